Background: an optimization exercise with open tools, aiming at small area, a short achievable clock period and few clock cycles. Do not read the settings as production practice. The RTL was checked by simulation tests, not by an equivalence proof against the original design. The runs stand in the order in which they began. Some may have run side by side, so a run need not build on the results above it, and the first need not be the original design. The series may have gaps, and a smaller design here may also do less where the tests do not look. No activity file was given, so power comes from the tool's default toggle rates.

`design.v`:
```
`timescale 1ns / 1ps
package RISCV_PKG;
    parameter REG_COUNT = 32,
              REG_WIDTH = 32,
              ADDRESS_PORT_WIDTH = 5,
              INSTRUCTION_SIZE = 32, 
              IMMEDIATE_SIZE = 32,
              WORD_LENGTH = 32,
              OPCODE_SIZE = 7, 
              MEM_WIDTH=4, 
              MEM_SIZE = 268435456, 
              HALF_MEM = 32768,
              MEM_ROWS = 1 << 25;
endpackage
import RISCV_PKG::*;
module ALU(input logic [REG_WIDTH-1:0] dataA, dataB,
           input logic [3:0] ALUOperation,
           output logic [REG_WIDTH-1:0] ALUOutput);
    always_comb begin
        case(ALUOperation)
            4'b0000: ALUOutput = dataA | dataB;
            4'b0001: ALUOutput = dataA & dataB;
            4'b0010: ALUOutput = dataA + dataB;
            4'b0011: ALUOutput = dataA - dataB;
            4'b0101: ALUOutput = {31'b0, ($signed(dataA) < $signed(dataB))};
            4'b1000: ALUOutput = dataA << dataB[4:0];
            4'b1001: ALUOutput = dataA ^ dataB;
            4'b1010: ALUOutput = $unsigned(dataA) >> dataB[4:0];
            4'b1011: ALUOutput = $signed(dataA) >>> dataB[4:0];
            4'b1101: ALUOutput = {31'b0, (dataA < dataB)};
            default: ALUOutput = 32'b0;
        endcase
    end
endmodule
`timescale 1ns / 1ps
module ALUControl(input logic [2:0] ALUOp,
                  input logic [2:0] func3,
                  input logic [6:0] func7,
                  output logic [3:0] ALUOperation);
    always_comb begin
        casez({ALUOp,func3, func7[5]})
            7'b000110?, 7'b101110?: ALUOperation = 4'b0000;
            7'b000111?, 7'b101111?: ALUOperation = 4'b0001;
            7'b100????, 7'b1010000, 7'b000000?, 7'b110????, 7'b001????, 7'b111????, 7'b010????: ALUOperation = 4'b0010;
            7'b1010001: ALUOperation = 4'b0011;
            7'b101010?, 7'b000010?: ALUOperation = 4'b0101;
            7'b101001?, 7'b000001?: ALUOperation = 4'b1000;
            7'b101100?, 7'b000100?: ALUOperation = 4'b1001;
            7'b1011010, 7'b0001010: ALUOperation = 4'b1010;
            7'b1011011, 7'b0001011: ALUOperation = 4'b1011;
            7'b101011?, 7'b000011?: ALUOperation = 4'b1101;
            default: ALUOperation = 4'b1111;
        endcase
    end
endmodule
import RISCV_PKG::*;
module BranchDecisionUnit(input logic [OPCODE_SIZE-1:0] Opcode, 
                          input logic [WORD_LENGTH-1:0] dataA, dataB,
                          input logic [2:0] Func3,
                          output logic ONE);
    always_comb begin
        case({Opcode, Func3}) 
            10'b1100011_000: ONE = ($signed(dataA) == $signed(dataB));
            10'b1100011_001: ONE = ($signed(dataA) != $signed(dataB));
            10'b1100011_100: ONE = ($signed(dataA) < $signed(dataB));
            10'b1100011_101: ONE = ($signed(dataA) >= $signed(dataB));
            10'b1100011_110: ONE = (dataA < dataB);
            10'b1100011_111: ONE = (dataA >= dataB);
            default: ONE = 1'b0;
        endcase
    end
endmodule
import RISCV_PKG::*;
module ControlUnit(input logic [OPCODE_SIZE-1:0] Opcode, 
                   input logic ONE,
                   output logic [2:0] ALUOp,
                   output logic ID_Flush, JumpReg, Jump, Branch, RegSrc1, RegSrc2, UpperImm, RegWrite, MemWrite, MemToReg, RetAddr, imm, 
                   output logic rvfi_i_bool);
    always_comb begin
        case(Opcode)
            7'b0110011: begin 
                JumpReg = 0; 
                Branch = 0;
                Jump = 0;
                RegSrc1 = 1;
                RegSrc2 = 1;
                UpperImm = 0;
                RegWrite = 1;
                MemWrite = 0;
                MemToReg = 0;
                RetAddr = 0;
                ALUOp = 3'b101;
                imm = 0;
                ID_Flush = 0;
                rvfi_i_bool = 1;
            end 
            7'b0010011: begin 
                JumpReg = 0; 
                Branch = 0;
                Jump = 0;
                RegSrc1 = 1;
                RegSrc2 = 0;
                UpperImm = 0;
                RegWrite = 1;
                MemWrite = 0;
                MemToReg = 0;
                RetAddr = 0;
                ALUOp = 3'b000;
                imm = 1;
                ID_Flush = 0;
                rvfi_i_bool = 1;
            end 
            7'b0000011: begin 
                JumpReg = 0; 
                Branch = 0;
                Jump = 0;
                RegSrc1 = 1;
                RegSrc2 = 0;
                UpperImm = 0;
                RegWrite = 1;
                MemWrite = 0;
                MemToReg = 1;
                RetAddr = 0;
                ALUOp = 3'b110;
                imm = 1;
                ID_Flush = 0;
                rvfi_i_bool = 1;
            end 
            7'b0100011: begin 
                JumpReg = 0; 
                Branch = 0;
                Jump = 0;
                RegSrc1 = 1;
                RegSrc2 = 0;
                UpperImm = 0;
                RegWrite = 0;
                MemWrite = 1;
                MemToReg = 0;
                RetAddr = 0;
                ALUOp = 3'b001;  
                imm = 1;
                ID_Flush = 0;
                rvfi_i_bool = 1;
            end 
            7'b1100011: begin 
                Jump = 0;
                JumpReg = 0; 
                Branch = 1;
                RegSrc1 = 1;
                RegSrc2 = 1;
                UpperImm = 0;
                RegWrite = 0;
                MemWrite = 0;
                MemToReg = 0;
                RetAddr = 0;
                ALUOp = 3'b011;  
                imm = 0;
                ID_Flush = ONE;
                rvfi_i_bool = 1;
            end 
            7'b1100111: begin 
                Jump = 1;
                JumpReg = 1; 
                Branch = 1;
                RegSrc1 = 0;
                RegSrc2 = 0;
                UpperImm = 0;
                RegWrite = 1;
                MemWrite = 0;
                MemToReg = 0;
                RetAddr = 1;
                ALUOp = 3'b100;  
                imm = 0;
                ID_Flush = 1;
                rvfi_i_bool = 1;
            end 
            7'b1101111: begin 
                Jump = 1;
                JumpReg = 0; 
                Branch = 1;
                RegSrc1 = 0;
                RegSrc2 = 0;
                UpperImm = 0;
                RegWrite = 1;
                MemWrite = 0;
                MemToReg = 0;
                RetAddr = 1;
                ALUOp = 3'b100;
                imm = 0;  
                ID_Flush = 1;
                rvfi_i_bool = 1;
            end 
            7'b0110111: begin 
                Jump = 0;
                JumpReg = 0; 
                Branch = 0;
                RegSrc1 = 0;
                RegSrc2 = 0;
                UpperImm = 1;
                RegWrite = 1;
                MemWrite = 0;
                MemToReg = 0;
                RetAddr = 0;
                ALUOp = 3'b010;  
                imm = 1;
                ID_Flush = 0;
                rvfi_i_bool = 1;
            end   
            7'b0010111: begin 
                Jump = 0;
                JumpReg = 0; 
                Branch = 0;
                RegSrc1 = 0;
                RegSrc2 = 0;
                UpperImm = 0;
                RegWrite = 1;
                MemWrite = 0;
                MemToReg = 0;
                RetAddr = 0;
                ALUOp = 3'b010;  
                imm = 1;
                ID_Flush = 0;
                rvfi_i_bool = 1;
            end
            default: begin
                JumpReg   = 0;
                Jump      = 0;
                Branch    = 0;
                RegSrc1   = 0;
                RegSrc2   = 0;
                UpperImm  = 0;
                RegWrite  = 0;
                MemWrite  = 0;
                MemToReg  = 0;
                RetAddr   = 0;
                ALUOp     = 3'b000;
                imm = 0;
                ID_Flush = 0;
                rvfi_i_bool = 0;
            end
        endcase
    end
endmodule
`timescale 1ns / 1ps
import RISCV_PKG::*;
module ImmediateGenerator(input logic [INSTRUCTION_SIZE-1:0] Instruction,
                          output logic [IMMEDIATE_SIZE-1:0] ImmediateOutput);
    logic [OPCODE_SIZE-1:0] Opcode;
    always_comb begin
        Opcode = Instruction[6:0];
        case(Opcode) 
            7'b0010011, 7'b0000011, 7'b1100111: ImmediateOutput = {{20{Instruction[31]}},Instruction[31:20]};
            7'b0010111, 7'b0110111: ImmediateOutput = {Instruction[31:12], 12'b0};
            7'b0100011: ImmediateOutput = {{20{Instruction[31]}}, Instruction[31:25], Instruction[11:7]};
            7'b1100011: ImmediateOutput = {{19{Instruction[31]}}, Instruction[31], Instruction[7], Instruction[30:25], Instruction[11:8], 1'b0};
            7'b1101111: ImmediateOutput = {{11{Instruction[31]}}, Instruction[31], Instruction[19:12], Instruction[20], Instruction[30:21], 1'b0};
            default: ImmediateOutput = 32'b0;
        endcase
    end
endmodule
import RISCV_PKG::*;
module HazardDetectionUnit(input logic MemToReg, 
                           input logic [ADDRESS_PORT_WIDTH-1:0] ID_EX_RD, IF_ID_RS1, IF_ID_RS2,
                           input logic RegBranch, EX_MEM_MemToReg,
                           input logic [ADDRESS_PORT_WIDTH-1:0] EX_MEM_RD,
                           output logic HazardDetected);
    always_comb begin
        HazardDetected = 1'b0;
        if (MemToReg && (ID_EX_RD != 0) && (ID_EX_RD == IF_ID_RS1 || ID_EX_RD == IF_ID_RS2)) begin
            HazardDetected = 1'b1;
        end
        else if (RegBranch && EX_MEM_MemToReg && (EX_MEM_RD != 0) && (EX_MEM_RD == IF_ID_RS1 || EX_MEM_RD == IF_ID_RS2)) begin
            HazardDetected = 1'b1;
        end
        else begin
            HazardDetected = 1'b0;
        end
    end
endmodule
import RISCV_PKG::*;
module ForwardingUnit(input logic [ADDRESS_PORT_WIDTH-1:0] ID_EX_RD, EX_MEM_RD, MEM_WB_RD, ID_RS1, ID_RS2, ID_EX_RS1, ID_EX_RS2,
                      input logic ID_EX_RegWrite, EX_MEM_RegWrite, MEM_WB_RegWrite, MemToReg,
                      output logic ForwardALU_A, ForwardALU_B, ForwardMemToRegData_A, ForwardMemToRegData_B, ForwardMemToRegData_RS1, ForwardMemToRegData_RS2, Forward_EX_MEM_ALU_To_ID_A, Forward_EX_MEM_ALU_To_ID_B, Forward_ID_EX_ALU_To_ID_A, Forward_ID_EX_ALU_To_ID_B);
    always_comb begin
        ForwardALU_A = 1'b0;
        ForwardALU_B = 1'b0;
        ForwardMemToRegData_A = 1'b0;
        ForwardMemToRegData_B = 1'b0; 
        ForwardMemToRegData_RS1 = 1'b0;
        ForwardMemToRegData_RS2 = 1'b0;
        Forward_EX_MEM_ALU_To_ID_A = 1'b0;
        Forward_EX_MEM_ALU_To_ID_B = 1'b0;
        Forward_ID_EX_ALU_To_ID_A = 1'b0;
        Forward_ID_EX_ALU_To_ID_B = 1'b0;
        if (EX_MEM_RD == ID_EX_RS1 && EX_MEM_RegWrite && EX_MEM_RD != 0) begin
            ForwardALU_A = 1'b1;
        end
        if (EX_MEM_RD == ID_EX_RS2 && EX_MEM_RegWrite && EX_MEM_RD != 0) begin
            ForwardALU_B = 1'b1;
        end
        if (MEM_WB_RD == ID_EX_RS1 && MEM_WB_RegWrite && MEM_WB_RD != 0) begin
            ForwardMemToRegData_A = 1'b1;
        end
        if (MEM_WB_RD == ID_EX_RS2 && MEM_WB_RegWrite && MEM_WB_RD != 0) begin
            ForwardMemToRegData_B = 1'b1;
        end
        if (MEM_WB_RD == ID_RS1 && MEM_WB_RegWrite && MEM_WB_RD != 0) begin
            ForwardMemToRegData_RS1 = 1'b1;
        end
        if (MEM_WB_RD == ID_RS2 && MEM_WB_RegWrite && MEM_WB_RD != 0) begin
            ForwardMemToRegData_RS2 = 1'b1;
        end
        if (EX_MEM_RD == ID_RS1 && EX_MEM_RegWrite && EX_MEM_RD !=0) begin
            Forward_EX_MEM_ALU_To_ID_A = 1'b1;
        end
        if (EX_MEM_RD == ID_RS2 && EX_MEM_RegWrite && EX_MEM_RD !=0) begin
            Forward_EX_MEM_ALU_To_ID_B = 1'b1;
        end
        if (ID_EX_RD == ID_RS1 && ID_EX_RegWrite && ID_EX_RD !=0) begin
            Forward_ID_EX_ALU_To_ID_A = 1'b1;
        end
        if (ID_EX_RD == ID_RS2 && ID_EX_RegWrite && ID_EX_RD !=0) begin
            Forward_ID_EX_ALU_To_ID_B = 1'b1;
        end
    end 
endmodule
`timescale 1ns / 1ps
import RISCV_PKG::*;
module RegisterFile (input logic [ADDRESS_PORT_WIDTH-1:0] ReadReg1, ReadReg2, WriteAddress,
                    input logic CLK, Reset, RegWrite,
                    input logic [REG_WIDTH-1:0] WriteData,
                    output logic [REG_WIDTH-1:0] ReadData1, ReadData2);
    logic [REG_COUNT-1:0][REG_WIDTH-1:0] Registers;
    always_comb begin
        ReadData1 = Registers[ReadReg1];
        ReadData2 = Registers[ReadReg2];
    end
    always @(posedge CLK or posedge Reset) begin
        if (Reset) begin
             Registers <= '0;
        end
        else begin
             if (RegWrite && (WriteAddress != 5'b0)) begin
                 Registers[WriteAddress]<= WriteData;
             end
        end
    end
endmodule
import RISCV_PKG::*;
module ProgramCounter(input logic CLK, Reset, JumpReg, Jump, Branch, ONE, RetainPC,
                      input logic [31:0] ImmediateOutput, ReadData1, IF_ID_PC,
                      input logic [WORD_LENGTH-1:0] IF_ID_ReadData1,
                      output logic signed [31:0] PC);
    always_ff @(posedge CLK or posedge Reset) begin
        if (Reset) begin
            PC <= -4;
        end
        else begin
            PC <= ((JumpReg && !RetainPC)? IF_ID_ReadData1: ((Jump||(Branch && ONE))? IF_ID_PC: PC))  +  ((RetainPC) ? 32'b0 : ((Jump||(Branch && ONE))? ImmediateOutput: 32'd4)); 
        end
    end
endmodule
import RISCV_PKG::*;
module InstructionFetch(input logic IF_Flush, CLK, EN, ONE, Reset, JumpReg, Jump, Branch, RetainPC, RetainIF_ID,
                        input logic Forward_ID_EX_ALU_To_ID_A, Forward_EX_MEM_ALU_To_ID_A, ForwardMemToRegData_RS1,
                        input logic [WORD_LENGTH-1:0] ImmediateOutput, ReadData1, WriteData,EX_ALUResult,EX_MEM_ALUResult,
                        input logic [INSTRUCTION_SIZE-1:0] imem_rdata,
                        input logic [WORD_LENGTH-1:0] IF_ID_ReadData1,
                        output logic [INSTRUCTION_SIZE-1:0] Instruction, PC, PCcomputed
                        );
    logic [INSTRUCTION_SIZE-1:0] InstructionFetched;
    logic [WORD_LENGTH-1:0] ForwardedRS1;
    always_comb begin
        if (Forward_ID_EX_ALU_To_ID_A) begin
            ForwardedRS1 = EX_ALUResult;
        end
        else if (Forward_EX_MEM_ALU_To_ID_A) begin
            ForwardedRS1 = EX_MEM_ALUResult;
        end
        else if (ForwardMemToRegData_RS1) begin
            ForwardedRS1 = WriteData;
        end
        else begin
            ForwardedRS1 = IF_ID_ReadData1;
        end
    end
    ProgramCounter ProgCount(
            .CLK(CLK),
            .Reset(Reset),
            .JumpReg(JumpReg),
            .Jump(Jump),
            .Branch(Branch),
            .IF_ID_PC(PC),
            .ONE(ONE),
            .ImmediateOutput(ImmediateOutput),
            .IF_ID_ReadData1(ForwardedRS1),
            .ReadData1(ReadData1),
            .PC(PCcomputed),
            .RetainPC(RetainPC)
        );
    assign InstructionFetched = imem_rdata;
    always_ff @(posedge CLK or posedge Reset) begin
        if (Reset) begin
            Instruction <= 32'b0;
            PC <= 32'b0;
        end
        else if (IF_Flush) begin
            Instruction <= 32'b0;
            PC <= 32'b0;
        end
        else if (EN && !RetainIF_ID) begin
            Instruction <= InstructionFetched;
            PC <= PCcomputed;
        end
    end
endmodule
import RISCV_PKG::*;
module InstructionDecode(
    input logic CLK, Reset, EN, MEM_WB_RegWrite, ForwardMemToRegData_RS1, ForwardMemToRegData_RS2, Forward_ID_EX_ALU_To_ID_A, Forward_ID_EX_ALU_To_ID_B, Forward_EX_MEM_ALU_To_ID_A, Forward_EX_MEM_ALU_To_ID_B,
    input logic [ADDRESS_PORT_WIDTH-1:0] prevReadReg1, prevReadReg2, MEM_WB_WriteAddress,
    input logic EX_MEM_MemToReg,
    input logic [ADDRESS_PORT_WIDTH-1:0] EX_MEM_WriteAddress,
    input logic [OPCODE_SIZE-1:0] prevOpcode, 
    input logic [WORD_LENGTH-1:0] previousPC, ReadInstruction, WriteData, EX_ALUResult, EX_MEM_ALUResult,
    output logic [2:0] ALUOp, Func3,
    output logic [6:0] Func7,
    output logic [OPCODE_SIZE-1:0] Opcode,
    output logic [ADDRESS_PORT_WIDTH-1:0] WriteAddress, ReadReg1, ReadReg2,
    output logic [WORD_LENGTH-1:0] dataA, ReadData1, ReadData2, PC, ImmediateOutput, ImmediateOutputforPC,
    output logic ID_EX_HazardDetected, ID_Flush, ONE, imm, JumpReg, Jump, Branch, RegSrc1, MemToReg, RegSrc2, RegWrite, UpperImm, MemWrite, RetAddr, HazardDetected,
    output logic rvfi_i_bool);
    logic [2:0] iALUOp;
    logic [WORD_LENGTH-1:0] iReadData1, iReadData2, dataB;
    logic iRegSrc1, iRegSrc2, iMemToReg, iUpperImm, iRegWrite, iMemWrite, iRetAddr, iimm;
    ControlUnit CU(
        .Opcode(prevOpcode),
        .ONE(ONE),
        .ALUOp(iALUOp),
        .JumpReg(JumpReg),
        .Jump(Jump),
        .Branch(Branch),
        .RegSrc1(iRegSrc1),
        .RegSrc2(iRegSrc2),
        .UpperImm(iUpperImm),
        .RegWrite(iRegWrite),
        .MemWrite(iMemWrite),
        .MemToReg(iMemToReg),
        .RetAddr(iRetAddr),
        .imm(iimm),
        .ID_Flush(ID_Flush),
        .rvfi_i_bool(rvfi_i_bool)
        );
    always_comb begin
        if (HazardDetected) begin
            dataA = WriteData;
        end
        else if (Forward_ID_EX_ALU_To_ID_A) begin
            dataA = EX_ALUResult;
        end
        else if (Forward_EX_MEM_ALU_To_ID_A) begin
            dataA = EX_MEM_ALUResult;
        end
        else if (ForwardMemToRegData_RS1) begin
            dataA = WriteData;
        end
        else begin
            dataA = iReadData1;
        end
        if (HazardDetected) begin
            dataB = WriteData;
        end
        else if (Forward_ID_EX_ALU_To_ID_B) begin
            dataB = EX_ALUResult;
        end
        else if (Forward_EX_MEM_ALU_To_ID_B) begin
            dataB = EX_MEM_ALUResult;
        end
        else if (ForwardMemToRegData_RS2) begin
            dataB = WriteData;
        end      
        else begin
            dataB = iReadData2;
        end
    end
    BranchDecisionUnit BDU(
        .Opcode(prevOpcode),
        .Func3(ReadInstruction[14:12]),
        .dataA(dataA),
        .dataB(dataB),
        .ONE(ONE)
    );  
    RegisterFile RF(.CLK(CLK), 
                  .Reset(Reset), 
                  .RegWrite(MEM_WB_RegWrite), 
                  .ReadReg1(prevReadReg1), 
                  .ReadReg2(prevReadReg2),
                  .WriteAddress(MEM_WB_WriteAddress),
                  .WriteData(WriteData),
                  .ReadData1(iReadData1),
                  .ReadData2(iReadData2)
                  );
    ImmediateGenerator IG(.Instruction(ReadInstruction),
                        .ImmediateOutput(ImmediateOutputforPC));
    HazardDetectionUnit HDU(
        .MemToReg(MemToReg),
        .ID_EX_RD(WriteAddress),
        .IF_ID_RS1(prevReadReg1),
        .IF_ID_RS2(prevReadReg2),
        .RegBranch(Branch && (JumpReg || !Jump)),
        .EX_MEM_MemToReg(EX_MEM_MemToReg),
        .EX_MEM_RD(EX_MEM_WriteAddress),
        .HazardDetected(HazardDetected)
    );
    always_ff @(posedge CLK) begin
        if (Reset || HazardDetected) begin
            ID_EX_HazardDetected <= (Branch) ? 1 : 0; 
            RegSrc1 <= 0;
            RegSrc2 <= 0;
            UpperImm <= 0;
            MemWrite <= 0;
            RegWrite <= 0;
            MemToReg <= 0;
            RetAddr <= 0;
            ALUOp <= 3'b000;
            ReadData1 <= 32'b0;
            ReadData2 <= 32'b0;
            PC <= 32'b0;
            ImmediateOutput <= 32'b0;
            Func3 <= 3'b0;
            Func7 <= 7'b0;
            WriteAddress <= 5'b0;
            ReadReg1 <= 5'b0;
            ReadReg2 <= 5'b0;
            Opcode <= 0;
            imm <= 0;
        end
        else if (EN) begin
            ID_EX_HazardDetected <= 0;
            RegSrc1 <= iRegSrc1;
            RegSrc2 <= iRegSrc2;
            UpperImm <= iUpperImm;
            MemWrite <= iMemWrite;
            RegWrite <= iRegWrite;
            MemToReg <= iMemToReg;
            RetAddr <= iRetAddr;
            ALUOp <= iALUOp;
            ReadData1 <= (ForwardMemToRegData_RS1)? WriteData : iReadData1;
            ReadData2 <= (ForwardMemToRegData_RS2)? WriteData : iReadData2;
            PC <= previousPC;
            ImmediateOutput <= ImmediateOutputforPC;
            Func3 <= ReadInstruction[14:12];
            Func7 <= ReadInstruction[31:25];
            WriteAddress <= ReadInstruction[11:7];
            ReadReg1 <= prevReadReg1;
            ReadReg2 <= prevReadReg2;
            Opcode <= prevOpcode;
            imm <= iimm;
        end
    end
endmodule
import RISCV_PKG::*;
module Execute(input logic CLK, EN, Reset, ID_EX_HazardDetected, HazardDetected, imm, MEM_WB_MemToReg, MEM_WB_RegWrite, UpperImm, RetAddr, RegSrc1, RegSrc2, prevMemToReg, prevRegWrite, prevMemWrite,
               input logic [WORD_LENGTH-1:0] PC, ReadData1, previousReadData2, ImmediateOutput, WB_WriteData,
               input logic [ADDRESS_PORT_WIDTH-1:0] ID_RS1, ID_RS2, prevWriteAddress, MEM_WB_WriteAddress, prevReadReg1, prevReadReg2,
               input logic [2:0] prevFunc3, ALUOp, 
               input logic [OPCODE_SIZE-1:0] Opcode,
               input logic [6:0] Func7,
               output logic [2:0] Func3,
               output logic [WORD_LENGTH-1:0] ALUResult, ReadData2, exReadData1, exImmediateOutput, iALUResult,
               output logic [ADDRESS_PORT_WIDTH-1:0] WriteAddress,
               output logic MemToReg, RegWrite, MemWrite, ForwardMemToRegData_RS1, ForwardMemToRegData_RS2, Forward_ID_EX_ALU_To_ID_A, Forward_ID_EX_ALU_To_ID_B, Forward_EX_MEM_ALU_To_ID_A, Forward_EX_MEM_ALU_To_ID_B);
    logic [3:0] ALUOperation;
    logic [WORD_LENGTH-1:0] DataA, DataB, FinalReadData2;   
    logic ForwardALU_A, ForwardALU_B, ForwardMemToRegData_A, ForwardMemToRegData_B;
    always_comb begin
        if (UpperImm) begin
            DataA = 32'b0;
        end
        else if (RetAddr) begin 
            DataA = PC;
        end
        else if (ForwardALU_A && RegSrc1) begin
            DataA = ALUResult;
        end
        else if (ForwardMemToRegData_A && RegSrc1 && (Opcode != 7'b1100111)) begin
            DataA = WB_WriteData;
        end
        else if (RegSrc1) begin
            DataA = ReadData1;
        end
        else begin
            DataA = PC;
        end
    end
    always_comb begin
        FinalReadData2 = previousReadData2;
        DataB = 0;    
        if (ForwardALU_B) begin
            FinalReadData2 = ALUResult;
        end
        else if (ForwardMemToRegData_B) begin
            FinalReadData2 = WB_WriteData;
        end
        if(imm) begin
            DataB = ImmediateOutput;
        end    
        else if (RetAddr) begin
            DataB = 4;
        end 
        else if (RegSrc2) begin
            DataB = FinalReadData2;
        end
    end
    ALUControl ALUCU(.ALUOp(ALUOp),
                .func3(prevFunc3),
                .func7(Func7),
                .ALUOperation(ALUOperation));
    ALU ALU(
        .dataA(DataA),
        .dataB(DataB),
        .ALUOperation(ALUOperation),
        .ALUOutput(iALUResult)        
        );
    ForwardingUnit FU(
        .EX_MEM_RD(WriteAddress),
        .MEM_WB_RD(MEM_WB_WriteAddress),
        .ID_EX_RS1(prevReadReg1),
        .ID_EX_RS2(prevReadReg2),
        .ID_RS1(ID_RS1),
        .ID_RS2(ID_RS2),
        .ID_EX_RD(prevWriteAddress),
        .ID_EX_RegWrite(prevRegWrite),
        .EX_MEM_RegWrite(RegWrite),
        .MEM_WB_RegWrite(MEM_WB_RegWrite),
        .MemToReg(MEM_WB_MemToReg),
        .ForwardALU_A(ForwardALU_A),
        .ForwardALU_B(ForwardALU_B),
        .ForwardMemToRegData_A(ForwardMemToRegData_A),
        .ForwardMemToRegData_B(ForwardMemToRegData_B),
        .ForwardMemToRegData_RS1(ForwardMemToRegData_RS1),
        .ForwardMemToRegData_RS2(ForwardMemToRegData_RS2),
        .Forward_ID_EX_ALU_To_ID_A(Forward_ID_EX_ALU_To_ID_A),
        .Forward_ID_EX_ALU_To_ID_B(Forward_ID_EX_ALU_To_ID_B),
        .Forward_EX_MEM_ALU_To_ID_A(Forward_EX_MEM_ALU_To_ID_A),
        .Forward_EX_MEM_ALU_To_ID_B(Forward_EX_MEM_ALU_To_ID_B)
        );
    always_ff @(posedge CLK) begin
        if (Reset || ID_EX_HazardDetected) begin
            MemWrite <= 1'b0;
            RegWrite <= 1'b0;
            MemToReg <= 1'b0;
            ALUResult <= 32'b0;
            ReadData2 <= 32'b0;   
            Func3 <= 3'b0;
            exReadData1 <= 32'b0;
            exImmediateOutput <= 32'b0;
            WriteAddress <= 5'b0;
        end
        else if (EN) begin
            MemWrite <= prevMemWrite;
            RegWrite <= prevRegWrite;
            MemToReg <= prevMemToReg;
            ALUResult <= iALUResult;
            ReadData2 <= FinalReadData2;
            Func3 <= prevFunc3;
            exReadData1 <= ReadData1;
            exImmediateOutput <= ImmediateOutput;
            WriteAddress <= prevWriteAddress;
        end
    end
endmodule
import RISCV_PKG::*;
module Memory(input logic CLK, EN, Reset, MemWrite, prevRegWrite, prevMemToReg,
              input logic [ADDRESS_PORT_WIDTH-1:0] prevWriteAddress,
              input logic [2:0] Funct3,
              input logic [WORD_LENGTH-1:0] ReadData2, prevALUResult,
              input logic [WORD_LENGTH-1:0] dmem_rdata,
              output logic [WORD_LENGTH-1:0] dmem_addr, dmem_wdata,
              output logic [3:0] dmem_wstrb,
              output logic RegWrite, MemToReg,
              output logic [ADDRESS_PORT_WIDTH-1:0] WriteAddress,
              output logic [WORD_LENGTH-1:0] ReadData, ALUResult);  
    logic [WORD_LENGTH-1:0] iReadData;
    logic [WORD_LENGTH-1:0] DataAddress, Word;
    assign DataAddress = prevALUResult;
    assign Word = dmem_rdata;
    assign dmem_addr = DataAddress;
    always_comb begin
        dmem_wstrb = 4'b0000;
        dmem_wdata = ReadData2;
        if (EN && MemWrite) begin
            case (Funct3)
                3'b010: begin  
                    dmem_wstrb = 4'b1111;
                end
                3'b001: begin  
                    dmem_wdata = {ReadData2[15:0], ReadData2[15:0]};
                    dmem_wstrb = DataAddress[1] ? 4'b1100 : 4'b0011;
                end
                3'b000: begin  
                    dmem_wdata = {4{ReadData2[7:0]}};
                    dmem_wstrb = 4'b0001 << DataAddress[1:0];
                end
                default: ;
            endcase
        end
    end
    always_comb begin
        if (EN) begin
            case (Funct3)
                3'b010: begin  
                    iReadData = Word;
                end
                3'b001: begin  
                    case (DataAddress[1])
                        1'b0: iReadData = {{16{Word[15]}}, Word[15:0]};
                        1'b1: iReadData = {{16{Word[31]}}, Word[31:16]};
                    endcase
                end
                3'b000: begin  
                    case (DataAddress[1:0])
                        2'b00: iReadData = {{24{Word[7]}},  Word[7:0]};
                        2'b01: iReadData = {{24{Word[15]}}, Word[15:8]};
                        2'b10: iReadData = {{24{Word[23]}}, Word[23:16]};
                        2'b11: iReadData = {{24{Word[31]}}, Word[31:24]};
                    endcase
                end
                3'b101: begin  
                    case (DataAddress[1])
                        1'b0: iReadData = {16'b0, Word[15:0]};
                        1'b1: iReadData = {16'b0, Word[31:16]};
                    endcase
                end
                3'b100: begin  
                    case (DataAddress[1:0])
                        2'b00: iReadData = {24'b0, Word[7:0]};
                        2'b01: iReadData = {24'b0, Word[15:8]};
                        2'b10: iReadData = {24'b0, Word[23:16]};
                        2'b11: iReadData = {24'b0, Word[31:24]};
                    endcase
                end
                default: iReadData = 32'b0;
            endcase
        end else begin
            iReadData = 32'b0;
        end
    end
    always_ff @(posedge CLK or posedge Reset) begin
        if (Reset) begin
            ReadData <= 32'b0;
            ALUResult <= 32'b0;
            RegWrite <= 0;
            MemToReg <= 0;
            WriteAddress <= 5'b0;
        end
        else if (EN) begin
            ReadData <= iReadData;
            ALUResult <= prevALUResult;
            RegWrite <= prevRegWrite;
            MemToReg <= prevMemToReg;
            WriteAddress <= prevWriteAddress;
        end
    end
endmodule
import RISCV_PKG::*;
module WriteBack(input logic CLK, MemToReg,
                input logic [WORD_LENGTH-1:0] ReadData, ALUResult,
                output logic [WORD_LENGTH-1:0] WriteData);
    always_comb begin 
        WriteData = (MemToReg) ? ReadData : ALUResult;
    end
endmodule
import RISCV_PKG::*;
module MainDatapath(input logic CLK, Reset,
                    output logic [31:0] imem_addr,
                    input  logic [31:0] imem_rdata,
                    output logic [31:0] dmem_addr,
                    output logic [31:0] dmem_wdata,
                    output logic [3:0]  dmem_wstrb,
                    input  logic [31:0] dmem_rdata);
    logic EN;
    assign EN = 1'b1;
    assign imem_addr = prevPC;
    logic [WORD_LENGTH-1:0] IF_PC, IF_Instruction, prevPC;
    logic [WORD_LENGTH-1:0] ReadData1_TO_IF, ID_PC, ID_ImmediateOutput, ImmediateOutputforPC, ID_ReadData1, ID_ReadData2;
    logic [WORD_LENGTH-1:0] iALUResult, EX_ALUResult, EX_ReadData2, EX_ReadData1, EX_ImmediateOutput;
    logic [WORD_LENGTH-1:0] MEM_ReadData, MEM_ALUResult;
    logic [WORD_LENGTH-1:0] WB_WriteData;
    logic ID_EX_HazardDetected;
    logic ID_ValidInstruction, ID_Flush, ID_imm, ID_JumpReg, ID_Jump, ID_Branch, ID_RegSrc1, ID_RegSrc2, ID_UpperImm, ID_RegWrite, ID_MemWrite, ID_MemToReg, ID_RetAddr, HazardDetected, ID_ONE;
    logic EX_RegWrite, EX_MemWrite, EX_MemToReg;
    logic MEM_RegWrite, MEM_MemToReg;
    logic ForwardMemToRegData_RS1, ForwardMemToRegData_RS2, Forward_ID_EX_ALU_To_ID_A, Forward_ID_EX_ALU_To_ID_B, Forward_EX_MEM_ALU_To_ID_A, Forward_EX_MEM_ALU_To_ID_B;
    logic [2:0] ID_Func3, EX_Func3, ID_ALUOp;
    logic [6:0] ID_Func7;
    logic [OPCODE_SIZE-1:0] ID_Opcode;
    logic [ADDRESS_PORT_WIDTH-1:0] ID_WriteAddress, EX_WriteAddress, MEM_WriteAddress;
    logic [ADDRESS_PORT_WIDTH-1:0] ID_ReadReg1, ID_ReadReg2;
    InstructionFetch IF_STAGE (
        .CLK(CLK),
        .EN(EN),
        .ONE(ID_ONE),
        .Reset(Reset),
        .Forward_ID_EX_ALU_To_ID_A(Forward_ID_EX_ALU_To_ID_A),
        .Forward_EX_MEM_ALU_To_ID_A(Forward_EX_MEM_ALU_To_ID_A),
        .ForwardMemToRegData_RS1(ForwardMemToRegData_RS1),
        .WriteData(WB_WriteData),
        .EX_ALUResult(iALUResult),
        .EX_MEM_ALUResult(EX_ALUResult),
        .JumpReg(ID_JumpReg),
        .Jump(ID_Jump),
        .Branch(ID_Branch),
        .ImmediateOutput(ImmediateOutputforPC),
        .IF_ID_ReadData1(ReadData1_TO_IF),
        .ReadData1(EX_ReadData1),
        .Instruction(IF_Instruction),
        .PC(IF_PC),
        .PCcomputed(prevPC),
        .RetainPC(HazardDetected || ID_EX_HazardDetected),
        .RetainIF_ID(HazardDetected || ID_EX_HazardDetected),
        .IF_Flush(ID_Flush),
        .imem_rdata(imem_rdata)
    );
    InstructionDecode ID_STAGE (
        .CLK(CLK),
        .Reset(Reset),
        .EN(EN),
        .ID_Flush(ID_Flush),
        .MEM_WB_RegWrite(MEM_RegWrite),
        .ID_EX_HazardDetected(ID_EX_HazardDetected),
        .prevReadReg1(IF_Instruction[19:15]),
        .prevReadReg2(IF_Instruction[24:20]),
        .MEM_WB_WriteAddress(MEM_WriteAddress),
        .EX_MEM_MemToReg(EX_MemToReg),
        .EX_MEM_WriteAddress(EX_WriteAddress),
        .prevOpcode(IF_Instruction[6:0]),
        .ForwardMemToRegData_RS1(ForwardMemToRegData_RS1),
        .ForwardMemToRegData_RS2(ForwardMemToRegData_RS2),
        .Forward_ID_EX_ALU_To_ID_A(Forward_ID_EX_ALU_To_ID_A), 
        .Forward_ID_EX_ALU_To_ID_B(Forward_ID_EX_ALU_To_ID_B), 
        .Forward_EX_MEM_ALU_To_ID_A(Forward_EX_MEM_ALU_To_ID_A), 
        .Forward_EX_MEM_ALU_To_ID_B(Forward_EX_MEM_ALU_To_ID_B),
        .Opcode(ID_Opcode),
        .previousPC(IF_PC),
        .ReadInstruction(IF_Instruction),
        .WriteData(WB_WriteData),
        .EX_ALUResult(iALUResult),
        .EX_MEM_ALUResult(EX_ALUResult),
        .ALUOp(ID_ALUOp),
        .Func3(ID_Func3),
        .Func7(ID_Func7),
        .WriteAddress(ID_WriteAddress),
        .ReadReg1(ID_ReadReg1),
        .ReadReg2(ID_ReadReg2),
        .ReadData1(ID_ReadData1),
        .ReadData2(ID_ReadData2),
        .dataA(ReadData1_TO_IF),
        .PC(ID_PC),
        .ImmediateOutput(ID_ImmediateOutput),
        .ImmediateOutputforPC(ImmediateOutputforPC),
        .JumpReg(ID_JumpReg),
        .Jump(ID_Jump),
        .Branch(ID_Branch),
        .RegSrc1(ID_RegSrc1),
        .MemToReg(ID_MemToReg),
        .RegSrc2(ID_RegSrc2),
        .RegWrite(ID_RegWrite),
        .UpperImm(ID_UpperImm),
        .MemWrite(ID_MemWrite),
        .RetAddr(ID_RetAddr),
        .HazardDetected(HazardDetected),
        .imm(ID_imm),
        .ONE(ID_ONE),
        .rvfi_i_bool(ID_ValidInstruction)
    );
    Execute EX_STAGE (
        .CLK(CLK),
        .EN(EN),
        .Reset(Reset),
        .Opcode(ID_Opcode),
        .UpperImm(ID_UpperImm),
        .imm(ID_imm),
        .RetAddr(ID_RetAddr),
        .RegSrc1(ID_RegSrc1),
        .RegSrc2(ID_RegSrc2),
        .ID_EX_HazardDetected(ID_EX_HazardDetected),
        .MEM_WB_WriteAddress(MEM_WriteAddress),
        .MEM_WB_MemToReg(MEM_MemToReg),
        .MEM_WB_RegWrite(MEM_RegWrite),
        .ID_RS1(IF_Instruction[19:15]),
        .ID_RS2(IF_Instruction[24:20]),
        .prevMemToReg(ID_MemToReg),
        .prevRegWrite(ID_RegWrite),
        .prevMemWrite(ID_MemWrite),
        .prevWriteAddress(ID_WriteAddress),
        .prevReadReg1(ID_ReadReg1),
        .prevReadReg2(ID_ReadReg2),
        .PC(ID_PC),
        .ReadData1(ID_ReadData1),
        .previousReadData2(ID_ReadData2),
        .ImmediateOutput(ID_ImmediateOutput),
        .prevFunc3(ID_Func3),
        .WB_WriteData(WB_WriteData),
        .ALUOp(ID_ALUOp),
        .Func7(ID_Func7),
        .Func3(EX_Func3),
        .ALUResult(EX_ALUResult),
        .iALUResult(iALUResult),
        .ReadData2(EX_ReadData2),
        .MemToReg(EX_MemToReg),
        .RegWrite(EX_RegWrite),
        .MemWrite(EX_MemWrite),
        .exReadData1(EX_ReadData1),
        .exImmediateOutput(EX_ImmediateOutput),
        .WriteAddress(EX_WriteAddress),
        .ForwardMemToRegData_RS1(ForwardMemToRegData_RS1),
        .ForwardMemToRegData_RS2(ForwardMemToRegData_RS2),
        .Forward_ID_EX_ALU_To_ID_A(Forward_ID_EX_ALU_To_ID_A), 
        .Forward_ID_EX_ALU_To_ID_B(Forward_ID_EX_ALU_To_ID_B), 
        .Forward_EX_MEM_ALU_To_ID_A(Forward_EX_MEM_ALU_To_ID_A), 
        .Forward_EX_MEM_ALU_To_ID_B(Forward_EX_MEM_ALU_To_ID_B),
        .HazardDetected(HazardDetected)
    );
    Memory MEM_STAGE (
        .CLK(CLK),
        .prevWriteAddress(EX_WriteAddress),
        .EN(EN),
        .Reset(Reset),
        .dmem_rdata(dmem_rdata),
        .dmem_addr(dmem_addr),
        .dmem_wdata(dmem_wdata),
        .dmem_wstrb(dmem_wstrb),
        .MemWrite(EX_MemWrite),
        .prevRegWrite(EX_RegWrite),
        .prevMemToReg(EX_MemToReg),
        .Funct3(EX_Func3),
        .ReadData2(EX_ReadData2),
        .prevALUResult(EX_ALUResult),
        .RegWrite(MEM_RegWrite),
        .MemToReg(MEM_MemToReg),
        .ReadData(MEM_ReadData),
        .ALUResult(MEM_ALUResult),
        .WriteAddress(MEM_WriteAddress)
    );
    WriteBack WB_STAGE (
        .CLK(CLK),
        .MemToReg(MEM_MemToReg),
        .ReadData(MEM_ReadData),
        .ALUResult(MEM_ALUResult),
        .WriteData(WB_WriteData)
    );
endmodule
```
`run.sh`:
```
#!/bin/bash
# synth_recipe.tcl (not shown) runs the flow's synth.tcl, then flattens the netlist and writes it again
# the make line also repeats each setting of config.mk as NAME=value (left out here)
make -C /OpenROAD-flow-scripts/flow DESIGN_CONFIG=/design/flow/config.mk WORK_HOME=/design/flow/orfs CLKGATE_MAP_FILE= SYNTH_SCRIPT=/design/flow/synth_recipe.tcl finish
```
`config.mk`:
```
export PLATFORM = sky130hd
export DESIGN_NAME = MainDatapath
export DESIGN_NICKNAME = MainDatapath
export VERILOG_FILES = /design/flow/design.v
export SDC_FILE = /design/flow/constraint.sdc
export NUM_CORES = 4
export LEC_CHECK = 0
export CAP_MARGIN = 20
export CORE_MARGIN = 2
export CORE_UTILIZATION = 40
export SLEW_MARGIN = 20
```
`constraint.sdc`:
```
create_clock -name core_clock -period 13.0 [get_ports {CLK}]
set_input_delay 2.6000 -clock core_clock [delete_from_list [all_inputs] [get_ports {CLK}]]
set_output_delay 2.6000 -clock core_clock [all_outputs]
set_load 0.01 [all_outputs]
```
==> results of run 1 <==
-- registers in the layout (all words and copies together), names as in the netlist, 7 cells and up --
name	flops
ID_STAGE.ReadData1	32
IF_STAGE.ProgCount.PC	32
ID_STAGE.ReadData2	32
MEM_STAGE.ALUResult	32
ID_STAGE.PC	32
IF_STAGE.Instruction	32
EX_STAGE.ReadData2	32
ID_STAGE.ImmediateOutput	32
EX_STAGE.ALUResult	32
ID_STAGE.Opcode	7
IF_STAGE.PC	32
MEM_STAGE.ReadData	32
ID_STAGE.RF.Registers	1024
-- per-stage QoR --
stage	area, um2	util (%)	total power [W]	setup TNS, ns
2_1_floorplan	83300	-	0.00617	0
3_3_place_gp	90200	43.5	0.00760	-2.20
3_5_place_dp	90200	43.5	0.00759	-2.72
4_1_cts	96100	46.4	0.0126	0
5_1_grt	96400	46.6	0.0130	-0.00140
6_report	96500	46.6	0.0127	0
-- per-layer routing --
| metal | vias to the layer above | share of wire [%] | GRT usage (%) | wire length (um) |
|---|---|---|---|---|
| met5 | - | 0.043 | 0 | 172 |
| met4 | 26 | 7.2 | 22.8 | 29000 |
| met3 | 1242 | 11 | 11.3 | 45600 |
| met2 | 5014 | 43 | 54.6 | 172000 |
| met1 | 37300 | 38 | 48.6 | 154000 |
| li1 | 29500 | - | - | - |
-- kinds of logic after synthesis --
| kind of cell | Yosys count | synth area share [%] |
|---|---|---|
| buf+inv | 915 | 4.32 |
| simple gates | 1983 | 10.3 |
| fa+ha+maj | 167 | 2.53 |
| flops | 1432 | 41.6 |
| xor+xnor | 94 | 0.988 |
| compound gates | 2206 | 17.6 |
| mux | 1061 | 22.7 |
-- repair_timing --
item | in CTS | in global routing
buffers inserted | 1 | 2
setup endpoints to repair | 9 | 9
gates resized for setup | 1 | 60
pin swaps | 1 | 18
-- power groups by stage --
stage / clock [W] / combinational (W) / sequential (W)
after floorplan: 0 / 0.00132 / 0.00484
after global placement: 0 / 0.00254 / 0.00506
after detailed placement: 0 / 0.00254 / 0.00505
after CTS: 0.00510 / 0.00255 / 0.00497
after global routing: 0.00528 / 0.00275 / 0.00498
final: 0.00508 / 0.00266 / 0.00499
-- layout by cell type, fill, tap and decap left out, drive strengths merged, types with 55 or more instances in the layout --
| cell | netlist | layout |
|---|---|---|
| dfrtp | 1161 | 1161 |
| nand2 | 987 | 987 |
| o21ai | 759 | 759 |
| mux4 | 647 | 647 |
| buf | 189 | 517 |
| nor2 | 516 | 516 |
| a21oi | 481 | 481 |
| mux2i | 316 | 316 |
| a22o | 252 | 252 |
| dfxtp | 241 | 241 |
| clkbuf | 609 | 225 |
| a32o | 180 | 180 |
| clkdlybuf4s50 | 0 | 165 |
| ha | 164 | 164 |
| and3 | 131 | 131 |
| inv | 115 | 122 |
| mux2 | 98 | 98 |
| nand3 | 93 | 93 |
| and2 | 59 | 59 |
| a211oi | 59 | 59 |
| o221ai | 58 | 58 |
| nor3 | 57 | 57 |
| xnor2 | 55 | 55 |
-- final cells by class --
type	instances	area (um2)
Antenna cell	21	52.6
Sequential cell	1432	34700
Inverter	117	447
Clock inverter	80	1210
Tap cell	2788	3490
Clock buffer	225	4660
Fill cell	19000	111000
Multi-Input combinational cell	5511	46000
Timing Repair Buffer	682	5900
-- worst paths after layout --
check | depth (start not counted) | endpoint | startpoint | slack (ns)
setup / recovery | 53 | IF_STAGE.ProgCount.PC[30]$_DFF_PP1_ | MEM_STAGE.WriteAddress[0]$_DFF_PP0_ | 0.42
hold / removal | 0 | ID_STAGE.RF.Registers[30]$_DFFE_PP0P_ | ID_STAGE.RF.Registers[30]$_DFFE_PP0P_ | 0.39
hold reg to reg | 0 | ID_STAGE.RF.Registers[30]$_DFFE_PP0P_ | ID_STAGE.RF.Registers[30]$_DFFE_PP0P_ | 0.39
min in group asynchronous | 2 | IF_STAGE.Instruction[27]$_DFFE_PP0P_ | Reset | 2.59
max in group asynchronous | 5 | ID_STAGE.RF.Registers[356]$_DFFE_PP0P_ | Reset | 7.73
setup reg to reg | 53 | IF_STAGE.ProgCount.PC[30]$_DFF_PP1_ | MEM_STAGE.WriteAddress[0]$_DFF_PP0_ | 0.42
==> out/results.env, run 1 <==
DETAILED_PLACE_HPWL_MM=271
WORST_PIN_SLEW_NS=1.35
MAX_CAP_VIOLS=0
TIMING.FINAL.SETUP_VIOLATIONS=0
SYNTH_AREA_PER_CELL_UM2=10.6
CRITICAL-PATH-SLOWEST-CELL='sky130_fd_sc_hd__or4b_4'
STATUS='complete, no violations'
INITIAL_CORE_UTILIZATION_PCT=40.2
FINAL.MIN_CLOCK_PERIOD_NS=12.58
TIMING_WORST_SETUP_PATH_TYPE='reg2reg'
NUMPLACEDINSTANCES=10500
CLOCK_LATENCY_NS=0.88
DIE_HEIGHT_UM=460
CRIT_PATH_START_KIND='flip-flop'
BUFFERS_ADDED_ON_PORTS=165
PIN_COUNT_OF_THE_BIGGEST_NET_ENTERING_GLOBAL_ROUTING=192
SYNTH-ASYNC-RESET-RATIO_PCT=83.2
SHARE_OF_THE_CLOCK_PERIOD_USED_BY_THE_WORST_PATH_AFTER_LAYOUT_PCT=96.7
TIMING.CLOCK.SKEW_NS=0.0617
GR-TOTAL-OVERFLOW=0
FINALWORSTSETUPSLACK_NS=0.424
MAX_FREQ_GHz=0.0795
P_SW_SHARE_PCT=32.6
P_INT_W=0.00858
DETAILEDROUTE.FIRSTPASSITERATIONCOUNT=6
PATH_BUF_INV=5
IOPINCOUNT=166
CTS_BUFS_INSERTED=163
MAXIMUM_CELL_STAGE_DELAY_ALONG_THE_CRITICAL_PATH_NS=0.61
MIN_PATH_TYPE='reg2reg'
ROUTED_WL_MM=401
PLACEMENT_ROWS=167
ARR_TIME_CRIT_PATH_NS=13.36
PLACE.GP.CONGESTION=1.10
DESIGN.DIE.AREA_UM2=212000
ROUTE.DETAILED.VIAS_PER_INST=6.74
FINISH.NET_COUNT=8140
POWER.SHARE.SEQUENTIAL_PCT=39.2
SYNTH_LARGEST_TYPE_AREA_FRACTION_PCT=34.9
CHIPWIDTH_UM=460
CRIT_PATH_END_KIND='flip-flop'
SYNTH_COMMONEST_CELLS='sky130_fd_sc_hd__dfrtp_1, sky130_fd_sc_hd__nand2_1, sky130_fd_sc_hd__o21ai_0'
INSTANCES_NO_FILL=10900
CP_MAX_FO=25
CLOCKPOWERSHARE_PCT=39.9
HTREE_LEVELS=4
SYNTHCELLS=7858
REPORT.FINAL.HOLD_VIOL_COUNT=0
SYNTH_AREA_LEADERS='sky130_fd_sc_hd__dfrtp_1, sky130_fd_sc_hd__mux4_2, sky130_fd_sc_hd__dfxtp_1'
CTS_HOLD_BUFFERS=0
TIMING.SLEW.HEADROOM_PCT=8.99
TIMING.CRITICAL_PATH.REQUIRED_NS=13.78
GR-USAGE-ALL-LAYERS_PCT=37.4
SYNTH.LARGEST_AREA_CELL='sky130_fd_sc_hd__dfrtp_1'
TIMING_MAX_TRANSITION_VIOLATIONS_FINAL=0
MAX-VDD-IR-DROP_uV=155
WL_PER_CELL_UM=37.0
AREAGROWTHSYNTHTOFINISH_PCT=15.8
CTS.SINKS=1432
CORE_REGION_AREA_UM2=207000
SYNTH.DISTINCT_CELLS=103
ANT_NETS=0
TIMING.HOLD.WS_NS=0.393
SYNTH_EDF_COUNT=0
PLACE_WORST_SETUP_SLACK_NS=-0.590
NETSWITCHINGPOWER_W=0.00414
CRITICAL_PATH.TOP_DELAY_FAMILY='compound AO/OA/AOI/OAI gates'
GRT_ANTENNA_BEFORE_REPAIR=36
MAX-CLOCK-PATH-BUFFERS=3
SYNTH-WARNING-COUNT=14
DETAIL_ROUTE.DRC_VIOLATIONS=0
YOSYSMOSTFREQUENTCELL='sky130_fd_sc_hd__dfrtp_1'
ROOT_BUFFER_MASTER='sky130_fd_sc_hd__clkbuf_16'
SYN_AREA_UM2=83300
PWR-SHARE-COMB_PCT=20.9
GRT_PASS1_VIAS=70800
FRACTION_OF_FINAL_LAYOUT_CELLS_SIZED_BEYOND_DRIVE_STRENGTH_1_PCT=22.5
TRITONCTS='done'
GRT_PASS1_WL_MM=559
DRT_FIRST_ITER_VIOLATIONS=10200
FLIP_FLOP_AND_LATCH_COUNT_AFTER_SYNTHESIS=1432
YS_DOMINANT_REG_CELL='sky130_fd_sc_hd__dfrtp_1'
ROUTE.VIAS.TOTAL=73100
YS_SEQ_AREA_SHARE_PCT=41.6
POWER_DENSITY_OVER_THE_CELLS_nW_PER_UM2=132
P_LEAK_nW=40.5
CP_COMMON_CELL='sky130_fd_sc_hd__a21oi_1'
CTS.REPORTEDPATHS.CLKPINSLEW_NS=0.06
Testbench counts, summed over its fixed seeds: cycles 166,588.
==> run 2: changes to the inputs <==
==> design.v (replaced) <==
package RISCV_PKG;
    parameter REG_COUNT = 32,
              REG_WIDTH = 32,
              ADDRESS_PORT_WIDTH = 5,
              WORD_LENGTH = 32;
endpackage
module ALU(input  logic [31:0] dataA, dataB,
           input  logic [2:0]  f3,
           input  logic        alt,           
           output logic [31:0] ALUOutput);
    logic [31:0] sr;
    assign sr = $signed({alt & dataA[31], dataA}) >>> dataB[4:0];
    always_comb begin
        case (f3)
            3'd0: ALUOutput = alt ? dataA - dataB : dataA + dataB;
            3'd1: ALUOutput = dataA << dataB[4:0];
            3'd2: ALUOutput = {31'b0, $signed(dataA) < $signed(dataB)};
            3'd3: ALUOutput = {31'b0, dataA < dataB};
            3'd4: ALUOutput = dataA ^ dataB;
            3'd5: ALUOutput = sr;
            3'd6: ALUOutput = dataA | dataB;
            default: ALUOutput = dataA & dataB;
        endcase
    end
endmodule
module RegisterFile (input  logic        CLK, Reset, RegWrite,
                     input  logic [4:0]  ReadReg1, ReadReg2, WriteAddress,
                     input  logic [31:0] WriteData,
                     output logic [31:0] ReadData1, ReadData2);
    logic [31:0] Registers [1:31];
    logic [31:1] Valid;
    logic [31:0] v;
    assign v = {Valid, 1'b0};
    always_ff @(posedge CLK)
        if (RegWrite && WriteAddress != 5'd0) Registers[WriteAddress] <= WriteData;
    always_ff @(posedge CLK or posedge Reset)
        if (Reset) Valid <= '0;
        else if (RegWrite && WriteAddress != 5'd0) Valid[WriteAddress] <= 1'b1;
    assign ReadData1 = (ReadReg1 == 5'd0) ? 32'd0 : (Registers[ReadReg1] & {32{v[ReadReg1]}});
    assign ReadData2 = (ReadReg2 == 5'd0) ? 32'd0 : (Registers[ReadReg2] & {32{v[ReadReg2]}});
endmodule
module MainDatapath(input  logic CLK, Reset,
                    output logic [31:0] imem_addr,
                    input  logic [31:0] imem_rdata,
                    output logic [31:0] dmem_addr,
                    output logic [31:0] dmem_wdata,
                    output logic [3:0]  dmem_wstrb,
                    input  logic [31:0] dmem_rdata);
    logic [31:0] pc, pc_next;
    assign imem_addr = pc;
    logic [31:0] ins, dpc;
    logic        dv;
    logic [31:0] m_res, m_sdata;
    logic [3:0]  m_wstrb;
    logic [4:0]  m_rd;
    logic        m_we, m_ld;
    logic [2:0]  m_f3;
    logic [4:0] opc;
    logic [2:0] f3;
    logic [4:0] rs1, rs2, rd;
    assign opc = ins[6:2];
    assign f3  = ins[14:12];
    assign rs1 = ins[19:15];
    assign rs2 = ins[24:20];
    assign rd  = ins[11:7];
    logic is_lui, is_auipc, is_jal, is_jalr, is_br, is_ld, is_st, is_opi, is_op;
    assign is_lui   = opc == 5'b01101;
    assign is_auipc = opc == 5'b00101;
    assign is_jal   = opc == 5'b11011;
    assign is_jalr  = opc == 5'b11001;
    assign is_br    = opc == 5'b11000;
    assign is_ld    = opc == 5'b00000;
    assign is_st    = opc == 5'b01000;
    assign is_opi   = opc == 5'b00100;
    assign is_op    = opc == 5'b01100;
    logic use1, use2, wr;
    assign use1 = is_jalr | is_br | is_ld | is_st | is_opi | is_op;
    assign use2 = is_br | is_st | is_op;
    assign wr   = is_lui | is_auipc | is_jal | is_jalr | is_ld | is_opi | is_op;
    logic [31:0] imm;
    always_comb begin
        if (is_st)                imm = {{20{ins[31]}}, ins[31:25], ins[11:7]};
        else if (is_br)           imm = {{19{ins[31]}}, ins[31], ins[7], ins[30:25], ins[11:8], 1'b0};
        else if (is_jal)          imm = {{11{ins[31]}}, ins[31], ins[19:12], ins[20], ins[30:21], 1'b0};
        else if (is_lui | is_auipc) imm = {ins[31:12], 12'b0};
        else                      imm = {{20{ins[31]}}, ins[31:20]};
    end
    logic [31:0] rf1, rf2, wb_data;
    logic        wb_we;
    RegisterFile RF(.CLK(CLK), .Reset(Reset), .RegWrite(wb_we),
                    .ReadReg1(rs1), .ReadReg2(rs2), .WriteAddress(m_rd),
                    .WriteData(wb_data), .ReadData1(rf1), .ReadData2(rf2));
    logic fw1, fw2;
    assign fw1 = m_we && !m_ld && (m_rd == rs1) && (rs1 != 5'd0);
    assign fw2 = m_we && !m_ld && (m_rd == rs2) && (rs2 != 5'd0);
    logic [31:0] a, b;
    assign a = fw1 ? m_res : rf1;
    assign b = fw2 ? m_res : rf2;
    logic stall;
    assign stall = dv && m_we && m_ld && (m_rd != 5'd0) &&
                   ((use1 && m_rd == rs1) || (use2 && m_rd == rs2));
    logic [31:0] opA, opB, alu;
    logic        alt;
    assign opA = (is_op | is_opi | is_ld | is_st) ? a : (is_lui ? 32'd0 : dpc);
    assign opB = is_op ? b : ((is_jal | is_jalr) ? 32'd4 : imm);
    assign alt = ins[30] & (is_op | (is_opi & f3 == 3'd5));
    ALU ALU(.dataA(opA), .dataB(opB), .f3((is_op | is_opi) ? f3 : 3'd0), .alt(alt), .ALUOutput(alu));
    logic eq, lt, ltu, cond;
    assign eq  = a == b;
    assign lt  = $signed(a) < $signed(b);
    assign ltu = a < b;
    always_comb begin
        case (f3)
            3'd0: cond = eq;
            3'd1: cond = !eq;
            3'd4: cond = lt;
            3'd5: cond = !lt;
            3'd6: cond = ltu;
            3'd7: cond = !ltu;
            default: cond = 1'b0;
        endcase
    end
    logic [31:0] tgt;
    assign tgt = (is_jalr ? a : dpc) + imm;
    logic redirect;
    assign redirect = dv && !stall && (is_jal || is_jalr || (is_br && cond));
    always_comb begin
        if (stall)         pc_next = pc;
        else if (redirect) pc_next = {tgt[31:1], 1'b0};
        else               pc_next = pc + 32'd4;
    end
    always_ff @(posedge CLK or posedge Reset)
        if (Reset) pc <= 32'd0;
        else       pc <= pc_next;
    always_ff @(posedge CLK or posedge Reset)
        if (Reset)       dv <= 1'b0;
        else if (!stall) dv <= !redirect;
    always_ff @(posedge CLK)
        if (!stall) begin
            ins <= imem_rdata;
            dpc <= pc;
        end
    logic [31:0] sdata;
    logic [3:0]  wstrb;
    always_comb begin
        case (f3[1:0])
            2'd0: begin sdata = {4{b[7:0]}};  wstrb = 4'b0001 << alu[1:0]; end
            2'd1: begin sdata = {2{b[15:0]}}; wstrb = alu[1] ? 4'b1100 : 4'b0011; end
            default: begin sdata = b;         wstrb = 4'b1111; end
        endcase
    end
    logic go;
    assign go = dv && !stall;
    always_ff @(posedge CLK or posedge Reset)
        if (Reset) begin
            m_we    <= 1'b0;
            m_wstrb <= 4'd0;
        end else begin
            m_we    <= go && wr && (rd != 5'd0);
            m_wstrb <= (go && is_st) ? wstrb : 4'd0;
        end
    always_ff @(posedge CLK) begin
        m_res   <= alu;
        m_sdata <= sdata;
        m_rd    <= rd;
        m_ld    <= is_ld;
        m_f3    <= f3;
    end
    assign dmem_addr  = m_res;
    assign dmem_wdata = m_sdata;
    assign dmem_wstrb = m_wstrb;
    logic [31:0] ldata;
    logic [7:0]  byte_;
    logic [15:0] half;
    assign half  = m_res[1] ? dmem_rdata[31:16] : dmem_rdata[15:0];
    assign byte_ = m_res[0] ? half[15:8] : half[7:0];
    always_comb begin
        case (m_f3[1:0])
            2'd0: ldata = {{24{byte_[7] & !m_f3[2]}}, byte_};
            2'd1: ldata = {{16{half[15] & !m_f3[2]}}, half};
            default: ldata = dmem_rdata;
        endcase
    end
    assign wb_data = m_ld ? ldata : m_res;
    assign wb_we   = m_we;
endmodule
==> run 2 against run 1 <==
  * Cell count shrank 33%
  * Core utilization decreased by 0.90 points
  * Die area fell by 19%
  * Global-route usage down 8.7 points
  * Critical endpoint is now m_res[31]$_DFF_P_
  * Via count down 36%
  * Maximum frequency increased by 47%
  * Critical path depth shrank 31
  * Synthesized cell count down 39%
==> out/results.env, run 2 <==
STATUS='complete, no violations'
FINAL.SETUP.TNS_NS=0
MIN_PATH_TYPE='reg2reg'
YS_SEQ_AREA_SHARE_PCT=51.8
WORST_PIN_SLEW_NS=1.29
POSTCTSSETUPREPAIRBUFS=0
TOP_USAGE_LAYER='met2'
TIMING.FINAL.SETUP_VIOLATIONS=0
FINISH.NET_COUNT=5190
DRT_FIRST_ITER_VIOLATIONS=6250
SYNTH.LARGEST_AREA_CELL='sky130_fd_sc_hd__edfxtp_1'
SETUP_REPAIR_AFTER_GLOBAL_ROUTING_MISSED_ITS_MARGIN='no'
SYNTH_AREA_PER_CELL_UM2=14.0
YOSYSMOSTFREQUENTCELL='sky130_fd_sc_hd__edfxtp_1'
ARR_TIME_CRIT_PATH_NS=9.18
STDCELL_AREA_UM2=76500
BUFFERS_ADDED_ON_PORTS=162
GRT_PASS1_WL_MM=350
ROUTED_WL_MM=251
INITIAL_CORE_UTILIZATION_PCT=40.3
CTSRESIZECOUNT=0
CRITICAL_PATH_END='m_res[31]$_DFF_P_'
REPORT.FINAL.HOLD_VIOL_COUNT=0
DIE_HEIGHT_UM=415
SHARE_OF_THE_CLOCK_PERIOD_USED_BY_THE_WORST_PATH_AFTER_LAYOUT_PCT=65.7
MAX-CLOCK-PATH-BUFFERS=3
SYNTH_EDF_COUNT=1053
GR-TOTAL-OVERFLOW=0
GRT_PASS1_VIAS=46200
FINAL.MIN_CLOCK_PERIOD_NS=8.54
CRIT_REG_REG_ENDPOINT='m_res[31]$_DFF_P_'
CHIPWIDTH_UM=415
CTS.SINKS=1204
TRITONCTS='done'
LARGEST-REGISTER='RF.Registers'
DETAIL_ROUTE.DRC_VIOLATIONS=0
CTS_HOLD_BUFFERS=0
POSTPLACECELLAREA_UM2=71900
TIMING.CRITICAL_PATH.REQUIRED_NS=13.65
IOPINCOUNT=166
TIMING.SLEW.HEADROOM_PCT=13.0
HTREE_LEVELS=4
DETAILED_PLACE_HPWL_MM=164
SYNTH_LARGEST_TYPE_AREA_FRACTION_PCT=46.8
CP_MAX_FO=59
YS_DOMINANT_REG_CELL='sky130_fd_sc_hd__edfxtp_1'
GR-USAGE-ALL-LAYERS_PCT=28.7
CRIT_PATH_END_KIND='flip-flop'
MET1_TRACK_DEMAND_OVER_RESOURCE_IN_GLOBAL_ROUTING_PCT=34.2
AREAGROWTHSYNTHTOFINISH_PCT=13.3
CLOCK_LATENCY_NS=0.79
SYNTH-ASYNC-RESET-RATIO_PCT=5.65
CTS.REPORTEDPATHS.CLKPINSLEW_NS=0.06
MAX_FREQ_GHz=0.117
GRT_ANTENNA_BEFORE_REPAIR=12
LAYOUT_TOP_REGISTERS='RF.Registers (992), m_res (32), m_sdata (32)'
MAX-VDD-IR-DROP_uV=129
PLACEMENT_ROWS=150
GROUTE.LAYER.MET3.USAGE_PCT=5.84
PIN_COUNT_OF_THE_BIGGEST_NET_ENTERING_GLOBAL_ROUTING=147
SYNTHCELLS=4811
ROOT_BUFFER_MASTER='sky130_fd_sc_hd__clkbuf_16'
TIMING.CLOCK.SKEW_NS=0.0345
TIMING_WORST_SETUP_PATH_TYPE='reg2reg'
ANT_NETS=0
PLACE.GP.CONGESTION=1.03
WL_PER_CELL_UM=34.5
POWER_DENSITY_OVER_THE_CELLS_nW_PER_UM2=174
MAX_CAP_VIOLS=0
FLIP_FLOP_AND_LATCH_COUNT_AFTER_SYNTHESIS=1204
FRACTION_OF_FINAL_LAYOUT_CELLS_SIZED_BEYOND_DRIVE_STRENGTH_1_PCT=22.7
R2R_SETUP_SLACK_NS=4.46
DETAILEDROUTE.FIRSTPASSITERATIONCOUNT=5
CRIT_PATH_START_KIND='flip-flop'
GROUTE.LAYER.MET2.USAGE_PCT=47.0
DESIGN.DIE.AREA_UM2=172000
SYNTH.DISTINCT_CELLS=94
TIMING_MAX_TRANSITION_VIOLATIONS_FINAL=0
CORE_REGION_AREA_UM2=167000
ROUTE.DETAILED.VIAS_PER_INST=6.42
SYNTH-WARNING-COUNT=3
P_LEAK_nW=27.0
WORSTREGTOREGCELLS=22
ROUTE.VIAS.TOTAL=46700
CTS_BUFS_INSERTED=137
SYNTH_AREA_LEADERS='sky130_fd_sc_hd__edfxtp_1, sky130_fd_sc_hd__mux4_2, sky130_fd_sc_hd__mux2i_1'
LARGEST_REG_FLOPS=992
SYN_AREA_UM2=67500
LAYOUT.CELLS.MOST_COMMON='sky130_fd_sc_hd__edfxtp_1'
MOSTFREQUENTLAYOUTCELLS='sky130_fd_sc_hd__edfxtp_1, sky130_fd_sc_hd__mux4_2, sky130_fd_sc_hd__a21oi_1'
SYNTH_COMMONEST_CELLS='sky130_fd_sc_hd__edfxtp_1, sky130_fd_sc_hd__mux4_2, sky130_fd_sc_hd__a21oi_1'
run 2: changes by cell type after synthesis, moves of 244 or more:
| cell | change |
|---|---|
| sky130_fd_sc_hd__a22o_1 | -244 |
| sky130_fd_sc_hd__clkbuf_1 | -428 |
| sky130_fd_sc_hd__dfrtp_1 | -1093 |
| sky130_fd_sc_hd__edfxtp_1 | +1053 |
| sky130_fd_sc_hd__nand2_1 | -687 |
| sky130_fd_sc_hd__o21ai_0 | -568 |
run 2: metal layers:
metal | part of all wire (%) | vias up
met2 | 48 | 2530
met4 | 8.0 | 4
li1 | - | 19500
met1 | 35 | 24000
met3 | 8.6 | 698
met5 | 0.0080 | -
run 2: worst max-delay path: stages (launching register included):
cell                       delay (ns)
sky130_fd_sc_hd__dfxtp_4         0.75
sky130_fd_sc_hd__buf_4           0.76
sky130_fd_sc_hd__mux4_2          0.42
sky130_fd_sc_hd__mux4_2          0.50
sky130_fd_sc_hd__mux2i_1         0.54
sky130_fd_sc_hd__o32ai_1         0.17
sky130_fd_sc_hd__buf_4           0.19
sky130_fd_sc_hd__a22oi_2         0.49
sky130_fd_sc_hd__inv_1           0.23
sky130_fd_sc_hd__ha_1            0.37
sky130_fd_sc_hd__nor2b_1         0.17
sky130_fd_sc_hd__o21ai_0         0.10
sky130_fd_sc_hd__a21oi_1         0.33
sky130_fd_sc_hd__o311ai_0        0.25
sky130_fd_sc_hd__o21ai_0         0.49
sky130_fd_sc_hd__a21oi_1         0.29
sky130_fd_sc_hd__o211ai_1        0.52
sky130_fd_sc_hd__nand2_1         0.08
sky130_fd_sc_hd__o21ai_0         0.42
sky130_fd_sc_hd__a211oi_1        0.16
sky130_fd_sc_hd__a311oi_1        0.58
sky130_fd_sc_hd__xor2_1          0.14
sky130_fd_sc_hd__o221ai_1        0.37
run 2: how the worst min path moves through the flow:
stage / startpoint / end / cells past startpoint
finish: RF.Valid[31]$_DFFE_PP0P_ / RF.Valid[31]$_DFFE_PP0P_ / 1
global route: RF.Valid[31]$_DFFE_PP0P_ / RF.Valid[31]$_DFFE_PP0P_ / 1
CTS: RF.Valid[31]$_DFFE_PP0P_ / RF.Valid[31]$_DFFE_PP0P_ / 1
detailed placement: RF.Valid[31]$_DFFE_PP0P_ / RF.Valid[31]$_DFFE_PP0P_ / 1
global placement: RF.Valid[14]$_DFFE_PP0P_ / RF.Valid[14]$_DFFE_PP0P_ / 1
floorplan: ins[12]$_DFFE_PN_ / m_f3[0]$_DFF_P_ / 0
run 2: cells by family (layout without fill, tap and decap cells):
| group | Yosys count | in the layout | synth area share [%] |
|---|---|---|---|
| fa+ha+maj | 177 | 177 | 3.31 |
| mux | 906 | 906 | 24.4 |
| compound gates | 1020 | 1020 | 10.0 |
| flops | 1204 | 1204 | 51.8 |
| buf+inv | 540 | 791 | 3.63 |
| simple gates | 892 | 892 | 5.92 |
| other cells | 1 | 6 | 0.00555 |
| xor+xnor | 71 | 71 | 0.921 |
run 2: power breakdown:
part | internal [W] | switching (W)
Combinational | 0.00146 | 0.00261
Sequential | 0.00488 | 0.000420
Clock | 0.00226 | 0.00165
Total | 0.00860 | 0.00468
run 2: layout make-up:
type | count | area, um2
Inverter | 202 | 764
Multi-Input combinational cell | 3067 | 30400
Sequential cell | 1204 | 35000
Tap cell | 2204 | 2760
Antenna cell | 5 | 12.5
Clock inverter | 68 | 693
Clock buffer | 186 | 3830
Timing Repair Buffer | 335 | 2980
Fill cell | 14700 | 90900
run 2: metrics by stage:
step / utilization, % / std cells / setup slack [ns] / hold slack, ns / power [W]
final: 45.7 / 7271 / 4.46 / 0.475 / 0.0133
after global routing: 45.7 / 7266 / 4.19 / 0.493 / 0.0137
after CTS: 45.7 / 7266 / 4.75 / 0.476 / 0.0132
after global placement: 42.9 / 7011 / 4.75 / 0.449 / 0.00931
after detailed placement: 43.0 / 7012 / 4.79 / 0.463 / 0.00934
after floorplan: - / 4811 / 6.88 / 0.346 / 0.00753
Testbench counts for the RTL of run 2, summed over its fixed seeds: cycles 166,588.
==> run 3: changes to the inputs <==
==> design.v (replaced) <==
package RISCV_PKG;
    parameter REG_COUNT = 32,
              REG_WIDTH = 32,
              ADDRESS_PORT_WIDTH = 5,
              WORD_LENGTH = 32;
endpackage
module ALU(input  logic [31:0] dataA, dataB,
           input  logic [2:0]  f3,
           input  logic        sub, alt,
           output logic [31:0] Sum,
           output logic [31:0] ALUOutput);
    logic [31:0] bx, sr, sl;
    assign bx = dataB ^ {32{sub}};
    logic [31:0] g [0:5];
    logic [31:0] p [0:5];
    assign g[0] = (dataA & bx) | {31'd0, (dataA[0] | bx[0]) & sub};
    assign p[0] = dataA ^ bx;
    for (genvar l = 0; l < 5; l++) begin : ks
        for (genvar j = 0; j < 32; j++) begin : bitj
            if (j >= (1 << l)) begin : mrg
                assign g[l+1][j] = g[l][j] | (p[l][j] & g[l][j - (1 << l)]);
                assign p[l+1][j] = p[l][j] & p[l][j - (1 << l)];
            end else begin : pass
                assign g[l+1][j] = g[l][j];
                assign p[l+1][j] = p[l][j];
            end
        end
    end
    assign Sum  = p[0] ^ {g[5][30:0], sub};
    logic        left;
    logic [31:0] sin, srev;
    assign left = f3 == 3'd1;
    always_comb
        for (int i = 0; i < 32; i++) begin
            sin[i]  = left ? dataA[31 - i] : dataA[i];
            srev[i] = sr[31 - i];
        end
    assign sr = 32'($signed({alt & !left & dataA[31], sin}) >>> dataB[4:0]);
    assign sl = srev;
    always_comb begin
        case (f3)
            3'd1: ALUOutput = sl;
            3'd4: ALUOutput = dataA ^ dataB;
            3'd5: ALUOutput = sr;
            3'd6: ALUOutput = dataA | dataB;
            default: ALUOutput = dataA & dataB;
        endcase
    end
endmodule
module RegisterFile (input  logic        CLK, RegWrite,
                     input  logic [31:1] Sel1, Sel2,        
                     input  logic [4:0]  WriteAddress,
                     input  logic [31:0] WriteData,
                     output logic [31:0] ReadData1, ReadData2);
    logic [31:0] Registers [1:31];
    always_ff @(posedge CLK)
        if (RegWrite && WriteAddress != 5'd0) Registers[WriteAddress] <= WriteData;
    always_comb begin
        ReadData1 = 32'd0;
        ReadData2 = 32'd0;
        for (int i = 1; i < 32; i++) begin
            ReadData1 = ReadData1 | (Registers[i] & {32{Sel1[i]}});
            ReadData2 = ReadData2 | (Registers[i] & {32{Sel2[i]}});
        end
    end
endmodule
module MainDatapath(input  logic CLK, Reset,
                    output logic [31:0] imem_addr,
                    input  logic [31:0] imem_rdata,
                    output logic [31:0] dmem_addr,
                    output logic [31:0] dmem_wdata,
                    output logic [3:0]  dmem_wstrb,
                    input  logic [31:0] dmem_rdata);
    localparam logic [4:0] OP_LUI = 5'b01101, OP_AUIPC = 5'b00101, OP_JAL = 5'b11011,
                           OP_JALR = 5'b11001, OP_BR = 5'b11000, OP_LD = 5'b00000,
                           OP_ST = 5'b01000, OP_OPI = 5'b00100, OP_OP = 5'b01100;
    logic [31:2] pc;                   
    logic [31:0] ins;                  
    logic [31:0] opa, opb;             
    logic        dv, fw1a, fw1r, fw2a, fw2r, fww1, fww2, ldh;
    logic [31:0] m_res, m_addr, m_sdata;    
    logic [3:0]  m_wstrb;
    logic [4:0]  m_rd;
    logic        m_we, m_ld, m_add;
    logic [2:0]  m_f3;
    logic [31:0] w_val;                
    logic [4:0]  w_rd;
    logic        w_we;
    assign imem_addr = {pc, 2'b00};
    logic [4:0] opc, rd, rs1, rs2;
    logic [2:0] f3;
    assign opc = ins[6:2];
    assign f3  = ins[14:12];
    assign rd  = ins[11:7];
    assign rs1 = ins[19:15];
    assign rs2 = ins[24:20];
    logic is_lui, is_auipc, is_jal, is_jalr, is_br, is_ld, is_st, is_opi, is_op, is_add, wr;
    logic f_add, f_sub, is_sub;
    logic f_lui, f_auipc, f_jal, f_jalr, f_br, f_ld, f_st, f_opi, f_op, f_wr;
    assign f_lui   = imem_rdata[6:2] == OP_LUI;
    assign f_auipc = imem_rdata[6:2] == OP_AUIPC;
    assign f_jal   = imem_rdata[6:2] == OP_JAL;
    assign f_jalr  = imem_rdata[6:2] == OP_JALR;
    assign f_br    = imem_rdata[6:2] == OP_BR;
    assign f_ld    = imem_rdata[6:2] == OP_LD;
    assign f_st    = imem_rdata[6:2] == OP_ST;
    assign f_opi   = imem_rdata[6:2] == OP_OPI;
    assign f_op    = imem_rdata[6:2] == OP_OP;
    assign f_add   = (f_op | f_opi) && imem_rdata[14:12] == 3'd0;    
    assign f_sub   = f_op && imem_rdata[30] && imem_rdata[14:12] == 3'd0;
    assign f_wr    = (f_lui | f_auipc | f_jal | f_jalr | f_ld | f_opi | f_op) && imem_rdata[11:7] != 5'd0;
    logic [31:0] simm, bimm, f_imm;
    assign simm = {{20{ins[31]}}, ins[31:25], ins[11:7]};
    assign bimm = {{19{ins[31]}}, ins[31], ins[7], ins[30:25], ins[11:8], 1'b0};
    always_comb begin
        if (f_lui | f_auipc) f_imm = {imem_rdata[31:12], 12'b0};
        else if (f_jal)      f_imm = {{11{imem_rdata[31]}}, imem_rdata[31], imem_rdata[19:12],
                                      imem_rdata[20], imem_rdata[30:21], 1'b0};
        else                 f_imm = {{20{imem_rdata[31]}}, imem_rdata[31:20]};
    end
    logic stall, redirect, go;
    assign stall = dv && ldh;
    assign go    = dv && !stall;
    logic [4:0]  f_opc, f_rs1, f_rs2;
    logic        f_use1, f_use2, dx_wr, dx_alu_wr, dx_ld_wr;
    logic        fw1_n, fw2_n, fww1_n, fww2_n, ldh_n;
    logic [31:0] f_dec1, f_dec2;
    assign f_opc  = imem_rdata[6:2];
    assign f_rs1  = imem_rdata[19:15];
    assign f_rs2  = imem_rdata[24:20];
    assign f_use1 = f_jalr | f_br | f_ld | f_st | f_opi | f_op;
    assign f_use2 = f_br | f_st | f_op;
    assign dx_wr     = dv && wr;
    assign dx_alu_wr = dx_wr && !is_ld;
    assign dx_ld_wr  = dx_wr && is_ld;
    assign fw1_n  = dx_alu_wr && f_rs1 == rd;
    assign fw2_n  = dx_alu_wr && f_use2 && f_rs2 == rd;
    assign fww1_n = m_we && f_rs1 == m_rd && !(dx_wr && f_rs1 == rd);
    assign fww2_n = m_we && f_use2 && f_rs2 == m_rd && !(dx_wr && f_rs2 == rd);
    assign ldh_n  = dx_ld_wr && ((f_use1 && f_rs1 == rd) || (f_use2 && f_rs2 == rd));
    assign f_dec1 = 32'd1 << f_rs1;
    assign f_dec2 = 32'd1 << f_rs2;
    logic [31:0] rf1, rf2, wb_data, opa_n, opb_n;
    logic [4:0] clr;
    logic       clearing;
    assign clearing = clr != 5'd0;
    always_ff @(posedge CLK or posedge Reset)
        if (Reset)         clr <= 5'd31;
        else if (clearing) clr <= clr - 5'd1;
    RegisterFile RF(.CLK(CLK), .RegWrite(w_we | clearing),
                    .Sel1(f_dec1[31:1]), .Sel2(f_dec2[31:1]),
                    .WriteAddress(clearing ? clr : w_rd),
                    .WriteData(wb_data & {32{!clearing}}), .ReadData1(rf1), .ReadData2(rf2));
    assign opa_n = (w_we && w_rd == f_rs1) ? wb_data : rf1;
    assign opb_n = !f_use2 ? f_imm : (w_we && w_rd == f_rs2) ? wb_data : rf2;
    logic [31:0] a, b;
    assign a = (opa & {32{!fw1a & !fw1r & !fww1}}) | (m_addr & {32{fw1a}}) | (m_res & {32{fw1r}}) |
               (wb_data & {32{fww1}});
    assign b = (opb & {32{!fw2a & !fw2r & !fww2}}) | (m_addr & {32{fw2a}}) | (m_res & {32{fw2r}}) |
               (wb_data & {32{fww2}});
    logic [31:0] opB, sum, alu, res;
    logic        lt, ltu;
    logic        sub;
    assign opB = is_st ? simm : b;
    assign sub = is_sub;
    ALU ALU(.dataA(a), .dataB(opB), .f3((is_op | is_opi) ? f3 : 3'd0), .sub(sub),
            .alt(ins[30]), .Sum(sum), .ALUOutput(alu));
    logic [31:0] tgt, pc4;
    assign pc4 = {pc, 2'b00};
    assign tgt = pc4 + ((is_br ? bimm : opb) - 32'd4);    
    always_comb begin
        if (is_lui)                 res = opb;
        else if (is_auipc)          res = tgt;
        else if (is_jal || is_jalr) res = pc4;
        else if (f3 == 3'd2)        res = {31'd0, lt};
        else if (f3 == 3'd3)        res = {31'd0, ltu};
        else                        res = alu;
    end
    logic [30:0] cl [0:5];
    logic [30:0] ce [0:5];
    assign cl[0] = ~a[30:0] & b[30:0];
    assign ce[0] = ~(a[30:0] ^ b[30:0]);
    for (genvar l = 0; l < 5; l++) begin : cmpt
        for (genvar j = 0; j < 31; j++) begin : bitj
            if (j >= (1 << l)) begin : mrg
                assign cl[l+1][j] = cl[l][j] | (ce[l][j] & cl[l][j - (1 << l)]);
                assign ce[l+1][j] = ce[l][j] & ce[l][j - (1 << l)];
            end else begin : pass
                assign cl[l+1][j] = cl[l][j];
                assign ce[l+1][j] = ce[l][j];
            end
        end
    end
    logic eq, cond, e31;
    assign e31 = !(a[31] ^ b[31]);
    assign eq  = e31 & ce[5][30];
    assign ltu = (!a[31] & b[31]) | (e31 & cl[5][30]);
    assign lt  = (a[31] & !b[31]) | (e31 & cl[5][30]);
    always_comb begin
        case (f3)
            3'd0: cond = eq;
            3'd1: cond = !eq;
            3'd4: cond = lt;
            3'd5: cond = !lt;
            3'd6: cond = ltu;
            3'd7: cond = !ltu;
            default: cond = 1'b0;
        endcase
    end
    assign redirect = go && (is_jal || is_jalr || (is_br && cond));
    always_ff @(posedge CLK or posedge Reset)
        if (Reset)         pc <= 30'd0;
        else if (stall || clearing) pc <= pc;
        else if (redirect) pc <= is_jalr ? sum[31:2] : tgt[31:2];
        else               pc <= pc + 30'd1;
    always_ff @(posedge CLK or posedge Reset)
        if (Reset)       dv <= 1'b0;
        else if (!stall) dv <= !redirect && !clearing;
    always_ff @(posedge CLK)
        if (!stall) begin
            ins  <= imem_rdata;
            is_lui   <= f_lui;
            is_auipc <= f_auipc;
            is_jal   <= f_jal;
            is_jalr  <= f_jalr;
            is_br    <= f_br;
            is_ld    <= f_ld;
            is_st    <= f_st;
            is_opi   <= f_opi;
            is_op    <= f_op;
            wr       <= f_wr;
            is_add   <= f_add;
            is_sub   <= f_sub;
            opa  <= opa_n;
            opb  <= opb_n;
            fw1a <= fw1_n && is_add;
            fw1r <= fw1_n && !is_add;
            fw2a <= fw2_n && is_add;
            fw2r <= fw2_n && !is_add;
            fww1 <= fww1_n;
            fww2 <= fww2_n;
            ldh  <= ldh_n;
        end else begin
            opa  <= a;
            opb  <= b;
            fw1a <= 1'b0;
            fw1r <= 1'b0;
            fw2a <= 1'b0;
            fw2r <= 1'b0;
            fww1 <= m_we && m_rd == rs1;
            fww2 <= m_we && m_rd == rs2 && (is_br || is_st || is_op);
            ldh  <= 1'b0;
        end
    logic [31:0] sdata;
    logic [3:0]  wstrb;
    always_comb begin
        case (f3[1:0])
            2'd0: begin sdata = {4{b[7:0]}};  wstrb = 4'b0001 << sum[1:0]; end
            2'd1: begin sdata = {2{b[15:0]}}; wstrb = sum[1] ? 4'b1100 : 4'b0011; end
            default: begin sdata = b;         wstrb = 4'b1111; end
        endcase
    end
    always_ff @(posedge CLK or posedge Reset)
        if (Reset) begin
            m_we    <= 1'b0;
            m_wstrb <= 4'd0;
        end else begin
            m_we    <= go && wr;
            m_wstrb <= (go && is_st) ? wstrb : 4'd0;
        end
    always_ff @(posedge CLK) begin
        m_res   <= res;
        m_addr  <= sum;
        m_sdata <= sdata;
        m_rd    <= rd;
        m_ld    <= is_ld;
        m_add   <= is_add;
        m_f3    <= f3;
    end
    assign dmem_addr  = m_addr;
    assign dmem_wdata = m_sdata;
    assign dmem_wstrb = m_wstrb;
    logic [31:0] ldata;
    logic [15:0] half;
    logic [7:0]  byte_;
    assign half  = m_addr[1] ? dmem_rdata[31:16] : dmem_rdata[15:0];
    assign byte_ = m_addr[0] ? half[15:8] : half[7:0];
    always_comb begin
        case (m_f3[1:0])
            2'd0: ldata = {{24{byte_[7] & !m_f3[2]}}, byte_};
            2'd1: ldata = {{16{half[15] & !m_f3[2]}}, half};
            default: ldata = dmem_rdata;
        endcase
    end
    always_ff @(posedge CLK or posedge Reset)
        if (Reset) w_we <= 1'b0;
        else       w_we <= m_we;
    always_ff @(posedge CLK) begin
        w_val <= m_ld ? ldata : m_add ? m_addr : m_res;
        w_rd  <= m_rd;
    end
    assign wb_data = w_val;
endmodule
==> flow/run.sh (new file) <==
#!/bin/bash
set -o pipefail
export SETUP_SLACK_MARGIN=8.5
export BUFFER_PORTS_ARGS="-buffer_cell sky130_fd_sc_hd__buf_2"
bash standard.sh > standard.log 2>&1
==> standard.sh (new file) <==
#!/bin/bash
# synth_recipe.tcl (not shown) runs the flow's synth.tcl, then flattens the netlist and writes it again
# the make line also repeats each setting of config.mk as NAME=value (left out here)
make -C /OpenROAD-flow-scripts/flow DESIGN_CONFIG=/design/flow/config.mk WORK_HOME=/design/flow/orfs CLKGATE_MAP_FILE= SYNTH_SCRIPT=/design/flow/synth_recipe.tcl "${@:-finish}"
--- a/config.mk
+++ b/config.mk
@@ -8,4 +8,6 @@
 export CAP_MARGIN = 20
 export CORE_MARGIN = 2
 export CORE_UTILIZATION = 40
+export CTS_CLUSTER_DIAMETER = 60
+export CTS_CLUSTER_SIZE = 20
 export SLEW_MARGIN = 20
removed: run.sh
==> run 3 against run 2 <==
  * Still clean on timing, DRC and antenna
  * Routed wire length grew 42%
  * Die area shrank 3.3%
  * Register-to-register slack gained 3.8 ns
  * Sequential power fell by 2%
  * Clock power decreased by 8.2%
  * Via count grew 33%
  * Synthesized cell count grew 20%
  * Critical path depth decreased by 11
  * Area after synthesis shrank 3.3%
  * Combinational power shrank about 20%
  * Critical endpoint is now m_res[28]$_DFF_P_
==> out/results.env, run 3 <==
STATUS='complete, no violations'
CRIT_PATH_END_KIND='flip-flop'
REPORT.FINAL.HOLD_VIOL_COUNT=0
CRIT_PATH_START_KIND='flip-flop'
FINAL.MIN_CLOCK_PERIOD_NS=4.76
SYNTH_TOP_FAMILY_BY_AREA='compound AO/OA/AOI/OAI gates'
INITIAL_CORE_UTILIZATION_PCT=40.2
AREAGROWTHSYNTHTOFINISH_PCT=18.8
GR-TOTAL-OVERFLOW=0
GR-USAGE-ALL-LAYERS_PCT=40.2
TIMING.CLOCK.SKEW_NS=0.0825
ROUTED_WL_MM=355
GRT_PASS1_VIAS=56800
DETAILEDROUTE.FIRSTPASSITERATIONCOUNT=14
FRACTION_OF_FINAL_LAYOUT_CELLS_SIZED_BEYOND_DRIVE_STRENGTH_1_PCT=19.5
SYNTH_COMPOUND_GATE_AREA_SHARE_PCT=22.6
SYNTH_AREA_LEADERS='sky130_fd_sc_hd__edfxtp_1, sky130_fd_sc_hd__a22oi_1, sky130_fd_sc_hd__dfxtp_1'
NETSWITCHINGPOWER_W=0.00442
BUFFERS_ADDED_ON_PORTS=161
MIN_PATH_TYPE='reg2reg'
FILL_CELLS=14500
HOLD_PATH.STARTPOINT='is_add$_DFFE_PN_'
SYNTH_AREA_PER_CELL_UM2=11.3
CHIPWIDTH_UM=408
SYNTH_XOR_AREA_SHARE_PCT=1.78
LAYOUT.CELLS.MOST_COMMON='sky130_fd_sc_hd__edfxtp_1'
P_SW_SHARE_PCT=36.7
HTREE_LEVELS=3
CRIT_PATH_CELLS='clkbuf_16 > or4b_1 > a2111oi_1 > nor3_1 > a21oi_1 > mux2i_1 > mux2_2 > o21ai_0 > o21ai_0 > o21ai_0 > a22o_1'
LARGEST_REG_FLOPS=992
ANT_NETS=0
TIMING_WORST_SETUP_PATH_TYPE='reg2reg'
MAX_CAP_VIOLS=0
LARGEST-REGISTER='RF.Registers'
FINAL.SETUP.TNS_NS=0
PATH_BUF_INV=1
ROUTE.DETAILED.VIAS_PER_INST=7.46
PLACEMENT_ROWS=148
MUXSHAREOFSYNTHAREA_PCT=2.04
CTS_HOLD_BUFFERS=0
DESIGN.DIE.AREA_UM2=167000
FLIP_FLOP_AND_LATCH_COUNT_AFTER_SYNTHESIS=1285
YS_SEQ_AREA_SHARE_PCT=55.5
FINISH.NET_COUNT=6268
ARR_TIME_CRIT_PATH_NS=5.49
ROUTE.VIAS.TOTAL=61900
ROOT_BUFFER_MASTER='sky130_fd_sc_hd__clkbuf_16'
POWER.SHARE.SEQUENTIAL_PCT=43.1
TIMING_MAX_TRANSITION_VIOLATIONS_FINAL=0
IOPINCOUNT=166
MAXIMUM_CELL_STAGE_DELAY_ALONG_THE_CRITICAL_PATH_NS=1.11
SYNTH-SIMPLE-AREA-SHARE_PCT=10.5
WORST_PIN_SLEW_NS=1.28
SYNTH-WARNING-COUNT=7
POWER_DENSITY_OVER_THE_CELLS_nW_PER_UM2=155
SYNTH.DISTINCT_CELLS=92
CRIT_PATH_START='fw1r$_SDFF_PP0_'
CP_COMMON_CELL='sky130_fd_sc_hd__o21ai_0'
SYNTH_LARGEST_TYPE_AREA_FRACTION_PCT=47.3
SETUP_REPAIR_AFTER_GLOBAL_ROUTING_MISSED_ITS_MARGIN='yes'
PWR-SHARE-COMB_PCT=27.1
GRT_PASS1_WL_MM=467
MAX-CLOCK-PATH-BUFFERS=3
MAX-VDD-IR-DROP_uV=148
P_INT_W=0.00764
DRT_FIRST_ITER_VIOLATIONS=12900
SYNTHCELLS=5788
MOSTFREQUENTLAYOUTCELLS='sky130_fd_sc_hd__edfxtp_1, sky130_fd_sc_hd__a22oi_1, sky130_fd_sc_hd__nand2_1'
CLOCK_LATENCY_NS=0.82
TIMING.HOLD.WS_NS=0.444
MAX_FREQ_GHz=0.210
SYNTH-ASYNC-RESET-RATIO_PCT=3.27
SYN_AREA_UM2=65300
CORE_REGION_AREA_UM2=162000
P_LEAK_nW=27.1
RR_STARTPOINT='fw1r$_SDFF_PP0_'
YOSYSMOSTFREQUENTCELL='sky130_fd_sc_hd__edfxtp_1'
SYNTH_EDF_COUNT=1029
CP_MAX_FO=28
CRITICAL_PATH.TOP_DELAY_FAMILY='compound AO/OA/AOI/OAI gates'
R2R_SETUP_SLACK_NS=8.24
YS_DOMINANT_REG_CELL='sky130_fd_sc_hd__edfxtp_1'
CLOCKPOWERSHARE_PCT=29.7
TIMING.SLEW.HEADROOM_PCT=14.4
CRITICAL-PATH-SLOWEST-CELL='sky130_fd_sc_hd__a2111oi_1'
PIN_COUNT_OF_THE_BIGGEST_NET_ENTERING_GLOBAL_ROUTING=66
SHARE_OF_THE_CLOCK_PERIOD_USED_BY_THE_WORST_PATH_AFTER_LAYOUT_PCT=36.6
TIMING.CRITICAL_PATH.REQUIRED_NS=13.73
SYNTH_COMMONEST_CELLS='sky130_fd_sc_hd__edfxtp_1, sky130_fd_sc_hd__a22oi_1, sky130_fd_sc_hd__nand2_1'
TIMING.FINAL.SETUP_VIOLATIONS=0
SYNTH_ADDER_AREA_SHARE_PCT=3.62
DETAIL_ROUTE.DRC_VIOLATIONS=0
DETAILED_PLACE_HPWL_MM=210
TRITONCTS='done'
CTS.SINKS=1285
WL_PER_CELL_UM=42.8
PLACE.GP.CONGESTION=1.05
SYNTH.LARGEST_AREA_CELL='sky130_fd_sc_hd__edfxtp_1'
GRT_ANTENNA_BEFORE_REPAIR=35
CTS.REPORTEDPATHS.CLKPINSLEW_NS=0.08
DIE_HEIGHT_UM=408
CTS_BUFS_INSERTED=106
## run 3: area by class of cell
class                           instances  area [um2]  share of cell area [%]
Antenna cell                           25        62.6                  0.0806
Clock buffer                          121        2810                    3.63
Clock inverter                         70         972                    1.25
Inverter                              208         820                    1.06
Multi-Input combinational cell       3862       29000                    37.4
Sequential cell                      1285       36300                    46.7
Tap cell                             2175        2720                    3.51
Timing Repair Buffer                  550        4920                    6.35
Timing Repair inverter                  1        5.00                 0.00645
## run 3: cells by family after synthesis
kind of cell,count (synthesis)
xor+xnor,133
mux,124
other cells,1
simple gates,1405
flops,1285
compound gates,2008
buf+inv,644
fa+ha+maj,188
## run 3: layer usage
layer	share of wire, %	global-route usage [%]
met5	0.083	0.632
met4	11	30.3
met2	40	56.7
met1	32	47.8
met3	17	18.3
## run 3: repair_timing
| item | CTS | global route |
|---|---|---|
| gates cloned | 6 | 14 |
| endpoints found under the setup margin | 471 | 219 |
| pin swaps | 65 | 114 |
| setup buffers | 102 | 83 |
| gates resized for setup | 305 | 247 |
## run 3: worst register-to-register path: stages, from the launching register on
cell	delay (ns)
sky130_fd_sc_hd__dfxtp_4	0.41
sky130_fd_sc_hd__clkbuf_16	0.24
sky130_fd_sc_hd__or4b_1	0.58
sky130_fd_sc_hd__a2111oi_1	1.11
sky130_fd_sc_hd__nor3_1	0.16
sky130_fd_sc_hd__a21oi_1	0.22
sky130_fd_sc_hd__mux2i_1	0.19
sky130_fd_sc_hd__mux2_2	0.33
sky130_fd_sc_hd__o21ai_0	0.54
sky130_fd_sc_hd__o21ai_0	0.39
sky130_fd_sc_hd__o21ai_0	0.25
sky130_fd_sc_hd__a22o_1	0.27
## run 3: final timing paths
path,cells past startpoint,endpoint
hold reg to reg,0,m_add$_DFF_P_
setup / recovery,11,m_res[28]$_DFF_P_
min in group asynchronous,3,m_we$_DFF_PP0_
hold / removal,0,m_add$_DFF_P_
max in group asynchronous,3,pc[18]$_DFFE_PP0N_
setup reg to reg,11,m_res[28]$_DFF_P_
## run 3: through the flow
step / total power [W] / util, % / instances / setup WS, ns / area, um2
6_report: 0.0121 / 47.8 / 8297 / 8.24 / 77600
5_1_grt: 0.0123 / 47.7 / 8276 / 8.28 / 77500
4_1_cts: 0.0117 / 46.5 / 8175 / 8.32 / 75500
3_5_place_dp: 0.00806 / 42.7 / 7876 / 6.41 / 69300
3_3_place_gp: 0.00803 / 42.7 / 7876 / 6.41 / 69300
2_1_floorplan: 0.00676 / - / 5789 / 8.50 / 65400
## run 3: power groups by stage
stage	clock [W]	sequential [W]	combinational (W)
2_1_floorplan	0	0.00504	0.00171
3_3_place_gp	0	0.00523	0.00279
3_5_place_dp	0	0.00524	0.00282
4_1_cts	0.00355	0.00515	0.00299
5_1_grt	0.00371	0.00519	0.00344
6_report	0.00359	0.00520	0.00327
Testbench counts for the RTL of run 3, summed over its fixed seeds: cycles 166,588.
==> run 4: changes to the inputs <==
--- a/design.v
+++ b/design.v
@@ -47,14 +47,16 @@
         endcase
     end
 endmodule
-module RegisterFile (input  logic        CLK, RegWrite,
+module RegisterFile (input  logic        CLK, Clear, RegWrite,
                      input  logic [31:1] Sel1, Sel2,        
                      input  logic [4:0]  WriteAddress,
                      input  logic [31:0] WriteData,
                      output logic [31:0] ReadData1, ReadData2);
     logic [31:0] Registers [1:31];
     always_ff @(posedge CLK)
-        if (RegWrite && WriteAddress != 5'd0) Registers[WriteAddress] <= WriteData;
+        for (int i = 1; i < 32; i++)
+            if (Clear || (RegWrite && WriteAddress == 5'(i)))
+                Registers[i] <= WriteData & {32{!Clear}};
     always_comb begin
         ReadData1 = 32'd0;
         ReadData2 = 32'd0;
@@ -78,7 +80,7 @@
     logic [31:0] ins;                  
     logic [31:0] opa, opb;             
     logic        dv, fw1a, fw1r, fw2a, fw2r, fww1, fww2, ldh;
-    logic [31:0] m_res, m_addr, m_sdata;    
+    logic [31:0] m_res, m_addr;        
     logic [3:0]  m_wstrb;
     logic [4:0]  m_rd;
     logic        m_we, m_ld, m_add;
@@ -141,16 +143,9 @@
     assign f_dec1 = 32'd1 << f_rs1;
     assign f_dec2 = 32'd1 << f_rs2;
     logic [31:0] rf1, rf2, wb_data, opa_n, opb_n;
-    logic [4:0] clr;
-    logic       clearing;
-    assign clearing = clr != 5'd0;
-    always_ff @(posedge CLK or posedge Reset)
-        if (Reset)         clr <= 5'd31;
-        else if (clearing) clr <= clr - 5'd1;
-    RegisterFile RF(.CLK(CLK), .RegWrite(w_we | clearing),
-                    .Sel1(f_dec1[31:1]), .Sel2(f_dec2[31:1]),
-                    .WriteAddress(clearing ? clr : w_rd),
-                    .WriteData(wb_data & {32{!clearing}}), .ReadData1(rf1), .ReadData2(rf2));
+    RegisterFile RF(.CLK(CLK), .Clear(Reset), .RegWrite(w_we),
+                    .Sel1(f_dec1[31:1]), .Sel2(f_dec2[31:1]), .WriteAddress(w_rd),
+                    .WriteData(wb_data), .ReadData1(rf1), .ReadData2(rf2));
     assign opa_n = (w_we && w_rd == f_rs1) ? wb_data : rf1;
     assign opb_n = !f_use2 ? f_imm : (w_we && w_rd == f_rs2) ? wb_data : rf2;
     logic [31:0] a, b;
@@ -158,7 +153,7 @@
                (wb_data & {32{fww1}});
     assign b = (opb & {32{!fw2a & !fw2r & !fww2}}) | (m_addr & {32{fw2a}}) | (m_res & {32{fw2r}}) |
                (wb_data & {32{fww2}});
-    logic [31:0] opB, sum, alu, res;
+    logic [31:0] opB, sum, alu, res, sdata;
     logic        lt, ltu;
     logic        sub;
     assign opB = is_st ? simm : b;
@@ -169,7 +164,8 @@
     assign pc4 = {pc, 2'b00};
     assign tgt = pc4 + ((is_br ? bimm : opb) - 32'd4);    
     always_comb begin
-        if (is_lui)                 res = opb;
+        if (is_st)                  res = sdata;
+        else if (is_lui)            res = opb;
         else if (is_auipc)          res = tgt;
         else if (is_jal || is_jalr) res = pc4;
         else if (f3 == 3'd2)        res = {31'd0, lt};
@@ -210,12 +206,12 @@
     assign redirect = go && (is_jal || is_jalr || (is_br && cond));
     always_ff @(posedge CLK or posedge Reset)
         if (Reset)         pc <= 30'd0;
-        else if (stall || clearing) pc <= pc;
+        else if (stall)    pc <= pc;
         else if (redirect) pc <= is_jalr ? sum[31:2] : tgt[31:2];
         else               pc <= pc + 30'd1;
     always_ff @(posedge CLK or posedge Reset)
         if (Reset)       dv <= 1'b0;
-        else if (!stall) dv <= !redirect && !clearing;
+        else if (!stall) dv <= !redirect;
     always_ff @(posedge CLK)
         if (!stall) begin
             ins  <= imem_rdata;
@@ -251,7 +247,6 @@
             fww2 <= m_we && m_rd == rs2 && (is_br || is_st || is_op);
             ldh  <= 1'b0;
         end
-    logic [31:0] sdata;
     logic [3:0]  wstrb;
     always_comb begin
         case (f3[1:0])
@@ -271,14 +266,13 @@
     always_ff @(posedge CLK) begin
         m_res   <= res;
         m_addr  <= sum;
-        m_sdata <= sdata;
         m_rd    <= rd;
         m_ld    <= is_ld;
         m_add   <= is_add;
         m_f3    <= f3;
     end
     assign dmem_addr  = m_addr;
-    assign dmem_wdata = m_sdata;
+    assign dmem_wdata = m_res;
     assign dmem_wstrb = m_wstrb;
     logic [31:0] ldata;
     logic [15:0] half;
==> run 4 against run 3 <==
  * Combinational power is 18% higher
  * Synthesized cell count is 0.22% lower
  * Count of clock-buffer cells in the layout is 10 lower
==> out/results.env, run 4 <==
SHARE_OF_THE_CLOCK_PERIOD_USED_BY_THE_WORST_PATH_AFTER_LAYOUT_PCT=39.3
P_LEAK_nW=29.1
INITIAL_CORE_UTILIZATION_PCT=40.3
CHIPWIDTH_UM=406
GROUTE.LAYER.MET3.USAGE_PCT=22.2
MAX_CAP_VIOLS=0
GROUTE.LAYER.MET2.USAGE_PCT=60.9
DETAIL_ROUTE.DRC_VIOLATIONS=0
HOLD_DEPTH=0
FINAL.SETUP.TNS_NS=0
SYNTH_LARGEST_TYPE_AREA_FRACTION_PCT=47.7
REPORT.FINAL.HOLD_VIOL_COUNT=0
STDCELL_AREA_UM2=78900
CTS.SINKS=1248
TIMING.CLOCK.SKEW_NS=0.0927
SYNTH-ASYNC-RESET-RATIO_PCT=2.96
ANT_NETS=0
TIMING.SLEW.HEADROOM_PCT=15.1
SYNTH_AREA_PER_CELL_UM2=11.2
CTS.REPORTEDPATHS.CLKPINSLEW_NS=0.08
TIMING_WORST_SETUP_PATH_TYPE='reg2reg'
ROUTE.DETAILED.VIAS_PER_INST=7.64
CRIT_PATH_END_KIND='flip-flop'
TOP_USAGE_LAYER='met2'
MET1_TRACK_DEMAND_OVER_RESOURCE_IN_GLOBAL_ROUTING_PCT=51.6
YS_DOMINANT_REG_CELL='sky130_fd_sc_hd__edfxtp_1'
DETAILED_PLACE_HPWL_MM=223
RR_STARTPOINT='fw2a$_SDFF_PP0_'
SYNTHCELLS=5775
GRT_PASS1_VIAS=58200
WL_PER_CELL_UM=45.6
ROOT_BUFFER_MASTER='sky130_fd_sc_hd__clkbuf_16'
HTREE_LEVELS=3
MAX_FREQ_GHz=0.196
DETAILEDROUTE.FIRSTPASSITERATIONCOUNT=14
SYNTH.DISTINCT_CELLS=93
DRT_FIRST_ITER_VIOLATIONS=14800
TIMING.CRITICAL_PATH.REQUIRED_NS=13.62
LAYOUT.CORE_UTILIZATION_PCT=49.1
SYN_AREA_UM2=64700
MIN_PATH_TYPE='reg2reg'
FLIP_FLOP_AND_LATCH_COUNT_AFTER_SYNTHESIS=1248
LARGEST-REGISTER='RF.Registers'
POWER_DENSITY_OVER_THE_CELLS_nW_PER_UM2=162
HOLD_PATH.STARTPOINT='is_add$_DFFE_PN_'
MAX-CLOCK-PATH-BUFFERS=3
SYNTH_AREA_LEADERS='sky130_fd_sc_hd__edfxtp_1, sky130_fd_sc_hd__a22oi_1, sky130_fd_sc_hd__dfxtp_1'
WORSTREGTOREGCELLS=19
CTS_HOLD_BUFFERS=0
R2R_SETUP_SLACK_NS=7.89
DESIGN.DIE.AREA_UM2=165000
WORST_PIN_SLEW_NS=1.27
TIMING.FINAL.SETUP_VIOLATIONS=0
SYNTH_COMMONEST_CELLS='sky130_fd_sc_hd__edfxtp_1, sky130_fd_sc_hd__a22oi_1, sky130_fd_sc_hd__nand2_1'
CRIT_PATH_START_KIND='flip-flop'
IOPINCOUNT=166
MAX-VDD-IR-DROP_uV=113
DIE_HEIGHT_UM=406
YS_SEQ_AREA_SHARE_PCT=54.8
FILL_CELLS=14300
CRIT_REG_REG_ENDPOINT='pc[18]$_DFFE_PP0N_'
SYNTH.LARGEST_AREA_CELL='sky130_fd_sc_hd__edfxtp_1'
GR-USAGE-ALL-LAYERS_PCT=44.5
POSTPLACECELLAREA_UM2=68900
CLOCK_LATENCY_NS=0.80
STATUS='complete, no violations'
GRT_ANTENNA_BEFORE_REPAIR=41
CORE_REGION_AREA_UM2=161000
CTS_BUFS_INSERTED=103
LAYOUT.CELLS.MOST_COMMON='sky130_fd_sc_hd__edfxtp_1'
YOSYSMOSTFREQUENTCELL='sky130_fd_sc_hd__edfxtp_1'
SYNTH-WARNING-COUNT=8
GR-TOTAL-OVERFLOW=0
LARGEST_REG_FLOPS=992
GRT_PASS1_WL_MM=499
ROUTED_WL_MM=383
WHS_ENDPOINT='m_add$_DFF_P_'
MOSTFREQUENTLAYOUTCELLS='sky130_fd_sc_hd__edfxtp_1, sky130_fd_sc_hd__a22oi_1, sky130_fd_sc_hd__buf_4'
FINISH.NET_COUNT=6383
ROUTE.VIAS.TOTAL=64100
FINAL.MIN_CLOCK_PERIOD_NS=5.11
CP_MAX_FO=5
FRACTION_OF_FINAL_LAYOUT_CELLS_SIZED_BEYOND_DRIVE_STRENGTH_1_PCT=21.9
PLACE.GP.CONGESTION=1.09
SETUP_REPAIR_AFTER_GLOBAL_ROUTING_MISSED_ITS_MARGIN='yes'
SYNTH_EDF_COUNT=1029
AREAGROWTHSYNTHTOFINISH_PCT=21.9
TIMING.HOLD.WS_NS=0.429
PLACEMENT_ROWS=147
BUFFERS_ADDED_ON_PORTS=161
TRITONCTS='done'
ARR_TIME_CRIT_PATH_NS=5.73
TIMING_MAX_TRANSITION_VIOLATIONS_FINAL=0
PIN_COUNT_OF_THE_BIGGEST_NET_ENTERING_GLOBAL_ROUTING=66
==> run 4: logic make-up (layout without fill, tap and decap cells) <==
group                    after synthesis  in the layout  synth area share (%)
multiplexers                         123            123                  2.11
flip-flops                          1248           1248                  54.8
buffers and inverters                663           1092                  3.97
adder cells (fa/ha/maj)              187            187                  3.64
other                                  1             28               0.00579
AND/OR/NAND/NOR                     1356           1359                  10.2
XOR/XNOR                             127            127                  1.72
AO/OA/AOI/OAI                       2070           2071                  23.6
==> run 4: worst max-delay path by stage <==
stage / endpoint / slack, ns / from
6_report: pc[18]$_DFFE_PP0N_ / 7.89 / fw2a$_SDFF_PP0_
5_1_grt: pc[15]$_DFFE_PP0N_ / 8.00 / fw2a$_SDFF_PP0_
4_1_cts: pc[18]$_DFFE_PP0N_ / 8.03 / fw2a$_SDFF_PP0_
3_5_place_dp: opb[1]$_DFF_P_ / 6.33 / imem_rdata[21]
3_3_place_gp: opb[1]$_DFF_P_ / 6.39 / imem_rdata[21]
2_1_floorplan: RF.Registers[29][0]$_DFFE_PP_ / 8.31 / Reset
==> run 4: layout make-up <==
class / instances / area [um2] / share of cell area (%)
antenna: 26 / 65.1 / 0.0825
inverter: 218 / 875 / 1.11
sequential: 1248 / 35500 / 45.0
clock inverter: 73 / 920 / 1.17
tap: 2160 / 2700 / 3.43
multi-input combinational: 3869 / 29600 / 37.6
clock buffer: 111 / 2650 / 3.36
timing repair buffer: 689 / 6540 / 8.29
timing repair inverter: 1 / 8.76 / 0.0111
==> run 4: power by group <==
part | switching (W) | total (W) | internal (W)
Clock | 0.00170 | 0.00342 | 0.00172
Combinational | 0.00259 | 0.00385 | 0.00126
Sequential | 0.000608 | 0.00548 | 0.00487
Total | 0.00490 | 0.0127 | 0.00785
==> run 4: metrics by stage <==
step / power, W / instances / setup slack (ns)
6_report: 0.0127 / 8395 / 7.89
5_1_grt: 0.0130 / 8376 / 8.00
4_1_cts: 0.0123 / 8254 / 8.03
3_5_place_dp: 0.00867 / 7865 / 6.33
3_3_place_gp: 0.00864 / 7865 / 6.39
2_1_floorplan: 0.00705 / 5776 / 8.31
==> run 4: layer usage <==
metal  wire, um  up-vias
li1           -    23900
met1     121000    30500
met2     148000     7253
met3      68900     2406
met4      43600       54
met5       1030        -
==> run 4: worst max-delay path, cell delays in order, from the launching register on <==
cell and delay, ns:
sky130_fd_sc_hd__dfxtp_4 0.40, sky130_fd_sc_hd__buf_12 0.18, sky130_fd_sc_hd__a222oi_1 0.94, sky130_fd_sc_hd__a21boi_4 0.35, sky130_fd_sc_hd__inv_4 0.07, sky130_fd_sc_hd__mux2i_4 0.18
sky130_fd_sc_hd__buf_12 0.16, sky130_fd_sc_hd__xnor2_4 0.07, sky130_fd_sc_hd__ha_4 0.22, sky130_fd_sc_hd__a211oi_2 0.25, sky130_fd_sc_hd__o21bai_1 0.16, sky130_fd_sc_hd__o311ai_1 0.32
sky130_fd_sc_hd__buf_4 0.27, sky130_fd_sc_hd__a21oi_4 0.08, sky130_fd_sc_hd__o21a_1 0.20, sky130_fd_sc_hd__o21a_1 0.19, sky130_fd_sc_hd__or3_4 0.36, sky130_fd_sc_hd__a31o_4 0.27
sky130_fd_sc_hd__mux2i_1 0.14, sky130_fd_sc_hd__a22oi_1 0.08
==> run 4: what timing repair did <==
action	in CTS	in global routing
buffers inserted	188	98
pin swaps	99	108
cloned	17	11
endpoints found under the setup margin	155	136
gates resized for setup	411	310
Testbench counts for the RTL of run 4, summed over its fixed seeds: cycles 166,588.
==> run 5: changes to the inputs <==
==> design.v: back to that of run 3 <==
==> flow/run.sh (replaced) <==
#!/bin/bash
set -o pipefail
export SETUP_SLACK_MARGIN=8.25
export BUFFER_PORTS_ARGS="-buffer_cell sky130_fd_sc_hd__buf_2"
bash standard.sh > standard.log 2>&1
==> run 5 against run 4 <==
  * Still clean
  * Register-to-register slack better by 0.28 ns
  * Design area down 4.3%
  * Non-clock buffer count decreased by 220
  * Critical endpoint is now opa[14]$_DFF_P_
  * Largest power group unchanged
==> out/results.env, run 5 <==
STATUS='complete, no violations'
WORST_PIN_SLEW_NS=1.24
HOLD_DEPTH=0
TIMING_WORST_SETUP_PATH_TYPE='in2reg'
PLACEMENT_ROWS=148
CTS_BUFS_INSERTED=103
TIMING.FINAL.SETUP_VIOLATIONS=0
PWR-SHARE-COMB_PCT=26.7
LAYOUT.CORE_UTILIZATION_PCT=46.5
REPORT.FINAL.HOLD_VIOL_COUNT=0
SYNTHCELLS=5788
CTS.REPORTEDPATHS.CLKPINSLEW_NS=0.08
CRIT_PATH_START_KIND='input port'
ARR_TIME_CRIT_PATH_NS=5.54
AREAGROWTHSYNTHTOFINISH_PCT=15.5
MAX-CLOCK-PATH-BUFFERS=3
SYNTH-ASYNC-RESET-RATIO_PCT=3.27
SHARE_OF_THE_CLOCK_PERIOD_USED_BY_THE_WORST_PATH_AFTER_LAYOUT_PCT=37.5
DESIGN.DIE.AREA_UM2=167000
WL_PER_CELL_UM=42.1
LAYOUT.CELLS.MOST_COMMON='sky130_fd_sc_hd__edfxtp_1'
DRT_FIRST_ITER_VIOLATIONS=12900
NETSWITCHINGPOWER_W=0.00428
MOSTFREQUENTLAYOUTCELLS='sky130_fd_sc_hd__edfxtp_1, sky130_fd_sc_hd__a22oi_1, sky130_fd_sc_hd__nand2_1'
GRT_ANTENNA_BEFORE_REPAIR=28
DIE_HEIGHT_UM=408
CP_MAX_FO=24
GRT_PASS1_VIAS=55900
P_LEAK_nW=26.4
ROUTE.DETAILED.VIAS_PER_INST=7.49
ROUTE.VIAS.TOTAL=61400
CORE_REGION_AREA_UM2=162000
YS_SEQ_AREA_SHARE_PCT=55.5
FINAL.SETUP.TNS_NS=0
TIMING.HOLD.WS_NS=0.460
BUFFERS_ADDED_ON_PORTS=161
MAX-VDD-IR-DROP_uV=127
IOPINCOUNT=166
HTREE_LEVELS=3
TRITONCTS='done'
INITIAL_CORE_UTILIZATION_PCT=40.2
DETAILED_PLACE_HPWL_MM=205
SYNTH.LARGEST_AREA_CELL='sky130_fd_sc_hd__edfxtp_1'
PIN_COUNT_OF_THE_BIGGEST_NET_ENTERING_GLOBAL_ROUTING=65
FINALWORSTSETUPSLACK_NS=8.13
SYNTH_LARGEST_TYPE_AREA_FRACTION_PCT=47.3
GR-TOTAL-OVERFLOW=0
PLACE.GP.CONGESTION=1.05
MIN_PATH_TYPE='reg2reg'
SYNTH_COMMONEST_CELLS='sky130_fd_sc_hd__edfxtp_1, sky130_fd_sc_hd__a22oi_1, sky130_fd_sc_hd__nand2_1'
YS_DOMINANT_REG_CELL='sky130_fd_sc_hd__edfxtp_1'
LARGEST-REGISTER='RF.Registers'
ROUTED_WL_MM=345
P_SW_SHARE_PCT=36.5
SYNTH-WARNING-COUNT=7
CTS.SINKS=1285
FRACTION_OF_FINAL_LAYOUT_CELLS_SIZED_BEYOND_DRIVE_STRENGTH_1_PCT=16.6
SYNTH_AREA_LEADERS='sky130_fd_sc_hd__edfxtp_1, sky130_fd_sc_hd__a22oi_1, sky130_fd_sc_hd__dfxtp_1'
YOSYSMOSTFREQUENTCELL='sky130_fd_sc_hd__edfxtp_1'
CTS_HOLD_BUFFERS=0
FINAL.MIN_CLOCK_PERIOD_NS=4.87
GR-USAGE-ALL-LAYERS_PCT=39.4
ROOT_BUFFER_MASTER='sky130_fd_sc_hd__clkbuf_16'
SETUP_REPAIR_AFTER_GLOBAL_ROUTING_MISSED_ITS_MARGIN='yes'
MAX_FREQ_GHz=0.205
ANT_NETS=0
POWER_DENSITY_OVER_THE_CELLS_nW_PER_UM2=156
TIMING.CLOCK.SKEW_NS=0.100
GRT_PASS1_WL_MM=459
CRIT_REG_REG_ENDPOINT='pc[29]$_DFFE_PP0N_'
LARGEST_REG_FLOPS=992
SYNTH.DISTINCT_CELLS=92
TIMING.SLEW.HEADROOM_PCT=16.8
POWER.SHARE.SEQUENTIAL_PCT=44.2
CLOCK_LATENCY_NS=0.81
PLACE_WORST_SETUP_SLACK_NS=6.44
WORSTREGTOREGCELLS=18
TIMING.CRITICAL_PATH.REQUIRED_NS=13.67
CRIT_PATH_END_KIND='flip-flop'
SYNTH_EDF_COUNT=1029
HOLD_PATH.STARTPOINT='m_we$_DFF_PP0_'
FINISH.NET_COUNT=6184
RR_STARTPOINT='fw2a$_SDFF_PP0_'
CHIPWIDTH_UM=408
MAX_CAP_VIOLS=0
R2R_SETUP_SLACK_NS=8.17
CLOCKPOWERSHARE_PCT=29.1
P_INT_W=0.00746
TIMING_MAX_TRANSITION_VIOLATIONS_FINAL=0
SYN_AREA_UM2=65300
SYNTH_AREA_PER_CELL_UM2=11.3
DETAIL_ROUTE.DRC_VIOLATIONS=0
WHS_ENDPOINT='w_we$_DFF_PP0_'
DETAILEDROUTE.FIRSTPASSITERATIONCOUNT=14
FILL_CELLS=14800
FLIP_FLOP_AND_LATCH_COUNT_AFTER_SYNTHESIS=1285
-- run 5: cell types whose count changed after synthesis, moves of 15 or more --
cell / change
sky130_fd_sc_hd__a211oi_1: -16
sky130_fd_sc_hd__a21o_1: -16
sky130_fd_sc_hd__a31oi_1: +15
sky130_fd_sc_hd__and2_1: +24
sky130_fd_sc_hd__clkbuf_1: -22
sky130_fd_sc_hd__dfxtp_1: +32
sky130_fd_sc_hd__nand2_1: -19
sky130_fd_sc_hd__nor2_1: +49
sky130_fd_sc_hd__nor2b_1: -29
sky130_fd_sc_hd__or4b_1: -15
-- run 5: critical path, stage by stage --
cell and delay, ns:
sky130_fd_sc_hd__clkbuf_4 0.22, sky130_fd_sc_hd__nand3b_1 0.36, sky130_fd_sc_hd__nor2_4 0.54, sky130_fd_sc_hd__buf_4 0.74, sky130_fd_sc_hd__a22o_1 0.25, sky130_fd_sc_hd__a221oi_1 0.05, sky130_fd_sc_hd__nand3_1 0.11, sky130_fd_sc_hd__nor2_1 0.05
sky130_fd_sc_hd__nand4_1 0.16, sky130_fd_sc_hd__o221ai_4 0.24, sky130_fd_sc_hd__o21ai_0 0.17
-- run 5: power groups by stage --
stage / Clock, W / Combinational [W] / Sequential (W)
after floorplan: 0 / 0.00171 / 0.00504
after global placement: 0 / 0.00282 / 0.00523
after detailed placement: 0 / 0.00284 / 0.00523
after CTS: 0.00340 / 0.00293 / 0.00514
after global routing: 0.00354 / 0.00331 / 0.00518
final: 0.00342 / 0.00314 / 0.00519
-- run 5: through the flow --
step | area, um2 | power, W | instances
2_1_floorplan | 65300 | 0.00675 | 5789
3_3_place_gp | 69200 | 0.00805 | 7863
5_1_grt | 75400 | 0.0120 | 8188
4_1_cts | 74100 | 0.0115 | 8108
3_5_place_dp | 69200 | 0.00807 | 7863
6_report | 75500 | 0.0117 | 8199
-- run 5: layout make-up --
class | instances | area [um2] | share of cell area [%]
antenna | 15 | 37.5 | 0.0497
clock buffer | 110 | 2630 | 3.48
clock inverter | 74 | 943 | 1.25
inverter | 208 | 802 | 1.06
multi-input combinational | 3862 | 28400 | 37.7
sequential | 1285 | 36300 | 48.1
tap | 2175 | 2720 | 3.61
timing repair buffer | 469 | 3630 | 4.82
timing repair inverter | 1 | 5.00 | 0.00663
-- run 5: kinds of logic (layout without fill, tap and decap cells) --
logic type	after synthesis	in the layout	share of synthesized area (%)
flops	1285	1285	55.5
simple gates	1405	1407	10.5
xor+xnor	133	133	1.78
other cells	1	17	0.00574
compound gates	2008	2008	22.6
buf+inv	644	862	3.89
mux	124	124	2.04
fa+ha+maj	188	188	3.62
-- run 5: worst max path at each step --
stage                          start                  to
global placement     fw2a$_SDFF_PP0_  pc[28]$_DFFE_PP0N_
detailed placement   fw2a$_SDFF_PP0_  pc[28]$_DFFE_PP0N_
floorplan             imem_rdata[20]      opb[7]$_DFF_P_
global route        w_val[0]$_DFF_P_  pc[24]$_DFFE_PP0N_
CTS                  fw1a$_SDFF_PP0_  pc[31]$_DFFE_PP0N_
finish                imem_rdata[18]     opa[14]$_DFF_P_
-- run 5: per-layer routing --
metal | track usage (%) | share of wire, % | vias up
met5 | 0.316 | 0.079 | -
met1 | 46.7 | 32 | 29500
li1 | - | - | 23400
met4 | 29.7 | 10 | 26
met2 | 56.4 | 40 | 6528
met3 | 16.9 | 17 | 1956
-- run 5: what timing repair did --
item,CTS,global route
pin swaps,57,58
endpoints found under the setup margin,130,394
gates cloned,3,5
gates resized for setup,183,136
buffers inserted,58,70
Testbench counts for the RTL of run 5, summed over its fixed seeds: cycles 166,588.
==> run 6: changes to the inputs <==
==> flow/run.sh (replaced) <==
#!/bin/bash
set -o pipefail
export SETUP_SLACK_MARGIN=8.5
export BUFFER_PORTS_ARGS="-buffer_cell sky130_fd_sc_hd__buf_2"
bash standard.sh > standard.log 2>&1
--- a/config.mk
+++ b/config.mk
@@ -9,5 +9,5 @@
 export CORE_MARGIN = 2
 export CORE_UTILIZATION = 40
 export CTS_CLUSTER_DIAMETER = 60
-export CTS_CLUSTER_SIZE = 20
+export CTS_CLUSTER_SIZE = 25
 export SLEW_MARGIN = 20
==> run 6 against run 5 <==
  * Maximum frequency is 3.4% higher
  * Clock power is 8.8% higher
  * Count of clock-buffer cells in the layout is 1 higher
  * Combinational power is 4% higher
  * Worst hold slack better by 0.011 ns
  * Cell count is 0.89% higher
  * Setup slack better by 0.16 ns
  * Critical endpoint is now pc[29]$_DFFE_PP0N_
  * Highest routed layer unchanged
==> out/results.env, run 6 <==
SYNTH_COMPOUND_GATE_AREA_SHARE_PCT=22.6
LAYOUT.CELLS.MOST_COMMON='sky130_fd_sc_hd__edfxtp_1'
FLIP_FLOP_AND_LATCH_COUNT_AFTER_SYNTHESIS=1285
MAX-VDD-IR-DROP_uV=173
ROOT_BUFFER_MASTER='sky130_fd_sc_hd__clkbuf_16'
ROUTED_WL_MM=353
TIMING.CLOCK.SKEW_NS=0.0921
YOSYSMOSTFREQUENTCELL='sky130_fd_sc_hd__edfxtp_1'
FINISH.NET_COUNT=6240
GRT_ANTENNA_BEFORE_REPAIR=25
POWER.SHARE.SEQUENTIAL_PCT=42.7
DETAILED_PLACE_HPWL_MM=210
CRIT_PATH_START_KIND='flip-flop'
POWER_DENSITY_OVER_THE_CELLS_nW_PER_UM2=158
PLACE.GP.CONGESTION=1.05
PWR-SHARE-COMB_PCT=26.7
DETAILEDROUTE.FIRSTPASSITERATIONCOUNT=13
IOPINCOUNT=166
CORE_REGION_AREA_UM2=162000
SYNTH_TOP_FAMILY_BY_AREA='compound AO/OA/AOI/OAI gates'
SYNTH_AREA_PER_CELL_UM2=11.3
YS_SEQ_AREA_SHARE_PCT=55.5
POSTPLACECELLAREA_UM2=69300
TRITONCTS='done'
STATUS='complete, no violations'
P_SW_SHARE_PCT=37.0
MAXIMUM_CELL_STAGE_DELAY_ALONG_THE_CRITICAL_PATH_NS=0.40
GROUTE.LAYER.MET2.USAGE_PCT=56.5
CP_MAX_FO=29
YS_DOMINANT_REG_CELL='sky130_fd_sc_hd__edfxtp_1'
TIMING.FINAL.SETUP_VIOLATIONS=0
CRITICAL-PATH-SLOWEST-CELL='sky130_fd_sc_hd__a222oi_1'
GROUTE.LAYER.MET3.USAGE_PCT=18.1
FINAL.MIN_CLOCK_PERIOD_NS=4.71
MET1_TRACK_DEMAND_OVER_RESOURCE_IN_GLOBAL_ROUTING_PCT=47.7
DESIGN.DIE.AREA_UM2=167000
BUFFERS_ADDED_ON_PORTS=161
DIE_HEIGHT_UM=408
TIMING.CRITICAL_PATH.REQUIRED_NS=13.64
CTS_BUFS_INSERTED=106
CTS.SINKS=1285
GRT_PASS1_WL_MM=465
ARR_TIME_CRIT_PATH_NS=5.35
SYNTH-ASYNC-RESET-RATIO_PCT=3.27
GRT_PASS1_VIAS=56600
WORST_PIN_SLEW_NS=1.19
CTS_HOLD_BUFFERS=0
MAX_CAP_VIOLS=0
MOSTFREQUENTLAYOUTCELLS='sky130_fd_sc_hd__edfxtp_1, sky130_fd_sc_hd__a22oi_1, sky130_fd_sc_hd__nand2_1'
REPORT.FINAL.HOLD_VIOL_COUNT=0
CRIT_PATH_CELLS='buf_12 > a222oi_1 > buf_4 > nand2_2 > o21bai_2 > buf_12 > clkinvlp_4 > xor2_2 > ha_4 > inv_1 > a2111oi_2 > mux2_4 > o31ai_4 > buf_4 > a31oi_4 > nand3_2 > o31ai_4 > a21oi_1 > xnor2_1 > a221o_1'
SYNTH_COMMONEST_CELLS='sky130_fd_sc_hd__edfxtp_1, sky130_fd_sc_hd__a22oi_1, sky130_fd_sc_hd__nand2_1'
CLOCKPOWERSHARE_PCT=30.6
FILL_CELLS=14600
SETUP_REPAIR_AFTER_GLOBAL_ROUTING_MISSED_ITS_MARGIN='yes'
FRACTION_OF_FINAL_LAYOUT_CELLS_SIZED_BEYOND_DRIVE_STRENGTH_1_PCT=19.2
SYN_AREA_UM2=65300
DETAIL_ROUTE.DRC_VIOLATIONS=0
SYNTH_LARGEST_TYPE_AREA_FRACTION_PCT=47.3
SYNTH_XOR_AREA_SHARE_PCT=1.78
MIN_PATH_TYPE='reg2reg'
MAX-CLOCK-PATH-BUFFERS=3
SYNTH-WARNING-COUNT=7
TOP_USAGE_LAYER='met2'
CHIPWIDTH_UM=408
SYNTH_ADDER_AREA_SHARE_PCT=3.62
SYNTH-SIMPLE-AREA-SHARE_PCT=10.5
AREAGROWTHSYNTHTOFINISH_PCT=18.3
SYNTH.DISTINCT_CELLS=92
SYNTH_EDF_COUNT=1029
PIN_COUNT_OF_THE_BIGGEST_NET_ENTERING_GLOBAL_ROUTING=66
INITIAL_CORE_UTILIZATION_PCT=40.2
P_INT_W=0.00767
MUXSHAREOFSYNTHAREA_PCT=2.04
TIMING.SLEW.HEADROOM_PCT=20.9
ROUTE.VIAS.TOTAL=61500
SYNTH.LARGEST_AREA_CELL='sky130_fd_sc_hd__edfxtp_1'
SYNTHCELLS=5788
LARGEST-REGISTER='RF.Registers'
DRT_FIRST_ITER_VIOLATIONS=12600
CRIT_PATH_END_KIND='flip-flop'
GR-TOTAL-OVERFLOW=0
PATH_BUF_INV=6
ANT_NETS=0
FINAL.SETUP.TNS_NS=0
SHARE_OF_THE_CLOCK_PERIOD_USED_BY_THE_WORST_PATH_AFTER_LAYOUT_PCT=36.2
ROUTE.DETAILED.VIAS_PER_INST=7.44
NETSWITCHINGPOWER_W=0.00450
LARGEST_REG_FLOPS=992
STDCELL_AREA_UM2=77200
P_LEAK_nW=27.0
WL_PER_CELL_UM=42.7
GR-USAGE-ALL-LAYERS_PCT=40.1
CRITICAL_PATH.TOP_DELAY_FAMILY='compound AO/OA/AOI/OAI gates'
PLACEMENT_ROWS=148
TIMING_WORST_SETUP_PATH_TYPE='reg2reg'
TIMING_MAX_TRANSITION_VIOLATIONS_FINAL=0
HTREE_LEVELS=3
CLOCK_LATENCY_NS=0.83
SYNTH_AREA_LEADERS='sky130_fd_sc_hd__edfxtp_1, sky130_fd_sc_hd__a22oi_1, sky130_fd_sc_hd__dfxtp_1'
CTS.REPORTEDPATHS.CLKPINSLEW_NS=0.08
MAX_FREQ_GHz=0.212
## run 6: changes by cell type in the layout (fill, tap and decap cells not counted), moves of 10 or more
| cell | before | now |
|---|---|---|
| sky130_fd_sc_hd__buf_12 | 15 | 36 |
| sky130_fd_sc_hd__buf_4 | 240 | 254 |
| sky130_fd_sc_hd__buf_6 | 39 | 56 |
| sky130_fd_sc_hd__inv_1 | 195 | 185 |
| sky130_fd_sc_hd__nand2_1 | 348 | 328 |
| sky130_fd_sc_hd__nand2_2 | 16 | 29 |
## run 6: kinds of logic (layout without fill, tap and decap cells)
group	count (synthesis)	in the layout
xor gates and xnor gates	133	133
AOI/OAI and AO/OA	2008	2008
and+or+nand+nor	1405	1407
muxes	124	124
adders and majority gates	188	188
buffers and inverters	644	933
other	1	19
DFF	1285	1285
## run 6: layout make-up
cell class	count	area [um2]	share of cell area, %
repair inverters	1	5.00	0.00648
inverters	208	821	1.06
repair buffers	522	4500	5.83
flip-flops and latches	1285	36300	46.9
clock inverters	91	1280	1.66
multi-input cells	3862	28900	37.4
well taps	2175	2720	3.52
clock buffers	111	2730	3.54
diodes	17	42.5	0.0551
## run 6: per-layer routing
layer / vias up / wire length [um]
met5: - / 419
met1: 29500 / 116000
met4: 28 / 36400
met2: 6413 / 141000
met3: 1957 / 59200
li1: 23600 / -
## run 6: worst paths after layout
| kind | startpoint | to | slack, ns | cells past startpoint |
|---|---|---|---|---|
| max | fw2a$_SDFF_PP0_ | pc[29]$_DFFE_PP0N_ | 8.29 | 20 |
| min | m_we$_DFF_PP0_ | w_we$_DFF_PP0_ | 0.47 | 0 |
| max reg2reg | fw2a$_SDFF_PP0_ | pc[29]$_DFFE_PP0N_ | 8.29 | 20 |
| min reg2reg | m_we$_DFF_PP0_ | w_we$_DFF_PP0_ | 0.47 | 0 |
| max in group asynchronous | Reset | pc[18]$_DFFE_PP0N_ | 10.46 | 3 |
| min in group asynchronous | Reset | w_we$_DFF_PP0_ | 1.94 | 3 |
## run 6: power groups by stage
stage / combinational, W / sequential [W] / clock (W)
2_1_floorplan: 0.00171 / 0.00504 / 0
4_1_cts: 0.00298 / 0.00515 / 0.00370
6_report: 0.00325 / 0.00520 / 0.00372
3_3_place_gp: 0.00279 / 0.00523 / 0
3_5_place_dp: 0.00282 / 0.00524 / 0
5_1_grt: 0.00342 / 0.00519 / 0.00385
## run 6: through the flow
| step | setup slack, ns | hold WS, ns | std cells | utilization [%] | power, W |
|---|---|---|---|---|---|
| floorplan | 8.50 | 0.343 | 5789 | - | 0.00676 |
| global route | 8.26 | 0.455 | 8259 | 47.5 | 0.0125 |
| finish | 8.29 | 0.470 | 8272 | 47.6 | 0.0122 |
| global placement | 6.41 | 0.411 | 7876 | 42.7 | 0.00803 |
| detailed placement | 6.41 | 0.421 | 7876 | 42.7 | 0.00806 |
| CTS | 8.29 | 0.450 | 8175 | 46.5 | 0.0118 |
## run 6: what timing repair did
item | CTS | global route
pin swaps | 64 | 83
cloned | 5 | 8
resized for setup | 290 | 227
endpoints found under the setup margin | 468 | 231
setup buffers | 92 | 72
==> run 7: changes to the inputs <==
--- a/config.mk
+++ b/config.mk
@@ -9,5 +9,6 @@
 export CORE_MARGIN = 2
 export CORE_UTILIZATION = 40
 export CTS_CLUSTER_DIAMETER = 60
-export CTS_CLUSTER_SIZE = 25
+export CTS_CLUSTER_SIZE = 20
 export SLEW_MARGIN = 20
+export TNS_END_PERCENT = 20
==> run 7 against run 6 <==
  * Non-clock buffer count increased by 7
  * Maximum frequency shrank 0.79%
  * Count of clock-buffer cells in the layout is the same
  * Worst hold slack worse by 0.022 ns
  * Clock skew down 0.025 ns
  * Via count increased by 0.43%
  * Flip-flop and latch count did not move
  * Synthesized cell count is the same
  * Sequential share of layout area rose by 0.49 points
  * Critical path type is now in2reg
==> out/results.env, run 7 <==
TIMING.CLOCK.SKEW_NS=0.0675
ARR_TIME_CRIT_PATH_NS=5.47
MAX_FREQ_GHz=0.211
CTS.SINKS=1285
POWER_DENSITY_OVER_THE_CELLS_nW_PER_UM2=155
TIMING.CRITICAL_PATH.REQUIRED_NS=13.72
MOSTFREQUENTLAYOUTCELLS='sky130_fd_sc_hd__edfxtp_1, sky130_fd_sc_hd__a22oi_1, sky130_fd_sc_hd__nand2_1'
P_LEAK_nW=26.9
FINALWORSTSETUPSLACK_NS=8.25
INITIAL_CORE_UTILIZATION_PCT=40.2
PLACEMENT_ROWS=148
YS_SEQ_AREA_SHARE_PCT=55.5
WL_PER_CELL_UM=42.5
STATUS='complete, no violations'
FLIP_FLOP_AND_LATCH_COUNT_AFTER_SYNTHESIS=1285
PLACE_WORST_SETUP_SLACK_NS=6.45
ROUTE.DETAILED.VIAS_PER_INST=7.48
GRT_PASS1_VIAS=56600
TIMING.FINAL.SETUP_VIOLATIONS=0
IOPINCOUNT=166
CTS.REPORTEDPATHS.CLKPINSLEW_NS=0.08
CORE_REGION_AREA_UM2=162000
CRIT_PATH_START_KIND='input port'
CP_MAX_FO=20
FINISH.NET_COUNT=6244
SETUP_REPAIR_AFTER_GLOBAL_ROUTING_MISSED_ITS_MARGIN='yes'
STDCELL_AREA_UM2=76400
SYNTH-WARNING-COUNT=7
PLACE.GP.CONGESTION=1.04
SYNTH_EDF_COUNT=1029
REPORT.FINAL.HOLD_VIOL_COUNT=0
FILL_CELLS=14700
DETAILEDROUTE.FIRSTPASSITERATIONCOUNT=13
PIN_COUNT_OF_THE_BIGGEST_NET_ENTERING_GLOBAL_ROUTING=65
TIMING_MAX_TRANSITION_VIOLATIONS_FINAL=0
SYNTH.DISTINCT_CELLS=92
CTS_BUFS_INSERTED=105
YS_DOMINANT_REG_CELL='sky130_fd_sc_hd__edfxtp_1'
AREAGROWTHSYNTHTOFINISH_PCT=17.0
ROUTE.VIAS.TOTAL=61800
DETAIL_ROUTE.DRC_VIOLATIONS=0
FINAL.MIN_CLOCK_PERIOD_NS=4.75
BUFFERS_ADDED_ON_PORTS=161
LAYOUT.CELLS.MOST_COMMON='sky130_fd_sc_hd__edfxtp_1'
CHIPWIDTH_UM=408
SYNTH_LARGEST_TYPE_AREA_FRACTION_PCT=47.3
DESIGN.DIE.AREA_UM2=167000
ROOT_BUFFER_MASTER='sky130_fd_sc_hd__clkbuf_16'
SYNTH_AREA_PER_CELL_UM2=11.3
GR-TOTAL-OVERFLOW=0
SYN_AREA_UM2=65300
GR-USAGE-ALL-LAYERS_PCT=40.5
MAX-CLOCK-PATH-BUFFERS=3
WORST_PIN_SLEW_NS=1.27
YOSYSMOSTFREQUENTCELL='sky130_fd_sc_hd__edfxtp_1'
GRT_ANTENNA_BEFORE_REPAIR=25
SYNTHCELLS=5788
TIMING.SLEW.HEADROOM_PCT=15.5
CRIT_PATH_END_KIND='flip-flop'
CTS_HOLD_BUFFERS=0
TRITONCTS='done'
TIMING_WORST_SETUP_PATH_TYPE='in2reg'
FRACTION_OF_FINAL_LAYOUT_CELLS_SIZED_BEYOND_DRIVE_STRENGTH_1_PCT=18.1
GRT_PASS1_WL_MM=469
CLOCK_LATENCY_NS=0.81
HTREE_LEVELS=3
LAYOUT.CORE_UTILIZATION_PCT=47.1
ANT_NETS=0
MAX_CAP_VIOLS=0
DIE_HEIGHT_UM=408
ROUTED_WL_MM=351
FINAL.SETUP.TNS_NS=0
SYNTH_AREA_LEADERS='sky130_fd_sc_hd__edfxtp_1, sky130_fd_sc_hd__a22oi_1, sky130_fd_sc_hd__dfxtp_1'
LARGEST_REG_FLOPS=992
SYNTH_COMMONEST_CELLS='sky130_fd_sc_hd__edfxtp_1, sky130_fd_sc_hd__a22oi_1, sky130_fd_sc_hd__nand2_1'
POSTPLACECELLAREA_UM2=69300
MIN_PATH_TYPE='reg2reg'
SHARE_OF_THE_CLOCK_PERIOD_USED_BY_THE_WORST_PATH_AFTER_LAYOUT_PCT=36.5
SYNTH-ASYNC-RESET-RATIO_PCT=3.27
DRT_FIRST_ITER_VIOLATIONS=13500
SYNTH.LARGEST_AREA_CELL='sky130_fd_sc_hd__edfxtp_1'
LARGEST-REGISTER='RF.Registers'
MAX-VDD-IR-DROP_uV=159
DETAILED_PLACE_HPWL_MM=206
-- run 7: cell count changes in the layout (fill, tap and decap cells not counted), sizes merged --
cell      change
nand3         -1
clkinvlp      -1
clkinv       +10
diode         -7
inv          -19
bufbuf       +10
or2           -1
clkbuf        -7
bufinv        -3
buf           +4
-- run 7: layer usage --
| layer | share of wire, % | vias to the layer above | track usage (%) |
|---|---|---|---|
| met2 | 40 | 6522 | 56.8 |
| met5 | 0.12 | - | 1.24 |
| met1 | 33 | 29700 | 48.1 |
| li1 | - | 23600 | - |
| met4 | 10 | 32 | 29.9 |
| met3 | 17 | 1935 | 19.0 |
-- run 7: cell type report --
| class | count | area, um2 | area share, % |
|---|---|---|---|
| Sequential cell | 1285 | 36300 | 47.4 |
| Multi-Input combinational cell | 3860 | 28500 | 37.3 |
| Timing Repair Buffer | 529 | 4500 | 5.89 |
| Tap cell | 2175 | 2720 | 3.56 |
| Clock buffer | 111 | 2690 | 3.52 |
| Clock inverter | 78 | 921 | 1.20 |
| Inverter | 208 | 816 | 1.07 |
| Antenna cell | 10 | 25.0 | 0.0327 |
| Timing Repair inverter | 1 | 5.00 | 0.00655 |
-- run 7: report_power, final --
group          internal, W  total (W)  switching (W)  leakage (nW)
clock              0.00168    0.00343        0.00175          1.75
combinational      0.00106    0.00322        0.00216          13.3
sequential         0.00476    0.00518       0.000417          11.8
-- run 7: critical path, cell delays in order --
cell and delay (ns):
sky130_fd_sc_hd__buf_4 0.19, sky130_fd_sc_hd__or2_4 0.32, sky130_fd_sc_hd__buf_12 0.15, sky130_fd_sc_hd__nor2_4 0.06, sky130_fd_sc_hd__buf_4 0.48, sky130_fd_sc_hd__buf_8 0.39
sky130_fd_sc_hd__a22oi_1 0.15, sky130_fd_sc_hd__nand4_1 0.12, sky130_fd_sc_hd__nor2_1 0.07, sky130_fd_sc_hd__a31oi_2 0.48, sky130_fd_sc_hd__a21oi_1 0.18, sky130_fd_sc_hd__o21ai_0 0.21
-- run 7: metrics by stage --
step | std cells | hold slack [ns] | total power, W
after floorplan | 5789 | 0.343 | 0.00676
after global placement | 7872 | 0.411 | 0.00802
after detailed placement | 7872 | 0.418 | 0.00805
after CTS | 8215 | 0.444 | 0.0116
final | 8257 | 0.448 | 0.0118
after global routing | 8249 | 0.455 | 0.0121
-- run 7: kinds of logic (layout without fill, tap and decap cells) --
logic type,after synthesis,count (layout),share of synthesized area (%)
fa+ha+maj,188,188,3.62
compound gates,2008,2008,22.6
other cells,1,12,0.00574
xor+xnor,133,133,1.78
buf+inv,644,927,3.89
flops,1285,1285,55.5
mux,124,124,2.04
simple gates,1405,1405,10.5
-- run 7: timing repair --
action	in CTS	in global routing
setup endpoints to repair	533	721
buffers inserted	140	28
resized for setup	343	53
cloned	14	0
pin swaps	102	44
-- run 7: worst paths after layout --
kind | startpoint | to | slack, ns | depth (start not counted)
setup reg to reg | fw1a$_SDFF_PP0_ | pc[14]$_DFFE_PP0N_ | 8.27 | 17
min in group asynchronous | Reset | dv$_DFFE_PP0N_ | 1.96 | 3
max in group asynchronous | Reset | pc[16]$_DFFE_PP0N_ | 10.49 | 3
hold / removal | is_add$_DFFE_PN_ | m_add$_DFF_P_ | 0.45 | 0
hold reg to reg | is_add$_DFFE_PN_ | m_add$_DFF_P_ | 0.45 | 0
setup / recovery | imem_rdata[20] | opb[14]$_DFF_P_ | 8.25 | 12
==> run 8: changes to the inputs <==
--- a/config.mk
+++ b/config.mk
@@ -9,6 +9,6 @@
 export CORE_MARGIN = 2
 export CORE_UTILIZATION = 40
 export CTS_CLUSTER_DIAMETER = 60
-export CTS_CLUSTER_SIZE = 20
+export CTS_CLUSTER_SIZE = 25
 export SLEW_MARGIN = 20
 export TNS_END_PERCENT = 20
==> run 8 against run 7 <==
  * Still clean on timing, DRC and antenna
  * Design area up 0.30%
  * Non-clock buffer count up 7
  * Combinational power about the same
  * Routed wire length down 0.35%
  * Area after synthesis unchanged
  * Core utilization up 0.14 points
  * Cell count up 0.17%
  * Via count down 0.46%
  * Sequential power about the same
  * Power up 0.21%
  * Critical path type is now reg2reg
  * Largest cell class unchanged
==> out/results.env, run 8 <==
FINAL.SETUP.TNS_NS=0
SYNTH_AREA_LEADERS='sky130_fd_sc_hd__edfxtp_1, sky130_fd_sc_hd__a22oi_1, sky130_fd_sc_hd__dfxtp_1'
TIMING.CLOCK.SKEW_NS=0.0678
AREAGROWTHSYNTHTOFINISH_PCT=17.4
GR-USAGE-ALL-LAYERS_PCT=40.4
SHARE_OF_THE_CLOCK_PERIOD_USED_BY_THE_WORST_PATH_AFTER_LAYOUT_PCT=36.6
DETAILEDROUTE.FIRSTPASSITERATIONCOUNT=13
CTS.SINKS=1285
FRACTION_OF_FINAL_LAYOUT_CELLS_SIZED_BEYOND_DRIVE_STRENGTH_1_PCT=18.3
TIMING.HOLD.WS_NS=0.454
CORE_REGION_AREA_UM2=162000
MAXIMUM_CELL_STAGE_DELAY_ALONG_THE_CRITICAL_PATH_NS=0.84
PLACEMENT_ROWS=148
DRT_FIRST_ITER_VIOLATIONS=13100
ROUTE.MET3.WL_MM=59.9
POWER_DENSITY_OVER_THE_CELLS_nW_PER_UM2=155
MAX_CAP_VIOLS=0
WORST_PIN_SLEW_NS=1.23
MAX-VDD-IR-DROP_uV=136
INITIAL_CORE_UTILIZATION_PCT=40.2
LARGEST_REG_FLOPS=992
GRT_PASS1_WL_MM=469
SYNTH_AREA_PER_CELL_UM2=11.3
SYNTH_ADDER_AREA_SHARE_PCT=3.62
SYNTH.DISTINCT_CELLS=92
CRIT_PATH_END_KIND='flip-flop'
CRIT_PATH_CELLS='buf_12 > buf_12 > a222oi_1 > buf_4 > a31o_2 > buf_6 > inv_2 > nor2_2 > o21ai_0 > mux2i_1 > mux4_2 > a221oi_1 > a2111oi_0'
MIN_PATH_TYPE='reg2reg'
TIMING.FINAL.SETUP_VIOLATIONS=0
MAX_FREQ_GHz=0.210
MAX-CLOCK-PATH-BUFFERS=3
YS_DOMINANT_REG_CELL='sky130_fd_sc_hd__edfxtp_1'
SYNTH_TOP_FAMILY_BY_AREA='compound AO/OA/AOI/OAI gates'
CTS.REPORTEDPATHS.CLKPINSLEW_NS=0.08
LARGEST-REGISTER='RF.Registers'
MOSTFREQUENTLAYOUTCELLS='sky130_fd_sc_hd__edfxtp_1, sky130_fd_sc_hd__a22oi_1, sky130_fd_sc_hd__nand2_1'
DETAILED_PLACE_HPWL_MM=206
SYNTH-ASYNC-RESET-RATIO_PCT=3.27
TIMING.SLEW.HEADROOM_PCT=17.9
TIMING_WORST_SETUP_PATH_TYPE='reg2reg'
PATH_BUF_INV=5
DETAIL_ROUTE.DRC_VIOLATIONS=0
SYN_AREA_UM2=65300
YOSYSMOSTFREQUENTCELL='sky130_fd_sc_hd__edfxtp_1'
DETAILROUTE.WIRELENGTH.MET2_MM=139
SYNTH_XOR_AREA_SHARE_PCT=1.78
CTS_HOLD_BUFFERS=0
PIN_COUNT_OF_THE_BIGGEST_NET_ENTERING_GLOBAL_ROUTING=65
GRT_ANTENNA_BEFORE_REPAIR=21
DIE_HEIGHT_UM=408
CRITICAL-PATH-SLOWEST-CELL='sky130_fd_sc_hd__a2111oi_0'
LAYOUT.CORE_UTILIZATION_PCT=47.2
FINISH.NET_COUNT=6250
ANT_NETS=0
CTS_BUFS_INSERTED=103
WL_PER_CELL_UM=42.3
SYNTH_COMPOUND_GATE_AREA_SHARE_PCT=22.6
SYNTH-SIMPLE-AREA-SHARE_PCT=10.5
BUFFERS_ADDED_ON_PORTS=161
IOPINCOUNT=166
P_LEAK_nW=26.9
SYNTH_EDF_COUNT=1029
CP_MAX_FO=40
ROUTE.VIAS.TOTAL=61500
REPORT.FINAL.HOLD_VIOL_COUNT=0
DRT-MET1-WL_MM=114
TIMING_MAX_TRANSITION_VIOLATIONS_FINAL=0
CRIT_PATH_START_KIND='flip-flop'
FINAL.MIN_CLOCK_PERIOD_NS=4.76
SYNTH_COMMONEST_CELLS='sky130_fd_sc_hd__edfxtp_1, sky130_fd_sc_hd__a22oi_1, sky130_fd_sc_hd__nand2_1'
CLOCK_LATENCY_NS=0.83
PLACE.GP.CONGESTION=1.04
TOP_LAYER_USED='met5'
SYNTHCELLS=5788
LAYOUT.CELLS.MOST_COMMON='sky130_fd_sc_hd__edfxtp_1'
FLIP_FLOP_AND_LATCH_COUNT_AFTER_SYNTHESIS=1285
GRT_PASS1_VIAS=56700
GR-TOTAL-OVERFLOW=0
SYNTH_LARGEST_TYPE_AREA_FRACTION_PCT=47.3
MUXSHAREOFSYNTHAREA_PCT=2.04
FINALWORSTSETUPSLACK_NS=8.24
HTREE_LEVELS=3
TIMING.CRITICAL_PATH.REQUIRED_NS=13.60
CP_COMMON_CELL='sky130_fd_sc_hd__buf_12'
ROOT_BUFFER_MASTER='sky130_fd_sc_hd__clkbuf_16'
ROUTED_WL_MM=350
DESIGN.DIE.AREA_UM2=167000
CHIPWIDTH_UM=408
CRITICAL_PATH.TOP_DELAY_FAMILY='compound AO/OA/AOI/OAI gates'
SETUP_REPAIR_AFTER_GLOBAL_ROUTING_MISSED_ITS_MARGIN='yes'
ROUTE.DETAILED.VIAS_PER_INST=7.43
PLACE_WORST_SETUP_SLACK_NS=6.45
SYNTH.LARGEST_AREA_CELL='sky130_fd_sc_hd__edfxtp_1'
SYNTH-WARNING-COUNT=7
YS_SEQ_AREA_SHARE_PCT=55.5
STATUS='complete, no violations'
TRITONCTS='done'
ARR_TIME_CRIT_PATH_NS=5.35
[run 8: path summary, 6_finish.rpt]
kind | start | endpoint | slack, ns | cells past startpoint
max | fww2$_DFF_P_ | m_res[11]$_DFF_P_ | 8.24 | 13
min | is_add$_DFFE_PN_ | m_add$_DFF_P_ | 0.45 | 0
max reg2reg | fww2$_DFF_P_ | m_res[11]$_DFF_P_ | 8.24 | 13
min reg2reg | is_add$_DFFE_PN_ | m_add$_DFF_P_ | 0.45 | 0
max in group asynchronous | Reset | pc[16]$_DFFE_PP0N_ | 10.51 | 3
min in group asynchronous | Reset | w_we$_DFF_PP0_ | 1.94 | 3
[run 8: worst register-to-register path, stage by stage (launching register included)]
cell and delay (ns):
sky130_fd_sc_hd__dfxtp_2 0.37, sky130_fd_sc_hd__buf_12 0.17, sky130_fd_sc_hd__buf_12 0.16, sky130_fd_sc_hd__a222oi_1 0.26, sky130_fd_sc_hd__buf_4 0.20, sky130_fd_sc_hd__a31o_2 0.16
sky130_fd_sc_hd__buf_6 0.31, sky130_fd_sc_hd__inv_2 0.38, sky130_fd_sc_hd__nor2_2 0.35, sky130_fd_sc_hd__o21ai_0 0.22, sky130_fd_sc_hd__mux2i_1 0.62, sky130_fd_sc_hd__mux4_2 0.42
sky130_fd_sc_hd__a221oi_1 0.08, sky130_fd_sc_hd__a2111oi_0 0.84
[run 8: per-layer routing]
layer,track usage [%],vias to the layer above
li1,-,23600
met1,48.2,29700
met2,56.6,6369
met3,18.5,1879
met4,30.6,12
met5,0.230,-
[run 8: per-stage QoR]
stage	area, um2	total power [W]	instances
floorplan	65400	0.00676	5789
global placement	69300	0.00802	7872
detailed placement	69300	0.00805	7872
CTS	76100	0.0116	8225
global route	76600	0.0121	8264
finish	76700	0.0119	8271
[run 8: kinds of logic after synthesis]
logic type	count (synthesis)
XOR/XNOR	133
AO/OA/AOI/OAI	2008
adder cells (fa/ha/maj)	188
AND/OR/NAND/NOR	1405
buffers and inverters	644
flip-flops	1285
other	1
multiplexers	124
[run 8: cell type report]
cell class	count	area (um2)
well taps	2175	2720
repair buffers	536	4600
multi-input cells	3861	28500
repair inverters	1	5.00
clock inverters	88	1120
diodes	10	25.0
clock buffers	107	2610
flip-flops and latches	1285	36300
fillers	14700	85700
inverters	208	816
[run 8: timing repair]
item                                    in CTS  in global routing
gates cloned                                13                  1
gates resized for setup                    339                 52
buffers inserted                           145                 33
endpoints found under the setup margin     533                705
pin swaps                                   95                 42
[run 8: power breakdown]
part | switching (W) | internal, W | leakage, nW | total, W
sequential | 0.000418 | 0.00476 | 11.8 | 0.00518
combinational | 0.00215 | 0.00106 | 13.4 | 0.00321
clock | 0.00184 | 0.00163 | 1.77 | 0.00347

## afterwards: timing with drivers on the ports
The flow's constraints put no driver on any port. The routed layouts listed below were extracted and timed again, unchanged, in two steps.
Step 1, drivers: a clkbuf_16 drives CLK and a buf_2 each remaining input, both assumed.
Step 2 times the ports against the registers' clock, not the clock port: input delays grow and output delays shrink by t, the midpoint of the rising clock arrivals with the driver on.
Three values: ideal ports, drivers, drivers and shift; two values: the first two.
| run | t, ns | setup slack, ns | hold WS [ns] | worst setup path after step 2 |
|---|---|---|---|---|
| run 1 | 0.940 | 0.424 / 0.424 / 0.424 | 0.393 / 0.393 / 0.393 | register to register |
| run 2 | 0.850 | 4.464 / 4.464 / 4.464 | 0.475 / 0.475 / 0.475 | register to register |
| run 3 | 0.883 | 8.240 / 8.240 / 7.490 | 0.444 / 0.444 / 0.444 | input to register |
| run 4 | 0.835 | 7.893 / 7.893 / 7.517 | 0.429 / 0.429 / 0.429 | input to register |
| run 5 | 0.844 | 8.128 / 8.166 / 7.346 | 0.460 / 0.460 / 0.460 | input to register |
| run 6 | 0.879 | 8.288 / 8.288 / 7.574 | 0.470 / 0.470 / 0.470 | input to register |
| run 7 | 0.869 | 8.250 / 8.268 / 7.445 | 0.448 / 0.448 / 0.448 | input to register |
| run 8 | 0.877 | 8.242 / 8.242 / 7.428 | 0.454 / 0.454 / 0.454 | input to register |
After both steps every run listed still meets setup and hold. The setup slack of run 8, which loses most, moves by 0.000 ns with the drivers and by -0.814 ns with both steps.
